This design comes from an exercise in tuning for small area on the open sky130 flow, not from production work.
At most, simulation tests tie the RTL to the original design; equivalence was not proved.
Order is by start time. A run may have started before the one above it ended, and the first run may already hold edits.
Some runs may be left out. An edit can pass the tests and still lose a function that they never use.
For runs 9 and 14, only the layout was checked, not whether the RTL still works.
No activity file was given, so power comes from the tool's default toggle rates.

`config.mk`:
```
export PLATFORM = sky130hd
export DESIGN_NAME = Top
export DESIGN_NICKNAME = Top
export VERILOG_FILES = /design/flow/design.v
export SDC_FILE = /design/flow/constraint.sdc
export NUM_CORES = 4
export LEC_CHECK = 0
export CAP_MARGIN = 20
export CORE_MARGIN = 2
export CORE_UTILIZATION = 40
export SLEW_MARGIN = 20
```
`constraint.sdc`:
```
create_clock -name core_clock -period 5.0 [get_ports {clk}]
set_input_delay 1.0000 -clock core_clock [delete_from_list [all_inputs] [get_ports {clk}]]
set_output_delay 1.0000 -clock core_clock [all_outputs]
set_load 0.01 [all_outputs]
```
`design.v`:
```
module control(clk,rst_n,seq_rdy,data_ack,currentState,inputBit);
	input clk,rst_n;
	input seq_rdy;
	output reg data_ack;
	output reg [1:0] currentState;
   output reg inputBit;
	reg [3:0] count_state;
	always@(posedge clk or negedge rst_n)begin
		if(!rst_n)begin
			currentState <= 2'b11;
		end else if(seq_rdy && inputBit)begin
			if(currentState == 3)begin
				currentState <= 2'b00;
			end else begin
				currentState <= currentState + 1;
			end
		end
	end
	always@(posedge clk or negedge rst_n)begin
		if(!rst_n)begin
			inputBit <= 1 ; 
		end else begin
			inputBit <= ~inputBit;  
		end
	end
	always@(posedge clk or negedge rst_n)begin
		if(!rst_n)begin
			data_ack <= 0 ; 
		end else if (count_state == 8)begin
			data_ack <= 1;  
		end else begin
			data_ack <= 0;
		end
	end
	always @(posedge clk or negedge rst_n) begin
		if (!rst_n) begin
			count_state <= 8;
		end else begin
			if (count_state == 8) begin
				count_state <= 1;
			end else begin
				count_state <= count_state + 1;
			end    
		end
	end
endmodule
module BMU(currentState,inputBit,rec_code,hamming_dist);
input [1:0] rec_code;
input [1:0] currentState;
input inputBit;
output reg[2:0] hamming_dist;
wire [1:0] Cn;
reg [1:0] expec_code;
assign Cn = rec_code ^ expec_code;
always@(*)begin
	hamming_dist = Cn[1] + Cn[0];
end
always@(*)begin
	case (currentState)
		2'd0:
			if(inputBit == 0)begin
				expec_code = 0;
			end else begin
				expec_code = 3;
			end
		2'd1:
			if(inputBit == 0)begin
				expec_code = 3;
			end else begin
				expec_code = 0;
			end
		2'd2:
			if(inputBit == 0)begin
				expec_code = 1;
			end else begin
				expec_code = 2;
			end
		2'd3:
			if(inputBit == 0)begin
				expec_code = 2;
			end else begin
				expec_code = 1;
			end
			default: expec_code = 2'd0;
	  endcase
end
endmodule
module PMU (
    input clk,
    input rst_n,
    input [2:0] hamming_dist,
    input [1:0] currentState,
    input inputBit,
	output reg [15:0]decoded_msg
	); 
parameter depth = 15;
reg [3:0] path_metrics [0:3];
reg [3:0] new_metrics [0:3];
wire [3:0] candidate_metric;
reg [1:0] nextState;
reg [3:0] count;
reg [15:0] survivors [0:3];
reg [15:0] new_survivors [0:3];
reg [1:0] new_path;
reg [3:0] bit_count [0:3]; 
reg [3:0] min_value;
reg [1:0] final_state;
reg [3:0] valid_count;
assign candidate_metric = path_metrics[currentState] + hamming_dist;
always @(posedge clk or negedge rst_n) begin
	if (!rst_n) begin
		path_metrics[0] <= 4'd0;
		path_metrics[1] <= 4'd3;
		path_metrics[2] <= 4'd3;
		path_metrics[3] <= 4'd3;
	end else if (count == 8) begin
		path_metrics[0] <= new_metrics[0];
		path_metrics[1] <= new_metrics[1];
		path_metrics[2] <= new_metrics[2];
		path_metrics[3] <= new_metrics[3];
	end
end
always @(posedge clk or negedge rst_n) begin
	if (!rst_n) begin
		new_metrics[0] <= 4'd3;
		new_metrics[1] <= 4'd3;
		new_metrics[2] <= 4'd3;
		new_metrics[3] <= 4'd3;
	end else if (count == 8 && valid_count < 12) begin
		new_metrics[0] <= 4'd3;
		new_metrics[1] <= 4'd3;
		new_metrics[2] <= 4'd3;
		new_metrics[3] <= 4'd3;
	end else begin
		if (candidate_metric < new_metrics[nextState]) begin
			case (nextState)
				2'd0: new_metrics[0] <= candidate_metric;
				2'd1: new_metrics[1] <= candidate_metric;
				2'd2: new_metrics[2] <= candidate_metric;
				2'd3: new_metrics[3] <= candidate_metric;
			endcase
		end
	end
end
always @(posedge clk or negedge rst_n) begin
	if (!rst_n) begin
		survivors[0] <= 0;
		survivors[1] <= 0;
		survivors[2] <= 0;
		survivors[3] <= 0;
	end else begin
		if(count == 8)begin
			survivors[0] <= new_survivors[0];
			survivors[1] <= new_survivors[1];
			survivors[2] <= new_survivors[2];
			survivors[3] <= new_survivors[3];
		end
		if(bit_count[0] >= depth || bit_count[1] >= depth || bit_count[2] >= depth || bit_count[3] >= depth)begin
			survivors[0] <= 16'd0;
			survivors[1] <= 16'd0;
			survivors[2] <= 16'd0;
			survivors[3] <= 16'd0;
		end
	end
end
always @(posedge clk or negedge rst_n) begin
	if(!rst_n)begin
		bit_count[0] <= 4'd0;
		bit_count[1] <= 4'd0;
		bit_count[2] <= 4'd0;
		bit_count[3] <= 4'd0;
	end else begin
		if(count == 8)begin
			bit_count[0] <= bit_count[0] + 4'd1;
			bit_count[1] <= bit_count[1] + 4'd1;
			bit_count[2] <= bit_count[2] + 4'd1;
			bit_count[3] <= bit_count[3] + 4'd1;
		end
		if(bit_count[0] >= depth || bit_count[1] >= depth || bit_count[2] >= depth || bit_count[3] >= depth)begin
			bit_count[0] <= 4'd0;
			bit_count[1] <= 4'd0;
			bit_count[2] <= 4'd0;
			bit_count[3] <= 4'd0;
		end
	end
end
always @(posedge clk or negedge rst_n) begin
	if(!rst_n)begin
		decoded_msg <= 16'b0;
	end else if(bit_count[0] >= depth || bit_count[1] >= depth || bit_count[2] >= depth || bit_count[3] >= depth)begin
		decoded_msg <= survivors[final_state];
	end
end
always @(posedge clk or negedge rst_n) begin
	if(!rst_n)begin
		min_value <= 4'b0;
		final_state <= 2'b0;
	end else begin
		min_value <= new_metrics[0];
		if(new_metrics[1] < min_value)begin
			min_value <= new_metrics[1];
			final_state <= 1;
		end else if(new_metrics[2] < min_value)begin
			min_value <= new_metrics[2];
			final_state <= 2;
		end else if(new_metrics[3] < min_value) begin
			min_value <= new_metrics[3];
			final_state <= 3;
		end
	end
end
always @(posedge clk or negedge rst_n) begin
	if (!rst_n) begin
		new_survivors[0] <= 0;
		new_survivors[1] <= 0;
		new_survivors[2] <= 0;
		new_survivors[3] <= 0;
	end else begin
		if (candidate_metric < new_metrics[nextState]) begin
			case (nextState)
				2'd0:new_survivors[0] <= {survivors[currentState][11:0], inputBit}; 
				2'd1:new_survivors[1] <= {survivors[currentState][11:0], inputBit}; 
				2'd2:new_survivors[2] <= {survivors[currentState][11:0], inputBit}; 
				2'd3:new_survivors[3] <= {survivors[currentState][11:0], inputBit}; 
			endcase
		end
	end
end
always @(posedge clk or negedge rst_n) begin
	if (!rst_n) begin
		count <= 0;
	end else begin
		if (count == 8) begin
			count <= 1;
		end else begin
			count <= count + 1;
		end    
	end
end
always @(posedge clk or negedge rst_n) begin
	if (!rst_n) begin
		valid_count <= 0;
	end else begin
		if(count == 7)begin
			valid_count <= valid_count +1;
		end
	end
end
always @(*) begin
	begin
		case (currentState)
			2'd0: nextState <= (inputBit == 0) ? 2'd0 : 2'd2;
			2'd1: nextState <= (inputBit == 0) ? 2'd0 : 2'd2;
			2'd2: nextState <= (inputBit == 0) ? 2'd1 : 2'd3;
			2'd3: nextState <= (inputBit == 0) ? 2'd1 : 2'd3;
			default: nextState <= 2'd0;
		endcase
	end
end
endmodule
module Top(clk,rst_n,rx,seq_rdy,data_ack,decoded_msg);
input clk,rst_n;
input [1:0]rx;
input seq_rdy;
output wire data_ack;
output wire [15:0] decoded_msg;
wire [1:0] currentState;
wire inputBit;
wire [2:0] hamming_dist;
control c1(
	.clk(clk),
	.rst_n(rst_n),
	.seq_rdy(seq_rdy),
	.data_ack(data_ack),
	.currentState(currentState),
	.inputBit(inputBit)
);
BMU b1(
	.rec_code(rx),
	.hamming_dist(hamming_dist),
	.currentState(currentState),
	.inputBit(inputBit)
);
PMU p1(
	.clk(clk),
	.rst_n(rst_n),
	.hamming_dist(hamming_dist),
	.currentState(currentState),
	.inputBit(inputBit),
	.decoded_msg(decoded_msg)
);
endmodule
```
`run.sh`:
```
#!/bin/bash
# synth_recipe.tcl (not shown) runs the flow's synth.tcl, then flattens the netlist and writes it again
# the make line also repeats each setting of config.mk as NAME=value (left out here)
make -C /OpenROAD-flow-scripts/flow DESIGN_CONFIG=/design/flow/config.mk WORK_HOME=/design/flow/orfs CLKGATE_MAP_FILE= SYNTH_SCRIPT=/design/flow/synth_recipe.tcl finish
```
==> flow_summary.toml, run 1 <==
[critical_path]
crit_slowest_cell = "dfstp_2"
crit_arrival_ns = 4.55
rr_endpoint = "p1.new_survivors[2][1]"
path_cells = "inv_1 -> ha_1 -> a222oi_1 -> nand2_1 -> o21ai_0 -> fa_1 -> inv_1 -> ha_1 -> xnor2_1 -> inv_1 -> ha_1 -> o21ai_1 -> a21oi_2 -> a211o_2 -> o21ai_0"
rrSetupSlack_ns = 0.74
cp_num_buf_inv = 3
crit_required_ns = 5.29
crit_family = "compound AO/OA/AOI/OAI gates"
startpoint_type = "flip-flop"
slowest_delay_ns = 0.70
critPathCaptureType = "flip-flop"
reg2reg_depth = 15
path_class = "flip-flop to flip-flop"
r2r-start = "c1.currentState[1]"
cp_max_fo = 27

[floorplan]
core_area_sq_um = 21090
start_util_pct = 40.77
io_pins = 22
die_y_um = 150.6
die_w_um = 150.6
die_area_sq_um = 22680
rows = 53

[timing]
rsz0062_at_grt = "no"
hold_viol_final = 0
fin_worst_skew_ns = 0.01371
period_share_pct = 85.16
relSlewSlack_pct = 39.97
setup_violations = 0
tns_ns = 0
fmax_mhz = 234.9
finalCriticalPeriod_ns = 4.258
slew_viol_final = 0
tightest_slew_ns = 0.9004

[drt]
drt-initial-drc-count = 428
route.vias.total = 5989
wl_per_cell_um = 16.25
dr.pass1.iters = 5
wl_um = 18640
drc = 0
antenna_left = 0
viasPerCell = 5.221

[synth]
yosys_warnings = 8
async_flop_share_pct = 100.0
synth.avg_cell_area_sq_um = 10.06
ys.flop_type = "dfrtp_1"
synth-seq-area-share_pct = 54.69
netlist_instances = 855
synth_cell_types = 44
synth_edf_count = 0
synth-seq-cells = 187
synthesis.area_sq_um = 8598

[place]
gp_congestion = 0.8168
dp_hpwl_um = 11700
placed_area_sq_um = 9000
portBuffers = 18
post-place-cells = 1115

[global_route]
grt_pass1_wl_um = 31620
grt_overflow = 0
top_usage_layer = "met2"
first_global_vias = 5930
track_usage_pct = 17.96
met2_usage_pct = 27.98
antenna_found_initial = 0
grt_start_max_net_pins = 90
gr-usage-met1_pct = 25.73
use_met3_pct = 2.939

[layout]
nets = 892
fin_area_sq_um = 9627
layout.cells.non_filler = 1147
final_util_pct = 45.65
syn_to_final_growth_pct = 11.96
drive_gt1_share_pct = 12.50
n_antenna_cell = 0

[cts]
cts_tree = "yes"
hold_buffers = 0
cts_setup_buffers = 0
cts_buffer_depth = 2
cts_root_buf = "clkbuf_16"
cts.sinks = 187
cts_resized = 0
numCtsBuffers = 17
clock_latency_ns = 0.44
clk_pin_slew_ns = 0.07
h-tree-depth = 4

[min_path]
hp-start = "p1.path_metrics[3][0]"
hp-class = "flip-flop to flip-flop"
min_to = "p1.path_metrics[3][0]"
whs_path_depth = 2

[run]
cap_violations = 0

[power]
power.density_nw_per_um2 = 639.9
cellLeakagePower_nw = 4.321
finalPower_mw = 6.160
worst_ir_drop_vdd_v = 0.0003445

[status]
outcome = "finished clean"
## placed cells by master (no fill, tap or decap), types with 12 or more instances in the layout
master	count
a222oi_1	16
mux4_2	16
dfstp_2	18
nand2_1	252
dfrtp_1	168
clkdlybuf4s50_1	17
nor2_1	30
inv_1	20
a21oi_1	72
buf_4	16
mux2_2	15
o21ai_0	48
clkbuf_16	17
ha_1	27
o21ai_1	23
nand3_1	12
## synthesized netlist by cell type (11+ instances only)
library cell,count,share of area [%]
nor2_1,31,1.4
ha_1,27,3.9
dfstp_2,18,5.5
mux2_2,15,2.0
a222oi_1,16,1.9
o21ai_1,23,1.3
clkbuf_1,15,0.65
nand3_1,12,0.70
nand2_1,252,11
xor2_1,11,1.1
dfrtp_1,169,49
buf_2,21,1.2
a21oi_1,72,4.2
o21ai_0,48,2.8
mux4_2,16,4.2
inv_1,20,0.87
## cell type report
| cell class | instances | area [sq um] |
|---|---|---|
| clock buffers | 19 | 442.9 |
| clock inverters | 13 | 182.7 |
| fillers | 1988 | 11460 |
| inverters | 20 | 75.07 |
| multi-input cells | 598 | 3555 |
| flip-flops and latches | 187 | 4703 |
| well taps | 275 | 344.1 |
| repair buffers | 35 | 324.1 |
## worst min-delay path, cell delays in order, from the launching register on
cell     delay (ns)
dfstp_2        0.37
nand2_1        0.05
nand2_1        0.05
## where the power goes
part	leakage [nW]	switching (mW)	internal, mW
registers	2.30	0.334	2.00
clock network	0.300	0.615	0.817
logic	1.72	1.46	0.938
total	4.32	2.41	3.75
## cell families after synthesis
group	after synthesis	share of synthesized area, %
compound gates	187	12.83
mux	37	6.854
simple gates	322	15.13
other cells	1	0.04361
flops	187	54.69
buf+inv	72	4.147
fa+ha+maj	28	4.162
xor+xnor	21	2.139
## how the worst max path moves through the flow
| stage | endpoint | slack (ns) | cells after the start | start |
|---|---|---|---|---|
| finish | p1.new_survivors[2][1] | 0.74 | 15 | c1.currentState[1] |
| global route | p1.new_survivors[2][2] | 0.39 | 16 | c1.currentState[1] |
| detailed placement | p1.new_survivors[2][5] | 0.76 | 15 | c1.currentState[1] |
| global placement | p1.new_survivors[2][1] | 0.85 | 15 | c1.currentState[1] |
| floorplan | p1.new_survivors[1][1] | 0.87 | 19 | c1.currentState[1] |
| CTS | p1.new_survivors[2][1] | 0.75 | 15 | c1.currentState[1] |
## per-stage QoR
stage          hold slack (ns)  worst slack (ns)
3_5_place_dp            0.4517            0.7649
3_3_place_gp            0.4497            0.8529
2_1_floorplan           0.4346            0.8651
6_report                0.4639            0.7421
4_1_cts                 0.4654            0.7477
5_1_grt                 0.4861            0.3857
## sequential cells by signal (all words and copies together), names as in the netlist, 4 cells and up
register          count
c1.count_state        4
p1.bit_count         16
p1.count              4
p1.decoded_msg       13
p1.min_value          4
p1.new_metrics       16
p1.new_survivors     52
p1.path_metrics      16
p1.survivors         52
p1.valid_count        4
## metal layers
metal	share of wire, %	vias up	wire length (um)
met5	0	-	0
met4	1.3	0	235
met3	4.3	17	797
met2	47	120	8752
met1	48	2930	8857
li1	-	2922	-
==> run 2, diff against run 1 <==
==> design.v (replaced) <==
module control(clk,rst_n,seq_rdy,data_ack,currentState,inputBit,frame_end,phase7);
	input clk,rst_n;
	input seq_rdy;
	output data_ack;
	output reg [1:0] currentState;
	output inputBit;
	output frame_end;
	output phase7;
	reg [2:0] phase;
	reg first;
	assign inputBit  = ~phase[0];
	assign data_ack  = (phase == 3'd1);
	assign frame_end = (phase == 3'd0) & ~first;
	assign phase7    = (phase == 3'd7);
	always@(posedge clk or negedge rst_n)begin
		if(!rst_n)begin
			currentState <= 2'b11;
		end else if(seq_rdy && inputBit)begin
			currentState <= currentState + 2'd1;
		end
	end
	always@(posedge clk or negedge rst_n)begin
		if(!rst_n)begin
			phase <= 3'd0;
			first <= 1'b1;
		end else begin
			phase <= phase + 3'd1;
			first <= 1'b0;
		end
	end
endmodule
module BMU(currentState,inputBit,rec_code,hamming_dist);
input [1:0] rec_code;
input [1:0] currentState;
input inputBit;
output [2:0] hamming_dist;
wire [1:0] expec_code;
wire [1:0] Cn;
assign expec_code[1] = inputBit ^ currentState[0];
assign expec_code[0] = inputBit ^ currentState[0] ^ currentState[1];
assign Cn = rec_code ^ expec_code;
assign hamming_dist = {1'b0, Cn[1] & Cn[0], Cn[1] ^ Cn[0]};
endmodule
module PMU (
    input clk,
    input rst_n,
    input [2:0] hamming_dist,
    input [1:0] currentState,
    input inputBit,
    input frame_end,
    input phase7,
	output [15:0] decoded_msg
	);
reg [3:0] path_metrics [0:3];
reg [3:0] new_metrics [0:3];
wire [3:0] candidate_metric;
wire [1:0] nextState;
reg [12:0] survivors [0:3];
reg [12:0] new_survivors [0:3];
reg [3:0] bit_count;
reg [3:0] min_value;
reg [1:0] final_state;
reg [3:0] valid_count;
reg [12:0] dmsg;
wire clear;
wire better;
wire [12:0] shifted;
integer i;
function [12:0] smask;
	input [1:0] k;
	begin
		smask = {11'h7ff, k[0], k[1]};
	end
endfunction
assign decoded_msg = {3'b000, dmsg};
assign nextState = {inputBit, currentState[1]};
assign candidate_metric = path_metrics[currentState] + hamming_dist;
assign better = candidate_metric < new_metrics[nextState];
assign clear = (bit_count == 4'd15);
assign shifted = {survivors[currentState][11:0], inputBit};
always @(posedge clk or negedge rst_n) begin
	if (!rst_n) begin
		path_metrics[0] <= 4'd0;
		path_metrics[1] <= 4'd3;
		path_metrics[2] <= 4'd3;
		path_metrics[3] <= 4'd3;
	end else if (frame_end) begin
		for (i = 0; i < 4; i = i + 1)
			path_metrics[i] <= new_metrics[i];
	end
end
always @(posedge clk or negedge rst_n) begin
	if (!rst_n) begin
		for (i = 0; i < 4; i = i + 1)
			new_metrics[i] <= 4'd3;
	end else if (frame_end && valid_count < 12) begin
		for (i = 0; i < 4; i = i + 1)
			new_metrics[i] <= 4'd3;
	end else if (better) begin
		new_metrics[nextState] <= candidate_metric;
	end
end
always @(posedge clk or negedge rst_n) begin
	if (!rst_n) begin
		for (i = 0; i < 4; i = i + 1)
			survivors[i] <= 13'd0;
	end else if (clear) begin
		for (i = 0; i < 4; i = i + 1)
			survivors[i] <= 13'd0;
	end else if (frame_end) begin
		for (i = 0; i < 4; i = i + 1)
			survivors[i] <= new_survivors[i] & smask(i);
	end
end
always @(posedge clk or negedge rst_n) begin
	if (!rst_n) begin
		for (i = 0; i < 4; i = i + 1)
			new_survivors[i] <= 13'd0;
	end else if (better) begin
		new_survivors[nextState] <= shifted & smask(nextState);
	end
end
always @(posedge clk or negedge rst_n) begin
	if (!rst_n) begin
		bit_count <= 4'd0;
	end else if (clear) begin
		bit_count <= 4'd0;
	end else if (frame_end) begin
		bit_count <= bit_count + 4'd1;
	end
end
always @(posedge clk or negedge rst_n) begin
	if (!rst_n) begin
		dmsg <= 13'd0;
	end else if (clear) begin
		dmsg <= survivors[final_state];
	end
end
always @(posedge clk or negedge rst_n) begin
	if (!rst_n) begin
		min_value <= 4'b0;
		final_state <= 2'b0;
	end else begin
		min_value <= new_metrics[0];
		if (new_metrics[1] < min_value) begin
			min_value <= new_metrics[1];
			final_state <= 2'd1;
		end else if (new_metrics[2] < min_value) begin
			min_value <= new_metrics[2];
			final_state <= 2'd2;
		end else if (new_metrics[3] < min_value) begin
			min_value <= new_metrics[3];
			final_state <= 2'd3;
		end
	end
end
always @(posedge clk or negedge rst_n) begin
	if (!rst_n) begin
		valid_count <= 4'd0;
	end else if (phase7) begin
		valid_count <= valid_count + 4'd1;
	end
end
endmodule
module Top(clk,rst_n,rx,seq_rdy,data_ack,decoded_msg);
input clk,rst_n;
input [1:0]rx;
input seq_rdy;
output wire data_ack;
output wire [15:0] decoded_msg;
wire [1:0] currentState;
wire inputBit;
wire frame_end;
wire phase7;
wire [2:0] hamming_dist;
control c1(
	.clk(clk),
	.rst_n(rst_n),
	.seq_rdy(seq_rdy),
	.data_ack(data_ack),
	.currentState(currentState),
	.inputBit(inputBit),
	.frame_end(frame_end),
	.phase7(phase7)
);
BMU b1(
	.rec_code(rx),
	.hamming_dist(hamming_dist),
	.currentState(currentState),
	.inputBit(inputBit)
);
PMU p1(
	.clk(clk),
	.rst_n(rst_n),
	.hamming_dist(hamming_dist),
	.currentState(currentState),
	.inputBit(inputBit),
	.frame_end(frame_end),
	.phase7(phase7),
	.decoded_msg(decoded_msg)
);
endmodule
--- a/config.mk
+++ b/config.mk
@@ -5,6 +5,7 @@
 export SDC_FILE = /design/flow/constraint.sdc
 export NUM_CORES = 4
 export LEC_CHECK = 0
+export ABC_AREA = 1
 export CAP_MARGIN = 20
 export CORE_MARGIN = 2
 export CORE_UTILIZATION = 40
==> run 2 against run 1 <==
Net effect:
- setup slack improved by 0.43 ns
- non-clock buffer count is 5 lower
- count of clock-buffer cells in the layout grew 1
- sequential share of layout area fell by 1.1 points
- routed wire length fell by 6.4%
- fmax grew 11%
- flip-flop and latch count shrank 26
==> flow_summary.toml, run 2 <==
[timing]
slew_viol_final = 0
fin_worst_skew_ns = 0.009654
fmax_mhz = 261.3
rsz0062_at_grt = "no"
hold_viol_final = 0
period_share_pct = 76.53
relSlewSlack_pct = 36.68
setup_violations = 0
tightest_slew_ns = 0.9498
finalCriticalPeriod_ns = 3.827
tns_ns = 0

[critical_path]
reg2reg_depth = 17
critPathCaptureType = "flip-flop"
path_cells = "clkdlybuf4s50_1 -> xnor2_1 -> xor2_1 -> ha_1 -> ha_1 -> inv_1 -> fa_1 -> or2_2 -> nand2_1 -> ha_1 -> nand2_1 -> inv_1 -> nand2_2 -> nand3_2 -> o21ai_0"
slowest_delay_ns = 0.42
crit_slowest_cell = "nand3_2"
crit_path_frequent_cell = "ha_1"
path_class = "primary input to flip-flop"
setup.worst_path.start = "rx[0]"
rr_endpoint = "p1.new_survivors[0][11]"
r2r-start = "c1.currentState[1]"
crit_arrival_ns = 4.16
cp_max_fo = 28
rrSetupSlack_ns = 1.23
crit_required_ns = 5.34
startpoint_type = "primary input"

[synth]
synth-seq-cells = 161
yosys_warnings = 6
synth_edf_count = 0
yosys-top-cells-count = "231 x nand2_1, 144 x dfrtp_1, 123 x o21ai_0, 93 x inv_1, 42 x nand3_1"
synthSimpleGateAreaFrac_pct = 16.34
synth_top_area_share_pct = 48.77
synth_cell_types = 34
yosys.cell_count.top_type = "nand2_1"
netlist_instances = 838
ys.flop_type = "dfrtp_1"
synth_fa_ha_area_share_pct = 4.505
synth.area.mux_share_pct = 0.3048
synth.avg_cell_area_sq_um = 8.817
synth-compound-area-share_pct = 15.33
yosysTopAreaCell = "dfrtp_1"
synth-seq-area-share_pct = 54.82
synth_top_family_by_area = "simple AND/OR/NAND/NOR gates"
async_flop_share_pct = 100.0
synth-xor-area-share_pct = 0.9483
synth_area_leaders = "dfrtp_1 49%, nand2_1 12%, o21ai_0 8.3%, dfstp_2 6.0%, inv_1 4.7%"
synthesis.area_sq_um = 7388

[drt]
wl_per_cell_um = 15.99
wl_um = 17440
viasPerCell = 5.148
dr.pass1.iters = 5
route.vias.total = 5617
antenna_left = 0
drt-initial-drc-count = 334
drc = 0

[cts]
cts_resized = 0
cts.sinks = 161
clock_latency_ns = 0.43
h-tree-depth = 4
clk_pin_slew_ns = 0.07
cts_setup_buffers = 0
cts_root_buf = "clkbuf_16"
cts_buffer_depth = 2
numCtsBuffers = 17
cts_tree = "yes"
hold_buffers = 0

[global_route]
met2_usage_pct = 29.27
track_usage_pct = 18.93
top_usage_layer = "met2"
grt_pass1_wl_um = 29170
grt_overflow = 0
use_met3_pct = 3.932
first_global_vias = 5489
grt_start_max_net_pins = 117
gr-usage-met1_pct = 27.05
antenna_found_initial = 0

[place]
gp_congestion = 0.8097
portBuffers = 18
dp_hpwl_um = 10800
placed_area_sq_um = 7757

[floorplan]
die_y_um = 139.9
io_pins = 22
die_w_um = 139.9
die_area_sq_um = 19570
start_util_pct = 40.99
core_area_sq_um = 18020
rows = 49

[power]
cellLeakagePower_nw = 4.034
power.density_nw_per_um2 = 676.2
worst_ir_drop_vdd_v = 0.0006365

[min_path]
hp-class = "flip-flop to flip-flop"
hp-start = "p1.new_survivors[2][0]"
whs_path_depth = 2
min_to = "p1.new_survivors[2][0]"

[layout]
most-common-layout-cells = "231 x nand2_1, 144 x dfrtp_1, 123 x o21ai_0, 93 x inv_1, 42 x nand3_1"
reg_top3 = "p1.new_survivors: 48 flops, p1.survivors: 48 flops"
drive_gt1_share_pct = 8.469
fin_area_sq_um = 8477
final_common_cell = "nand2_1"
n_antenna_cell = 0
nets = 880
seqCellArea_sq_um = 4050
syn_to_final_growth_pct = 14.73
multi_input_area_sq_um = 2788
fill_cells = 1736

[status]
outcome = "finished clean"

[run]
cap_violations = 0
run 2: cell count changes after synthesis, sizes merged, moves of 20 or more:
cell   change
a21oi     -56
dfrtp     -25
inv       +76
nand2     -20
nand3     +30
o21ai     +56
o22ai     +38
run 2: cell type report:
cell class,count,share of cell area (%)
repair buffers,30,3.616
multi-input cells,542,32.89
clock buffers,20,5.387
flip-flops and latches,161,47.78
clock inverters,12,2.657
inverters,97,4.295
well taps,229,3.380
run 2: worst max-delay path by stage:
| stage | end | slack [ns] | cells after the start |
|---|---|---|---|
| detailed placement | p1.new_survivors[2][12] | 0.76 | 17 |
| CTS | p1.new_survivors[2][6] | 1.19 | 17 |
| global route | p1.new_survivors[0][10] | 0.74 | 18 |
| finish | p1.new_survivors[0][11] | 1.17 | 15 |
| floorplan | p1.new_metrics[2][2] | 1.54 | 22 |
| global placement | p1.new_survivors[0][7] | 0.81 | 15 |
run 2: where the power goes:
part	switching (mW)	internal, mW	total (mW)	leakage (nW)
Clock	0.536	0.967	1.50	0.335
Combinational	1.55	0.702	2.25	1.64
Sequential	0.238	1.74	1.98	2.06
run 2: per-layer routing:
| metal | wire (um) | vias to the layer above | part of all wire, % |
|---|---|---|---|
| met2 | 8145 | 125 | 47 |
| li1 | - | 2780 | - |
| met1 | 8375 | 2693 | 48 |
| met4 | 212 | 0 | 1.2 |
| met3 | 710 | 19 | 4.1 |
| met5 | 0 | - | 0 |
run 2: through the flow:
| step | power (mW) | setup slack, ns | hold WS (ns) | utilization [%] | cells |
|---|---|---|---|---|---|
| after floorplan | 3.588 | 1.538 | 0.4222 | - | 841 |
| after global placement | 4.188 | 0.8073 | 0.4370 | 43.04 | 1057 |
| after detailed placement | 4.231 | 0.7563 | 0.4427 | 43.04 | 1057 |
| after CTS | 5.755 | 1.194 | 0.4585 | 46.82 | 1089 |
| after global routing | 6.229 | 0.7368 | 0.4810 | 47.03 | 1091 |
| final | 5.732 | 1.173 | 0.4545 | 47.03 | 1091 |
run 2: worst max-delay path, delay by kind of cell:
kind | cells | cell delay, ns
AO/OA/AOI/OAI | 1 | 0.33
adder cells (fa/ha/maj) | 4 | 1.05
buffers and inverters | 3 | 0.51
XOR/XNOR | 2 | 0.31
AND/OR/NAND/NOR | 5 | 0.95
run 2: cells by family (layout without fill, tap and decap cells):
logic type | Yosys count | count (layout)
fa+ha+maj | 26 | 26
buf+inv | 138 | 159
xor+xnor | 8 | 8
simple gates | 298 | 298
mux | 2 | 2
flops | 161 | 161
other cells | 1 | 4
compound gates | 204 | 204
==> run 3, diff against run 2 <==
--- a/design.v
+++ b/design.v
@@ -51,20 +51,22 @@
     input phase7,
 	output [15:0] decoded_msg
 	);
-reg [3:0] path_metrics [0:3];
-reg [3:0] new_metrics [0:3];
-wire [3:0] candidate_metric;
+reg [1:0] path_metrics [0:3];
+reg [1:0] new_metrics [0:3];
+wire [2:0] candidate_metric;
 wire [1:0] nextState;
-reg [12:0] survivors [0:3];
-reg [12:0] new_survivors [0:3];
+reg [12:0] surv [0:3];
+reg [1:0] ptr [0:3];
+reg [12:1] pend;
 reg [3:0] bit_count;
-reg [3:0] min_value;
+reg [1:0] min_value;
 reg [1:0] final_state;
 reg [3:0] valid_count;
 reg [12:0] dmsg;
 wire clear;
+wire masked;
 wire better;
-wire [12:0] shifted;
+wire [11:0] src;
 integer i;
 function [12:0] smask;
 	input [1:0] k;
@@ -72,18 +74,37 @@
 		smask = {11'h7ff, k[0], k[1]};
 	end
 endfunction
+function [12:0] resolve;
+	input [1:0] k;
+	input [1:0] p;
+	input [12:0] cur;
+	input [12:0] sa;
+	input [12:0] sb;
+	input [12:1] pd;
+	input msk;
+	begin
+		case (p)
+			2'd0: resolve = cur;
+			2'd1: resolve = msk ? {12'd0, k[1]} : {sa[11:0], k[1]};
+			2'd2: resolve = msk ? {12'd0, k[1]} : {sb[11:0], k[1]};
+			default: resolve = k[1] ? {pd, 1'b1} : 13'd0;
+		endcase
+		resolve = resolve & smask(k);
+	end
+endfunction
 assign decoded_msg = {3'b000, dmsg};
 assign nextState = {inputBit, currentState[1]};
-assign candidate_metric = path_metrics[currentState] + hamming_dist;
-assign better = candidate_metric < new_metrics[nextState];
+assign candidate_metric = {1'b0, path_metrics[currentState]} + hamming_dist;
+assign better = candidate_metric < {1'b0, new_metrics[nextState]};
 assign clear = (bit_count == 4'd15);
-assign shifted = {survivors[currentState][11:0], inputBit};
-always @(posedge clk or negedge rst_n) begin
-	if (!rst_n) begin
-		path_metrics[0] <= 4'd0;
-		path_metrics[1] <= 4'd3;
-		path_metrics[2] <= 4'd3;
-		path_metrics[3] <= 4'd3;
+assign masked = (bit_count == 4'd0);
+assign src = masked ? 12'd0 : surv[currentState][11:0];
+always @(posedge clk or negedge rst_n) begin
+	if (!rst_n) begin
+		path_metrics[0] <= 2'd0;
+		path_metrics[1] <= 2'd3;
+		path_metrics[2] <= 2'd3;
+		path_metrics[3] <= 2'd3;
 	end else if (frame_end) begin
 		for (i = 0; i < 4; i = i + 1)
 			path_metrics[i] <= new_metrics[i];
@@ -92,32 +113,48 @@
 always @(posedge clk or negedge rst_n) begin
 	if (!rst_n) begin
 		for (i = 0; i < 4; i = i + 1)
-			new_metrics[i] <= 4'd3;
+			new_metrics[i] <= 2'd3;
 	end else if (frame_end && valid_count < 12) begin
 		for (i = 0; i < 4; i = i + 1)
-			new_metrics[i] <= 4'd3;
+			new_metrics[i] <= 2'd3;
 	end else if (better) begin
-		new_metrics[nextState] <= candidate_metric;
-	end
-end
-always @(posedge clk or negedge rst_n) begin
-	if (!rst_n) begin
-		for (i = 0; i < 4; i = i + 1)
-			survivors[i] <= 13'd0;
-	end else if (clear) begin
-		for (i = 0; i < 4; i = i + 1)
-			survivors[i] <= 13'd0;
+		new_metrics[nextState] <= candidate_metric[1:0];
+	end
+end
+always @(posedge clk or negedge rst_n) begin
+	if (!rst_n) begin
+		for (i = 0; i < 4; i = i + 1)
+			surv[i] <= 13'd0;
 	end else if (frame_end) begin
 		for (i = 0; i < 4; i = i + 1)
-			survivors[i] <= new_survivors[i] & smask(i);
-	end
-end
-always @(posedge clk or negedge rst_n) begin
-	if (!rst_n) begin
-		for (i = 0; i < 4; i = i + 1)
-			new_survivors[i] <= 13'd0;
-	end else if (better) begin
-		new_survivors[nextState] <= shifted & smask(nextState);
+			surv[i] <= resolve(i, ptr[i], surv[i], surv[{i[0], 1'b0}],
+			                   surv[{i[0], 1'b1}], pend, masked & i[1]);
+	end
+end
+always @(posedge clk or negedge rst_n) begin
+	if (!rst_n) begin
+		for (i = 0; i < 4; i = i + 1)
+			ptr[i] <= 2'd0;
+	end else begin
+		if (frame_end) begin
+			for (i = 0; i < 4; i = i + 1)
+				ptr[i] <= 2'd0;
+		end
+		if (better) begin
+			if (frame_end)
+				ptr[nextState] <= 2'd3;
+			else if (masked && !nextState[1])
+				ptr[nextState] <= 2'd3;
+			else
+				ptr[nextState] <= currentState[0] ? 2'd2 : 2'd1;
+		end
+	end
+end
+always @(posedge clk or negedge rst_n) begin
+	if (!rst_n) begin
+		pend <= 12'd0;
+	end else if (frame_end && better) begin
+		pend <= src;
 	end
 end
 always @(posedge clk or negedge rst_n) begin
@@ -133,12 +170,12 @@
 	if (!rst_n) begin
 		dmsg <= 13'd0;
 	end else if (clear) begin
-		dmsg <= survivors[final_state];
-	end
-end
-always @(posedge clk or negedge rst_n) begin
-	if (!rst_n) begin
-		min_value <= 4'b0;
+		dmsg <= surv[final_state];
+	end
+end
+always @(posedge clk or negedge rst_n) begin
+	if (!rst_n) begin
+		min_value <= 2'b0;
 		final_state <= 2'b0;
 	end else begin
 		min_value <= new_metrics[0];
--- a/config.mk
+++ b/config.mk
@@ -5,7 +5,6 @@
 export SDC_FILE = /design/flow/constraint.sdc
 export NUM_CORES = 4
 export LEC_CHECK = 0
-export ABC_AREA = 1
 export CAP_MARGIN = 20
 export CORE_MARGIN = 2
 export CORE_UTILIZATION = 40
==> run 3 against run 2 <==
Net effect:
- combinational power fell by 3%
- first-iteration DRC count rose by 120%
- fmax fell by 15%
- critical path depth fell by 3
- global-route usage rose by 2.9 points
- hold slack improved by 0.0038 ns
- via count fell by 7.4%
- routed wire length fell by 0.57%
- still clean on timing, DRC and antenna
- sequential power fell by 15%
- cell count fell by 20%
==> flow_summary.toml, run 3 <==
[status]
outcome = "finished clean"

[timing]
setup_violations = 0
hold_viol_final = 0
relSlewSlack_pct = 27.68
setup_ws_ns = 0.4809
period_share_pct = 90.38
fmax_mhz = 221.3
tns_ns = 0
finalCriticalPeriod_ns = 4.519
whs_ns = 0.4584
tightest_slew_ns = 1.084
slew_viol_final = 0
fin_worst_skew_ns = 0.007720
rsz0062_at_grt = "no"

[cts]
numCtsBuffers = 17
h-tree-depth = 4
cts_tree = "yes"
cts_buffer_depth = 2
cts_resized = 0
clock_latency_ns = 0.42
clk_pin_slew_ns = 0.05
cts_root_buf = "clkbuf_16"
cts.sinks = 115
hold_buffers = 0
cts_setup_buffers = 0

[critical_path]
crit_path_frequent_cell = "ha_1"
cp_max_fo = 12
path_cells = "inv_1 -> ha_1 -> buf_4 -> a222oi_1 -> a21oi_1 -> ha_1 -> fa_1 -> ha_1 -> a211o_1 -> a31oi_2 -> nand4_2 -> mux2_4"
startpoint_type = "flip-flop"
slowest_delay_ns = 0.60
crit_required_ns = 5.30
crit_arrival_ns = 4.82
crit_slowest_cell = "dfstp_2"
path_class = "flip-flop to flip-flop"
critPathCaptureType = "flip-flop"

[place]
post-place-cells = 840
portBuffers = 18
gp_congestion = 0.8271
dp_slack_ns = 0.2600
placed_area_sq_um = 6710
dp_hpwl_um = 10500

[global_route]
grt_start_max_net_pins = 57
track_usage_pct = 21.86
grt_pass1_wl_um = 27970
grt_overflow = 0
antenna_found_initial = 0
first_global_vias = 5197

[layout]
final_util_pct = 46.25
fin_area_sq_um = 7293
layout.cells.non_filler = 872
n_antenna_cell = 0
most-common-layout-cells = "98 x nand2_1, 98 x dfrtp_1, 50 x a21oi_1, 44 x nor2_1, 29 x nand3_1"
syn_to_final_growth_pct = 14.05
largest_register_ffs = 48
largest_register = "p1.surv"
nets = 675
drive_gt1_share_pct = 15.85
reg_top3 = "p1.surv: 48 flops, p1.dmsg: 13 flops, p1.pend: 12 flops"

[drt]
viasPerCell = 5.966
dr.pass1.iters = 5
drc = 0
antenna_left = 0
route.vias.total = 5202
wl_um = 17340
wl_per_cell_um = 19.89
drt-initial-drc-count = 742

[synth]
yosys_warnings = 6
synth.avg_cell_area_sq_um = 10.05
synth_top_area_share_pct = 38.35
synth_area_leaders = "dfrtp_1 38%, dfstp_2 7.0%, nand2_1 5.8%, ha_1 5.1%, mux4_2 4.2%"
synth_edf_count = 0
async_flop_share_pct = 100.0
yosysTopAreaCell = "dfrtp_1"
synth-seq-cells = 115
ys.flop_type = "dfrtp_1"
synth_cell_types = 49
netlist_instances = 636
yosys-top-cells-count = "98 x dfrtp_1, 98 x nand2_1, 50 x a21oi_1, 46 x nor2_1, 29 x nand3_1"
synthesis.area_sq_um = 6395
synth-seq-area-share_pct = 45.33

[floorplan]
die_area_sq_um = 17010
io_pins = 22
start_util_pct = 40.55
die_y_um = 130.4
die_w_um = 130.4
core_area_sq_um = 15770
rows = 46

[power]
power.density_nw_per_um2 = 697.4
worst_ir_drop_vdd_v = 0.0003523
finalPower_mw = 5.086
cellLeakagePower_nw = 3.247

[min_path]
hp-class = "flip-flop to flip-flop"

[run]
cap_violations = 0
-- run 3: cell types whose count changed after synthesis, moves of 17 or more --
cell / before / now
a21oi_1: 17 / 50
a22o_1: 1 / 24
a22oi_1: 0 / 23
dfrtp_1: 144 / 98
inv_1: 93 / 20
nand2_1: 231 / 98
nand2b_1: 0 / 17
nor2_1: 16 / 46
o21ai_0: 123 / 20
o22ai_1: 40 / 1
-- run 3: layer usage --
layer	track usage [%]	share of wire [%]	vias to the layer above
met2	33.38	46	261
met5	0	0	-
met4	10.64	3.1	0
met1	29.13	43	2581
li1	-	-	2308
met3	5.660	8.6	52
-- run 3: cells by family after synthesis --
logic type / Yosys count / share of synthesized area, %
compound gates: 157 / 17.41
xor+xnor: 9 / 1.233
fa+ha+maj: 27 / 5.400
buf+inv: 63 / 4.715
flops: 115 / 45.33
mux: 46 / 10.62
other cells: 1 / 0.05864
simple gates: 218 / 15.22
-- run 3: layout make-up --
cell class              count  area [sq um]
repair buffers             28         252.7
inverters                  20         75.07
clock inverters             3         40.04
well taps                 216         270.3
clock buffers              29         540.5
flip-flops and latches    115          2899
multi-input cells         461          3216
fillers                  1487          8477
-- run 3: path summary, 6_finish.rpt --
path	slack (ns)	cells past startpoint	end	from
setup / recovery	0.48	12	p1.pend[7]	c1.currentState[0]
hold / removal	0.46	2	p1.path_metrics[3][0]	p1.path_metrics[3][0]
setup reg to reg	0.48	12	p1.pend[7]	c1.currentState[0]
hold reg to reg	0.46	2	p1.path_metrics[3][0]	p1.path_metrics[3][0]
max in group asynchronous	3.37	2	p1.path_metrics[2][0]	rst_n
min in group asynchronous	0.63	1	p1.path_metrics[0][1]	rst_n
-- run 3: worst max-delay path: cells and delay by family, from the launching register on --
family | cells | cell delay (ns)
fa+ha+maj | 4 | 1.31
compound gates | 4 | 1.13
flops | 1 | 0.60
simple gates | 1 | 0.53
mux | 1 | 0.50
buf+inv | 2 | 0.31
-- run 3: power breakdown --
part	leakage [nW]	internal, mW	switching [mW]
registers	1.44	1.25	0.447
clock network	0.288	0.775	0.424
logic	1.52	0.936	1.26
==> run 4, diff against run 3 <==
--- a/design.v
+++ b/design.v
@@ -55,7 +55,9 @@
 reg [1:0] new_metrics [0:3];
 wire [2:0] candidate_metric;
 wire [1:0] nextState;
-reg [12:0] surv [0:3];
+wire [51:0] survf;
+wire [12:0] surv0 = survf[12:0], surv1 = survf[25:13], surv2 = survf[38:26], surv3 = survf[51:39];
+reg [12:0] surv_cs, surv_fs;
 reg [1:0] ptr [0:3];
 reg [12:1] pend;
 reg [3:0] bit_count;
@@ -74,31 +76,27 @@
 		smask = {11'h7ff, k[0], k[1]};
 	end
 endfunction
-function [12:0] resolve;
-	input [1:0] k;
-	input [1:0] p;
-	input [12:0] cur;
-	input [12:0] sa;
-	input [12:0] sb;
-	input [12:1] pd;
-	input msk;
-	begin
-		case (p)
-			2'd0: resolve = cur;
-			2'd1: resolve = msk ? {12'd0, k[1]} : {sa[11:0], k[1]};
-			2'd2: resolve = msk ? {12'd0, k[1]} : {sb[11:0], k[1]};
-			default: resolve = k[1] ? {pd, 1'b1} : 13'd0;
-		endcase
-		resolve = resolve & smask(k);
-	end
-endfunction
 assign decoded_msg = {3'b000, dmsg};
 assign nextState = {inputBit, currentState[1]};
 assign candidate_metric = {1'b0, path_metrics[currentState]} + hamming_dist;
 assign better = candidate_metric < {1'b0, new_metrics[nextState]};
 assign clear = (bit_count == 4'd15);
 assign masked = (bit_count == 4'd0);
-assign src = masked ? 12'd0 : surv[currentState][11:0];
+always @(*) begin
+	case (currentState)
+		2'd0: surv_cs = surv0;
+		2'd1: surv_cs = surv1;
+		2'd2: surv_cs = surv2;
+		default: surv_cs = surv3;
+	endcase
+	case (final_state)
+		2'd0: surv_fs = surv0;
+		2'd1: surv_fs = surv1;
+		2'd2: surv_fs = surv2;
+		default: surv_fs = surv3;
+	endcase
+end
+assign src = masked ? 12'd0 : surv_cs[11:0];
 always @(posedge clk or negedge rst_n) begin
 	if (!rst_n) begin
 		path_metrics[0] <= 2'd0;
@@ -121,16 +119,32 @@
 		new_metrics[nextState] <= candidate_metric[1:0];
 	end
 end
-always @(posedge clk or negedge rst_n) begin
-	if (!rst_n) begin
-		for (i = 0; i < 4; i = i + 1)
-			surv[i] <= 13'd0;
-	end else if (frame_end) begin
-		for (i = 0; i < 4; i = i + 1)
-			surv[i] <= resolve(i, ptr[i], surv[i], surv[{i[0], 1'b0}],
-			                   surv[{i[0], 1'b1}], pend, masked & i[1]);
-	end
-end
+wire [3:0] hold, sel_a, sel_b, sel_p;
+genvar g;
+generate
+	for (g = 0; g < 4; g = g + 1) begin : res
+		reg [12:0] q;
+		wire mk = masked & (g >= 2);
+		assign hold[g]  = ~frame_end | (ptr[g] == 2'd0);
+		assign sel_a[g] = frame_end & (ptr[g] == 2'd1) & ~mk;
+		assign sel_b[g] = frame_end & (ptr[g] == 2'd2) & ~mk;
+		assign sel_p[g] = frame_end & (ptr[g] == 2'd3) & (g >= 2);
+		wire [12:0] sa = survf[(g % 2) * 26 +: 13];
+		wire [12:0] sb = survf[(g % 2) * 26 + 13 +: 13];
+		wire [12:0] nxt = ( ({13{hold[g]}} & q)
+		                  | ({13{sel_a[g]}} & {sa[11:0], 1'b1})
+		                  | ({13{sel_b[g]}} & {sb[11:0], 1'b1})
+		                  | ({13{sel_p[g]}} & {pend, 1'b1})
+		                  | {12'd0, ~hold[g] & (g >= 2)} ) & smask(g);
+		always @(posedge clk or negedge rst_n) begin
+			if (!rst_n)
+				q <= 13'd0;
+			else
+				q <= nxt;
+		end
+		assign survf[g * 13 +: 13] = q;
+	end
+endgenerate
 always @(posedge clk or negedge rst_n) begin
 	if (!rst_n) begin
 		for (i = 0; i < 4; i = i + 1)
@@ -170,7 +184,7 @@
 	if (!rst_n) begin
 		dmsg <= 13'd0;
 	end else if (clear) begin
-		dmsg <= surv[final_state];
+		dmsg <= surv_fs;
 	end
 end
 always @(posedge clk or negedge rst_n) begin
==> run 4 against run 3 <==
Net effect:
- largest power group is now registers
- first-iteration DRC count is 15% lower
- cell count down 13%
- combinational power down 36%
- highest routed layer unchanged
- hold slack worse by 0.00084 ns
- largest cell class is now sequential cells
==> flow_summary.toml, run 4 <==
[timing]
relSlewSlack_pct = 22.24
slew_viol_final = 0
tightest_slew_ns = 1.159
setup_violations = 0
hold_viol_final = 0
fmax_mhz = 228.3
tns_ns = 0
fin_worst_skew_ns = 0.01121
finalCriticalPeriod_ns = 4.380
period_share_pct = 87.60
setup_ws_ns = 0.6201
rsz0062_at_grt = "no"

[cts]
cts_root_buf = "clkbuf_16"
hold_buffers = 0
numCtsBuffers = 17
cts_resized = 0
clk_pin_slew_ns = 0.05
cts_buffer_depth = 2
cts_setup_buffers = 0
clock_latency_ns = 0.42
cts.sinks = 115
h-tree-depth = 4
cts_tree = "yes"

[layout]
final_util_pct = 47.58
drive_gt1_share_pct = 18.39
layout.cells.non_filler = 755
most-common-layout-cells = "102 x nand2_1, 98 x dfrtp_1, 34 x a222oi_1, 32 x o21ai_0, 21 x a22oi_1"
n_antenna_cell = 0
largest_register = "p1.res.q"
largest_register_ffs = 48
syn_to_final_growth_pct = 16.16
final_common_cell = "nand2_1"
fill_cells = 1307
nets = 584
reg_top3 = "p1.res.q: 48 flops, p1.dmsg: 13 flops, p1.pend: 12 flops"

[synth]
async_flop_share_pct = 100.0
yosysTopAreaCell = "dfrtp_1"
yosys-top-cells-count = "102 x nand2_1, 98 x dfrtp_1, 34 x a222oi_1, 33 x o21ai_0, 21 x a22oi_1"
synth_edf_count = 0
synth-seq-area-share_pct = 48.51
ys.flop_type = "dfrtp_1"
synth_top_area_share_pct = 41.04
netlist_instances = 545
yosys.cell_count.top_type = "nand2_1"
synth_area_leaders = "dfrtp_1 41%, dfstp_2 7.5%, nand2_1 6.4%, a222oi_1 5.7%, mux4_2 4.5%"
synth-seq-cells = 115
synth_cell_types = 53
yosys_warnings = 5
synth.avg_cell_area_sq_um = 10.96
synthesis.area_sq_um = 5976

[critical_path]
crit_family = "adder cells"
crit_path_frequent_cell = "ha_1"
path_cells = "inv_1 -> ha_1 -> a222oi_1 -> mux2i_1 -> ha_1 -> fa_1 -> ha_1 -> a211oi_2 -> o2111ai_2 -> buf_4 -> mux2_4"
crit_slowest_cell = "dfstp_2"
path_class = "flip-flop to flip-flop"
crit_required_ns = 5.29
startpoint_type = "flip-flop"
crit_arrival_ns = 4.67
critPathCaptureType = "flip-flop"
cp_max_fo = 13
cp_num_buf_inv = 2
slowest_delay_ns = 0.67

[floorplan]
start_util_pct = 40.96
die_w_um = 126.2
core_area_sq_um = 14590
die_y_um = 126.2
die_area_sq_um = 15930
rows = 44
io_pins = 22

[global_route]
grt_start_max_net_pins = 47
antenna_found_initial = 0
track_usage_pct = 20.66
grt_overflow = 0
grt_pass1_wl_um = 25520
first_global_vias = 4551

[place]
gp_congestion = 0.8551
portBuffers = 18
post-place-cells = 724
dp_slack_ns = 0.5804
dp_hpwl_um = 9898

[run]
cap_violations = 0

[power]
cellLeakagePower_nw = 3.096
finalPower_mw = 4.149
power.density_nw_per_um2 = 597.6
worst_ir_drop_vdd_v = 0.0003473

[status]
outcome = "finished clean"

[drt]
dr.pass1.iters = 6
antenna_left = 0
wl_um = 15680
route.vias.total = 4566
wl_per_cell_um = 20.77
drt-initial-drc-count = 630
drc = 0
viasPerCell = 6.048

[min_path]
hp-class = "flip-flop to flip-flop"
[run 4: tightest hold or removal path, delay by kind of cell, from the launching register on]
kind,cells,cell delay [ns]
simple gates,2,0.10
flops,1,0.36
[run 4: layer usage]
metal	share of wire, %	up-vias	global-route usage (%)
met5	0	-	0
met4	1.9	0	7.951
met3	7.6	24	5.777
met2	47	204	31.02
met1	43	2286	28.52
li1	-	2052	-
[run 4: cell families after synthesis]
kind of cell               after synthesis  share of synthesized area (%)
AOI/OAI and AO/OA                      136                          17.15
xor gates and xnor gates                 9                          1.319
adders and majority gates               20                          4.313
buffers and inverters                   50                          3.664
DFF                                    115                          48.51
muxes                                   50                          12.04
other                                    1                        0.06275
and+or+nand+nor                        164                          12.94
[run 4: area by class of cell]
class,instances,area [sq um],share of cell area (%)
clock buffer,22,474.2,6.831
clock inverter,9,152.6,2.199
inverter,14,52.55,0.7570
multi-input combinational,383,2880,41.49
sequential,115,2899,41.76
tap,184,230.2,3.317
timing repair buffer,28,252.7,3.641
[run 4: metrics by stage]
step / area, sq um / hold slack [ns]
6_report: 6942 / 0.4575
5_1_grt: 6942 / 0.4801
4_1_cts: 6935 / 0.4610
3_5_place_dp: 6309 / 0.4488
3_3_place_gp: 6309 / 0.4505
2_1_floorplan: 5987 / 0.4388
[run 4: worst paths after layout]
path / from / to / slack [ns] / depth (start not counted)
worst max-delay path: c1.currentState[1] / p1.pend[4] / 0.62 / 11
worst min-delay path: p1.path_metrics[2][1] / p1.path_metrics[2][1] / 0.46 / 2
worst max register to register: c1.currentState[1] / p1.pend[4] / 0.62 / 11
worst min register to register: p1.path_metrics[2][1] / p1.path_metrics[2][1] / 0.46 / 2
max in group asynchronous: rst_n / p1.res[3].q[10] / 3.59 / 2
min in group asynchronous: rst_n / p1.res[2].q[2] / 0.49 / 1
[run 4: report_power, final]
group | switching, mW | internal, mW | total (mW) | leakage [nW]
sequential | 0.291 | 1.16 | 1.45 | 1.47
clock | 0.421 | 0.868 | 1.29 | 0.298
combinational | 0.810 | 0.595 | 1.41 | 1.32
==> run 5, diff against run 4 <==
--- a/config.mk
+++ b/config.mk
@@ -8,4 +8,5 @@
 export CAP_MARGIN = 20
 export CORE_MARGIN = 2
 export CORE_UTILIZATION = 40
+export CTS_BUF_LIST = sky130_fd_sc_hd__clkbuf_4 sky130_fd_sc_hd__clkbuf_2
 export SLEW_MARGIN = 20
==> run 5 against run 4 <==
Net effect:
- first-iteration DRC count grew 19%
- synthesized cell count stayed put
- cell area is 4.6% lower
- clock power decreased by 41%
- power is 13% lower
- die area is the same
- critical endpoint unchanged
- sequential share of layout area up 2.0 points
- fmax up 0.89%
- critical path type unchanged
- combinational power is essentially flat
==> flow_summary.toml, run 5 <==
[status]
outcome = "finished clean"

[synth]
synth.avg_cell_area_sq_um = 10.96
synth_top_area_share_pct = 41.04
yosysTopAreaCell = "dfrtp_1"
netlist_instances = 545
yosys.cell_count.top_type = "nand2_1"
synth_edf_count = 0
ys.flop_type = "dfrtp_1"
synth-seq-area-share_pct = 48.51
async_flop_share_pct = 100.0
synthesis.area_sq_um = 5976
yosys-top-cells-count = "102 x nand2_1, 98 x dfrtp_1, 34 x a222oi_1, 33 x o21ai_0, 21 x a22oi_1"
yosys_warnings = 5
synth_cell_types = 53
synth_area_leaders = "dfrtp_1 41%, dfstp_2 7.5%, nand2_1 6.4%, a222oi_1 5.7%, mux4_2 4.5%"
synth-seq-cells = 115

[timing]
period_share_pct = 86.82
fmax_mhz = 230.4
tightest_slew_ns = 1.157
setup_violations = 0
relSlewSlack_pct = 22.34
slew_viol_final = 0
whs_ns = 0.3389
rsz0062_at_grt = "no"
finalCriticalPeriod_ns = 4.341
tns_ns = 0
setup_ws_ns = 0.6588
fin_worst_skew_ns = 0.02439
hold_viol_final = 0

[critical_path]
rr_endpoint = "p1.pend[4]"
cp_max_fo = 13
crit_end = "p1.pend[4]"
crit_arrival_ns = 4.77
startpoint_type = "flip-flop"
reg2reg_depth = 11
r2r-start = "c1.currentState[1]"
critPathCaptureType = "flip-flop"
rrSetupSlack_ns = 0.66
path_class = "flip-flop to flip-flop"
crit_required_ns = 5.43
setup.worst_path.start = "c1.currentState[1]"

[layout]
largest_register = "p1.res.q"
most-common-layout-cells = "102 x nand2_1, 98 x dfrtp_1, 34 x a222oi_1, 32 x o21ai_0, 21 x a22oi_1"
nets = 584
syn_to_final_growth_pct = 10.80
largest_register_ffs = 48
final_common_cell = "nand2_1"
reg_top3 = "p1.res.q: 48 flops, p1.dmsg: 13 flops, p1.pend: 12 flops"
seqCellArea_sq_um = 2899
fill_cells = 1344
multi_input_area_sq_um = 2880
n_antenna_cell = 0
drive_gt1_share_pct = 18.21

[global_route]
first_global_vias = 4469
grt_overflow = 0
grt_start_max_net_pins = 47
antenna_found_initial = 0
grt_pass1_wl_um = 25370
track_usage_pct = 20.63

[floorplan]
io_pins = 22
core_area_sq_um = 14590
rows = 44
start_util_pct = 40.96
die_w_um = 126.2
die_y_um = 126.2
die_area_sq_um = 15930

[place]
portBuffers = 18
gp_congestion = 0.8551
dp_hpwl_um = 9898
dp_slack_ns = 0.5804

[power]
power.internal_mw = 2.153
worst_ir_drop_vdd_v = 0.0003770
switching_share_pct = 40.54
power.density_nw_per_um2 = 546.9
p_sw_mw = 1.468
p_clk_share_pct = 21.0
cellLeakagePower_nw = 2.955
pwr-share-comb_pct = 39.0
p_seq_share_pct = 40.1

[drt]
route.vias.total = 4579
drt-initial-drc-count = 748
wl_um = 15750
viasPerCell = 6.065
dr.pass1.iters = 8
antenna_left = 0
wl_per_cell_um = 20.86
drc = 0

[cts]
cts.sinks = 115
cts_buffer_depth = 2
cts_setup_buffers = 0
cts_root_buf = "clkbuf_4"
clock_latency_ns = 0.56
clk_pin_slew_ns = 0.12
numCtsBuffers = 17
hold_buffers = 0
cts_resized = 0
h-tree-depth = 4
cts_tree = "yes"

[run]
cap_violations = 0

[min_path]
hp-class = "primary input to asynchronous set/reset pin"
run 5: how the worst min path moves through the flow:
stage / startpoint / end / slack (ns)
after floorplan: p1.path_metrics[1][0] / p1.path_metrics[1][0] / 0.44
after global routing: rst_n / p1.pend[5] / 0.32
after CTS: rst_n / p1.pend[3] / 0.32
after global placement: p1.path_metrics[2][0] / p1.path_metrics[2][0] / 0.45
final: rst_n / p1.res[2].q[2] / 0.34
after detailed placement: p1.path_metrics[3][0] / p1.path_metrics[3][0] / 0.45
run 5: per-layer routing:
metal	global-route usage, %	wire length (um)
met1	28.76	6869
met2	31.44	7369
met3	5.650	1276
met4	6.529	233
met5	0	0
run 5: logic make-up (layout without fill, tap and decap cells):
logic type | Yosys count | after routing | synth area share, %
AO/OA/AOI/OAI | 136 | 136 | 17.15
XOR/XNOR | 9 | 9 | 1.319
adder cells (fa/ha/maj) | 20 | 20 | 4.313
buffers and inverters | 50 | 73 | 3.664
flip-flops | 115 | 115 | 48.51
multiplexers | 50 | 50 | 12.04
other | 1 | 4 | 0.06275
AND/OR/NAND/NOR | 164 | 164 | 12.94
run 5: worst max-delay path: stages, from the launching register on:
cell and delay (ns):
dfstp_2 0.69, inv_1 0.19, ha_1 0.48, a222oi_1 0.46, mux2i_1 0.13, ha_1 0.21, fa_1 0.52, ha_1 0.45
a211oi_2 0.37, o2111ai_2 0.15, buf_4 0.24, mux2_4 0.31
run 5: metrics by stage:
step	instance area, sq um	cells	util, %	power [mW]
2_1_floorplan	5987	548	-	2.468
3_3_place_gp	6309	724	43.24	2.799
3_5_place_dp	6309	724	43.24	2.851
4_1_cts	6615	755	45.34	3.619
5_1_grt	6621	755	45.39	3.860
6_report	6621	755	45.39	3.622
run 5: cell type report:
cell class	count	share of cell area (%)
Clock buffer	19	2.154
Multi-Input combinational cell	383	43.50
Sequential cell	115	43.78
Clock inverter	12	2.475
Inverter	14	0.7937
Tap cell	184	3.477
Timing Repair Buffer	28	3.817
run 5: power by group through the flow:
stage / clock network (mW) / registers, mW / logic (mW)
after CTS: 0.775 / 1.44 / 1.40
final: 0.759 / 1.45 / 1.41
after global routing: 0.816 / 1.49 / 1.56
after global placement: 0 / 1.45 / 1.35
after floorplan: 0 / 1.32 / 1.15
after detailed placement: 0 / 1.46 / 1.39
==> run 6, diff against run 5 <==
==> flow/run.sh (new file) <==
#!/bin/bash
# The standard ORFS layout (standard.sh, unchanged synthesis), with:
#  - clock tree from small clock buffers and no dummy balancing loads,
#  - the smallest buffer on every input and output port,
#  - power recovery after global routing, which downsizes cells on paths
#    with slack.
# ORFS writes each tool's log under orfs/logs; make's own output goes to
# flow_make.log.
set -euo pipefail
bash standard.sh \
  "CTS_ARGS=-sink_clustering_enable -repair_clock_nets -dont_use_dummy_load -buf_list {sky130_fd_sc_hd__clkbuf_4 sky130_fd_sc_hd__clkbuf_2}" \
  "BUFFER_PORTS_ARGS=-buffer_cell sky130_fd_sc_hd__buf_1" \
  RECOVER_POWER=100 \
  finish > flow_make.log 2>&1
==> standard.sh (new file) <==
#!/bin/bash
# synth_recipe.tcl (not shown) runs the flow's synth.tcl, then flattens the netlist and writes it again
# the make line also repeats each setting of config.mk as NAME=value (left out here)
make -C /OpenROAD-flow-scripts/flow DESIGN_CONFIG=/design/flow/config.mk WORK_HOME=/design/flow/orfs CLKGATE_MAP_FILE= SYNTH_SCRIPT=/design/flow/synth_recipe.tcl "${@:-finish}"
--- a/config.mk
+++ b/config.mk
@@ -8,5 +8,4 @@
 export CAP_MARGIN = 20
 export CORE_MARGIN = 2
 export CORE_UTILIZATION = 40
-export CTS_BUF_LIST = sky130_fd_sc_hd__clkbuf_4 sky130_fd_sc_hd__clkbuf_2
 export SLEW_MARGIN = 20
removed: run.sh
==> run 6 against run 5 <==
Net effect:
- the layout now fails its checks (capacitance limit, slew limit)
- critical path depth unchanged
- clock power is 41% lower
- power decreased by 9.7%
- critical path type unchanged
- fmax rose by 0.84%
- synthesized cell count unchanged
- highest routed layer unchanged
==> flow_summary.toml, run 6 <==
[synth]
synth_top_area_share_pct = 41.04
synth-xor-area-share_pct = 1.319
yosys-top-cells-count = "102 x nand2_1, 98 x dfrtp_1, 34 x a222oi_1, 33 x o21ai_0, 21 x a22oi_1"
synth-seq-cells = 115
yosys_warnings = 5
synth-seq-area-share_pct = 48.51
synthSimpleGateAreaFrac_pct = 12.94
synth_fa_ha_area_share_pct = 4.313
yosysTopAreaCell = "dfrtp_1"
async_flop_share_pct = 100.0
ys.flop_type = "dfrtp_1"
synth_top_family_by_area = "compound AO/OA/AOI/OAI gates"
yosys.cell_count.top_type = "nand2_1"
synth_area_leaders = "dfrtp_1 41%, dfstp_2 7.5%, nand2_1 6.4%, a222oi_1 5.7%, mux4_2 4.5%"
synth.avg_cell_area_sq_um = 10.96
synth-compound-area-share_pct = 17.15
synth_cell_types = 53
netlist_instances = 545
synthesis.area_sq_um = 5976
synth_edf_count = 0
synth.area.mux_share_pct = 12.04

[drt]
antenna_left = 0
viasPerCell = 6.127
dr.pass1.iters = 9
wl_per_cell_um = 20.99
wl_um = 15570
drc = 0
drt-initial-drc-count = 697
route.vias.total = 4546

[layout]
syn_to_final_growth_pct = 4.795
layout.cells.non_filler = 742
final_common_cell = "nand2_1"
largest_register = "p1.res.q"
drive_gt1_share_pct = 13.11
largest_register_ffs = 48
most-common-layout-cells = "102 x nand2_1, 98 x dfrtp_1, 35 x o21ai_0, 34 x a222oi_1, 21 x a22oi_1"
nets = 584
reg_top3 = "p1.res.q: 48 flops, p1.dmsg: 13 flops, p1.pend: 12 flops"

[timing]
fin_worst_skew_ns = 0.03870
setup_ws_ns = 0.6951
finalCriticalPeriod_ns = 4.305
slew_viol_final = 77
hold_viol_final = 0
tightest_slew_ns = 3.633
whs_ns = 0.4573
period_share_pct = 86.10
rsz0062_at_grt = "no"
fmax_mhz = 232.3
setup_violations = 0
relSlewSlack_pct = -142.2
tns_ns = 0

[power]
finalPower_mw = 3.270
cellLeakagePower_nw = 2.780
worst_ir_drop_vdd_v = 0.0003008
power.density_nw_per_um2 = 522.1

[cts]
hold_buffers = 0
cts.sinks = 115
cts_resized = 0
clock_latency_ns = 0.52
cts_root_buf = "clkbuf_4"
cts_tree = "yes"
numCtsBuffers = 17
h-tree-depth = 4
cts_setup_buffers = 0
clk_pin_slew_ns = 0.09
cts_buffer_depth = 2

[global_route]
grt_start_max_net_pins = 66
grt_pass1_wl_um = 25420
use_met3_pct = 5.098
met2_usage_pct = 31.63
first_global_vias = 4557
gr-usage-met1_pct = 28.02
grt_overflow = 0
track_usage_pct = 20.38
top_usage_layer = "met2"
antenna_found_initial = 1

[place]
gp_congestion = 0.8238
dp_hpwl_um = 10000
post-place-cells = 724
dp_slack_ns = 0.8688
portBuffers = 18

[min_path]
hp-class = "flip-flop to flip-flop"

[critical_path]
crit_required_ns = 5.37
rrSetupSlack_ns = 0.70
startpoint_type = "flip-flop"
cp_max_fo = 13
crit_arrival_ns = 4.68
critPathCaptureType = "flip-flop"
path_class = "flip-flop to flip-flop"

[floorplan]
io_pins = 22
rows = 44
die_w_um = 126.2
die_y_um = 126.2
core_area_sq_um = 14590
start_util_pct = 40.96
die_area_sq_um = 15930

[run]
cap_violations = 3

[status]
violations = "capacitance limit, slew limit"
outcome = "finished with violations"
run 6: per-stage QoR:
stage / utilization (%) / cell area, sq um
after global placement: 42.51 / 6202
after CTS: 43.39 / 6330
after floorplan: - / 5987
after global routing: 42.92 / 6262
after detailed placement: 42.51 / 6202
final: 42.92 / 6262
run 6: path summary, 6_finish.rpt:
| kind | startpoint | to | cells past startpoint |
|---|---|---|---|
| setup / recovery | c1.currentState[1] | p1.ptr[1][1] | 11 |
| hold / removal | p1.path_metrics[3][1] | p1.path_metrics[3][1] | 2 |
| setup reg to reg | c1.currentState[1] | p1.ptr[1][1] | 11 |
| hold reg to reg | p1.path_metrics[3][1] | p1.path_metrics[3][1] | 2 |
| max in group asynchronous | rst_n | p1.pend[10] | 2 |
| min in group asynchronous | rst_n | p1.res[1].q[5] | 1 |
run 6: where the power goes:
part / total, mW / leakage, nW / internal [mW] / switching [mW]
Sequential: 1.45 / 1.47 / 1.16 / 0.288
Combinational: 1.38 / 1.23 / 0.579 / 0.796
Clock: 0.448 / 0.0782 / 0.155 / 0.294
run 6: worst max-delay path, stage by stage, from the launching register on:
cell and delay, ns:
dfstp_1 0.77, inv_1 0.23, ha_1 0.46, a222oi_1 0.33
mux2i_1 0.12, ha_1 0.20, fa_1 0.53, ha_1 0.44
a211oi_2 0.36, o2111ai_1 0.40, nand3_1 0.20, o21ai_0 0.10
run 6: per-layer routing:
layer / part of all wire [%] / vias to the layer above
met5: 0 / -
met4: 1.1 / 0
met3: 6.3 / 18
met2: 48 / 196
met1: 45 / 2294
li1: - / 2038
run 6: layout make-up:
cell class	count	area (sq um)
Multi-Input combinational cell	383	2828
Antenna cell	1	2.502
Inverter	14	52.55
Sequential cell	115	2899
Clock buffer	17	127.6
Tap cell	184	230.2
Timing Repair Buffer	28	122.6
Fill cell	1379	8327
run 6: kinds of logic (layout without fill, tap and decap cells):
group,after synthesis,in the layout
and+or+nand+nor,164,164
AOI/OAI and AO/OA,136,136
DFF,115,115
muxes,50,50
buffers and inverters,50,59
adders and majority gates,20,20
xor gates and xnor gates,9,9
other,1,5
==> run 7, diff against run 6 <==
--- a/design.v
+++ b/design.v
@@ -57,7 +57,7 @@
 wire [1:0] nextState;
 wire [51:0] survf;
 wire [12:0] surv0 = survf[12:0], surv1 = survf[25:13], surv2 = survf[38:26], surv3 = survf[51:39];
-reg [12:0] surv_cs, surv_fs;
+reg [12:0] surv_rd;
 reg [1:0] ptr [0:3];
 reg [12:1] pend;
 reg [3:0] bit_count;
@@ -66,6 +66,7 @@
 reg [3:0] valid_count;
 reg [12:0] dmsg;
 wire clear;
+reg pend_zero;
 wire masked;
 wire better;
 wire [11:0] src;
@@ -82,21 +83,16 @@
 assign better = candidate_metric < {1'b0, new_metrics[nextState]};
 assign clear = (bit_count == 4'd15);
 assign masked = (bit_count == 4'd0);
+wire [1:0] rd_sel = frame_end ? currentState : final_state;
 always @(*) begin
-	case (currentState)
-		2'd0: surv_cs = surv0;
-		2'd1: surv_cs = surv1;
-		2'd2: surv_cs = surv2;
-		default: surv_cs = surv3;
+	case (rd_sel)
+		2'd0: surv_rd = surv0;
+		2'd1: surv_rd = surv1;
+		2'd2: surv_rd = surv2;
+		default: surv_rd = surv3;
 	endcase
-	case (final_state)
-		2'd0: surv_fs = surv0;
-		2'd1: surv_fs = surv1;
-		2'd2: surv_fs = surv2;
-		default: surv_fs = surv3;
-	endcase
-end
-assign src = masked ? 12'd0 : surv_cs[11:0];
+end
+assign src = surv_rd[11:0];
 always @(posedge clk or negedge rst_n) begin
 	if (!rst_n) begin
 		path_metrics[0] <= 2'd0;
@@ -128,7 +124,7 @@
 		assign hold[g]  = ~frame_end | (ptr[g] == 2'd0);
 		assign sel_a[g] = frame_end & (ptr[g] == 2'd1) & ~mk;
 		assign sel_b[g] = frame_end & (ptr[g] == 2'd2) & ~mk;
-		assign sel_p[g] = frame_end & (ptr[g] == 2'd3) & (g >= 2);
+		assign sel_p[g] = frame_end & (ptr[g] == 2'd3) & (g >= 2) & ~pend_zero;
 		wire [12:0] sa = survf[(g % 2) * 26 +: 13];
 		wire [12:0] sb = survf[(g % 2) * 26 + 13 +: 13];
 		wire [12:0] nxt = ( ({13{hold[g]}} & q)
@@ -167,8 +163,10 @@
 always @(posedge clk or negedge rst_n) begin
 	if (!rst_n) begin
 		pend <= 12'd0;
+		pend_zero <= 1'b0;
 	end else if (frame_end && better) begin
 		pend <= src;
+		pend_zero <= masked;
 	end
 end
 always @(posedge clk or negedge rst_n) begin
@@ -184,7 +182,7 @@
 	if (!rst_n) begin
 		dmsg <= 13'd0;
 	end else if (clear) begin
-		dmsg <= surv_fs;
+		dmsg <= surv_rd;
 	end
 end
 always @(posedge clk or negedge rst_n) begin
==> run.sh (new file) <==
#!/bin/bash
# synth_recipe.tcl (not shown) runs the flow's synth.tcl, then flattens the netlist and writes it again
# the make line also repeats each setting of config.mk as NAME=value (left out here)
make -C /OpenROAD-flow-scripts/flow DESIGN_CONFIG=/design/flow/config.mk WORK_HOME=/design/flow/orfs CLKGATE_MAP_FILE= SYNTH_SCRIPT=/design/flow/synth_recipe.tcl finish
removed: flow/run.sh
removed: standard.sh
==> run 7 against run 6 <==
Net effect:
- now clean on timing, DRC and antenna
- critical path type is now primary input to flip-flop
- count of clock-buffer cells in the layout rose by 10
- die area decreased by 3.6%
- clock power rose by 150%
- largest power group unchanged
- critical endpoint is now p1.pend[12]
==> flow_summary.toml, run 7 <==
[layout]
most-common-layout-cells = "110 x nand2_1, 99 x dfrtp_1, 48 x a22oi_1, 39 x o21ai_0, 26 x mux2_2"
fin_area_sq_um = 6616
largest_register = "p1.res.q"
largest_register_ffs = 48
reg_top3 = "p1.res.q: 48 flops, p1.dmsg: 13 flops, p1.pend: 12 flops"
final_util_pct = 47.30
syn_to_final_growth_pct = 14.96
final_common_cell = "nand2_1"
nets = 598
n_antenna_cell = 0
fill_cells = 1281
drive_gt1_share_pct = 14.97

[synth]
synth_top_area_share_pct = 43.04
yosys_warnings = 5
ys.flop_type = "dfrtp_1"
synth-seq-cells = 116
yosys-top-cells-count = "110 x nand2_1, 99 x dfrtp_1, 48 x a22oi_1, 40 x o21ai_0, 26 x mux2_2"
synth_area_leaders = "dfrtp_1 43%, dfstp_2 7.8%, nand2_1 7.2%, a22oi_1 6.3%, mux2_2 5.1%"
yosys.cell_count.top_type = "nand2_1"
yosysTopAreaCell = "dfrtp_1"
netlist_instances = 556
synth-seq-area-share_pct = 50.80
synth_cell_types = 46
synth_edf_count = 0
synthesis.area_sq_um = 5756
synth.avg_cell_area_sq_um = 10.35
async_flop_share_pct = 100.0

[min_path]
hp-start = "p1.path_metrics[1][0]"
whs_path_depth = 2
min_to = "p1.path_metrics[1][0]"
hp-class = "flip-flop to flip-flop"

[cts]
cts_setup_buffers = 0
cts_root_buf = "clkbuf_16"
cts_resized = 0
clk_pin_slew_ns = 0.05
clock_latency_ns = 0.43
numCtsBuffers = 17
cts_tree = "yes"
h-tree-depth = 4
cts_buffer_depth = 2
hold_buffers = 0
cts.sinks = 116

[critical_path]
critPathCaptureType = "flip-flop"
slowest_delay_ns = 0.53
reg2reg_depth = 11
crit_slowest_cell = "fa_1"
rr_endpoint = "p1.pend[12]"
crit_path_frequent_cell = "ha_1"
crit_arrival_ns = 4.13
cp_num_buf_inv = 3
crit_required_ns = 5.31
path_cells = "clkdlybuf4s50_1 -> xor2_1 -> xnor2_1 -> ha_1 -> ha_1 -> fa_1 -> ha_1 -> inv_1 -> o311ai_2 -> buf_4 -> mux2_2"
crit_family = "adder cells"
r2r-start = "c1.currentState[0]"
path_class = "primary input to flip-flop"
rrSetupSlack_ns = 1.26
cp_max_fo = 14
startpoint_type = "primary input"

[drt]
antenna_left = 0
routed-wl-met2_um = 7162
wl_met3_um = 840
wl_per_cell_um = 19.40
wl_met1_um = 6511
viasPerCell = 5.863
wl_um = 14900
route.vias.total = 4503
top_layer = "met4"
drc = 0
drt-initial-drc-count = 535
dr.pass1.iters = 5

[global_route]
antenna_found_initial = 0
track_usage_pct = 21.01
first_global_vias = 4359
grt_overflow = 0
grt_pass1_wl_um = 23880
grt_start_max_net_pins = 65

[floorplan]
io_pins = 22
rows = 43
die_w_um = 124.0
start_util_pct = 41.14
die_area_sq_um = 15360
core_area_sq_um = 13990
die_y_um = 124.0

[timing]
tns_ns = 0
period_share_pct = 76.45
rsz0062_at_grt = "no"
tightest_slew_ns = 1.151
fmax_mhz = 261.6
hold_viol_final = 0
relSlewSlack_pct = 23.12
fin_worst_skew_ns = 0.007590
setup_violations = 0
slew_viol_final = 0
finalCriticalPeriod_ns = 3.822

[power]
worst_ir_drop_vdd_v = 0.0005755
switching_share_pct = 37.09
power.density_nw_per_um2 = 574.8
cellLeakagePower_nw = 2.895
p_seq_share_pct = 36.7
power.internal_mw = 2.392
p_sw_mw = 1.410
p_clk_share_pct = 28.9
pwr-share-comb_pct = 34.4

[place]
dp_hpwl_um = 9176
placed_area_sq_um = 6088
portBuffers = 18
gp_congestion = 0.8262

[status]
outcome = "finished clean"

[run]
cap_violations = 0
## run 7: worst max-delay path by stage
stage / from / end / slack [ns] / cells past startpoint
4_1_cts: rx[0] / p1.pend[3] / 1.18 / 11
3_5_place_dp: rx[0] / p1.pend[12] / 0.74 / 11
6_report: rx[0] / p1.pend[12] / 1.18 / 11
5_1_grt: rx[0] / p1.pend[12] / 1.0 / 11
3_3_place_gp: rx[0] / p1.pend[6] / 0.82 / 11
2_1_floorplan: rx[0] / p1.pend[10] / 1.25 / 10
## run 7: final cells by class
class | instances | area [sq um] | area share [%]
clock inverter | 5 | 25.02 | 0.3782
tap | 180 | 225.2 | 3.404
multi-input combinational | 399 | 2641 | 39.92
timing repair buffer | 27 | 245.2 | 3.706
sequential | 116 | 2924 | 44.19
clock buffer | 27 | 503.0 | 7.602
inverter | 14 | 52.55 | 0.7943
## run 7: cell families (layout without fill, tap and decap cells)
logic type / count (synthesis) / count (layout) / share of synthesized area [%]
other cells: 1 / 4 / 0.06515
mux: 46 / 46 / 9.108
compound gates: 146 / 146 / 17.65
xor+xnor: 9 / 9 / 1.370
fa+ha+maj: 18 / 18 / 4.043
flops: 116 / 116 / 50.80
simple gates: 176 / 176 / 13.30
buf+inv: 44 / 73 / 3.652
## run 7: power by group through the flow
| stage | Clock (mW) | Sequential [mW] | Combinational, mW |
|---|---|---|---|
| after CTS | 1.11 | 1.39 | 1.30 |
| final | 1.10 | 1.40 | 1.31 |
| after detailed placement | 0 | 1.41 | 1.29 |
| after global routing | 1.16 | 1.42 | 1.47 |
| after global placement | 0 | 1.40 | 1.24 |
| after floorplan | 0 | 1.33 | 1.02 |
## run 7: worst register-to-register path, delay by kind of cell (launching register included)
kind	cells	cell delay, ns
buffers and inverters	3	0.49
AOI/OAI and AO/OA	2	0.66
muxes	2	0.50
adders and majority gates	4	1.35
DFF	1	0.63
## run 7: per-stage QoR
stage          worst slack, ns  hold slack (ns)  total power [mW]  instances
2_1_floorplan            1.253           0.4388             2.348        559
3_3_place_gp            0.8217           0.4508             2.636        736
3_5_place_dp            0.7354           0.4570             2.697        736
4_1_cts                  1.176           0.4653             3.810        768
5_1_grt                 0.9974           0.4829             4.050        768
6_report                 1.178           0.4623             3.803        768
## run 7: layer usage
| metal | global-route usage (%) | vias to the layer above |
|---|---|---|
| met5 | 0 | - |
| met1 | 27.01 | 2245 |
| met3 | 4.487 | 36 |
| met4 | 10.11 | 0 |
| li1 | - | 2046 |
| met2 | 33.79 | 176 |
==> run 8, diff against run 7 <==
==> flow/run.sh (new file) <==
#!/bin/bash
# The standard ORFS layout (standard.sh, unchanged synthesis), with:
#  - clock tree from small clock buffers and no dummy balancing loads,
#  - the smallest buffer on every input and output port,

#    with slack.
# ORFS writes each tool's log under orfs/logs; make's own output goes to
# flow_make.log.
set -euo pipefail
bash standard.sh \
  "CTS_ARGS=-sink_clustering_enable -repair_clock_nets -dont_use_dummy_load -buf_list {sky130_fd_sc_hd__clkbuf_4 sky130_fd_sc_hd__clkbuf_2}" \
  "BUFFER_PORTS_ARGS=-buffer_cell sky130_fd_sc_hd__buf_1" \
  finish > flow_make.log 2>&1
==> standard.sh (new file) <==
#!/bin/bash
# synth_recipe.tcl (not shown) runs the flow's synth.tcl, then flattens the netlist and writes it again
# the make line also repeats each setting of config.mk as NAME=value (left out here)
make -C /OpenROAD-flow-scripts/flow DESIGN_CONFIG=/design/flow/config.mk WORK_HOME=/design/flow/orfs CLKGATE_MAP_FILE= SYNTH_SCRIPT=/design/flow/synth_recipe.tcl "${@:-finish}"
removed: run.sh
==> run 8 against run 7 <==
Net effect:
- still clean on timing, DRC and antenna
- utilization down 3.6 points
- sequential power about the same
- clock skew increased by 0.019 ns
- critical endpoint is now p1.pend[10]
- largest cell class unchanged
- highest routed layer unchanged
==> flow_summary.toml, run 8 <==
[layout]
most-common-layout-cells = "110 x nand2_1, 99 x dfrtp_1, 48 x a22oi_1, 39 x o21ai_0, 26 x mux2_2"
largest_register_ffs = 48
drive_gt1_share_pct = 13.79
nets = 598
n_antenna_cell = 0
largest_register = "p1.res.q"
reg_top3 = "p1.res.q: 48 flops, p1.dmsg: 13 flops, p1.pend: 12 flops"
syn_to_final_growth_pct = 6.152
final_util_pct = 43.68
final_common_cell = "nand2_1"

[synth]
synth_top_family_by_area = "compound AO/OA/AOI/OAI gates"
synth-xor-area-share_pct = 1.370
synthesis.area_sq_um = 5756
synth_area_leaders = "dfrtp_1 43%, dfstp_2 7.8%, nand2_1 7.2%, a22oi_1 6.3%, mux2_2 5.1%"
synthSimpleGateAreaFrac_pct = 13.30
synth_fa_ha_area_share_pct = 4.043
yosys_warnings = 5
synth_cell_types = 46
synth.avg_cell_area_sq_um = 10.35
async_flop_share_pct = 100.0
synth-seq-area-share_pct = 50.80
synth.area.mux_share_pct = 9.109
synth_top_area_share_pct = 43.04
ys.flop_type = "dfrtp_1"
yosys.cell_count.top_type = "nand2_1"
synth_edf_count = 0
synth-seq-cells = 116
netlist_instances = 556
synth-compound-area-share_pct = 17.65
yosys-top-cells-count = "110 x nand2_1, 99 x dfrtp_1, 48 x a22oi_1, 40 x o21ai_0, 26 x mux2_2"
yosysTopAreaCell = "dfrtp_1"

[critical_path]
rr_endpoint = "p1.pend[10]"
cp_max_fo = 14
startpoint_type = "flip-flop"
setup.worst_path.start = "c1.currentState[0]"
critPathCaptureType = "flip-flop"
rrSetupSlack_ns = 1.36
path_class = "flip-flop to flip-flop"
r2r-start = "c1.currentState[0]"
crit_arrival_ns = 4.04
reg2reg_depth = 11
crit_end = "p1.pend[10]"
crit_required_ns = 5.40

[power]
power.density_nw_per_um2 = 509.2
cellLeakagePower_nw = 2.668
worst_ir_drop_vdd_v = 0.0004504

[global_route]
grt_overflow = 0
grt_start_max_net_pins = 59
antenna_found_initial = 0
first_global_vias = 4363
track_usage_pct = 20.37
grt_pass1_wl_um = 23430

[place]
dp_hpwl_um = 9149
gp_congestion = 0.8305
portBuffers = 18

[drt]
route.vias.total = 4349
wl_um = 14300
drt-initial-drc-count = 395
dr.pass1.iters = 5
viasPerCell = 5.776
antenna_left = 0
drc = 0
wl_per_cell_um = 18.99

[cts]
h-tree-depth = 4
cts_buffer_depth = 2
hold_buffers = 0
clock_latency_ns = 0.53
numCtsBuffers = 17
cts.sinks = 116
cts_resized = 0
cts_setup_buffers = 0
clk_pin_slew_ns = 0.09
cts_root_buf = "clkbuf_4"
cts_tree = "yes"

[floorplan]
start_util_pct = 41.14
die_area_sq_um = 15360
rows = 43
core_area_sq_um = 13990
io_pins = 22
die_w_um = 124.0
die_y_um = 124.0

[timing]
fmax_mhz = 274.4
fin_worst_skew_ns = 0.02678
period_share_pct = 72.87
tightest_slew_ns = 1.108
finalCriticalPeriod_ns = 3.644
hold_viol_final = 0
tns_ns = 0
setup_violations = 0
slew_viol_final = 0
relSlewSlack_pct = 25.67
rsz0062_at_grt = "no"

[status]
outcome = "finished clean"

[min_path]
hp-class = "flip-flop to flip-flop"
whs_path_depth = 2

[run]
cap_violations = 0
==> run 8: metal layers <==
metal,GRT usage (%),routed length [um]
met5,0,0
met4,8.357,233
met3,4.899,876
met2,32.28,6914
met1,26.87,6277
==> run 8: stage by stage <==
stage	setup slack, ns	area [sq um]	power [mW]	std cells	hold WS [ns]
floorplan	1.253	5767	2.348	559	0.4388
finish	1.356	6110	3.111	753	0.4648
global route	1.154	6110	3.386	753	0.4805
detailed placement	1.161	5982	2.678	736	0.4530
CTS	1.315	6110	3.134	753	0.4688
global placement	1.215	5982	2.631	736	0.4526
==> run 8: final cells by class <==
cell class / count / area [sq um]
Timing Repair Buffer: 27 / 138.9
Clock buffer: 17 / 127.6
Fill cell: 1357 / 7879
Sequential cell: 116 / 2924
Tap cell: 180 / 225.2
Inverter: 14 / 52.55
Multi-Input combinational cell: 399 / 2641
==> run 8: worst min-delay path by stage <==
stage / from / endpoint / slack, ns
after floorplan: p1.path_metrics[1][0] / p1.path_metrics[1][0] / 0.44
final: p1.path_metrics[1][1] / p1.path_metrics[1][1] / 0.46
after global routing: p1.path_metrics[1][1] / p1.path_metrics[1][1] / 0.48
after CTS: p1.path_metrics[1][0] / p1.path_metrics[1][0] / 0.47
after detailed placement: p1.path_metrics[1][0] / p1.path_metrics[1][0] / 0.45
after global placement: p1.path_metrics[1][0] / p1.path_metrics[1][0] / 0.45
==> run 8: worst max-delay path, stage by stage, from the launching register on <==
cell and delay [ns]:
dfstp_2 0.64, inv_1 0.14, ha_1 0.24, a222oi_1 0.34, mux2i_1 0.14, ha_1 0.21
fa_1 0.52, ha_1 0.34, inv_1 0.05, o311ai_2 0.26, buf_4 0.28, mux2_2 0.36
==> run 8: power by group <==
part	internal [mW]	total (mW)	switching (mW)	leakage (nW)
clock network	0.155	0.448	0.293	0.0782
logic	0.519	1.27	0.753	1.10
registers	1.18	1.39	0.211	1.49
==> run 8: logic make-up (layout without fill, tap and decap cells) <==
group,Yosys count,count (layout)
XOR/XNOR,9,9
other,1,4
flip-flops,116,116
AO/OA/AOI/OAI,146,146
AND/OR/NAND/NOR,176,176
adder cells (fa/ha/maj),18,18
buffers and inverters,44,58
multiplexers,46,46
==> run 9, diff against run 8 <==
--- a/design.v
+++ b/design.v
@@ -51,8 +51,18 @@
     input phase7,
 	output [15:0] decoded_msg
 	);
-reg [1:0] path_metrics [0:3];
-reg [1:0] new_metrics [0:3];
+reg [1:0] pm_n [0:3];
+reg [1:0] nm_n [0:3];
+wire [1:0] path_metrics [0:3];
+wire [1:0] new_metrics [0:3];
+assign path_metrics[0] = ~pm_n[0];
+assign path_metrics[1] = ~pm_n[1];
+assign path_metrics[2] = ~pm_n[2];
+assign path_metrics[3] = ~pm_n[3];
+assign new_metrics[0] = ~nm_n[0];
+assign new_metrics[1] = ~nm_n[1];
+assign new_metrics[2] = ~nm_n[2];
+assign new_metrics[3] = ~nm_n[3];
 wire [2:0] candidate_metric;
 wire [1:0] nextState;
 wire [51:0] survf;
@@ -95,24 +105,24 @@
 assign src = surv_rd[11:0];
 always @(posedge clk or negedge rst_n) begin
 	if (!rst_n) begin
-		path_metrics[0] <= 2'd0;
-		path_metrics[1] <= 2'd3;
-		path_metrics[2] <= 2'd3;
-		path_metrics[3] <= 2'd3;
+		pm_n[0] <= 2'd3;
+		pm_n[1] <= 2'd0;
+		pm_n[2] <= 2'd0;
+		pm_n[3] <= 2'd0;
 	end else if (frame_end) begin
 		for (i = 0; i < 4; i = i + 1)
-			path_metrics[i] <= new_metrics[i];
-	end
-end
-always @(posedge clk or negedge rst_n) begin
-	if (!rst_n) begin
-		for (i = 0; i < 4; i = i + 1)
-			new_metrics[i] <= 2'd3;
+			pm_n[i] <= nm_n[i];
+	end
+end
+always @(posedge clk or negedge rst_n) begin
+	if (!rst_n) begin
+		for (i = 0; i < 4; i = i + 1)
+			nm_n[i] <= 2'd0;
 	end else if (frame_end && valid_count < 12) begin
 		for (i = 0; i < 4; i = i + 1)
-			new_metrics[i] <= 2'd3;
+			nm_n[i] <= 2'd0;
 	end else if (better) begin
-		new_metrics[nextState] <= candidate_metric[1:0];
+		nm_n[nextState] <= ~candidate_metric[1:0];
 	end
 end
 wire [3:0] hold, sel_a, sel_b, sel_p;
==> flow/run.sh (replaced) <==
#!/bin/bash
# The standard ORFS layout (standard.sh, with its unchanged synthesis),
# except that:
#  - the clock tree is built from small clock buffers, without dummy
#    balancing loads;
#  - every input and output port gets the smallest buffer (buf_1).
# ORFS writes each tool's log under orfs/logs; make's own output goes to
# flow_make.log.
set -euo pipefail
bash standard.sh \
  "CTS_ARGS=-sink_clustering_enable -repair_clock_nets -dont_use_dummy_load -buf_list {sky130_fd_sc_hd__clkbuf_4 sky130_fd_sc_hd__clkbuf_2}" \
  "BUFFER_PORTS_ARGS=-buffer_cell sky130_fd_sc_hd__buf_1" \
  finish > flow_make.log 2>&1
--- a/config.mk
+++ b/config.mk
@@ -7,5 +7,5 @@
 export LEC_CHECK = 0
 export CAP_MARGIN = 20
 export CORE_MARGIN = 2
-export CORE_UTILIZATION = 40
+export CORE_UTILIZATION = 60
 export SLEW_MARGIN = 20
==> run 9 against run 8 <==
Net effect:
- sequential power barely moved
- cell area shrank 1.6%
- die area shrank 33%
- non-clock buffer count is 1 lower
- count of clock-buffer cells in the layout did not move
- power fell by 0.19%
- global-route usage rose by 8.3 points
- largest cell class unchanged
- critical path type unchanged
- still clean
- synthesized cell count up 2.3%
- fmax decreased by 6.6%
==> flow_summary.toml, run 9 <==
[timing]
tns_ns = 0
relSlewSlack_pct = 14.97
tightest_slew_ns = 1.267
fin_worst_skew_ns = 0.03155
whs_ns = 0.4713
rsz0062_at_grt = "no"
fmax_mhz = 256.4
slew_viol_final = 0
setup_ws_ns = 1.099
setup_violations = 0
hold_viol_final = 0
finalCriticalPeriod_ns = 3.901
period_share_pct = 78.01

[critical_path]
crit_slowest_cell = "dfstp_2"
crit_required_ns = 5.36
crit_arrival_ns = 4.26
path_class = "flip-flop to flip-flop"
path_cells = "inv_1 -> ha_1 -> inv_1 -> o22ai_1 -> a211oi_1 -> a21oi_1 -> ha_1 -> fa_1 -> ha_1 -> nor2_1 -> nand3_1 -> mux2_1"
critPathCaptureType = "flip-flop"
startpoint_type = "flip-flop"
crit_path_frequent_cell = "ha_1"
cp_max_fo = 13
slowest_delay_ns = 0.66

[layout]
drive_gt1_share_pct = 10.48
largest_register_ffs = 48
fin_area_sq_um = 6015
largest_register = "p1.res.q"
nets = 607
fill_cells = 760
n_antenna_cell = 0
syn_to_final_growth_pct = 5.048
reg_top3 = "p1.res.q: 48 flops, p1.dmsg: 13 flops, p1.pend: 12 flops"
layout.cells.non_filler = 711
final_common_cell = "dfrtp_1"
most-common-layout-cells = "111 x dfrtp_1, 108 x nand2_1, 53 x a22oi_1, 41 x o21ai_0, 26 x nor2_1"

[floorplan]
rows = 35
core_area_sq_um = 9240
die_y_um = 101.7
die_area_sq_um = 10340
start_util_pct = 61.96
io_pins = 22
die_w_um = 101.7

[cts]
cts.sinks = 116
clk_pin_slew_ns = 0.07
numCtsBuffers = 17
hold_buffers = 0
cts_buffer_depth = 2
cts_resized = 0
cts_tree = "yes"
h-tree-depth = 4
cts_root_buf = "clkbuf_4"
cts_setup_buffers = 0
clock_latency_ns = 0.51

[synth]
synth_edf_count = 0
netlist_instances = 569
synth-seq-cells = 116
synthesis.area_sq_um = 5725
ys.flop_type = "dfrtp_1"
yosys.cell_count.top_type = "dfrtp_1"
yosys-top-cells-count = "111 x dfrtp_1, 108 x nand2_1, 53 x a22oi_1, 42 x o21ai_0, 26 x nor2_1"
synth_top_area_share_pct = 48.51
synth_area_leaders = "dfrtp_1 49%, nand2_1 7.1%, a22oi_1 6.9%, mux2_2 4.1%, ha_1 3.7%"
synth_cell_types = 46
yosys_warnings = 5
yosysTopAreaCell = "dfrtp_1"
synth.avg_cell_area_sq_um = 10.06
synth-seq-area-share_pct = 50.81
async_flop_share_pct = 100.0

[drt]
drt-initial-drc-count = 366
antenna_left = 0
wl_per_cell_um = 19.17
dr.pass1.iters = 5
drc = 0
wl_um = 13630
viasPerCell = 6.214
route.vias.total = 4418

[min_path]
hp-class = "flip-flop to flip-flop"

[global_route]
track_usage_pct = 28.69
antenna_found_initial = 0
grt_pass1_wl_um = 22340
grt_start_max_net_pins = 66
grt_overflow = 0
first_global_vias = 4278

[power]
worst_ir_drop_vdd_v = 0.0006636
cellLeakagePower_nw = 2.676
power.density_nw_per_um2 = 516.2

[status]
outcome = "finished clean"

[place]
post-place-cells = 694
dp_hpwl_um = 8839
placed_area_sq_um = 5882
gp_congestion = 0.8751
portBuffers = 18
dp_slack_ns = 0.8637

[run]
cap_violations = 0
[run 9: final timing paths]
check,startpoint,endpoint,slack (ns),cells after the start
min in group asynchronous,rst_n,p1.res[0].q[10],0.63,1
worst max-delay path,c1.currentState[1],p1.pend[7],1.10,12
worst min-delay path,p1.pm_n[0][1],p1.pm_n[0][1],0.47,2
worst min register to register,p1.pm_n[0][1],p1.pm_n[0][1],0.47,2
worst max register to register,c1.currentState[1],p1.pend[7],1.10,12
max in group asynchronous,rst_n,p1.pm_n[0][0],3.32,2
[run 9: logic make-up (layout without fill, tap and decap cells)]
logic type,Yosys count,after routing,share of synthesized area [%]
simple gates,175,175,13.18
buf+inv,51,61,3.911
xor+xnor,9,9,1.377
mux,43,43,8.457
fa+ha+maj,18,18,4.065
other cells,1,4,0.06550
flops,116,116,50.81
compound gates,156,156,18.14
[run 9: layout make-up]
class                           instances  area (sq um)  share of cell area [%]
Timing Repair Buffer                   26         131.4                   2.184
Tap cell                              129         161.4                   2.684
Sequential cell                       116          2909                   48.37
Clock buffer                           17         127.6                   2.122
Multi-Input combinational cell        405          2618                   43.52
Inverter                               18         67.56                   1.123
[run 9: routing by layer]
metal | part of all wire [%] | global-route usage (%) | up-vias
met5 | 0 | 0 | -
met4 | 2.8 | 11.85 | 0
met3 | 5.9 | 5.452 | 33
met2 | 49 | 46.20 | 158
met1 | 42 | 38.35 | 2178
li1 | - | - | 2049
[run 9: where the power goes]
| group | internal [mW] | switching, mW |
|---|---|---|
| combinational | 0.506 | 0.785 |
| clock | 0.155 | 0.288 |
| sequential | 1.15 | 0.218 |
[run 9: metrics by stage]
step,power [mW],utilization [%]
floorplan,2.302,-
CTS,3.103,65.04
finish,3.105,65.09
detailed placement,2.657,63.66
global placement,2.599,63.66
global route,3.336,65.09
[run 9: critical path: cells and delay by family (launching register included)]
| kind | cells | cell delay, ns |
|---|---|---|
| adders and majority gates | 4 | 1.11 |
| buffers and inverters | 2 | 0.22 |
| AOI/OAI and AO/OA | 3 | 0.39 |
| and+or+nand+nor | 2 | 0.87 |
| DFF | 1 | 0.66 |
| muxes | 1 | 0.53 |
==> run 10, diff against run 9 <==
--- a/design.v
+++ b/design.v
@@ -4,13 +4,11 @@
 	output data_ack;
 	output reg [1:0] currentState;
 	output inputBit;
-	output frame_end;
+	output reg frame_end;
 	output phase7;
 	reg [2:0] phase;
-	reg first;
 	assign inputBit  = ~phase[0];
 	assign data_ack  = (phase == 3'd1);
-	assign frame_end = (phase == 3'd0) & ~first;
 	assign phase7    = (phase == 3'd7);
 	always@(posedge clk or negedge rst_n)begin
 		if(!rst_n)begin
@@ -22,10 +20,10 @@
 	always@(posedge clk or negedge rst_n)begin
 		if(!rst_n)begin
 			phase <= 3'd0;
-			first <= 1'b1;
+			frame_end <= 1'b0;
 		end else begin
 			phase <= phase + 3'd1;
-			first <= 1'b0;
+			frame_end <= phase7;
 		end
 	end
 endmodule
--- a/config.mk
+++ b/config.mk
@@ -7,5 +7,5 @@
 export LEC_CHECK = 0
 export CAP_MARGIN = 20
 export CORE_MARGIN = 2
-export CORE_UTILIZATION = 60
+export CORE_UTILIZATION = 40
 export SLEW_MARGIN = 20
==> run 10 against run 9 <==
Net effect:
- first-iteration DRC count is 36% higher
- critical path depth is 2 higher
- clock power is 2% higher
- sequential power is 12% lower
- area after synthesis is 2.0% lower
- utilization is 21 points lower
- via count is 7.9% lower
- cell count is 1.8% lower
- routed wire length is 1.8% lower
- non-clock buffer count is 4 higher
- sequential share of layout area is 0.10 points lower
- hold slack worse by 0.012 ns
- critical endpoint is now p1.pend[3]
==> flow_summary.toml, run 10 <==
[status]
outcome = "finished clean"

[timing]
finalCriticalPeriod_ns = 4.091
relSlewSlack_pct = 19.61
fmax_mhz = 244.4
setup_violations = 0
rsz0062_at_grt = "no"
fin_worst_skew_ns = 0.03907
tns_ns = 0
hold_viol_final = 0
period_share_pct = 81.82
whs_ns = 0.4592
tightest_slew_ns = 1.198
slew_viol_final = 0

[layout]
syn_to_final_growth_pct = 7.358
seqCellArea_sq_um = 2908
nets = 542
final_common_cell = "dfrtp_1"
n_antenna_cell = 0
most-common-layout-cells = "112 x dfrtp_1, 82 x nand2_1, 36 x o21ai_0, 33 x mux2_2, 23 x a222oi_1"
drive_gt1_share_pct = 18.15
fill_cells = 1328
final_util_pct = 43.74
largest_register_ffs = 48
reg_top3 = "p1.res.q: 48 flops, p1.dmsg: 13 flops, p1.pend: 12 flops"
multi_input_area_sq_um = 2527
largest_register = "p1.res.q"

[global_route]
antenna_found_initial = 0
first_global_vias = 4183
grt_pass1_wl_um = 22200
grt_overflow = 0
track_usage_pct = 19.57
grt_start_max_net_pins = 53

[critical_path]
path_class = "flip-flop to flip-flop"
crit_arrival_ns = 4.48
critPathCaptureType = "flip-flop"
startpoint_type = "flip-flop"
crit_required_ns = 5.39
r2r-start = "c1.currentState[1]"
cp_max_fo = 13
setup.worst_path.start = "c1.currentState[1]"

[cts]
cts_root_buf = "clkbuf_4"
cts.sinks = 116
h-tree-depth = 4
hold_buffers = 0
cts_tree = "yes"
cts_buffer_depth = 2
clk_pin_slew_ns = 0.10
numCtsBuffers = 17
clock_latency_ns = 0.52
cts_setup_buffers = 0
cts_resized = 0

[synth]
synth_cell_types = 48
synth_top_area_share_pct = 49.94
async_flop_share_pct = 100.0
synth_edf_count = 0
yosys.cell_count.top_type = "dfrtp_1"
synth-seq-cells = 116
yosysTopAreaCell = "dfrtp_1"
synth.avg_cell_area_sq_um = 11.29
netlist_instances = 497
synth_area_leaders = "dfrtp_1 50%, mux2_2 6.6%, nand2_1 5.5%, mux4_2 5.2%, a222oi_1 4.1%"
yosys-top-cells-count = "112 x dfrtp_1, 82 x nand2_1, 39 x o21ai_0, 33 x mux2_2, 23 x a222oi_1"
yosys_warnings = 5
synth-seq-area-share_pct = 51.82
ys.flop_type = "dfrtp_1"
synthesis.area_sq_um = 5612

[place]
dp_hpwl_um = 8562
gp_congestion = 0.8603
portBuffers = 18

[drt]
drt-initial-drc-count = 496
antenna_left = 0
route.vias.total = 4067
wl_um = 13380
viasPerCell = 5.827
drc = 0
dr.pass1.iters = 6
wl_per_cell_um = 19.17

[run]
cap_violations = 0

[floorplan]
rows = 43
start_util_pct = 40.74
die_area_sq_um = 14990
die_y_um = 122.4
die_w_um = 122.4
io_pins = 22
core_area_sq_um = 13770

[power]
power.density_nw_per_um2 = 428.6
cellLeakagePower_nw = 2.680
worst_ir_drop_vdd_v = 0.0004156

[min_path]
hp-class = "primary input to asynchronous set/reset pin"
## run 10: final cells by class
| class | instances | area share [%] |
|---|---|---|
| sequential | 116 | 48.27 |
| tap | 180 | 3.738 |
| timing repair buffer | 30 | 2.679 |
| clock buffer | 17 | 2.118 |
| inverter | 20 | 1.246 |
| multi-input combinational | 335 | 41.95 |
## run 10: through the flow
stage	instance area, sq um	total power, mW	instances	setup slack, ns
2_1_floorplan	5619	1.918	499	1.081
3_3_place_gp	5891	2.112	681	0.8683
3_5_place_dp	5891	2.144	681	0.7609
4_1_cts	6018	2.599	698	0.9327
5_1_grt	6025	2.779	698	0.6411
6_report	6025	2.582	698	0.9091
## run 10: where the power goes
group	internal (mW)	switching [mW]	total (mW)	leakage, nW
combinational	0.387	0.541	0.929	1.07
clock	0.155	0.297	0.452	0.0782
sequential	1.08	0.123	1.20	1.54
## run 10: cells by family (layout without fill, tap and decap cells)
logic type,after synthesis,after routing,synth area share (%)
flip-flops,116,116,51.82
adder cells (fa/ha/maj),17,17,3.924
buffers and inverters,48,67,3.724
other,1,3,0.06683
AO/OA/AOI/OAI,120,120,15.25
AND/OR/NAND/NOR,134,134,10.84
XOR/XNOR,9,9,1.405
multiplexers,52,52,12.98
## run 10: final timing paths
path	endpoint	slack, ns	cells past startpoint
setup / recovery	p1.pend[3]	0.91	14
hold / removal	p1.pend[11]	0.46	1
setup reg to reg	p1.pend[3]	0.91	14
hold reg to reg	p1.dmsg[0]	0.48	2
max in group asynchronous	p1.min_value[0]	3.47	2
min in group core_clock	p1.dmsg[0]	0.48	2
## run 10: layer usage
metal	GRT usage (%)	wire length, um
met1	26.08	5733
met5	0	0
met2	31.11	6475
met4	7.830	192
met3	4.322	982
## run 10: critical path, cell delays in order, from the launching register on
cell and delay (ns):
dfstp_2 0.72, inv_1 0.13, ha_1 0.20, inv_1 0.07, o22ai_1 0.10, a211oi_1 0.27
a21oi_1 0.07, ha_1 0.20, fa_1 0.51, ha_1 0.44, a211oi_1 0.41, nand2_1 0.11
a21oi_2 0.12, buf_4 0.25, mux2_2 0.36
==> run 11, diff against run 10 <==
--- a/flow/run.sh
+++ b/flow/run.sh
@@ -8,6 +8,6 @@
 # flow_make.log.
 set -euo pipefail
 bash standard.sh \
-  "CTS_ARGS=-sink_clustering_enable -repair_clock_nets -dont_use_dummy_load -buf_list {sky130_fd_sc_hd__clkbuf_4 sky130_fd_sc_hd__clkbuf_2}" \
+  "CTS_ARGS=-sink_clustering_enable -repair_clock_nets -dont_use_dummy_load -sink_clustering_size 20 -sink_clustering_max_diameter 80 -buf_list {sky130_fd_sc_hd__clkbuf_4 sky130_fd_sc_hd__clkbuf_2}" \
   "BUFFER_PORTS_ARGS=-buffer_cell sky130_fd_sc_hd__buf_1" \
   finish > flow_make.log 2>&1
--- a/config.mk
+++ b/config.mk
@@ -7,5 +7,5 @@
 export LEC_CHECK = 0
 export CAP_MARGIN = 20
 export CORE_MARGIN = 2
-export CORE_UTILIZATION = 40
+export CORE_UTILIZATION = 60
 export SLEW_MARGIN = 20
==> run 11 against run 10 <==
Net effect:
- fmax up 0.64%
- still clean on timing, DRC and antenna
- setup slack better by 0.026 ns
- flip-flop and latch count did not move
- power is 0.12% higher
- count of clock-buffer cells in the layout unchanged
- die area decreased by 32%
- synthesized cell count is the same
- register-to-register slack improved by 0.03 ns
- routed wire length shrank 2.2%
==> flow_summary.toml, run 11 <==
[cts]
hold_buffers = 0
cts_tree = "yes"
cts_root_buf = "clkbuf_4"
clk_pin_slew_ns = 0.08
cts_setup_buffers = 0
cts_resized = 0
numCtsBuffers = 17
h-tree-depth = 4
cts.sinks = 116
cts_buffer_depth = 2
clock_latency_ns = 0.50

[timing]
period_share_pct = 81.30
rsz0062_at_grt = "no"
fin_worst_skew_ns = 0.03091
finalCriticalPeriod_ns = 4.065
fmax_mhz = 246.0
setup_violations = 0
tns_ns = 0
tightest_slew_ns = 1.230
relSlewSlack_pct = 17.82
slew_viol_final = 0
hold_viol_final = 0

[run]
cap_violations = 0

[critical_path]
cp_num_buf_inv = 3
startpoint_type = "flip-flop"
worst-path-stages = 14
path_cells = "inv_1 -> ha_1 -> inv_1 -> o22ai_1 -> a211oi_1 -> a21oi_1 -> ha_1 -> fa_1 -> ha_1 -> a211oi_1 -> nand2_1 -> a21oi_2 -> buf_4 -> mux2_2"
r2r-start = "c1.currentState[1]"
crit_slowest_cell = "dfstp_2"
rrSetupSlack_ns = 0.94
path_class = "flip-flop to flip-flop"
reg2reg_depth = 14
crit_path_frequent_cell = "ha_1"
crit_arrival_ns = 4.43
slowest_delay_ns = 0.70
critPathCaptureType = "flip-flop"
crit_required_ns = 5.37
rr_endpoint = "p1.pend[11]"
cp_max_fo = 13
crit_family = "adder cells"

[layout]
fin_area_sq_um = 5939
nets = 542
most-common-layout-cells = "112 x dfrtp_1, 82 x nand2_1, 36 x o21ai_0, 33 x mux2_2, 23 x a222oi_1"
largest_register = "p1.res.q"
fill_cells = 754
largest_register_ffs = 48
final_common_cell = "dfrtp_1"
syn_to_final_growth_pct = 5.842
reg_top3 = "p1.res.q: 48 flops, p1.dmsg: 13 flops, p1.pend: 12 flops"
n_antenna_cell = 0
drive_gt1_share_pct = 18.15
final_util_pct = 64.89

[synth]
synth.avg_cell_area_sq_um = 11.29
yosysTopAreaCell = "dfrtp_1"
synth_area_leaders = "dfrtp_1 50%, mux2_2 6.6%, nand2_1 5.5%, mux4_2 5.2%, a222oi_1 4.1%"
synth_cell_types = 48
synth_top_area_share_pct = 49.94
ys.flop_type = "dfrtp_1"
async_flop_share_pct = 100.0
netlist_instances = 497
yosys_warnings = 5
synth-seq-cells = 116
synth-seq-area-share_pct = 51.82
synthesis.area_sq_um = 5612
synth_edf_count = 0
yosys.cell_count.top_type = "dfrtp_1"
yosys-top-cells-count = "112 x dfrtp_1, 82 x nand2_1, 39 x o21ai_0, 33 x mux2_2, 23 x a222oi_1"

[global_route]
track_usage_pct = 28.02
first_global_vias = 4149
antenna_found_initial = 0
grt_start_max_net_pins = 58
grt_overflow = 0
grt_pass1_wl_um = 21450

[floorplan]
die_area_sq_um = 10140
die_y_um = 100.7
rows = 35
start_util_pct = 61.31
io_pins = 22
core_area_sq_um = 9153
die_w_um = 100.7

[status]
outcome = "finished clean"

[place]
portBuffers = 18
dp_hpwl_um = 8409
placed_area_sq_um = 5804
gp_congestion = 0.8001

[drt]
drt-initial-drc-count = 369
antenna_left = 0
dr.pass1.iters = 8
viasPerCell = 6.471
wl_per_cell_um = 20.82
route.vias.total = 4070
wl_um = 13090
drc = 0

[min_path]
hp-start = "p1.valid_count[3]"
whs_path_depth = 1
hp-class = "flip-flop to flip-flop"
min_to = "p1.valid_count[3]"

[power]
worst_ir_drop_vdd_v = 0.0004703
power.density_nw_per_um2 = 435.2
finalPower_mw = 2.585
cellLeakagePower_nw = 2.681
-- run 11: cell types whose count changed in the layout (fill, tap and decap cells not counted), sizes merged --
cell    change
clkinv      +1
inv         -1
-- run 11: power breakdown --
part | internal, mW | total, mW | switching [mW] | leakage (nW)
Combinational | 0.389 | 0.932 | 0.543 | 1.07
Clock | 0.155 | 0.448 | 0.293 | 0.0782
Sequential | 1.08 | 1.20 | 0.126 | 1.54
Total | 1.62 | 2.58 | 0.962 | 2.68
-- run 11: how the worst max path moves through the flow --
stage,start,end
after floorplan,rx[0],p1.pend[10]
after global placement,rx[0],p1.pend[6]
after detailed placement,rx[0],p1.pend[11]
after CTS,c1.currentState[1],p1.pend[10]
after global routing,c1.currentState[1],p1.pend[10]
final,c1.currentState[1],p1.pend[11]
-- run 11: cells by family after synthesis --
family | after synthesis | synth area share [%]
adder cells (fa/ha/maj) | 17 | 3.924
flip-flops | 116 | 51.82
XOR/XNOR | 9 | 1.405
AND/OR/NAND/NOR | 134 | 10.84
buffers and inverters | 48 | 3.724
multiplexers | 52 | 12.98
AO/OA/AOI/OAI | 120 | 15.25
other | 1 | 0.06683
-- run 11: metrics by stage --
step	worst slack (ns)	hold WS [ns]	instances
6_report	0.9351	0.4827	629
4_1_cts	0.9470	0.4867	629
5_1_grt	0.5652	0.5179	629
3_5_place_dp	0.7394	0.4743	612
3_3_place_gp	0.9059	0.4614	612
2_1_floorplan	1.081	0.4448	499
-- run 11: layout make-up --
class	count	area (sq um)	area share, %
multi-input combinational	335	2529	42.57
timing repair buffer	30	161.4	2.718
tap	111	138.9	2.338
clock buffer	17	127.6	2.149
inverter	20	75.07	1.264
sequential	116	2908	48.96
-- run 11: routing by layer --
metal	wire length, um	global-route usage [%]	vias up
met5	0	0	-
met4	507	15.38	0
met3	860	6.103	43
met2	6333	44.51	179
met1	5392	35.91	1979
li1	-	-	1869
==> run 12, diff against run 11 <==
==> flow/run.sh (replaced) <==
#!/bin/bash
# The standard ORFS layout (standard.sh, with its unchanged synthesis),
# except that:
#  - the clock tree is built from clkbuf_8 clock buffers in clusters of up to 30 registers, without dummy
#    balancing loads;
#  - every input and output port gets the smallest buffer (buf_1);
#  - after global routing, power recovery downsizes cells on paths with
#    slack, and flow/post_grt.tcl then repairs slew and capacitance again.
# ORFS writes each tool's log under orfs/logs; make's own output goes to
# flow_make.log.
set -euo pipefail
bash standard.sh \
  "CTS_ARGS=-sink_clustering_enable -repair_clock_nets -dont_use_dummy_load -sink_clustering_size 30 -sink_clustering_max_diameter 100 -buf_list {sky130_fd_sc_hd__clkbuf_8}" \
  "BUFFER_PORTS_ARGS=-buffer_cell sky130_fd_sc_hd__buf_1" \
  RECOVER_POWER=100 \
  "POST_GLOBAL_ROUTE_TCL=$(pwd)/flow/post_grt.tcl" \
  finish > flow_make.log 2>&1
==> flow/post_grt.tcl (new file) <==
# Runs after global routing and power recovery (which downsizes cells on paths
# with slack): repair max slew and capacitance again, since power recovery
# does not keep them, then re-legalise, re-route the changed nets and rewrite
# the route guides for the detailed router.
log_cmd global_route -start_incremental
repair_design_helper
log_cmd detailed_placement
log_cmd global_route -end_incremental
log_cmd estimate_parasitics -global_routing
write_guides $::env(RESULTS_DIR)/route.guide
==> run 12 against run 11 <==
Net effect:
- still clean on timing, DRC and antenna
- flip-flop and latch count did not move
- combinational power fell by 0.6%
- count of clock-buffer cells in the layout unchanged
- die area did not move
- clock power up 37%
- global-route usage rose by 0.49 points
- highest routed layer unchanged
- clock skew shrank 0.0088 ns
- register-to-register slack worse by 0.19 ns
- via count barely moved
- sequential power about the same
- critical path depth is the same
==> flow_summary.toml, run 12 <==
[layout]
syn_to_final_growth_pct = 7.469
most-common-layout-cells = "112 x dfrtp_1, 82 x nand2_1, 36 x o21ai_0, 33 x mux2_2, 23 x a222oi_1"
largest_register_ffs = 48
drive_gt1_share_pct = 17.50
final_common_cell = "dfrtp_1"
nets = 544
n_antenna_cell = 0
largest_register = "p1.res.q"
reg_top3 = "p1.res.q: 48 flops, p1.dmsg: 13 flops, p1.pend: 12 flops"

[cts]
cts_setup_buffers = 0
cts_buffer_depth = 2
cts_tree = "yes"
clk_pin_slew_ns = 0.06
clock_latency_ns = 0.44
cts_resized = 0
cts.sinks = 116
cts_root_buf = "clkbuf_8"
numCtsBuffers = 17
hold_buffers = 0
h-tree-depth = 4

[global_route]
grt_start_max_net_pins = 58
grt_pass1_wl_um = 21600
first_global_vias = 4142
grt_overflow = 0
track_usage_pct = 28.51
antenna_found_initial = 0

[drt]
antenna_left = 0
drt-initial-drc-count = 323
route.vias.total = 4072
dr.pass1.iters = 6
routed-wl-met2_um = 6397
wl_met3_um = 805
wl_per_cell_um = 20.97
wl_met1_um = 5453
top_layer = "met4"
wl_um = 13230
drc = 0
viasPerCell = 6.453

[critical_path]
crit_family = "adder cells"
path_class = "flip-flop to flip-flop"
critPathCaptureType = "flip-flop"
crit_arrival_ns = 4.56
crit_slowest_cell = "dfstp_1"
slowest_delay_ns = 0.82
cp_max_fo = 13
startpoint_type = "flip-flop"
crit_required_ns = 5.30
crit_path_frequent_cell = "ha_1"
path_cells = "inv_1 -> ha_1 -> inv_1 -> o22ai_1 -> a211oi_1 -> a21oi_1 -> ha_1 -> fa_1 -> ha_1 -> a211oi_1 -> nand2_1 -> a21oi_2 -> buf_4 -> mux2_2"
cp_num_buf_inv = 3

[place]
portBuffers = 18
dp_hpwl_um = 8409
gp_congestion = 0.8001
dp_slack_ns = 0.7394

[synth]
netlist_instances = 497
synth_cell_types = 48
yosys-top-cells-count = "112 x dfrtp_1, 82 x nand2_1, 39 x o21ai_0, 33 x mux2_2, 23 x a222oi_1"
async_flop_share_pct = 100.0
ys.flop_type = "dfrtp_1"
yosys.cell_count.top_type = "dfrtp_1"
synth-seq-cells = 116
synthesis.area_sq_um = 5612
yosys_warnings = 5
synth_top_area_share_pct = 49.94
synth.avg_cell_area_sq_um = 11.29
synth_area_leaders = "dfrtp_1 50%, mux2_2 6.6%, nand2_1 5.5%, mux4_2 5.2%, a222oi_1 4.1%"
synth_edf_count = 0
synth-seq-area-share_pct = 51.82
yosysTopAreaCell = "dfrtp_1"

[timing]
fmax_mhz = 234.9
slew_viol_final = 0
fin_worst_skew_ns = 0.02207
finalCriticalPeriod_ns = 4.257
hold_viol_final = 0
period_share_pct = 85.14
setup_violations = 0
relSlewSlack_pct = 25.77
tightest_slew_ns = 1.111
tns_ns = 0
setup_ws_ns = 0.7432

[floorplan]
io_pins = 22
die_w_um = 100.7
die_y_um = 100.7
rows = 35
die_area_sq_um = 10140
start_util_pct = 61.31
core_area_sq_um = 9153

[run]
cap_violations = 0

[power]
power.density_nw_per_um2 = 455.0
cellLeakagePower_nw = 2.723
worst_ir_drop_vdd_v = 0.0005267

[status]
outcome = "finished clean"

[min_path]
hp-class = "flip-flop to flip-flop"
run 12: cell counts after synthesis:
Identical to the previous run, type by type.
run 12: logic make-up after synthesis:
kind of cell | Yosys count | synth area share (%)
flops | 116 | 51.82
mux | 52 | 12.98
compound gates | 120 | 15.25
fa+ha+maj | 17 | 3.924
other cells | 1 | 0.06683
simple gates | 134 | 10.84
buf+inv | 48 | 3.724
xor+xnor | 9 | 1.405
run 12: final cells by class:
class / instances / area, sq um
Timing Repair Buffer: 32 / 158.9
Fill cell: 760 / 3122
Sequential cell: 116 / 2908
Tap cell: 111 / 138.9
Clock buffer: 17 / 234.0
Inverter: 20 / 75.07
Multi-Input combinational cell: 335 / 2516
run 12: report_power, final:
group	total, mW	switching [mW]	internal, mW	leakage (nW)
Sequential	1.20	0.125	1.08	1.54
Combinational	0.926	0.540	0.386	1.07
Clock	0.614	0.317	0.297	0.122
Total	2.74	0.981	1.76	2.72
run 12: worst paths after layout:
path,from,endpoint,slack [ns],depth (start not counted)
max,c1.currentState[1],p1.pend[11],0.74,14
min,p1.valid_count[3],p1.valid_count[3],0.48,1
max reg2reg,c1.currentState[1],p1.pend[11],0.74,14
min reg2reg,p1.valid_count[3],p1.valid_count[3],0.48,1
max in group asynchronous,rst_n,p1.ptr[2][1],3.01,2
min in group asynchronous,rst_n,p1.dmsg[7],0.65,1
run 12: worst register-to-register path: stages, from the launching register on:
cell      delay, ns
dfstp_1        0.82
inv_1          0.16
ha_1           0.21
inv_1          0.07
o22ai_1        0.09
a211oi_1       0.21
a21oi_1        0.07
ha_1           0.19
fa_1           0.53
ha_1           0.45
a211oi_1       0.44
nand2_1        0.12
a21oi_2        0.14
buf_4          0.25
mux2_2         0.37
run 12: per-layer routing:
metal  vias to the layer above  GRT usage (%)
met3                        47          7.559
met5                         -              0
met2                       157          44.72
li1                       1864              -
met4                         0          17.07
met1                      2004          35.52
run 12: through the flow:
stage	power (mW)	instances	util, %	cell area (sq um)	hold slack [ns]
2_1_floorplan	1.918	499	-	5619	0.4448
3_3_place_gp	2.102	612	63.42	5804	0.4614
3_5_place_dp	2.146	612	63.42	5804	0.4743
4_1_cts	2.756	629	65.97	6038	0.4831
6_report	2.744	631	65.89	6031	0.4790
==> run 13, diff against run 12 <==
==> flow/run.sh (replaced) <==
#!/bin/bash
# The standard ORFS layout (standard.sh, with its unchanged synthesis),
# except that:
#  - the clock tree is built from small clock buffers, without dummy
#    balancing loads;
#  - every input and output port gets the smallest buffer (buf_1);
#  - after global routing, power recovery downsizes cells on paths with
#    slack, and flow/post_grt.tcl then repairs slew and capacitance again.
# ORFS writes each tool's log under orfs/logs; make's own output goes to
# flow_make.log.
set -euo pipefail
bash standard.sh \
  "CTS_ARGS=-sink_clustering_enable -repair_clock_nets -dont_use_dummy_load -buf_list {sky130_fd_sc_hd__clkbuf_4 sky130_fd_sc_hd__clkbuf_2}" \
  "BUFFER_PORTS_ARGS=-buffer_cell sky130_fd_sc_hd__buf_1" \
  RECOVER_POWER=100 \
  "POST_GLOBAL_ROUTE_TCL=$(pwd)/flow/post_grt.tcl" \
  finish > flow_make.log 2>&1
==> run 13 against run 12 <==
Net effect:
- non-clock buffer count fell by 1
- via count barely moved
- combinational power fell by 0.6%
- count of clock-buffer cells in the layout did not move
- power fell by 6.4%
- synthesized cell count did not move
- first-iteration DRC count rose by 0.62%
- register-to-register slack improved by 0.03 ns
- routed wire length fell by 1.2%
==> flow_summary.toml, run 13 <==
[global_route]
grt_pass1_wl_um = 21450
antenna_found_initial = 0
grt_overflow = 0
first_global_vias = 4149
grt_start_max_net_pins = 58
track_usage_pct = 28.02

[power]
p_seq_share_pct = 46.8
finalPower_mw = 2.569
pwr-share-comb_pct = 35.8
power.density_nw_per_um2 = 434.6
cellLeakagePower_nw = 2.674
power.internal_mw = 1.619
p_clk_share_pct = 17.4
switching_share_pct = 36.99
p_sw_mw = 0.9502
worst_ir_drop_vdd_v = 0.0004775

[place]
portBuffers = 18
dp_hpwl_um = 8409
gp_congestion = 0.8001

[synth]
synth_edf_count = 0
yosys-top-cells-count = "112 x dfrtp_1, 82 x nand2_1, 39 x o21ai_0, 33 x mux2_2, 23 x a222oi_1"
yosysTopAreaCell = "dfrtp_1"
synthesis.area_sq_um = 5612
synth_cell_types = 48
synth.avg_cell_area_sq_um = 11.29
async_flop_share_pct = 100.0
yosys_warnings = 5
netlist_instances = 497
synth_area_leaders = "dfrtp_1 50%, mux2_2 6.6%, nand2_1 5.5%, mux4_2 5.2%, a222oi_1 4.1%"
synth_top_area_share_pct = 49.94
ys.flop_type = "dfrtp_1"
yosys.cell_count.top_type = "dfrtp_1"
synth-seq-cells = 116
synth-seq-area-share_pct = 51.82

[cts]
cts_resized = 0
cts_root_buf = "clkbuf_4"
clk_pin_slew_ns = 0.08
clock_latency_ns = 0.51
cts_setup_buffers = 0
cts.sinks = 116
numCtsBuffers = 17
cts_buffer_depth = 2
h-tree-depth = 4
hold_buffers = 0
cts_tree = "yes"

[floorplan]
rows = 35
core_area_sq_um = 9153
die_area_sq_um = 10140
io_pins = 22
start_util_pct = 61.31
die_y_um = 100.7
die_w_um = 100.7

[layout]
syn_to_final_growth_pct = 5.329
n_antenna_cell = 0
largest_register_ffs = 48
seqCellArea_sq_um = 2908
most-common-layout-cells = "112 x dfrtp_1, 82 x nand2_1, 36 x o21ai_0, 33 x mux2_2, 23 x a222oi_1"
largest_register = "p1.res.q"
final_common_cell = "dfrtp_1"
reg_top3 = "p1.res.q: 48 flops, p1.dmsg: 13 flops, p1.pend: 12 flops"
fill_cells = 765
nets = 543
multi_input_area_sq_um = 2512
drive_gt1_share_pct = 17.34

[critical_path]
path_class = "flip-flop to flip-flop"
crit_arrival_ns = 4.60
startpoint_type = "flip-flop"
cp_max_fo = 13
critPathCaptureType = "flip-flop"
crit_required_ns = 5.37
crit_path_frequent_cell = "ha_1"
path_cells = "inv_1 -> ha_1 -> inv_1 -> o22ai_1 -> a211oi_1 -> a21oi_1 -> ha_1 -> fa_1 -> ha_1 -> a211oi_1 -> nand2_1 -> a21oi_1 -> clkbuf_2 -> mux2_2"
crit_slowest_cell = "dfstp_2"
slowest_delay_ns = 0.70
setup.worst_path.start = "c1.currentState[1]"
r2r-start = "c1.currentState[1]"

[drt]
wl_um = 13070
dr.pass1.iters = 7
wl_per_cell_um = 20.75
drc = 0
drt-initial-drc-count = 325
route.vias.total = 4069
viasPerCell = 6.459
antenna_left = 0

[status]
outcome = "finished clean"

[timing]
fin_worst_skew_ns = 0.03303
fmax_mhz = 236.4
relSlewSlack_pct = 20.42
hold_viol_final = 0
tns_ns = 0
slew_viol_final = 0
tightest_slew_ns = 1.191
finalCriticalPeriod_ns = 4.230
setup_violations = 0
period_share_pct = 84.60

[min_path]
hp-start = "p1.valid_count[3]"
hp-class = "flip-flop to flip-flop"

[run]
cap_violations = 0
==> run 13: cell types whose count changed in the layout (fill, tap and decap cells not counted) <==
cell      before  now
a21oi_1       13   14
a21oi_2        1    0
buf_4          8    6
clkbuf_2       4    5
clkbuf_4       1   18
clkbuf_8      17    0
dfstp_1        1    0
dfstp_2        3    4
==> run 13: worst max-delay path, delay by kind of cell, from the launching register on <==
kind | cells | cell delay (ns)
adder cells (fa/ha/maj) | 4 | 1.35
buffers and inverters | 3 | 0.59
AND/OR/NAND/NOR | 1 | 0.10
multiplexers | 1 | 0.38
flip-flops | 1 | 0.70
AO/OA/AOI/OAI | 5 | 0.98
==> run 13: logic make-up after synthesis <==
kind of cell	Yosys count	synth area share (%)
buffers and inverters	48	3.724
AOI/OAI and AO/OA	120	15.25
DFF	116	51.82
muxes	52	12.98
and+or+nand+nor	134	10.84
adders and majority gates	17	3.924
xor gates and xnor gates	9	1.405
other	1	0.06683
==> run 13: layout make-up <==
cell class	instances	share of cell area [%]
sequential	116	49.20
multi-input combinational	335	42.51
timing repair buffer	31	2.519
tap	111	2.350
clock buffer	17	2.159
inverter	20	1.270
==> run 13: metal layers <==
metal  share of wire, %  global-route usage (%)  up-vias  wire [um]
li1                   -                       -     1868          -
met2                 48                   44.51      167       6226
met4                4.2                   15.38        0        552
met3                6.4                   6.103       41        841
met5                  0                       0        -          0
met1                 42                   35.91     1993       5450
==> run 13: per-stage QoR <==
step	hold slack [ns]	util, %	instance area (sq um)	worst slack (ns)	instances
floorplan	0.4448	-	5619	1.081	499
global placement	0.4614	63.42	5804	0.9059	612
detailed placement	0.4743	63.42	5804	0.7394	612
CTS	0.4867	64.81	5932	0.9470	629
finish	0.4802	64.58	5911	0.7699	630
==> run 13: path summary, 6_finish.rpt <==
path                       cells after the start  slack [ns]                end
setup / recovery                              14        0.77        p1.pend[10]
hold / removal                                 1        0.48  p1.valid_count[3]
setup reg to reg                              14        0.77        p1.pend[10]
hold reg to reg                                1        0.48  p1.valid_count[3]
max in group asynchronous                      2        3.08      p1.nm_n[1][1]
min in group asynchronous                      1        0.57         p1.dmsg[7]
==> run 13: power by group through the flow <==
stage	clock (mW)	combinational (mW)	sequential, mW
floorplan	0	0.753	1.17
global placement	0	0.886	1.22
detailed placement	0	0.929	1.22
CTS	0.460	0.930	1.20
finish	0.447	0.920	1.20
==> run 14, diff against run 13 <==
--- a/design.v
+++ b/design.v
@@ -168,11 +168,8 @@
 		end
 	end
 end
-always @(posedge clk or negedge rst_n) begin
-	if (!rst_n) begin
-		pend <= 12'd0;
-		pend_zero <= 1'b0;
-	end else if (frame_end && better) begin
+always @(posedge clk) begin
+	if (frame_end && better) begin
 		pend <= src;
 		pend_zero <= masked;
 	end
==> run 14 against run 13 <==
Net effect:
- clock power is essentially flat
- sequential power grew 24%
- flip-flop and latch count unchanged
- area after synthesis rose by 3.1%
==> flow_summary.toml, run 14 <==
[synth]
synth_top_area_share_pct = 42.80
ys.flop_type = "dfrtp_1"
yosys.cell_count.top_type = "dfrtp_1"
synth-seq-cells = 116
synth_edf_count = 13
async_flop_share_pct = 88.79
netlist_instances = 522
synth.avg_cell_area_sq_um = 11.09
synth-seq-area-share_pct = 51.36
synth_cell_types = 56
yosys_warnings = 5
yosys-top-cells-count = "99 x dfrtp_1, 60 x nand2_1, 59 x o21ai_0, 40 x mux2i_1, 22 x a221o_1"
synth_area_leaders = "dfrtp_1 43%, mux2i_1 6.9%, edfxtp_1 6.7%, o21ai_0 5.1%, nand2_1 3.9%"
synthesis.area_sq_um = 5788
yosysTopAreaCell = "dfrtp_1"

[cts]
numCtsBuffers = 17
cts_tree = "yes"
cts_root_buf = "clkbuf_4"
hold_buffers = 0
cts_buffer_depth = 2
clk_pin_slew_ns = 0.08
h-tree-depth = 4
cts.sinks = 116
cts_setup_buffers = 0
clock_latency_ns = 0.52
cts_resized = 0

[drt]
antenna_left = 0
viasPerCell = 6.232
route.vias.total = 4163
drc = 0
wl_per_cell_um = 19.92
drt-initial-drc-count = 355
dr.pass1.iters = 5
wl_um = 13310

[power]
worst_ir_drop_vdd_v = 0.0002915
finalPower_mw = 3.261
cellLeakagePower_nw = 2.606
power.density_nw_per_um2 = 530.4

[timing]
setup_ws_ns = 0.7085
fin_worst_skew_ns = 0.03022
setup_violations = 0
hold_viol_final = 0
fmax_mhz = 233.0
whs_ns = 0.3583
slew_viol_final = 0
tightest_slew_ns = 1.139
finalCriticalPeriod_ns = 4.292
tns_ns = 0
period_share_pct = 85.83
relSlewSlack_pct = 23.89

[floorplan]
die_w_um = 102.2
die_area_sq_um = 10450
core_area_sq_um = 9284
rows = 35
io_pins = 22
die_y_um = 102.2
start_util_pct = 62.35

[critical_path]
crit_required_ns = 5.36
slowest_delay_ns = 0.83
reg2reg_depth = 13
critPathCaptureType = "flip-flop"
path_class = "flip-flop to flip-flop"
cp_num_buf_inv = 2
startpoint_type = "flip-flop"
rrSetupSlack_ns = 0.71
rr_endpoint = "p1.nm_n[3][1]"
crit_path_frequent_cell = "ha_1"
r2r-start = "c1.currentState[1]"
crit_slowest_cell = "dfstp_1"
cp_max_fo = 11
crit_arrival_ns = 4.65
path_cells = "inv_1 -> ha_1 -> inv_1 -> o22ai_1 -> a211oi_1 -> a21oi_1 -> ha_1 -> fa_1 -> ha_1 -> a211o_1 -> a2111oi_4 -> mux2i_1 -> nor2_2"
crit_family = "adder cells"

[global_route]
gr-usage-met1_pct = 41.35
met2_usage_pct = 40.84
use_met3_pct = 7.114
grt_pass1_wl_um = 21570
track_usage_pct = 27.81
grt_start_max_net_pins = 75
antenna_found_initial = 0
top_usage_layer = "met1"
first_global_vias = 4120
grt_overflow = 0

[run]
cap_violations = 0

[status]
outcome = "finished clean"

[min_path]
hp-class = "primary input to asynchronous set/reset pin"

[place]
gp_congestion = 0.8659
dp_slack_ns = 0.8441
portBuffers = 18
dp_hpwl_um = 8391

[layout]
nets = 563
syn_to_final_growth_pct = 6.226
largest_register_ffs = 48
most-common-layout-cells = "99 x dfrtp_1, 60 x nand2_1, 58 x o21ai_0, 40 x mux2i_1, 22 x a221o_1"
largest_register = "p1.res.q"
drive_gt1_share_pct = 11.32
n_antenna_cell = 0
fill_cells = 741
reg_top3 = "p1.res.q: 48 flops, p1.dmsg: 13 flops, p1.pend: 12 flops"
final_common_cell = "dfrtp_1"
-- run 14: logic make-up (layout without fill, tap and decap cells) --
logic type                 count (synthesis)  in the layout  synth area share (%)
muxes                                     63             63                 12.17
buffers and inverters                     51             66                 3.999
and+or+nand+nor                          124            124                 10.33
AOI/OAI and AO/OA                        141            141                 16.90
adders and majority gates                 17             17                 3.805
xor gates and xnor gates                   9              9                 1.362
DFF                                      116            116                 51.36
other                                      1              3               0.06479
-- run 14: metrics by stage --
step | instances | util (%) | instance area (sq um)
CTS | 662 | 65.36 | 6068
finish | 668 | 66.23 | 6148
detailed placement | 645 | 63.99 | 5941
global placement | 645 | 63.89 | 5932
floorplan | 524 | - | 5796
-- run 14: cell type report --
class | instances | area [sq um] | share of cell area [%]
tap | 129 | 161.4 | 2.625
clock buffer | 17 | 127.6 | 2.076
multi-input combinational | 357 | 2616 | 42.55
inverter | 20 | 75.07 | 1.221
sequential | 116 | 2973 | 48.35
timing repair buffer | 29 | 195.2 | 3.175
-- run 14: how the worst max path moves through the flow --
stage	from	to	slack [ns]	cells after the start
global placement	rx[0]	p1.nm_n[3][1]	0.95	11
finish	c1.currentState[1]	p1.nm_n[3][1]	0.71	13
floorplan	rx[0]	p1.pend[10]	0.43	8
detailed placement	rx[0]	p1.nm_n[3][1]	0.84	11
CTS	c1.currentState[1]	p1.nm_n[3][1]	0.96	13
-- run 14: metal layers --
layer / share of wire [%] / vias up
met5: 0 / -
met3: 7.8 / 9
met4: 0.67 / 0
li1: - / 1933
met1: 47 / 2057
met2: 44 / 164
-- run 14: where the power goes --
part           switching, mW  total (mW)  internal [mW]  leakage (nW)
clock                  0.292       0.447          0.155        0.0782
combinational          0.749        1.33          0.577          1.06
sequential             0.248        1.49           1.24          1.47
==> run 15, diff against run 14 <==
--- a/design.v
+++ b/design.v
@@ -168,8 +168,11 @@
 		end
 	end
 end
-always @(posedge clk) begin
-	if (frame_end && better) begin
+always @(posedge clk or negedge rst_n) begin
+	if (!rst_n) begin
+		pend <= 12'd0;
+		pend_zero <= 1'b0;
+	end else if (frame_end && better) begin
 		pend <= src;
 		pend_zero <= masked;
 	end
--- a/config.mk
+++ b/config.mk
@@ -5,7 +5,7 @@
 export SDC_FILE = /design/flow/constraint.sdc
 export NUM_CORES = 4
 export LEC_CHECK = 0
-export CAP_MARGIN = 20
+export CAP_MARGIN = 5
 export CORE_MARGIN = 2
 export CORE_UTILIZATION = 60
-export SLEW_MARGIN = 20
+export SLEW_MARGIN = 5
==> run 15 against run 14 <==
Net effect:
- fmax increased by 1.4%
- power shrank 21%
- flip-flop and latch count unchanged
- global-route usage rose by 0.21 points
- first-iteration DRC count up 20%
- utilization fell by 1.6 points
- cell area fell by 3.8%
- critical endpoint is now p1.pend[10]
==> flow_summary.toml, run 15 <==
[status]
outcome = "finished clean"

[cts]
cts_resized = 0
cts_buffer_depth = 2
cts_setup_buffers = 0
clk_pin_slew_ns = 0.08
cts_tree = "yes"
cts.sinks = 116
cts_root_buf = "clkbuf_4"
numCtsBuffers = 17
hold_buffers = 0
h-tree-depth = 4
clock_latency_ns = 0.51

[global_route]
grt_overflow = 0
grt_start_max_net_pins = 58
first_global_vias = 4149
track_usage_pct = 28.02
antenna_found_initial = 0
grt_pass1_wl_um = 21450

[drt]
drc = 0
drt-initial-drc-count = 425
wl_um = 13080
antenna_left = 0
wl_per_cell_um = 20.70
dr.pass1.iters = 7
viasPerCell = 6.462
route.vias.total = 4084

[critical_path]
crit_arrival_ns = 4.59
slowest_delay_ns = 0.69
cp_max_fo = 13
cp_num_buf_inv = 3
crit_slowest_cell = "dfstp_2"
crit_family = "adder cells"
crit_path_frequent_cell = "ha_1"
startpoint_type = "flip-flop"
crit_required_ns = 5.36
critPathCaptureType = "flip-flop"
path_class = "flip-flop to flip-flop"
path_cells = "inv_1 -> ha_1 -> inv_1 -> o22ai_1 -> a211oi_1 -> a21oi_1 -> ha_1 -> fa_1 -> ha_1 -> a211oi_1 -> nand2_1 -> a21oi_1 -> clkbuf_2 -> mux2_2"

[layout]
largest_register = "p1.res.q"
largest_register_ffs = 48
reg_top3 = "p1.res.q: 48 flops, p1.dmsg: 13 flops, p1.pend: 12 flops"
drive_gt1_share_pct = 16.70
fill_cells = 766
n_antenna_cell = 0
seqCellArea_sq_um = 2908
final_common_cell = "dfrtp_1"
most-common-layout-cells = "112 x dfrtp_1, 82 x nand2_1, 36 x o21ai_0, 33 x mux2_2, 23 x a222oi_1"
multi_input_area_sq_um = 2505
nets = 545
syn_to_final_growth_pct = 5.373

[power]
worst_ir_drop_vdd_v = 0.0004804
cellLeakagePower_nw = 2.672
power.density_nw_per_um2 = 434.8

[place]
gp_congestion = 0.8001
dp_hpwl_um = 8409
portBuffers = 18

[timing]
hold_viol_final = 0
fin_worst_skew_ns = 0.03485
fmax_mhz = 236.2
setup_violations = 0
period_share_pct = 84.68
relSlewSlack_pct = 18.69
tns_ns = 0
slew_viol_final = 0
whs_ns = 0.4818
tightest_slew_ns = 1.217
finalCriticalPeriod_ns = 4.234

[floorplan]
die_w_um = 100.7
core_area_sq_um = 9153
io_pins = 22
die_y_um = 100.7
die_area_sq_um = 10140
rows = 35
start_util_pct = 61.31

[synth]
synth_edf_count = 0
synthesis.area_sq_um = 5612
yosys_warnings = 5
synth_cell_types = 48
async_flop_share_pct = 100.0
synth_top_area_share_pct = 49.94
synth_area_leaders = "dfrtp_1 50%, mux2_2 6.6%, nand2_1 5.5%, mux4_2 5.2%, a222oi_1 4.1%"
synth.avg_cell_area_sq_um = 11.29
netlist_instances = 497
ys.flop_type = "dfrtp_1"
yosysTopAreaCell = "dfrtp_1"
yosys-top-cells-count = "112 x dfrtp_1, 82 x nand2_1, 39 x o21ai_0, 33 x mux2_2, 23 x a222oi_1"
synth-seq-area-share_pct = 51.82
yosys.cell_count.top_type = "dfrtp_1"
synth-seq-cells = 116

[min_path]
hp-class = "flip-flop to flip-flop"

[run]
cap_violations = 0
## run 15: cell types whose count changed in the layout (fill, tap and decap cells not counted), sizes merged, moves of 6 or more
| cell | change |
|---|---|
| mux2i | -36 |
| a222oi | +23 |
| a221o | -22 |
| nand2 | +22 |
| o21ai | -22 |
| nand2b | -15 |
| mux2 | +14 |
| dfrtp | +13 |
| edfxtp | -13 |
| mux4 | +11 |
| clkbuf | +6 |
## run 15: logic make-up (layout without fill, tap and decap cells)
group,count (synthesis),after routing,synth area share [%]
simple gates,134,134,10.84
xor+xnor,9,9,1.405
flops,116,116,51.82
other cells,1,3,0.06683
buf+inv,48,70,3.724
fa+ha+maj,17,17,3.924
compound gates,120,120,15.25
mux,52,52,12.98
## run 15: metrics by stage
stage                     area (sq um)  setup WS [ns]  utilization (%)  total power, mW  cells
after floorplan                   5619          1.081                -            1.918    499
after global placement            5804         0.9059            63.42            2.102    612
after detailed placement          5804         0.7394            63.42            2.146    612
after CTS                         5932         0.9470            64.81            2.590    629
final                             5913         0.7658            64.61            2.571    632
## run 15: report_power, final
| part | internal (mW) | switching [mW] |
|---|---|---|
| Clock | 0.155 | 0.292 |
| Combinational | 0.385 | 0.536 |
| Sequential | 1.08 | 0.124 |
| Total | 1.62 | 0.952 |
## run 15: final timing paths
| check | start | endpoint | slack, ns | cells past startpoint |
|---|---|---|---|---|
| worst max-delay path | c1.currentState[1] | p1.pend[10] | 0.77 | 14 |
| worst min-delay path | p1.valid_count[3] | p1.valid_count[3] | 0.48 | 1 |
| worst max register to register | c1.currentState[1] | p1.pend[10] | 0.77 | 14 |
| worst min register to register | p1.valid_count[3] | p1.valid_count[3] | 0.48 | 1 |
| max in group asynchronous | rst_n | p1.nm_n[1][1] | 3.07 | 2 |
| min in group asynchronous | rst_n | p1.dmsg[7] | 0.58 | 1 |
## run 15: layout make-up
| type | instances | area share, % |
|---|---|---|
| flip-flops and latches | 116 | 49.17 |
| multi-input cells | 335 | 42.36 |
| repair buffers | 33 | 2.687 |
| well taps | 111 | 2.349 |
| clock buffers | 17 | 2.158 |
| inverters | 20 | 1.270 |
## run 15: routing by layer
layer | wire length (um) | track usage (%) | vias to the layer above
met4 | 503 | 15.38 | 0
li1 | - | - | 1867
met1 | 5352 | 35.91 | 1996
met3 | 931 | 6.103 | 39
met2 | 6294 | 44.51 | 182
met5 | 0 | 0 | -
==> run 16, diff against run 15 <==
--- a/config.mk
+++ b/config.mk
@@ -5,7 +5,8 @@
 export SDC_FILE = /design/flow/constraint.sdc
 export NUM_CORES = 4
 export LEC_CHECK = 0
-export CAP_MARGIN = 5
+export CAP_MARGIN = 20
 export CORE_MARGIN = 2
 export CORE_UTILIZATION = 60
-export SLEW_MARGIN = 5
+export GPL_TIMING_DRIVEN = 0
+export SLEW_MARGIN = 20
==> run 16 against run 15 <==
Net effect:
- still clean
- utilization is 0.87 points higher
- cell area rose by 1.4%
- critical path depth up 1
- area after synthesis did not move
- synthesized cell count is the same
- count of clock-buffer cells in the layout stayed put
- clock skew is 0.0076 ns lower
- largest cell class unchanged
==> flow_summary.toml, run 16 <==
[drt]
wl_per_cell_um = 21.00
wl_um = 13630
drt-initial-drc-count = 426
drc = 0
antenna_left = 0
viasPerCell = 6.532
dr.pass1.iters = 9
route.vias.total = 4239

[power]
power.internal_mw = 1.623
p_clk_share_pct = 16.9
p_seq_share_pct = 45.8
p_sw_mw = 0.9730
worst_ir_drop_vdd_v = 0.0005855
power.density_nw_per_um2 = 433.1
cellLeakagePower_nw = 2.698
switching_share_pct = 37.49
pwr-share-comb_pct = 37.3

[layout]
drive_gt1_share_pct = 15.61
seqCellArea_sq_um = 2908
final_common_cell = "dfrtp_1"
largest_register = "p1.res.q"
layout.cells.non_filler = 649
n_antenna_cell = 0
nets = 562
fill_cells = 750
syn_to_final_growth_pct = 6.800
most-common-layout-cells = "112 x dfrtp_1, 82 x nand2_1, 39 x o21ai_0, 33 x mux2_2, 23 x a222oi_1"
largest_register_ffs = 48
multi_input_area_sq_um = 2504
reg_top3 = "p1.res.q: 48 flops, p1.dmsg: 13 flops, p1.pend: 12 flops"

[timing]
fin_worst_skew_ns = 0.02728
tightest_slew_ns = 0.8425
fmax_mhz = 222.8
finalCriticalPeriod_ns = 4.488
slew_viol_final = 0
setup_ws_ns = 0.5118
relSlewSlack_pct = 43.83
tns_ns = 0
whs_ns = 0.4858
setup_violations = 0
period_share_pct = 89.76
hold_viol_final = 0

[critical_path]
rrSetupSlack_ns = 0.51
crit_arrival_ns = 4.87
reg2reg_depth = 15
critPathCaptureType = "flip-flop"
cp_max_fo = 10
path_class = "flip-flop to flip-flop"
rr_endpoint = "p1.pend[8]"
startpoint_type = "flip-flop"
r2r-start = "c1.currentState[1]"
crit_required_ns = 5.38

[place]
dp_hpwl_um = 9449
gp_congestion = 0.8755
post-place-cells = 631
portBuffers = 18
dp_slack_ns = 0.5680

[synth]
synthesis.area_sq_um = 5612
synth-seq-cells = 116
synth-seq-area-share_pct = 51.82
synth.avg_cell_area_sq_um = 11.29
synth_cell_types = 48
ys.flop_type = "dfrtp_1"
synth_edf_count = 0
yosys.cell_count.top_type = "dfrtp_1"
async_flop_share_pct = 100.0
synth_top_area_share_pct = 49.94
synth_area_leaders = "dfrtp_1 50%, mux2_2 6.6%, nand2_1 5.5%, mux4_2 5.2%, a222oi_1 4.1%"
netlist_instances = 497
yosys_warnings = 5
yosys-top-cells-count = "112 x dfrtp_1, 82 x nand2_1, 39 x o21ai_0, 33 x mux2_2, 23 x a222oi_1"
yosysTopAreaCell = "dfrtp_1"

[global_route]
antenna_found_initial = 0
grt_start_max_net_pins = 35
first_global_vias = 4347
track_usage_pct = 29.36
grt_pass1_wl_um = 22290
grt_overflow = 0

[cts]
cts_resized = 0
cts_root_buf = "clkbuf_4"
cts.sinks = 116
cts_tree = "yes"
numCtsBuffers = 17
clock_latency_ns = 0.51
cts_setup_buffers = 0
hold_buffers = 0
cts_buffer_depth = 2
h-tree-depth = 4
clk_pin_slew_ns = 0.10

[floorplan]
io_pins = 22
rows = 35
die_y_um = 100.7
die_area_sq_um = 10140
core_area_sq_um = 9153
start_util_pct = 61.31
die_w_um = 100.7

[run]
cap_violations = 0

[min_path]
hp-class = "flip-flop to flip-flop"
whs_path_depth = 1
hp-start = "p1.valid_count[3]"
min_to = "p1.valid_count[3]"

[status]
outcome = "finished clean"
==> run 16: cell counts after synthesis <==
No cell type changed its count.
==> run 16: per-layer routing <==
metal / wire [um] / part of all wire [%] / vias to the layer above / GRT usage, %
met3: 966 / 7.1 / 40 / 6.657
met2: 6791 / 50 / 201 / 48.82
met4: 476 / 3.5 / 0 / 13.59
met5: 0 / 0 / - / 0
met1: 5393 / 40 / 2097 / 36.62
li1: - / - / 1901 / -
==> run 16: power by group through the flow <==
stage	sequential, mW	clock, mW	combinational [mW]
floorplan	1.17	0	0.753
global placement	1.20	0	0.931
detailed placement	1.20	0	0.973
CTS	1.19	0.452	0.979
finish	1.19	0.438	0.968
==> run 16: how the worst max path moves through the flow <==
stage / start / to / cells past startpoint
after floorplan: rx[0] / p1.pend[10] / 11
after global placement: rst_n / p1.min_value[0] / 1
after detailed placement: rx[0] / p1.pend[9] / 12
after CTS: c1.currentState[1] / p1.pend[8] / 15
final: c1.currentState[1] / p1.pend[8] / 15
==> run 16: cell families after synthesis <==
kind of cell,Yosys count,synth area share (%)
mux,52,12.98
other cells,1,0.06683
simple gates,134,10.84
buf+inv,48,3.724
xor+xnor,9,1.405
compound gates,120,15.25
fa+ha+maj,17,3.924
flops,116,51.82
==> run 16: worst max-delay path, stage by stage, from the launching register on <==
cell and delay, ns:
dfstp_2 0.57, buf_2 0.24, inv_1 0.13, ha_1 0.20
inv_1 0.07, o22ai_1 0.09, a211oi_1 0.23, a21oi_1 0.09
ha_1 0.22, fa_1 0.52, ha_1 0.45, a211oi_1 0.41
nand2_1 0.10, a21oi_1 0.38, buf_4 0.31, mux2_2 0.36
==> run 16: area by class of cell <==
type,instances,share of cell area (%)
flip-flops and latches,116,48.52
multi-input cells,335,41.77
well taps,111,2.317
clock buffers,17,2.129
plain buffers,28,2.025
repair buffers,22,1.983
inverters,20,1.253
==> run 16: stage by stage <==
step                power, mW  area (sq um)  utilization [%]
finish                  2.596          5993            65.48
CTS                     2.619          6023            65.81
detailed placement      2.177          5896            64.42
global placement        2.130          5826            63.65
floorplan               1.918          5619                -

[separate check: timing with driven ports]
The results above use ideal ports. As a check the final layouts listed here were re-extracted and re-timed, cells and wires unchanged. Step 1 (the two cells are an assumption about what drives the block):
set clk [get_ports {clk}]
set_driving_cell -lib_cell sky130_fd_sc_hd__clkbuf_16 $clk
set_driving_cell -lib_cell sky130_fd_sc_hd__buf_2 [delete_from_list [all_inputs] $clk]
Step 2 times the ports against the registers' clock, not the clock port: input delays grow and output delays shrink by t, the midpoint of the rising clock arrivals with the driver on. Three values: no drivers, after step 1, after step 2; two values: the first two.
run | shift t [ns] | setup slack, ns | worst hold slack (ns)
run 1 | 0.472 | 0.742 / 0.742 / 0.742 | 0.464 / 0.464 / 0.464
run 2 | 0.465 | 1.173 / 1.190 / 0.725 | 0.455 / 0.455 / 0.455
run 3 | 0.456 | 0.481 / 0.481 / 0.184 | 0.458 / 0.458 / 0.458
run 4 | 0.449 | 0.620 / 0.620 / 0.565 | 0.458 / 0.458 / 0.458
run 5 | 0.577 | 0.659 / 0.659 / 0.571 | 0.339 / 0.331 / 0.466
run 6 | 0.545 | 0.695 / 0.695 / 0.564 | 0.457 / 0.457 / 0.457
run 7 | 0.465 | 1.178 / 1.196 / 0.732 | 0.462 / 0.462 / 0.462
run 8 | 0.546 | 1.356 / 1.356 / 1.185 | 0.465 / 0.465 / 0.465
run 9 | 0.527 | 1.099 / 1.099 / 0.837 | 0.471 / 0.471 / 0.471
run 10 | 0.536 | 0.909 / 0.909 / 0.769 | 0.459 / 0.455 / 0.480
run 11 | 0.519 | 0.935 / 0.935 / 0.721 | 0.483 / 0.483 / 0.483
run 12 | 0.459 | 0.743 / 0.743 / 0.693 | 0.479 / 0.479 / 0.479
run 13 | 0.527 | 0.770 / 0.770 / 0.549 | 0.480 / 0.480 / 0.480
run 14 | 0.539 | 0.708 / 0.708 / 0.708 | 0.358 / 0.351 / 0.480
run 15 | 0.522 | 0.766 / 0.766 / 0.546 | 0.482 / 0.482 / 0.482
run 16 | 0.531 | 0.512 / 0.512 / 0.406 | 0.486 / 0.486 / 0.486
The setup slack of run 2, which loses most, moves by +0.017 ns with the drivers and by -0.448 ns with both steps. Setup slack includes reset recovery checks.
